Background: an optimization exercise with open tools, aiming at small area and a short achievable clock period. Do not read the settings as production practice. Where RTL was checked, it was by simulation tests only, not by an equivalence proof against the original. Runs are listed by start time; runs that overlapped did not see each other's results, and the first one shown may already differ from the original design. The series may have gaps, and a smaller design here may also do less where the tests do not look. For run 2, only the layout was checked, not whether the RTL still works. No activity file was given, so power comes from the tool's default toggle rates.

==> flow/design.v <==
module pe #(
  parameter DATA_W = 8,
  parameter ACC_W  = 16
)(
  input  logic                 clk,
  input  logic                 rst_n,
  input  logic [DATA_W-1:0]    a_in,
  input  logic [DATA_W-1:0]    w_in,
  output logic [DATA_W-1:0]    a_out,
  output logic [DATA_W-1:0]    w_out,
  output logic [ACC_W-1:0]     psum_out
);
  logic [ACC_W-1:0] mult;
  assign mult     = a_in * w_in;
  assign a_out    = a_in;
  assign w_out    = w_in;
  always_ff @(posedge clk or negedge rst_n) begin
    if (!rst_n)
      psum_out <= '0;
    else
      psum_out <= psum_out + mult;
  end
endmodule
module systolic_array_4x4 #(
  parameter DATA_W = 8,
  parameter ACC_W  = 16,
  parameter N      = 4
)(
  input  logic                   clk,
  input  logic                   rst_n,
  input  logic [N*DATA_W-1:0]    a_in,     
  input  logic [N*DATA_W-1:0]    w_in,     
  output logic [N*N*ACC_W-1:0]   result    
);
  logic [N-1:0][DATA_W-1:0]          a_q, w_q;
  logic [N-1:0][N:0][DATA_W-1:0]     a_reg;    
  logic [N:0][N-1:0][DATA_W-1:0]     w_reg;    
  logic [N-1:0][N-1:0][ACC_W-1:0]    psum;
  integer i;
  always_ff @(posedge clk or negedge rst_n) begin
    if (!rst_n) begin
      for (i = 0; i < N; i++) begin
        a_q[i] <= 0;
        w_q[i] <= 0;
      end
    end else begin
      for (i = 0; i < N; i++) begin
        a_q[i] <= a_in[i*DATA_W +: DATA_W];
        w_q[i] <= w_in[i*DATA_W +: DATA_W];
      end
    end
  end
  genvar gi, gj;
  generate
    for (gi = 0; gi < N; gi++) begin : EDGE
      assign a_reg[gi][0] = a_q[gi];
      assign w_reg[0][gi] = w_q[gi];
    end
    for (gi = 0; gi < N; gi++) begin : ROW
      for (gj = 0; gj < N; gj++) begin : COL
        pe #(.DATA_W(DATA_W), .ACC_W(ACC_W)) u_pe (
          .clk(clk), .rst_n(rst_n),
          .a_in   (a_reg[gi][gj]),
          .w_in   (w_reg[gi][gj]),
          .a_out  (a_reg[gi][gj+1]),
          .w_out  (w_reg[gi+1][gj]),
          .psum_out(psum[gi][gj])
        );
        assign result[(gi*N+gj)*ACC_W +: ACC_W] = psum[gi][gj];
      end
    end
  endgenerate
endmodule
==> flow/config.mk <==
export PLATFORM = sky130hd
export DESIGN_NAME = systolic_array_4x4
export DESIGN_NICKNAME = systolic_array_4x4
export VERILOG_FILES = /design/flow/design.v
export SDC_FILE = /design/flow/constraint.sdc
export NUM_CORES = 4
export LEC_CHECK = 0
export CAP_MARGIN = 20
export CORE_MARGIN = 2
export CORE_UTILIZATION = 40
export SLEW_MARGIN = 20
==> flow/run.sh <==
#!/bin/bash
# synth_recipe.tcl (not shown) runs the flow's synth.tcl, then flattens the netlist and writes it again
# the make line also repeats each setting of config.mk as NAME=value (left out here)
make -C /OpenROAD-flow-scripts/flow DESIGN_CONFIG=/design/flow/config.mk WORK_HOME=/design/flow/orfs CLKGATE_MAP_FILE= SYNTH_SCRIPT=/design/flow/synth_recipe.tcl finish
==> flow/constraint.sdc <==
create_clock -name core_clock -period 5.2 [get_ports {clk}]
set_input_delay 1.0400 -clock core_clock [delete_from_list [all_inputs] [get_ports {clk}]]
set_output_delay 1.0400 -clock core_clock [all_outputs]
set_load 0.01 [all_outputs]
==> run notes, run 1 <==
Critical Path RT=5.75 ns; post-layout minimum cycle time=4.89 ns; total number of clock tree sinks=320; vias in the first global route=37,200; Skew-Pair Late Insertion Delay=0.66 ns; measured slew at the worst slew-check pin=0.878 ns; Worst R2R Setup Slack=0.31 ns; endpoint of the most critical setup path=ROW[2].COL[2].u_pe.psum_out[15]; final instance count without filler cells=7,323; number of hold-repair buffers added at the cts stage=0; kind of start point of the critical path=flop; run status=no timing/DRC/antenna violations; number of antenna-violating nets in the routed design=0; maximum fanout encountered on the critical timing path=18; routed vias/inst=4.73; number of hold violations in the final report=0; Synth-to-Final Area Change=15.6%; RD Place Congestion=0.848; maximum number of pins on one net before global-route repair=80; H-tree depth=2; Critical Path Source=a_q[21]; clock-pin transition on the worst setup and hold timing paths=0.06 ns; fraction of layout cells with a size suffix above 1=0.0384; number of flip-flops and latches in the synthesized netlist=320; critical setup path kind=reg2reg; number of buffers added on ports=321; CTS root buf=sky130_fd_sc_hd__clkbuf_16; first drt pass iteration count=4; setup repair after global routing missed its margin=false; maxcap violations=0; number of violations reported at the end of detailed-routing iteration 0=1,488; endpoints failing setup=0; Die Area=0.124 mm²; final number of max-transition violations=0; Setup Fix Bufs, Post-CTS=0; setup TNS after final layout=0 ns; achievable frequency=0.205 GHz; Post-CTS Resized=0; Slew HR=0.415; count of flip-flops with a built-in enable after synthesis=0; average size of a mapped cell=9.05 µm²; Hold Crit Class=in2async; Fin Clk Skew=0.0409 ns; buffer depth of the longest clock path=3; Post-Route Hold Slack=0.407 ns; total core area=0.120 mm²; post-synthesis net count=6,791; number of instances in the placed design=7,227; Synth Instances=5,365; Detail Placement HPWL=99,100 µm; drt drc=0; data arrival time of the critical path=5.44 ns; number of antenna violations at the first check in global routing=2; Async S/R FF share, synth=1.00; Remaining Overflow, GRT=0; height of the die=352 µm; num ports=322; die outline width=352 µm; wire length of the first global-routing pass=204,000 µm; Rows=127; average wire per cell in the routed design=17.0 µm; warning count from the yosys run=2; clock tree from TritonCTS=yes; post-layout net count=7,093; Final Cycle Share=0.940; FF-to-FF path depth=15; synthesized cell area=0.0486 mm²; number of library cell types mapped by synthesis=63; sequential share of the synthesized area=0.165; gr usage total=0.207; endpoint of the most critical register-to-register path=ROW[2].COL[2].u_pe.psum_out[15]; critical path capture point type=flop; startpoint of the worst-slack reg-to-reg timing path=a_q[21]; overall via count from detail_route=34,600; Routed Wire Length=124,000 µm; effective utilization at floorplan=0.404; total clock buffers created by CTS=50; most used flip-flop cell after synthesis=sky130_fd_sc_hd__dfrtp_1
-- cells in the final DEF (no fill, tap or decap), types with 16 or more instances in the layout --
cell type	count
sky130_fd_sc_hd__a211oi_1	16
sky130_fd_sc_hd__a21o_1	32
sky130_fd_sc_hd__a21oi_1	116
sky130_fd_sc_hd__and2_1	509
sky130_fd_sc_hd__buf_12	31
sky130_fd_sc_hd__buf_4	94
sky130_fd_sc_hd__clkbuf_16	51
sky130_fd_sc_hd__clkdlybuf4s50_1	320
sky130_fd_sc_hd__dfrtp_1	316
sky130_fd_sc_hd__fa_1	800
sky130_fd_sc_hd__ha_1	560
sky130_fd_sc_hd__inv_1	1587
sky130_fd_sc_hd__nand2_1	561
sky130_fd_sc_hd__nor2_1	93
sky130_fd_sc_hd__nor2b_1	34
sky130_fd_sc_hd__nor3_1	28
sky130_fd_sc_hd__o21a_1	26
sky130_fd_sc_hd__o21ai_0	78
sky130_fd_sc_hd__o21bai_1	19
sky130_fd_sc_hd__xnor2_1	156
sky130_fd_sc_hd__xor2_1	35
-- synthesized netlist by cell type (5+ instances only) --
cell                       count  area (µm²)
sky130_fd_sc_hd__a31oi_1       9        56.3
sky130_fd_sc_hd__and3_1        6        37.5
sky130_fd_sc_hd__nand2b_1     15        93.8
sky130_fd_sc_hd__nand3b_1      9        67.6
sky130_fd_sc_hd__nor2_1       93         349
sky130_fd_sc_hd__xor2_1       35         307
sky130_fd_sc_hd__clkbuf_1    196         736
sky130_fd_sc_hd__dfrtp_1     320        8010
sky130_fd_sc_hd__o21a_1       26         195
sky130_fd_sc_hd__mux2i_1       6        60.1
sky130_fd_sc_hd__and2_1      509        3180
sky130_fd_sc_hd__o31ai_1       7        52.6
sky130_fd_sc_hd__or3_1         7        43.8
sky130_fd_sc_hd__o311ai_0      5        43.8
sky130_fd_sc_hd__nand4_1      10        62.6
sky130_fd_sc_hd__nor4_1        6        37.5
sky130_fd_sc_hd__o21bai_1     19         143
sky130_fd_sc_hd__and4_1        5        43.8
sky130_fd_sc_hd__nand2_1     561        2110
sky130_fd_sc_hd__a221o_1       5        50.1
sky130_fd_sc_hd__a21oi_1     116         581
sky130_fd_sc_hd__ha_1        560        7010
sky130_fd_sc_hd__o22ai_1       8        50.1
sky130_fd_sc_hd__o311a_1       5        50.1
sky130_fd_sc_hd__a211o_1       5        43.8
sky130_fd_sc_hd__o21ai_0      78         390
sky130_fd_sc_hd__nand3_1      14        70.1
sky130_fd_sc_hd__o221ai_1      5        43.8
sky130_fd_sc_hd__or2_2         6        37.5
sky130_fd_sc_hd__nor2b_1      34         213
sky130_fd_sc_hd__fa_1        800       16000
sky130_fd_sc_hd__xnor2_1     156        1370
sky130_fd_sc_hd__a21o_1       32         240
sky130_fd_sc_hd__o31a_1        6        52.6
sky130_fd_sc_hd__inv_1      1587        5960
sky130_fd_sc_hd__nor3_1       28         140
sky130_fd_sc_hd__a211oi_1     16         120
-- registers in the layout, summed over array words and instances, names as in the netlist --
signal	flops
a_q	32
w_q	32
ROW.COL.u_pe.psum_out	256
-- kinds of logic (layout without fill, tap and decap cells) --
kind of cell,after synthesis,in the layout,share of synthesized area
xor gates and xnor gates,191,191,0.0344
other,0,5,0
and+or+nand+nor,1318,1318,0.136
muxes,7,7,0.00147
AOI/OAI and AO/OA,386,386,0.0512
adders and majority gates,1360,1360,0.474
buffers and inverters,1783,2124,0.138
DFF,320,320,0.165
-- worst min-delay path by stage --
stage	start	to	slack [ns]
floorplan	ROW[0].COL[0].u_pe.psum_out[0]	ROW[0].COL[0].u_pe.psum_out[0]	0.55
global placement	ROW[1].COL[1].u_pe.psum_out[0]	ROW[1].COL[1].u_pe.psum_out[0]	0.49
detailed placement	ROW[1].COL[1].u_pe.psum_out[0]	ROW[1].COL[1].u_pe.psum_out[0]	0.50
CTS	rst_n	ROW[1].COL[0].u_pe.psum_out[0]	0.39
global route	rst_n	ROW[1].COL[0].u_pe.psum_out[0]	0.44
finish	rst_n	ROW[1].COL[0].u_pe.psum_out[0]	0.41
-- worst max-delay path, stage by stage (launching register included) --
cell,delay (ns)
sky130_fd_sc_hd__dfrtp_1,0.91
sky130_fd_sc_hd__buf_4,0.33
sky130_fd_sc_hd__nand2_1,0.10
sky130_fd_sc_hd__fa_1,0.51
sky130_fd_sc_hd__fa_1,0.54
sky130_fd_sc_hd__inv_1,0.05
sky130_fd_sc_hd__fa_1,0.49
sky130_fd_sc_hd__inv_1,0.05
sky130_fd_sc_hd__fa_1,0.47
sky130_fd_sc_hd__inv_1,0.04
sky130_fd_sc_hd__ha_1,0.30
sky130_fd_sc_hd__o21ai_0,0.26
sky130_fd_sc_hd__a21o_1,0.16
sky130_fd_sc_hd__a21boi_0,0.09
sky130_fd_sc_hd__a311oi_1,0.32
sky130_fd_sc_hd__xnor2_1,0.15
-- final cells by class --
cell class              count  area (µm²)
repair buffers            446        4540
well taps                1612        2020
fillers                 11600       64000
multi-input cells        3262       33900
diodes                      5        12.5
flip-flops and latches    320        8010
inverters                1587        5960
clock buffers              73        1460
clock inverters            18         272
-- per-stage QoR --
step                      utilization  worst slack [ns]  cell area [µm²]
after CTS                       0.467             0.296            56100
after global placement          0.453             0.361            54400
after floorplan                     -             0.799            48600
final                           0.467             0.312            56100
after global routing            0.467           0.00952            56100
after detailed placement        0.453             0.318            54400
-- per-layer routing --
| layer | vias to the layer above | track usage | routed length [µm] |
|---|---|---|---|
| met5 | - | 0 | 0 |
| met4 | 0 | 0.0585 | 3500 |
| met3 | 149 | 0.0376 | 6700 |
| met2 | 678 | 0.339 | 58200 |
| met1 | 17500 | 0.282 | 55800 |
| li1 | 16300 | - | - |
Power of run 1 is not shown: the default activity estimate is doubtful for this run.
==> inputs of run 2 (changes only) <==
==> flow/design.v (replaced) <==
module pe (
  input  logic        clk,
  input  logic        rst_n,
  input  logic [7:0]  a_n,
  input  logic [7:0]  w_n,
  output logic [15:0] psum_out
);
  logic [7:0][7:0] pp;
  logic [15:0] acc, nxt;
  assign acc = psum_out;
  genvar i, j;
  for (i = 0; i < 8; i++) begin : PPI
    for (j = 0; j < 8; j++) begin : PPJ
      assign pp[i][j] = ~(a_n[i] | w_n[j]);
    end
  end
  logic s1;
  logic c2;
  logic s3;
  logic c4;
  logic s5;
  logic c6;
  logic s7;
  logic c8;
  logic s9;
  logic c10;
  logic s11;
  logic c12;
  logic s13;
  logic c14;
  logic s15;
  logic c16;
  logic s17;
  logic c18;
  logic s19;
  logic c20;
  logic s21;
  logic c22;
  logic s23;
  logic c24;
  logic s25;
  logic c26;
  logic s27;
  logic c28;
  logic s29;
  logic c30;
  logic s31;
  logic c32;
  logic s33;
  logic c34;
  logic s35;
  logic c36;
  logic s37;
  logic c38;
  logic s39;
  logic c40;
  logic s41;
  logic c42;
  logic s43;
  logic c44;
  logic s45;
  logic c46;
  logic s47;
  logic c48;
  logic s49;
  logic c50;
  logic s51;
  logic c52;
  logic s53;
  logic c54;
  logic s55;
  logic c56;
  logic s57;
  logic c58;
  logic s59;
  logic c60;
  logic s61;
  logic c62;
  logic s63;
  logic c64;
  logic s65;
  logic c66;
  logic s67;
  logic c68;
  logic s69;
  logic c70;
  logic s71;
  logic c72;
  logic s73;
  logic c74;
  logic s75;
  logic c76;
  logic s77;
  logic c78;
  logic s79;
  logic c80;
  logic s81;
  logic c82;
  logic s83;
  logic c84;
  logic s85;
  logic c86;
  logic s87;
  logic c88;
  logic s89;
  logic c90;
  logic s91;
  logic c92;
  logic s93;
  logic c94;
  logic s95;
  logic c96;
  logic s97;
  logic c98;
  logic s99;
  logic c100;
  logic s101;
  logic c102;
  logic s103;
  logic c104;
  logic s105;
  logic c106;
  logic s107;
  logic c108;
  logic s109;
  logic c110;
  logic s111;
  logic c112;
  ha u_s1 (.a(acc[1]), .b(pp[0][1]), .s(s1), .c(c2));
  fa u_s3 (.a(acc[2]), .b(pp[0][2]), .ci(pp[1][1]), .s(s3), .co(c4));
  ha u_s5 (.a(pp[2][0]), .b(c2), .s(s5), .c(c6));
  fa u_s7 (.a(acc[3]), .b(pp[0][3]), .ci(pp[1][2]), .s(s7), .co(c8));
  fa u_s9 (.a(pp[2][1]), .b(pp[3][0]), .ci(c4), .s(s9), .co(c10));
  ha u_s11 (.a(c6), .b(s7), .s(s11), .c(c12));
  fa u_s13 (.a(acc[4]), .b(pp[0][4]), .ci(pp[1][3]), .s(s13), .co(c14));
  fa u_s15 (.a(pp[2][2]), .b(pp[3][1]), .ci(pp[4][0]), .s(s15), .co(c16));
  fa u_s17 (.a(c8), .b(s13), .ci(s15), .s(s17), .co(c18));
  ha u_s19 (.a(c12), .b(c10), .s(s19), .c(c20));
  fa u_s21 (.a(acc[5]), .b(pp[0][5]), .ci(pp[1][4]), .s(s21), .co(c22));
  fa u_s23 (.a(pp[2][3]), .b(pp[3][2]), .ci(pp[4][1]), .s(s23), .co(c24));
  fa u_s25 (.a(pp[5][0]), .b(c14), .ci(c16), .s(s25), .co(c26));
  fa u_s27 (.a(s21), .b(s23), .ci(c18), .s(s27), .co(c28));
  ha u_s29 (.a(s25), .b(c20), .s(s29), .c(c30));
  fa u_s31 (.a(acc[6]), .b(pp[0][6]), .ci(pp[1][5]), .s(s31), .co(c32));
  fa u_s33 (.a(pp[2][4]), .b(pp[3][3]), .ci(pp[4][2]), .s(s33), .co(c34));
  fa u_s35 (.a(pp[5][1]), .b(pp[6][0]), .ci(c22), .s(s35), .co(c36));
  fa u_s37 (.a(c24), .b(s31), .ci(s33), .s(s37), .co(c38));
  fa u_s39 (.a(c26), .b(s35), .ci(s37), .s(s39), .co(c40));
  ha u_s41 (.a(c30), .b(c28), .s(s41), .c(c42));
  fa u_s43 (.a(acc[7]), .b(pp[0][7]), .ci(pp[1][6]), .s(s43), .co(c44));
  fa u_s45 (.a(pp[2][5]), .b(pp[3][4]), .ci(pp[4][3]), .s(s45), .co(c46));
  fa u_s47 (.a(pp[5][2]), .b(pp[6][1]), .ci(pp[7][0]), .s(s47), .co(c48));
  fa u_s49 (.a(c32), .b(c34), .ci(s43), .s(s49), .co(c50));
  fa u_s51 (.a(s45), .b(s47), .ci(c36), .s(s51), .co(c52));
  fa u_s53 (.a(c38), .b(s49), .ci(s51), .s(s53), .co(c54));
  ha u_s55 (.a(c40), .b(c42), .s(s55), .c(c56));
  fa u_s57 (.a(acc[8]), .b(pp[1][7]), .ci(pp[2][6]), .s(s57), .co(c58));
  fa u_s59 (.a(pp[3][5]), .b(pp[4][4]), .ci(pp[5][3]), .s(s59), .co(c60));
  fa u_s61 (.a(pp[6][2]), .b(pp[7][1]), .ci(c44), .s(s61), .co(c62));
  fa u_s63 (.a(c46), .b(c48), .ci(s57), .s(s63), .co(c64));
  fa u_s65 (.a(s59), .b(s61), .ci(c50), .s(s65), .co(c66));
  fa u_s67 (.a(s63), .b(c52), .ci(s65), .s(s67), .co(c68));
  ha u_s69 (.a(c54), .b(c56), .s(s69), .c(c70));
  fa u_s71 (.a(acc[9]), .b(pp[2][7]), .ci(pp[3][6]), .s(s71), .co(c72));
  fa u_s73 (.a(pp[4][5]), .b(pp[5][4]), .ci(pp[6][3]), .s(s73), .co(c74));
  fa u_s75 (.a(pp[7][2]), .b(c58), .ci(c60), .s(s75), .co(c76));
  fa u_s77 (.a(s71), .b(s73), .ci(c62), .s(s77), .co(c78));
  fa u_s79 (.a(c64), .b(s75), .ci(s77), .s(s79), .co(c80));
  fa u_s81 (.a(c66), .b(s79), .ci(c68), .s(s81), .co(c82));
  fa u_s83 (.a(acc[10]), .b(pp[3][7]), .ci(pp[4][6]), .s(s83), .co(c84));
  fa u_s85 (.a(pp[5][5]), .b(pp[6][4]), .ci(pp[7][3]), .s(s85), .co(c86));
  fa u_s87 (.a(c72), .b(c74), .ci(s83), .s(s87), .co(c88));
  fa u_s89 (.a(s85), .b(c76), .ci(s87), .s(s89), .co(c90));
  fa u_s91 (.a(c78), .b(s89), .ci(c80), .s(s91), .co(c92));
  fa u_s93 (.a(acc[11]), .b(pp[4][7]), .ci(pp[5][6]), .s(s93), .co(c94));
  fa u_s95 (.a(pp[6][5]), .b(pp[7][4]), .ci(c84), .s(s95), .co(c96));
  fa u_s97 (.a(c86), .b(s93), .ci(s95), .s(s97), .co(c98));
  fa u_s99 (.a(c88), .b(s97), .ci(c90), .s(s99), .co(c100));
  fa u_s101 (.a(acc[12]), .b(pp[5][7]), .ci(pp[6][6]), .s(s101), .co(c102));
  fa u_s103 (.a(pp[7][5]), .b(c94), .ci(s101), .s(s103), .co(c104));
  fa u_s105 (.a(c96), .b(s103), .ci(c98), .s(s105), .co(c106));
  fa u_s107 (.a(acc[13]), .b(pp[6][7]), .ci(pp[7][6]), .s(s107), .co(c108));
  fa u_s109 (.a(c102), .b(s107), .ci(c104), .s(s109), .co(c110));
  fa u_s111 (.a(acc[14]), .b(pp[7][7]), .ci(c108), .s(s111), .co(c112));
  wire [15:0] ra = {acc[15],s111,s109,s105,s99,s91,c70,s67,s53,s39,s29,s17,s11,s3,pp[1][0],acc[0]};
  wire [15:0] rb = {c112,c110,c106,c100,c92,c82,s81,s69,s55,s41,s27,s19,s9,s5,s1,pp[0][0]};
  logic nd21;
  nd2 u_nd21 (.a(ra[0]), .b(rb[0]), .y(nd21));
  logic nr22;
  nr2 u_nr22 (.a(ra[0]), .b(rb[0]), .y(nr22));
  logic nd23;
  nd2 u_nd23 (.a(ra[1]), .b(rb[1]), .y(nd23));
  logic nr24;
  nr2 u_nr24 (.a(ra[1]), .b(rb[1]), .y(nr24));
  logic nd25;
  nd2 u_nd25 (.a(ra[2]), .b(rb[2]), .y(nd25));
  logic nr26;
  nr2 u_nr26 (.a(ra[2]), .b(rb[2]), .y(nr26));
  logic nd27;
  nd2 u_nd27 (.a(ra[3]), .b(rb[3]), .y(nd27));
  logic nr28;
  nr2 u_nr28 (.a(ra[3]), .b(rb[3]), .y(nr28));
  logic nd29;
  nd2 u_nd29 (.a(ra[4]), .b(rb[4]), .y(nd29));
  logic nr210;
  nr2 u_nr210 (.a(ra[4]), .b(rb[4]), .y(nr210));
  logic nd211;
  nd2 u_nd211 (.a(ra[5]), .b(rb[5]), .y(nd211));
  logic nr212;
  nr2 u_nr212 (.a(ra[5]), .b(rb[5]), .y(nr212));
  logic nd213;
  nd2 u_nd213 (.a(ra[6]), .b(rb[6]), .y(nd213));
  logic nr214;
  nr2 u_nr214 (.a(ra[6]), .b(rb[6]), .y(nr214));
  logic nd215;
  nd2 u_nd215 (.a(ra[7]), .b(rb[7]), .y(nd215));
  logic nr216;
  nr2 u_nr216 (.a(ra[7]), .b(rb[7]), .y(nr216));
  logic nd217;
  nd2 u_nd217 (.a(ra[8]), .b(rb[8]), .y(nd217));
  logic nr218;
  nr2 u_nr218 (.a(ra[8]), .b(rb[8]), .y(nr218));
  logic nd219;
  nd2 u_nd219 (.a(ra[9]), .b(rb[9]), .y(nd219));
  logic nr220;
  nr2 u_nr220 (.a(ra[9]), .b(rb[9]), .y(nr220));
  logic nd221;
  nd2 u_nd221 (.a(ra[10]), .b(rb[10]), .y(nd221));
  logic nr222;
  nr2 u_nr222 (.a(ra[10]), .b(rb[10]), .y(nr222));
  logic nd223;
  nd2 u_nd223 (.a(ra[11]), .b(rb[11]), .y(nd223));
  logic nr224;
  nr2 u_nr224 (.a(ra[11]), .b(rb[11]), .y(nr224));
  logic nd225;
  nd2 u_nd225 (.a(ra[12]), .b(rb[12]), .y(nd225));
  logic nr226;
  nr2 u_nr226 (.a(ra[12]), .b(rb[12]), .y(nr226));
  logic nd227;
  nd2 u_nd227 (.a(ra[13]), .b(rb[13]), .y(nd227));
  logic nr228;
  nr2 u_nr228 (.a(ra[13]), .b(rb[13]), .y(nr228));
  logic nd229;
  nd2 u_nd229 (.a(ra[14]), .b(rb[14]), .y(nd229));
  logic nr230;
  nr2 u_nr230 (.a(ra[14]), .b(rb[14]), .y(nr230));
  logic nd231;
  nd2 u_nd231 (.a(ra[15]), .b(rb[15]), .y(nd231));
  logic nr232;
  nr2 u_nr232 (.a(ra[15]), .b(rb[15]), .y(nr232));
  logic x233;
  x2 u_x233 (.a(ra[0]), .b(rb[0]), .y(x233));
  logic x234;
  x2 u_x234 (.a(ra[1]), .b(rb[1]), .y(x234));
  logic x235;
  x2 u_x235 (.a(ra[2]), .b(rb[2]), .y(x235));
  logic x236;
  x2 u_x236 (.a(ra[3]), .b(rb[3]), .y(x236));
  logic x237;
  x2 u_x237 (.a(ra[4]), .b(rb[4]), .y(x237));
  logic x238;
  x2 u_x238 (.a(ra[5]), .b(rb[5]), .y(x238));
  logic x239;
  x2 u_x239 (.a(ra[6]), .b(rb[6]), .y(x239));
  logic x240;
  x2 u_x240 (.a(ra[7]), .b(rb[7]), .y(x240));
  logic x241;
  x2 u_x241 (.a(ra[8]), .b(rb[8]), .y(x241));
  logic x242;
  x2 u_x242 (.a(ra[9]), .b(rb[9]), .y(x242));
  logic x243;
  x2 u_x243 (.a(ra[10]), .b(rb[10]), .y(x243));
  logic x244;
  x2 u_x244 (.a(ra[11]), .b(rb[11]), .y(x244));
  logic x245;
  x2 u_x245 (.a(ra[12]), .b(rb[12]), .y(x245));
  logic x246;
  x2 u_x246 (.a(ra[13]), .b(rb[13]), .y(x246));
  logic x247;
  x2 u_x247 (.a(ra[14]), .b(rb[14]), .y(x247));
  logic x248;
  x2 u_x248 (.a(ra[15]), .b(rb[15]), .y(x248));
  logic oai2149;
  oai21 u_oai2149 (.a(nr24), .b(nd21), .c(nd23), .y(oai2149));
  logic nr250;
  nr2 u_nr250 (.a(nr24), .b(nr22), .y(nr250));
  logic oai2151;
  oai21 u_oai2151 (.a(nr26), .b(nd23), .c(nd25), .y(oai2151));
  logic nr252;
  nr2 u_nr252 (.a(nr26), .b(nr24), .y(nr252));
  logic oai2153;
  oai21 u_oai2153 (.a(nr28), .b(nd25), .c(nd27), .y(oai2153));
  logic nr254;
  nr2 u_nr254 (.a(nr28), .b(nr26), .y(nr254));
  logic oai2155;
  oai21 u_oai2155 (.a(nr210), .b(nd27), .c(nd29), .y(oai2155));
  logic nr256;
  nr2 u_nr256 (.a(nr210), .b(nr28), .y(nr256));
  logic oai2157;
  oai21 u_oai2157 (.a(nr212), .b(nd29), .c(nd211), .y(oai2157));
  logic nr258;
  nr2 u_nr258 (.a(nr212), .b(nr210), .y(nr258));
  logic oai2159;
  oai21 u_oai2159 (.a(nr214), .b(nd211), .c(nd213), .y(oai2159));
  logic nr260;
  nr2 u_nr260 (.a(nr214), .b(nr212), .y(nr260));
  logic oai2161;
  oai21 u_oai2161 (.a(nr216), .b(nd213), .c(nd215), .y(oai2161));
  logic nr262;
  nr2 u_nr262 (.a(nr216), .b(nr214), .y(nr262));
  logic oai2163;
  oai21 u_oai2163 (.a(nr218), .b(nd215), .c(nd217), .y(oai2163));
  logic nr264;
  nr2 u_nr264 (.a(nr218), .b(nr216), .y(nr264));
  logic oai2165;
  oai21 u_oai2165 (.a(nr220), .b(nd217), .c(nd219), .y(oai2165));
  logic nr266;
  nr2 u_nr266 (.a(nr220), .b(nr218), .y(nr266));
  logic oai2167;
  oai21 u_oai2167 (.a(nr222), .b(nd219), .c(nd221), .y(oai2167));
  logic nr268;
  nr2 u_nr268 (.a(nr222), .b(nr220), .y(nr268));
  logic oai2169;
  oai21 u_oai2169 (.a(nr224), .b(nd221), .c(nd223), .y(oai2169));
  logic nr270;
  nr2 u_nr270 (.a(nr224), .b(nr222), .y(nr270));
  logic oai2171;
  oai21 u_oai2171 (.a(nr226), .b(nd223), .c(nd225), .y(oai2171));
  logic nr272;
  nr2 u_nr272 (.a(nr226), .b(nr224), .y(nr272));
  logic oai2173;
  oai21 u_oai2173 (.a(nr228), .b(nd225), .c(nd227), .y(oai2173));
  logic nr274;
  nr2 u_nr274 (.a(nr228), .b(nr226), .y(nr274));
  logic oai2175;
  oai21 u_oai2175 (.a(nr230), .b(nd227), .c(nd229), .y(oai2175));
  logic nr276;
  nr2 u_nr276 (.a(nr230), .b(nr228), .y(nr276));
  logic oai2177;
  oai21 u_oai2177 (.a(nr232), .b(nd229), .c(nd231), .y(oai2177));
  logic nr278;
  nr2 u_nr278 (.a(nr232), .b(nr230), .y(nr278));
  logic inv179;
  inv1 u_inv179 (.a(nd21), .y(inv179));
  logic inv180;
  inv1 u_inv180 (.a(nr22), .y(inv180));
  logic aoi2181;
  aoi21 u_aoi2181 (.a(nr252), .b(inv179), .c(oai2151), .y(aoi2181));
  logic nd282;
  nd2 u_nd282 (.a(nr252), .b(inv180), .y(nd282));
  logic aoi2183;
  aoi21 u_aoi2183 (.a(nr254), .b(oai2149), .c(oai2153), .y(aoi2183));
  logic nd284;
  nd2 u_nd284 (.a(nr254), .b(nr250), .y(nd284));
  logic aoi2185;
  aoi21 u_aoi2185 (.a(nr256), .b(oai2151), .c(oai2155), .y(aoi2185));
  logic nd286;
  nd2 u_nd286 (.a(nr256), .b(nr252), .y(nd286));
  logic aoi2187;
  aoi21 u_aoi2187 (.a(nr258), .b(oai2153), .c(oai2157), .y(aoi2187));
  logic nd288;
  nd2 u_nd288 (.a(nr258), .b(nr254), .y(nd288));
  logic aoi2189;
  aoi21 u_aoi2189 (.a(nr260), .b(oai2155), .c(oai2159), .y(aoi2189));
  logic nd290;
  nd2 u_nd290 (.a(nr260), .b(nr256), .y(nd290));
  logic aoi2191;
  aoi21 u_aoi2191 (.a(nr262), .b(oai2157), .c(oai2161), .y(aoi2191));
  logic nd292;
  nd2 u_nd292 (.a(nr262), .b(nr258), .y(nd292));
  logic aoi2193;
  aoi21 u_aoi2193 (.a(nr264), .b(oai2159), .c(oai2163), .y(aoi2193));
  logic nd294;
  nd2 u_nd294 (.a(nr264), .b(nr260), .y(nd294));
  logic aoi2195;
  aoi21 u_aoi2195 (.a(nr266), .b(oai2161), .c(oai2165), .y(aoi2195));
  logic nd296;
  nd2 u_nd296 (.a(nr266), .b(nr262), .y(nd296));
  logic aoi2197;
  aoi21 u_aoi2197 (.a(nr268), .b(oai2163), .c(oai2167), .y(aoi2197));
  logic nd298;
  nd2 u_nd298 (.a(nr268), .b(nr264), .y(nd298));
  logic aoi2199;
  aoi21 u_aoi2199 (.a(nr270), .b(oai2165), .c(oai2169), .y(aoi2199));
  logic nd2100;
  nd2 u_nd2100 (.a(nr270), .b(nr266), .y(nd2100));
  logic aoi21101;
  aoi21 u_aoi21101 (.a(nr272), .b(oai2167), .c(oai2171), .y(aoi21101));
  logic nd2102;
  nd2 u_nd2102 (.a(nr272), .b(nr268), .y(nd2102));
  logic aoi21103;
  aoi21 u_aoi21103 (.a(nr274), .b(oai2169), .c(oai2173), .y(aoi21103));
  logic nd2104;
  nd2 u_nd2104 (.a(nr274), .b(nr270), .y(nd2104));
  logic aoi21105;
  aoi21 u_aoi21105 (.a(nr276), .b(oai2171), .c(oai2175), .y(aoi21105));
  logic nd2106;
  nd2 u_nd2106 (.a(nr276), .b(nr272), .y(nd2106));
  logic aoi21107;
  aoi21 u_aoi21107 (.a(nr278), .b(oai2173), .c(oai2177), .y(aoi21107));
  logic nd2108;
  nd2 u_nd2108 (.a(nr278), .b(nr274), .y(nd2108));
  logic oai21109;
  oai21 u_oai21109 (.a(nd286), .b(nd21), .c(aoi2185), .y(oai21109));
  logic nr2110;
  nr2 u_nr2110 (.a(nd286), .b(nr22), .y(nr2110));
  logic inv1111;
  inv1 u_inv1111 (.a(oai2149), .y(inv1111));
  logic inv1112;
  inv1 u_inv1112 (.a(nr250), .y(inv1112));
  logic oai21113;
  oai21 u_oai21113 (.a(nd288), .b(inv1111), .c(aoi2187), .y(oai21113));
  logic nr2114;
  nr2 u_nr2114 (.a(nd288), .b(inv1112), .y(nr2114));
  logic oai21115;
  oai21 u_oai21115 (.a(nd290), .b(aoi2181), .c(aoi2189), .y(oai21115));
  logic nr2116;
  nr2 u_nr2116 (.a(nd290), .b(nd282), .y(nr2116));
  logic oai21117;
  oai21 u_oai21117 (.a(nd292), .b(aoi2183), .c(aoi2191), .y(oai21117));
  logic nr2118;
  nr2 u_nr2118 (.a(nd292), .b(nd284), .y(nr2118));
  logic oai21119;
  oai21 u_oai21119 (.a(nd294), .b(aoi2185), .c(aoi2193), .y(oai21119));
  logic nr2120;
  nr2 u_nr2120 (.a(nd294), .b(nd286), .y(nr2120));
  logic oai21121;
  oai21 u_oai21121 (.a(nd296), .b(aoi2187), .c(aoi2195), .y(oai21121));
  logic nr2122;
  nr2 u_nr2122 (.a(nd296), .b(nd288), .y(nr2122));
  logic oai21123;
  oai21 u_oai21123 (.a(nd298), .b(aoi2189), .c(aoi2197), .y(oai21123));
  logic nr2124;
  nr2 u_nr2124 (.a(nd298), .b(nd290), .y(nr2124));
  logic oai21125;
  oai21 u_oai21125 (.a(nd2100), .b(aoi2191), .c(aoi2199), .y(oai21125));
  logic nr2126;
  nr2 u_nr2126 (.a(nd2100), .b(nd292), .y(nr2126));
  logic oai21127;
  oai21 u_oai21127 (.a(nd2102), .b(aoi2193), .c(aoi21101), .y(oai21127));
  logic nr2128;
  nr2 u_nr2128 (.a(nd2102), .b(nd294), .y(nr2128));
  logic oai21129;
  oai21 u_oai21129 (.a(nd2104), .b(aoi2195), .c(aoi21103), .y(oai21129));
  logic nr2130;
  nr2 u_nr2130 (.a(nd2104), .b(nd296), .y(nr2130));
  logic oai21131;
  oai21 u_oai21131 (.a(nd2106), .b(aoi2197), .c(aoi21105), .y(oai21131));
  logic nr2132;
  nr2 u_nr2132 (.a(nd2106), .b(nd298), .y(nr2132));
  logic oai21133;
  oai21 u_oai21133 (.a(nd2108), .b(aoi2199), .c(aoi21107), .y(oai21133));
  logic nr2134;
  nr2 u_nr2134 (.a(nd2108), .b(nd2100), .y(nr2134));
  logic inv1135;
  inv1 u_inv1135 (.a(nd21), .y(inv1135));
  logic inv1136;
  inv1 u_inv1136 (.a(nr22), .y(inv1136));
  logic aoi21137;
  aoi21 u_aoi21137 (.a(nr2120), .b(inv1135), .c(oai21119), .y(aoi21137));
  logic nd2138;
  nd2 u_nd2138 (.a(nr2120), .b(inv1136), .y(nd2138));
  logic aoi21139;
  aoi21 u_aoi21139 (.a(nr2122), .b(oai2149), .c(oai21121), .y(aoi21139));
  logic nd2140;
  nd2 u_nd2140 (.a(nr2122), .b(nr250), .y(nd2140));
  logic inv1141;
  inv1 u_inv1141 (.a(aoi2181), .y(inv1141));
  logic inv1142;
  inv1 u_inv1142 (.a(nd282), .y(inv1142));
  logic aoi21143;
  aoi21 u_aoi21143 (.a(nr2124), .b(inv1141), .c(oai21123), .y(aoi21143));
  logic nd2144;
  nd2 u_nd2144 (.a(nr2124), .b(inv1142), .y(nd2144));
  logic inv1145;
  inv1 u_inv1145 (.a(aoi2183), .y(inv1145));
  logic inv1146;
  inv1 u_inv1146 (.a(nd284), .y(inv1146));
  logic aoi21147;
  aoi21 u_aoi21147 (.a(nr2126), .b(inv1145), .c(oai21125), .y(aoi21147));
  logic nd2148;
  nd2 u_nd2148 (.a(nr2126), .b(inv1146), .y(nd2148));
  logic aoi21149;
  aoi21 u_aoi21149 (.a(nr2128), .b(oai21109), .c(oai21127), .y(aoi21149));
  logic nd2150;
  nd2 u_nd2150 (.a(nr2128), .b(nr2110), .y(nd2150));
  logic aoi21151;
  aoi21 u_aoi21151 (.a(nr2130), .b(oai21113), .c(oai21129), .y(aoi21151));
  logic nd2152;
  nd2 u_nd2152 (.a(nr2130), .b(nr2114), .y(nd2152));
  logic aoi21153;
  aoi21 u_aoi21153 (.a(nr2132), .b(oai21115), .c(oai21131), .y(aoi21153));
  logic nd2154;
  nd2 u_nd2154 (.a(nr2132), .b(nr2116), .y(nd2154));
  logic aoi21155;
  aoi21 u_aoi21155 (.a(nr2134), .b(oai21117), .c(oai21133), .y(aoi21155));
  logic nd2156;
  nd2 u_nd2156 (.a(nr2134), .b(nr2118), .y(nd2156));
  logic xn2157;
  xn2 u_xn2157 (.a(x234), .b(nd21), .y(xn2157));
  logic x2158;
  x2 u_x2158 (.a(x235), .b(oai2149), .y(x2158));
  logic xn2159;
  xn2 u_xn2159 (.a(x236), .b(aoi2181), .y(xn2159));
  logic xn2160;
  xn2 u_xn2160 (.a(x237), .b(aoi2183), .y(xn2160));
  logic x2161;
  x2 u_x2161 (.a(x238), .b(oai21109), .y(x2161));
  logic x2162;
  x2 u_x2162 (.a(x239), .b(oai21113), .y(x2162));
  logic x2163;
  x2 u_x2163 (.a(x240), .b(oai21115), .y(x2163));
  logic x2164;
  x2 u_x2164 (.a(x241), .b(oai21117), .y(x2164));
  logic xn2165;
  xn2 u_xn2165 (.a(x242), .b(aoi21137), .y(xn2165));
  logic xn2166;
  xn2 u_xn2166 (.a(x243), .b(aoi21139), .y(xn2166));
  logic xn2167;
  xn2 u_xn2167 (.a(x244), .b(aoi21143), .y(xn2167));
  logic xn2168;
  xn2 u_xn2168 (.a(x245), .b(aoi21147), .y(xn2168));
  logic xn2169;
  xn2 u_xn2169 (.a(x246), .b(aoi21149), .y(xn2169));
  logic xn2170;
  xn2 u_xn2170 (.a(x247), .b(aoi21151), .y(xn2170));
  logic xn2171;
  xn2 u_xn2171 (.a(x248), .b(aoi21153), .y(xn2171));
  assign nxt = {xn2171,xn2170,xn2169,xn2168,xn2167,xn2166,xn2165,x2164,x2163,x2162,x2161,xn2160,xn2159,x2158,xn2157,x233};
  always_ff @(posedge clk or negedge rst_n) begin
    if (!rst_n) psum_out <= 16'd0;
    else        psum_out <= nxt;
  end
endmodule
module fa (input logic a, b, ci, output logic s, co);
  assign s  = a ^ b ^ ci;
  assign co = (a & b) | (a & ci) | (b & ci);
endmodule
module x2 (input logic a, b, output logic y);
  assign y = a ^ b;
endmodule
module xn2 (input logic a, b, output logic y);
  assign y = ~(a ^ b);
endmodule
module nd2 (input logic a, b, output logic y);
  assign y = ~(a & b);
endmodule
module nr2 (input logic a, b, output logic y);
  assign y = ~(a | b);
endmodule
module inv1 (input logic a, output logic y);
  assign y = ~a;
endmodule
module aoi21 (input logic a, b, c, output logic y);
  assign y = ~((a & b) | c);
endmodule
module oai21 (input logic a, b, c, output logic y);
  assign y = ~((a | b) & c);
endmodule
module ha (input logic a, b, output logic s, c);
  assign s = a ^ b;
  assign c = a & b;
endmodule
module systolic_array_4x4 #(
  parameter DATA_W = 8,
  parameter ACC_W  = 16,
  parameter N      = 4
)(
  input  logic                   clk,
  input  logic                   rst_n,
  input  logic [N*DATA_W-1:0]    a_in,     
  input  logic [N*DATA_W-1:0]    w_in,     
  output logic [N*N*ACC_W-1:0]   result    
);
  logic [N-1:0][DATA_W-1:0] a_q, w_q, a_qn, w_qn;
  always_ff @(posedge clk or negedge rst_n) begin
    if (!rst_n) begin
      a_q <= '0;
      w_q <= '0;
    end else begin
      a_q <= a_in;
      w_q <= w_in;
    end
  end
  assign a_qn = ~a_q;
  assign w_qn = ~w_q;
  genvar gi, gj;
  for (gi = 0; gi < N; gi++) begin : ROW
    for (gj = 0; gj < N; gj++) begin : COL
      pe u_pe (
        .clk(clk), .rst_n(rst_n),
        .a_n(a_qn[gi]), .w_n(w_qn[gj]),
        .psum_out(result[(gi*N+gj)*ACC_W +: ACC_W])
      );
    end
  end
endmodule
--- a/flow/config.mk
+++ b/flow/config.mk
@@ -9,3 +9,4 @@
 export CORE_MARGIN = 2
 export CORE_UTILIZATION = 40
 export SLEW_MARGIN = 20
+export SYNTH_HIERARCHICAL = 1
==> run 2 against run 1 <==
Against the previous run: hold slack gained 0.0069 ns; wire length grew 8.8%; final area shrank 11%; via count shrank 1.7%; die area shrank 8.0%; flip-flop and latch count is the same; fmax grew 3.6%; clock-buffer cell count shrank 9; synthesized area shrank 8.1%; first-iteration DRC count grew 47%; worst setup slack gained 0.17 ns; highest routed layer is now met5; cell count shrank 10%.
==> run notes, run 2 <==
number of violations reported at the end of detailed-routing iteration 0=2,182 (was 1,488); num ports=322 (unchanged); drt drc=0 (unchanged); setup repair after global routing missed its margin=false (unchanged); final number of max-transition violations=0 (unchanged); total number of clock tree sinks=320 (unchanged); number of hold violations in the final report=0 (unchanged); Critical Path RT=5.75 ns (about the same); data arrival time of the critical path=5.27 ns (was 5.44 ns); average size of a mapped cell=9.27 µm² (was 9.05 µm²); buffer depth of the longest clock path=3 (unchanged); most used flip-flop cell after synthesis=sky130_fd_sc_hd__dfrtp_1 (unchanged); achievable frequency=0.212 GHz (was 0.205 GHz); number of hold-repair buffers added at the cts stage=0 (unchanged); leading area contributor after synthesis=sky130_fd_sc_hd__fa_1 (unchanged); clock-pin transition on the worst setup and hold timing paths=0.06 ns (about the same); CTS root buf=sky130_fd_sc_hd__clkbuf_16 (unchanged); maxcap violations=0 (unchanged); post-layout net count=6,010 (was 7,093); Post-CTS Resized=0 (unchanged); register with the highest flop count=ROW.COL.u_pe.psum_out (unchanged); dominant cells by area after synthesis=sky130_fd_sc_hd__fa_1 (34%), sky130_fd_sc_hd__dfrtp_1 (18%), sky130_fd_sc_hd__nor2_1 (13%) (was sky130_fd_sc_hd__fa_1 (33%), sky130_fd_sc_hd__dfrtp_1 (16%), sky130_fd_sc_hd__ha_1 (14%)); Die Area=0.114 mm² (was 0.124 mm²); post-synthesis net count=5,778 (was 6,791); Skew-Pair Late Insertion Delay=0.63 ns (was 0.66 ns); number of antenna cells inserted=0 (was 5); Critical Path Stages=13 (was 15); sequential share of the synthesized area=0.179 (was 0.165); routed vias/inst=5.18 (was 4.73); number of flip-flops and latches in the synthesized netlist=320 (unchanged); die outline width=338 µm (was 352 µm); synthesized cell area=0.0446 mm² (was 0.0486 mm²); run status=no timing/DRC/antenna violations (unchanged); total core area=0.111 mm² (was 0.120 mm²); first drt pass iteration count=5 (was 4); most frequent cells in the layout=sky130_fd_sc_hd__nor2_1 (1,568), sky130_fd_sc_hd__fa_1 (768), sky130_fd_sc_hd__nand2_1 (416) (was sky130_fd_sc_hd__inv_1 (1,587), sky130_fd_sc_hd__fa_1 (800), sky130_fd_sc_hd__nand2_1 (561)); FF-to-FF path depth=13 (was 15); average wire per cell in the routed design=20.6 µm (was 17.0 µm); total clock buffers created by CTS=46 (was 50); Setup Fix Bufs, Post-CTS=0 (unchanged); commonest non-fill, non-tap cell in the layout=sky130_fd_sc_hd__nor2_1 (was sky130_fd_sc_hd__inv_1); endpoints failing setup=0 (unchanged); Final Cycle Share=0.908 (was 0.940); Detail Placement HPWL=104,000 µm (was 99,100 µm); Async S/R FF share, synth=1.00 (unchanged); startpoint of the worst-slack reg-to-reg timing path=a_q[2] (was a_q[21]); Remaining Overflow, GRT=0 (unchanged); maximum number of pins on one net before global-route repair=93 (was 80); height of the die=338 µm (was 352 µm); Synth-to-Final Area Change=11.8% (was 15.6%); number of buffers added on ports=321 (unchanged); area share of the leading cell type in the synthesized netlist=0.344 (was 0.330); number of library cell types mapped by synthesis=12 (was 63); master of the slowest instance on the critical path=sky130_fd_sc_hd__clkinv_1 (was sky130_fd_sc_hd__dfrtp_1); Rows=122 (was 127); Fin Clk Skew=0.0209 ns (was 0.0409 ns); fraction of layout cells with a size suffix above 1=0.104 (was 0.0384); RD Place Congestion=0.953 (was 0.848); vias in the first global route=36,200 (was 37,200); post-layout minimum cycle time=4.72 ns (was 4.89 ns); most numerous cell in the Yosys netlist=sky130_fd_sc_hd__nor2_1 (was sky130_fd_sc_hd__inv_1); kind of start point of the critical path=flop (unchanged); number of antenna violations at the first check in global routing=1 (was 2); overall via count from detail_route=34,100 (was 34,600); Worst R2R Setup Slack=0.48 ns (was 0.31 ns); Routed Wire Length=135,000 µm (was 124,000 µm); largest delay contributor family on the critical path=adder cells (unchanged); gr usage total=0.243 (was 0.207); effective utilization at floorplan=0.403 (was 0.404); max FFs per register=256 (unchanged); critical path capture point type=flop (unchanged); measured slew at the worst slew-check pin=0.998 ns (was 0.878 ns); Slew HR=0.334 (was 0.415); wire length of the first global-routing pass=211,000 µm (was 204,000 µm); maximum fanout encountered on the critical timing path=17 (was 18); series of cell instances along the critical path=clkinv_1, buf_4, nor2_1, fa_1, fa_1, fa_1, fa_1, nor2_1, nor2_1, nand2_1, nor2_1, a21oi_2, xnor2_1 (was buf_4, nand2_1, fa_1, fa_1, inv_1, fa_1, inv_1, fa_1, inv_1, ha_1, o21ai_0, a21o_1, a21boi_0, a311oi_1, xnor2_1); Worst path max stage delay=0.66 ns (was 0.91 ns); registers with the highest flip-flop counts=ROW.COL.u_pe.psum_out: 256 flops, a_q: 32 flops, w_q: 32 flops (unchanged); clock tree from TritonCTS=yes (unchanged); warning count from the yosys run=8 (was 2); Hold Crit Class=in2async (unchanged); number of antenna-violating nets in the routed design=0 (unchanged); count of flip-flops with a built-in enable after synthesis=0 (unchanged); Synth Instances=4,816 (was 5,365); endpoint of the most critical register-to-register path=ROW[0].COL[2].u_pe.psum_out[15] (was ROW[2].COL[2].u_pe.psum_out[15]); H-tree depth=2 (unchanged); Bufs and invs on worst path=2 (was 4); Filler Cells Inserted=10,700 (was 11,600); critical setup path kind=reg2reg (unchanged); setup TNS after final layout=0 ns (unchanged); most frequent cells after synthesis=sky130_fd_sc_hd__nor2_1 (1,568), sky130_fd_sc_hd__fa_1 (768), sky130_fd_sc_hd__nand2_1 (416), sky130_fd_sc_hd__o21ai_1 (400), sky130_fd_sc_hd__xor2_1 (336) (was sky130_fd_sc_hd__inv_1 (1,587), sky130_fd_sc_hd__fa_1 (800), sky130_fd_sc_hd__nand2_1 (561), sky130_fd_sc_hd__ha_1 (560), sky130_fd_sc_hd__and2_1 (509))
[run 2: area by class of cell]
class / count / area (µm²) / area share
Multi-Input combinational cell: 4096 / 33600 / 0.672
Clock inverter: 22 / 277 / 0.00554
Clock buffer: 64 / 1380 / 0.0277
Tap cell: 1488 / 1860 / 0.0373
Sequential cell: 320 / 8010 / 0.160
Inverter: 144 / 541 / 0.0108
Timing Repair Buffer: 440 / 4290 / 0.0859
[run 2: worst max path at each step]
stage / start / endpoint / slack (ns)
after detailed placement: a_q[2] / ROW[0].COL[2].u_pe.psum_out[15] / 0.53
after global placement: a_q[2] / ROW[0].COL[2].u_pe.psum_out[11] / 0.57
after CTS: a_q[2] / ROW[0].COL[2].u_pe.psum_out[15] / 0.51
final: a_q[2] / ROW[0].COL[2].u_pe.psum_out[15] / 0.48
after global routing: a_q[2] / ROW[0].COL[2].u_pe.psum_out[9] / 0.23
after floorplan: a_q[0] / ROW[0].COL[0].u_pe.psum_out[15] / 1.45
[run 2: metal layers]
layer | global-route usage | wire, µm | part of all wire
met1 | 0.340 | 60700 | 0.45
met2 | 0.388 | 61900 | 0.46
met3 | 0.0444 | 9030 | 0.067
met4 | 0.0650 | 3500 | 0.026
met5 | 0 | 7 | 0.000052
[run 2: logic make-up after synthesis]
logic type / synth area share
AOI/OAI and AO/OA: 0.108
xor gates and xnor gates: 0.0973
adders and majority gates: 0.380
buffers and inverters: 0.0686
DFF: 0.179
and+or+nand+nor: 0.167
[run 2: per-module statistics from Yosys (local to each module, per instance), a selection]
| module | cells inside | copies in the design |
|---|---|---|
| systolic_array_4x4 | 128 | 1 |
| fa | 1 | 768 |
| aoi21 | 1 | 320 |
| nr2 | 1 | 544 |
| x2 | 1 | 336 |
| xn2 | 1 | 160 |
[run 2: per-stage QoR]
stage / hold slack (ns) / utilization / setup slack, ns / instances / area [µm²]
floorplan: 0.519 / - / 1.45 / 4816 / 44600
global placement: 0.476 / 0.436 / 0.566 / 6488 / 48300
detailed placement: 0.481 / 0.436 / 0.534 / 6488 / 48300
CTS: 0.425 / 0.451 / 0.508 / 6574 / 49900
global route: 0.465 / 0.451 / 0.231 / 6574 / 49900
finish: 0.414 / 0.451 / 0.480 / 6574 / 49900
Power of run 2 is left out: the tool's default activity adds up to more than one toggle a clock period on the data nets, which glitch-free logic cannot reach.
==> inputs of run 3 (changes only) <==
--- a/flow/design.v
+++ b/flow/design.v
@@ -285,248 +285,156 @@
   logic nr250;
   nr2 u_nr250 (.a(nr24), .b(nr22), .y(nr250));
   logic oai2151;
-  oai21 u_oai2151 (.a(nr26), .b(nd23), .c(nd25), .y(oai2151));
+  oai21 u_oai2151 (.a(nr28), .b(nd25), .c(nd27), .y(oai2151));
   logic nr252;
-  nr2 u_nr252 (.a(nr26), .b(nr24), .y(nr252));
+  nr2 u_nr252 (.a(nr28), .b(nr26), .y(nr252));
   logic oai2153;
-  oai21 u_oai2153 (.a(nr28), .b(nd25), .c(nd27), .y(oai2153));
+  oai21 u_oai2153 (.a(nr212), .b(nd29), .c(nd211), .y(oai2153));
   logic nr254;
-  nr2 u_nr254 (.a(nr28), .b(nr26), .y(nr254));
+  nr2 u_nr254 (.a(nr212), .b(nr210), .y(nr254));
   logic oai2155;
-  oai21 u_oai2155 (.a(nr210), .b(nd27), .c(nd29), .y(oai2155));
+  oai21 u_oai2155 (.a(nr216), .b(nd213), .c(nd215), .y(oai2155));
   logic nr256;
-  nr2 u_nr256 (.a(nr210), .b(nr28), .y(nr256));
+  nr2 u_nr256 (.a(nr216), .b(nr214), .y(nr256));
   logic oai2157;
-  oai21 u_oai2157 (.a(nr212), .b(nd29), .c(nd211), .y(oai2157));
+  oai21 u_oai2157 (.a(nr220), .b(nd217), .c(nd219), .y(oai2157));
   logic nr258;
-  nr2 u_nr258 (.a(nr212), .b(nr210), .y(nr258));
+  nr2 u_nr258 (.a(nr220), .b(nr218), .y(nr258));
   logic oai2159;
-  oai21 u_oai2159 (.a(nr214), .b(nd211), .c(nd213), .y(oai2159));
+  oai21 u_oai2159 (.a(nr224), .b(nd221), .c(nd223), .y(oai2159));
   logic nr260;
-  nr2 u_nr260 (.a(nr214), .b(nr212), .y(nr260));
+  nr2 u_nr260 (.a(nr224), .b(nr222), .y(nr260));
   logic oai2161;
-  oai21 u_oai2161 (.a(nr216), .b(nd213), .c(nd215), .y(oai2161));
+  oai21 u_oai2161 (.a(nr228), .b(nd225), .c(nd227), .y(oai2161));
   logic nr262;
-  nr2 u_nr262 (.a(nr216), .b(nr214), .y(nr262));
+  nr2 u_nr262 (.a(nr228), .b(nr226), .y(nr262));
   logic oai2163;
-  oai21 u_oai2163 (.a(nr218), .b(nd215), .c(nd217), .y(oai2163));
+  oai21 u_oai2163 (.a(nr232), .b(nd229), .c(nd231), .y(oai2163));
   logic nr264;
-  nr2 u_nr264 (.a(nr218), .b(nr216), .y(nr264));
-  logic oai2165;
-  oai21 u_oai2165 (.a(nr220), .b(nd217), .c(nd219), .y(oai2165));
-  logic nr266;
-  nr2 u_nr266 (.a(nr220), .b(nr218), .y(nr266));
-  logic oai2167;
-  oai21 u_oai2167 (.a(nr222), .b(nd219), .c(nd221), .y(oai2167));
-  logic nr268;
-  nr2 u_nr268 (.a(nr222), .b(nr220), .y(nr268));
-  logic oai2169;
-  oai21 u_oai2169 (.a(nr224), .b(nd221), .c(nd223), .y(oai2169));
-  logic nr270;
-  nr2 u_nr270 (.a(nr224), .b(nr222), .y(nr270));
-  logic oai2171;
-  oai21 u_oai2171 (.a(nr226), .b(nd223), .c(nd225), .y(oai2171));
-  logic nr272;
-  nr2 u_nr272 (.a(nr226), .b(nr224), .y(nr272));
+  nr2 u_nr264 (.a(nr232), .b(nr230), .y(nr264));
+  logic aoi2165;
+  aoi21 u_aoi2165 (.a(nr252), .b(oai2149), .c(oai2151), .y(aoi2165));
+  logic nd266;
+  nd2 u_nd266 (.a(nr252), .b(nr250), .y(nd266));
+  logic aoi2167;
+  aoi21 u_aoi2167 (.a(nr256), .b(oai2153), .c(oai2155), .y(aoi2167));
+  logic nd268;
+  nd2 u_nd268 (.a(nr256), .b(nr254), .y(nd268));
+  logic aoi2169;
+  aoi21 u_aoi2169 (.a(nr260), .b(oai2157), .c(oai2159), .y(aoi2169));
+  logic nd270;
+  nd2 u_nd270 (.a(nr260), .b(nr258), .y(nd270));
+  logic aoi2171;
+  aoi21 u_aoi2171 (.a(nr264), .b(oai2161), .c(oai2163), .y(aoi2171));
+  logic nd272;
+  nd2 u_nd272 (.a(nr264), .b(nr262), .y(nd272));
   logic oai2173;
-  oai21 u_oai2173 (.a(nr228), .b(nd225), .c(nd227), .y(oai2173));
+  oai21 u_oai2173 (.a(nd268), .b(aoi2165), .c(aoi2167), .y(oai2173));
   logic nr274;
-  nr2 u_nr274 (.a(nr228), .b(nr226), .y(nr274));
+  nr2 u_nr274 (.a(nd268), .b(nd266), .y(nr274));
   logic oai2175;
-  oai21 u_oai2175 (.a(nr230), .b(nd227), .c(nd229), .y(oai2175));
+  oai21 u_oai2175 (.a(nd272), .b(aoi2169), .c(aoi2171), .y(oai2175));
   logic nr276;
-  nr2 u_nr276 (.a(nr230), .b(nr228), .y(nr276));
-  logic oai2177;
-  oai21 u_oai2177 (.a(nr232), .b(nd229), .c(nd231), .y(oai2177));
-  logic nr278;
-  nr2 u_nr278 (.a(nr232), .b(nr230), .y(nr278));
+  nr2 u_nr276 (.a(nd272), .b(nd270), .y(nr276));
+  logic aoi2177;
+  aoi21 u_aoi2177 (.a(nr276), .b(oai2173), .c(oai2175), .y(aoi2177));
+  logic nd278;
+  nd2 u_nd278 (.a(nr276), .b(nr274), .y(nd278));
   logic inv179;
-  inv1 u_inv179 (.a(nd21), .y(inv179));
+  inv1 u_inv179 (.a(oai2173), .y(inv179));
   logic inv180;
-  inv1 u_inv180 (.a(nr22), .y(inv180));
-  logic aoi2181;
-  aoi21 u_aoi2181 (.a(nr252), .b(inv179), .c(oai2151), .y(aoi2181));
-  logic nd282;
-  nd2 u_nd282 (.a(nr252), .b(inv180), .y(nd282));
-  logic aoi2183;
-  aoi21 u_aoi2183 (.a(nr254), .b(oai2149), .c(oai2153), .y(aoi2183));
-  logic nd284;
-  nd2 u_nd284 (.a(nr254), .b(nr250), .y(nd284));
+  inv1 u_inv180 (.a(nr274), .y(inv180));
+  logic oai2181;
+  oai21 u_oai2181 (.a(nd270), .b(inv179), .c(aoi2169), .y(oai2181));
+  logic nr282;
+  nr2 u_nr282 (.a(nd270), .b(inv180), .y(nr282));
+  logic inv183;
+  inv1 u_inv183 (.a(aoi2165), .y(inv183));
+  logic inv184;
+  inv1 u_inv184 (.a(nd266), .y(inv184));
   logic aoi2185;
-  aoi21 u_aoi2185 (.a(nr256), .b(oai2151), .c(oai2155), .y(aoi2185));
+  aoi21 u_aoi2185 (.a(nr254), .b(inv183), .c(oai2153), .y(aoi2185));
   logic nd286;
-  nd2 u_nd286 (.a(nr256), .b(nr252), .y(nd286));
+  nd2 u_nd286 (.a(nr254), .b(inv184), .y(nd286));
   logic aoi2187;
-  aoi21 u_aoi2187 (.a(nr258), .b(oai2153), .c(oai2157), .y(aoi2187));
+  aoi21 u_aoi2187 (.a(nr258), .b(oai2173), .c(oai2157), .y(aoi2187));
   logic nd288;
-  nd2 u_nd288 (.a(nr258), .b(nr254), .y(nd288));
+  nd2 u_nd288 (.a(nr258), .b(nr274), .y(nd288));
   logic aoi2189;
-  aoi21 u_aoi2189 (.a(nr260), .b(oai2155), .c(oai2159), .y(aoi2189));
+  aoi21 u_aoi2189 (.a(nr262), .b(oai2181), .c(oai2161), .y(aoi2189));
   logic nd290;
-  nd2 u_nd290 (.a(nr260), .b(nr256), .y(nd290));
-  logic aoi2191;
-  aoi21 u_aoi2191 (.a(nr262), .b(oai2157), .c(oai2161), .y(aoi2191));
-  logic nd292;
-  nd2 u_nd292 (.a(nr262), .b(nr258), .y(nd292));
-  logic aoi2193;
-  aoi21 u_aoi2193 (.a(nr264), .b(oai2159), .c(oai2163), .y(aoi2193));
-  logic nd294;
-  nd2 u_nd294 (.a(nr264), .b(nr260), .y(nd294));
-  logic aoi2195;
-  aoi21 u_aoi2195 (.a(nr266), .b(oai2161), .c(oai2165), .y(aoi2195));
-  logic nd296;
-  nd2 u_nd296 (.a(nr266), .b(nr262), .y(nd296));
-  logic aoi2197;
-  aoi21 u_aoi2197 (.a(nr268), .b(oai2163), .c(oai2167), .y(aoi2197));
-  logic nd298;
-  nd2 u_nd298 (.a(nr268), .b(nr264), .y(nd298));
-  logic aoi2199;
-  aoi21 u_aoi2199 (.a(nr270), .b(oai2165), .c(oai2169), .y(aoi2199));
-  logic nd2100;
-  nd2 u_nd2100 (.a(nr270), .b(nr266), .y(nd2100));
-  logic aoi21101;
-  aoi21 u_aoi21101 (.a(nr272), .b(oai2167), .c(oai2171), .y(aoi21101));
-  logic nd2102;
-  nd2 u_nd2102 (.a(nr272), .b(nr268), .y(nd2102));
-  logic aoi21103;
-  aoi21 u_aoi21103 (.a(nr274), .b(oai2169), .c(oai2173), .y(aoi21103));
-  logic nd2104;
-  nd2 u_nd2104 (.a(nr274), .b(nr270), .y(nd2104));
-  logic aoi21105;
-  aoi21 u_aoi21105 (.a(nr276), .b(oai2171), .c(oai2175), .y(aoi21105));
-  logic nd2106;
-  nd2 u_nd2106 (.a(nr276), .b(nr272), .y(nd2106));
-  logic aoi21107;
-  aoi21 u_aoi21107 (.a(nr278), .b(oai2173), .c(oai2177), .y(aoi21107));
-  logic nd2108;
-  nd2 u_nd2108 (.a(nr278), .b(nr274), .y(nd2108));
+  nd2 u_nd290 (.a(nr262), .b(nr282), .y(nd290));
+  logic inv191;
+  inv1 u_inv191 (.a(oai2149), .y(inv191));
+  logic inv192;
+  inv1 u_inv192 (.a(nr250), .y(inv192));
+  logic oai2193;
+  oai21 u_oai2193 (.a(nr26), .b(inv191), .c(nd25), .y(oai2193));
+  logic nr294;
+  nr2 u_nr294 (.a(nr26), .b(inv192), .y(nr294));
+  logic oai2195;
+  oai21 u_oai2195 (.a(nr210), .b(aoi2165), .c(nd29), .y(oai2195));
+  logic nr296;
+  nr2 u_nr296 (.a(nr210), .b(nd266), .y(nr296));
+  logic oai2197;
+  oai21 u_oai2197 (.a(nr214), .b(aoi2185), .c(nd213), .y(oai2197));
+  logic nr298;
+  nr2 u_nr298 (.a(nr214), .b(nd286), .y(nr298));
+  logic inv199;
+  inv1 u_inv199 (.a(oai2173), .y(inv199));
+  logic inv1100;
+  inv1 u_inv1100 (.a(nr274), .y(inv1100));
+  logic oai21101;
+  oai21 u_oai21101 (.a(nr218), .b(inv199), .c(nd217), .y(oai21101));
+  logic nr2102;
+  nr2 u_nr2102 (.a(nr218), .b(inv1100), .y(nr2102));
+  logic oai21103;
+  oai21 u_oai21103 (.a(nr222), .b(aoi2187), .c(nd221), .y(oai21103));
+  logic nr2104;
+  nr2 u_nr2104 (.a(nr222), .b(nd288), .y(nr2104));
+  logic inv1105;
+  inv1 u_inv1105 (.a(oai2181), .y(inv1105));
+  logic inv1106;
+  inv1 u_inv1106 (.a(nr282), .y(inv1106));
+  logic oai21107;
+  oai21 u_oai21107 (.a(nr226), .b(inv1105), .c(nd225), .y(oai21107));
+  logic nr2108;
+  nr2 u_nr2108 (.a(nr226), .b(inv1106), .y(nr2108));
   logic oai21109;
-  oai21 u_oai21109 (.a(nd286), .b(nd21), .c(aoi2185), .y(oai21109));
+  oai21 u_oai21109 (.a(nr230), .b(aoi2189), .c(nd229), .y(oai21109));
   logic nr2110;
-  nr2 u_nr2110 (.a(nd286), .b(nr22), .y(nr2110));
-  logic inv1111;
-  inv1 u_inv1111 (.a(oai2149), .y(inv1111));
-  logic inv1112;
-  inv1 u_inv1112 (.a(nr250), .y(inv1112));
-  logic oai21113;
-  oai21 u_oai21113 (.a(nd288), .b(inv1111), .c(aoi2187), .y(oai21113));
-  logic nr2114;
-  nr2 u_nr2114 (.a(nd288), .b(inv1112), .y(nr2114));
-  logic oai21115;
-  oai21 u_oai21115 (.a(nd290), .b(aoi2181), .c(aoi2189), .y(oai21115));
-  logic nr2116;
-  nr2 u_nr2116 (.a(nd290), .b(nd282), .y(nr2116));
-  logic oai21117;
-  oai21 u_oai21117 (.a(nd292), .b(aoi2183), .c(aoi2191), .y(oai21117));
-  logic nr2118;
-  nr2 u_nr2118 (.a(nd292), .b(nd284), .y(nr2118));
-  logic oai21119;
-  oai21 u_oai21119 (.a(nd294), .b(aoi2185), .c(aoi2193), .y(oai21119));
-  logic nr2120;
-  nr2 u_nr2120 (.a(nd294), .b(nd286), .y(nr2120));
-  logic oai21121;
-  oai21 u_oai21121 (.a(nd296), .b(aoi2187), .c(aoi2195), .y(oai21121));
-  logic nr2122;
-  nr2 u_nr2122 (.a(nd296), .b(nd288), .y(nr2122));
-  logic oai21123;
-  oai21 u_oai21123 (.a(nd298), .b(aoi2189), .c(aoi2197), .y(oai21123));
-  logic nr2124;
-  nr2 u_nr2124 (.a(nd298), .b(nd290), .y(nr2124));
-  logic oai21125;
-  oai21 u_oai21125 (.a(nd2100), .b(aoi2191), .c(aoi2199), .y(oai21125));
-  logic nr2126;
-  nr2 u_nr2126 (.a(nd2100), .b(nd292), .y(nr2126));
-  logic oai21127;
-  oai21 u_oai21127 (.a(nd2102), .b(aoi2193), .c(aoi21101), .y(oai21127));
-  logic nr2128;
-  nr2 u_nr2128 (.a(nd2102), .b(nd294), .y(nr2128));
-  logic oai21129;
-  oai21 u_oai21129 (.a(nd2104), .b(aoi2195), .c(aoi21103), .y(oai21129));
-  logic nr2130;
-  nr2 u_nr2130 (.a(nd2104), .b(nd296), .y(nr2130));
-  logic oai21131;
-  oai21 u_oai21131 (.a(nd2106), .b(aoi2197), .c(aoi21105), .y(oai21131));
-  logic nr2132;
-  nr2 u_nr2132 (.a(nd2106), .b(nd298), .y(nr2132));
-  logic oai21133;
-  oai21 u_oai21133 (.a(nd2108), .b(aoi2199), .c(aoi21107), .y(oai21133));
-  logic nr2134;
-  nr2 u_nr2134 (.a(nd2108), .b(nd2100), .y(nr2134));
-  logic inv1135;
-  inv1 u_inv1135 (.a(nd21), .y(inv1135));
-  logic inv1136;
-  inv1 u_inv1136 (.a(nr22), .y(inv1136));
-  logic aoi21137;
-  aoi21 u_aoi21137 (.a(nr2120), .b(inv1135), .c(oai21119), .y(aoi21137));
-  logic nd2138;
-  nd2 u_nd2138 (.a(nr2120), .b(inv1136), .y(nd2138));
-  logic aoi21139;
-  aoi21 u_aoi21139 (.a(nr2122), .b(oai2149), .c(oai21121), .y(aoi21139));
-  logic nd2140;
-  nd2 u_nd2140 (.a(nr2122), .b(nr250), .y(nd2140));
-  logic inv1141;
-  inv1 u_inv1141 (.a(aoi2181), .y(inv1141));
-  logic inv1142;
-  inv1 u_inv1142 (.a(nd282), .y(inv1142));
-  logic aoi21143;
-  aoi21 u_aoi21143 (.a(nr2124), .b(inv1141), .c(oai21123), .y(aoi21143));
-  logic nd2144;
-  nd2 u_nd2144 (.a(nr2124), .b(inv1142), .y(nd2144));
-  logic inv1145;
-  inv1 u_inv1145 (.a(aoi2183), .y(inv1145));
-  logic inv1146;
-  inv1 u_inv1146 (.a(nd284), .y(inv1146));
-  logic aoi21147;
-  aoi21 u_aoi21147 (.a(nr2126), .b(inv1145), .c(oai21125), .y(aoi21147));
-  logic nd2148;
-  nd2 u_nd2148 (.a(nr2126), .b(inv1146), .y(nd2148));
-  logic aoi21149;
-  aoi21 u_aoi21149 (.a(nr2128), .b(oai21109), .c(oai21127), .y(aoi21149));
-  logic nd2150;
-  nd2 u_nd2150 (.a(nr2128), .b(nr2110), .y(nd2150));
-  logic aoi21151;
-  aoi21 u_aoi21151 (.a(nr2130), .b(oai21113), .c(oai21129), .y(aoi21151));
-  logic nd2152;
-  nd2 u_nd2152 (.a(nr2130), .b(nr2114), .y(nd2152));
-  logic aoi21153;
-  aoi21 u_aoi21153 (.a(nr2132), .b(oai21115), .c(oai21131), .y(aoi21153));
-  logic nd2154;
-  nd2 u_nd2154 (.a(nr2132), .b(nr2116), .y(nd2154));
-  logic aoi21155;
-  aoi21 u_aoi21155 (.a(nr2134), .b(oai21117), .c(oai21133), .y(aoi21155));
-  logic nd2156;
-  nd2 u_nd2156 (.a(nr2134), .b(nr2118), .y(nd2156));
-  logic xn2157;
-  xn2 u_xn2157 (.a(x234), .b(nd21), .y(xn2157));
-  logic x2158;
-  x2 u_x2158 (.a(x235), .b(oai2149), .y(x2158));
-  logic xn2159;
-  xn2 u_xn2159 (.a(x236), .b(aoi2181), .y(xn2159));
-  logic xn2160;
-  xn2 u_xn2160 (.a(x237), .b(aoi2183), .y(xn2160));
-  logic x2161;
-  x2 u_x2161 (.a(x238), .b(oai21109), .y(x2161));
-  logic x2162;
-  x2 u_x2162 (.a(x239), .b(oai21113), .y(x2162));
-  logic x2163;
-  x2 u_x2163 (.a(x240), .b(oai21115), .y(x2163));
-  logic x2164;
-  x2 u_x2164 (.a(x241), .b(oai21117), .y(x2164));
-  logic xn2165;
-  xn2 u_xn2165 (.a(x242), .b(aoi21137), .y(xn2165));
-  logic xn2166;
-  xn2 u_xn2166 (.a(x243), .b(aoi21139), .y(xn2166));
-  logic xn2167;
-  xn2 u_xn2167 (.a(x244), .b(aoi21143), .y(xn2167));
-  logic xn2168;
-  xn2 u_xn2168 (.a(x245), .b(aoi21147), .y(xn2168));
-  logic xn2169;
-  xn2 u_xn2169 (.a(x246), .b(aoi21149), .y(xn2169));
-  logic xn2170;
-  xn2 u_xn2170 (.a(x247), .b(aoi21151), .y(xn2170));
-  logic xn2171;
-  xn2 u_xn2171 (.a(x248), .b(aoi21153), .y(xn2171));
-  assign nxt = {xn2171,xn2170,xn2169,xn2168,xn2167,xn2166,xn2165,x2164,x2163,x2162,x2161,xn2160,xn2159,x2158,xn2157,x233};
+  nr2 u_nr2110 (.a(nr230), .b(nd290), .y(nr2110));
+  logic xn2111;
+  xn2 u_xn2111 (.a(x234), .b(nd21), .y(xn2111));
+  logic x2112;
+  x2 u_x2112 (.a(x235), .b(oai2149), .y(x2112));
+  logic x2113;
+  x2 u_x2113 (.a(x236), .b(oai2193), .y(x2113));
+  logic xn2114;
+  xn2 u_xn2114 (.a(x237), .b(aoi2165), .y(xn2114));
+  logic x2115;
+  x2 u_x2115 (.a(x238), .b(oai2195), .y(x2115));
+  logic xn2116;
+  xn2 u_xn2116 (.a(x239), .b(aoi2185), .y(xn2116));
+  logic x2117;
+  x2 u_x2117 (.a(x240), .b(oai2197), .y(x2117));
+  logic x2118;
+  x2 u_x2118 (.a(x241), .b(oai2173), .y(x2118));
+  logic x2119;
+  x2 u_x2119 (.a(x242), .b(oai21101), .y(x2119));
+  logic xn2120;
+  xn2 u_xn2120 (.a(x243), .b(aoi2187), .y(xn2120));
+  logic x2121;
+  x2 u_x2121 (.a(x244), .b(oai21103), .y(x2121));
+  logic x2122;
+  x2 u_x2122 (.a(x245), .b(oai2181), .y(x2122));
+  logic x2123;
+  x2 u_x2123 (.a(x246), .b(oai21107), .y(x2123));
+  logic xn2124;
+  xn2 u_xn2124 (.a(x247), .b(aoi2189), .y(xn2124));
+  logic x2125;
+  x2 u_x2125 (.a(x248), .b(oai21109), .y(x2125));
+  assign nxt = {x2125,xn2124,x2123,x2122,x2121,xn2120,x2119,x2118,x2117,xn2116,x2115,xn2114,x2113,x2112,xn2111,x233};
   always_ff @(posedge clk or negedge rst_n) begin
     if (!rst_n) psum_out <= 16'd0;
     else        psum_out <= nxt;
==> run 3 against run 2 <==
Against the previous run: still clean; register-to-register slack better by 0.17 ns; first-iteration DRC count down 25%; hold slack better by 0.036 ns; flip-flop and latch count unchanged; final area down 8.6%; die area down 9.0%; global-route usage down 2.2 points; core utilization up 0.39 points; clock skew up 0.0040 ns; non-clock buffer count down 10; critical endpoint is now ROW[3].COL[3].u_pe.psum_out[15]; largest cell class unchanged.
==> run notes, run 3 <==
Die Area=0.104 mm² (was 0.114 mm²); run status=no timing/DRC/antenna violations (unchanged); startpoint of the worst-slack reg-to-reg timing path=w_q[24] (was a_q[2]); CTS root buf=sky130_fd_sc_hd__clkbuf_16 (unchanged); Fin Clk Skew=0.0249 ns (was 0.0209 ns); RD Place Congestion=0.841 (was 0.953); Placed Instance Area=0.0442 mm² (was 0.0483 mm²); number of hold-repair buffers added at the cts stage=0 (unchanged); most numerous cell in the Yosys netlist=sky130_fd_sc_hd__nor2_1 (unchanged); final number of max-transition violations=0 (unchanged); vias in the first global route=30,800 (was 36,200); leading area contributor after synthesis=sky130_fd_sc_hd__fa_1 (unchanged); Async S/R FF share, synth=1.00 (unchanged); drt drc=0 (unchanged); number of hold violations in the final report=0 (unchanged); H-tree depth=2 (unchanged); post-layout minimum cycle time=4.55 ns (was 4.72 ns); data arrival time of the critical path=5.09 ns (was 5.27 ns); Final Cycle Share=0.876 (was 0.908); number of library cell types mapped by synthesis=12 (unchanged); most frequent cells in the layout=sky130_fd_sc_hd__nor2_1 (1,344), sky130_fd_sc_hd__fa_1 (768), sky130_fd_sc_hd__xor2_1 (416) (was sky130_fd_sc_hd__nor2_1 (1,568), sky130_fd_sc_hd__fa_1 (768), sky130_fd_sc_hd__nand2_1 (416)); Post-CTS Resized=0 (unchanged); synthesized cell area=0.0406 mm² (was 0.0446 mm²); measured slew at the worst slew-check pin=0.841 ns (was 0.998 ns); Synth-to-Final Area Change=12.5% (was 11.8%); Skew-Pair Late Insertion Delay=0.63 ns (about the same); total clock buffers created by CTS=45 (was 46); Synth Instances=4,080 (was 4,816); Worst path max stage delay=0.46 ns (was 0.66 ns); number of antenna-violating nets in the routed design=0 (unchanged); gr usage total=0.221 (was 0.243); warning count from the yosys run=8 (unchanged); Slew HR=0.439 (was 0.334); FF-to-FF path depth=17 (was 13); critical setup path kind=reg2reg (unchanged); master of the slowest instance on the critical path=sky130_fd_sc_hd__fa_1 (was sky130_fd_sc_hd__clkinv_1); sequential share of the synthesized area=0.197 (was 0.179); most frequent cells after synthesis=sky130_fd_sc_hd__nor2_1 (1,344), sky130_fd_sc_hd__fa_1 (768), sky130_fd_sc_hd__xor2_1 (416), sky130_fd_sc_hd__dfrtp_1 (320), sky130_fd_sc_hd__nand2_1 (272) (was sky130_fd_sc_hd__nor2_1 (1,568), sky130_fd_sc_hd__fa_1 (768), sky130_fd_sc_hd__nand2_1 (416), sky130_fd_sc_hd__o21ai_1 (400), sky130_fd_sc_hd__xor2_1 (336)); registers with the highest flip-flop counts=ROW.COL.u_pe.psum_out: 256 flops, a_q: 32 flops, w_q: 32 flops (unchanged); wire length of the first global-routing pass=176,000 µm (was 211,000 µm); number of buffers added on ports=321 (unchanged); achievable frequency=0.220 GHz (was 0.212 GHz); largest delay contributor family on the critical path=adder cells (unchanged); first drt pass iteration count=7 (was 5); number of violations reported at the end of detailed-routing iteration 0=1,638 (was 2,182); num ports=322 (unchanged); Setup Fix Bufs, Post-CTS=0 (unchanged); series of cell instances along the critical path=inv_1, buf_4, nor2_1, fa_1, fa_1, fa_1, ha_1, ha_1, nor2_1, nor2_1, nand2_1, o21ai_1, inv_1, o21ai_1, a21oi_2, o21ai_1, xor2_1 (was clkinv_1, buf_4, nor2_1, fa_1, fa_1, fa_1, fa_1, nor2_1, nor2_1, nand2_1, nor2_1, a21oi_2, xnor2_1); setup repair after global routing missed its margin=false (unchanged); die outline width=323 µm (was 338 µm); fraction of layout cells with a size suffix above 1=0.0626 (was 0.104); most used flip-flop cell after synthesis=sky130_fd_sc_hd__dfrtp_1 (unchanged); average size of a mapped cell=9.95 µm² (was 9.27 µm²); count of flip-flops with a built-in enable after synthesis=0 (unchanged); Routed Wire Length=110,000 µm (was 135,000 µm); maxcap violations=0 (unchanged); maximum number of pins on one net before global-route repair=83 (was 93); commonest non-fill, non-tap cell in the layout=sky130_fd_sc_hd__nor2_1 (unchanged); dominant cells by area after synthesis=sky130_fd_sc_hd__fa_1 (38%), sky130_fd_sc_hd__dfrtp_1 (20%), sky130_fd_sc_hd__nor2_1 (12%) (was sky130_fd_sc_hd__fa_1 (34%), sky130_fd_sc_hd__dfrtp_1 (18%), sky130_fd_sc_hd__nor2_1 (13%)); Rows=116 (was 122); endpoints failing setup=0 (unchanged); clock tree from TritonCTS=yes (unchanged); number of antenna violations at the first check in global routing=1 (unchanged); critical path capture point type=flop (unchanged); maximum fanout encountered on the critical timing path=10 (was 17); total core area=0.100 mm² (was 0.111 mm²); kind of start point of the critical path=flop (unchanged); area share of the leading cell type in the synthesized netlist=0.379 (was 0.344); setup TNS after final layout=0 ns (unchanged); routed vias/inst=5.03 (was 5.18); max FFs per register=256 (unchanged); Detail Placement HPWL=83,500 µm (was 104,000 µm); average wire per cell in the routed design=19.4 µm (was 20.6 µm); endpoint of the most critical register-to-register path=ROW[3].COL[3].u_pe.psum_out[15] (was ROW[0].COL[2].u_pe.psum_out[15]); number of flip-flops and latches in the synthesized netlist=320 (unchanged); Worst R2R Setup Slack=0.65 ns (was 0.48 ns); clock-pin transition on the worst setup and hold timing paths=0.06 ns (about the same); total number of clock tree sinks=320 (unchanged); post-synthesis net count=5,042 (was 5,778); post-layout net count=5,263 (was 6,010); Bufs and invs on worst path=3 (was 2); Hold Crit Class=in2async (unchanged); register with the highest flop count=ROW.COL.u_pe.psum_out (unchanged); overall via count from detail_route=28,600 (was 34,100); height of the die=323 µm (was 338 µm); Filler Cells Inserted=9,426 (was 10,700); number of antenna cells inserted=0 (unchanged); effective utilization at floorplan=0.405 (was 0.403); Remaining Overflow, GRT=0 (unchanged); buffer depth of the longest clock path=3 (unchanged); Critical Path RT=5.74 ns (was 5.75 ns); post-route standard cell area excluding fillers=0.0456 mm² (was 0.0499 mm²)
-- run 3: cell types whose count changed after synthesis, sizes merged --
cell,change
xor2,+80
nand2,-144
o21ai,-144
nor2,-224
xnor2,-80
a21oi,-224
-- run 3: cells by family (layout without fill, tap and decap cells) --
| group | count (synthesis) | in the layout | synth area share |
|---|---|---|---|
| DFF | 320 | 320 | 0.197 |
| xor gates and xnor gates | 496 | 496 | 0.107 |
| adders and majority gates | 896 | 896 | 0.418 |
| buffers and inverters | 400 | 648 | 0.0755 |
| and+or+nand+nor | 1616 | 1616 | 0.149 |
| AOI/OAI and AO/OA | 352 | 352 | 0.0523 |
-- run 3: area by class of cell --
type | count | area, µm² | area share
Multi-Input combinational cell | 3360 | 29500 | 0.647
Sequential cell | 320 | 8010 | 0.175
Timing Repair Buffer | 430 | 4460 | 0.0978
Tap cell | 1357 | 1700 | 0.0372
Clock buffer | 66 | 1350 | 0.0295
Inverter | 144 | 541 | 0.0118
Clock inverter | 8 | 68.8 | 0.00151
-- run 3: how the worst max path moves through the flow --
stage / startpoint / to / slack (ns) / depth (start not counted)
after floorplan: a_q[0] / ROW[0].COL[0].u_pe.psum_out[15] / 1.30 / 15
after global placement: w_q[22] / ROW[3].COL[2].u_pe.psum_out[15] / 0.68 / 15
after detailed placement: w_q[22] / ROW[3].COL[2].u_pe.psum_out[15] / 0.62 / 15
after CTS: w_q[22] / ROW[3].COL[2].u_pe.psum_out[15] / 0.61 / 15
after global routing: w_q[16] / ROW[3].COL[2].u_pe.psum_out[15] / 0.35 / 17
final: w_q[24] / ROW[3].COL[3].u_pe.psum_out[15] / 0.65 / 17
-- run 3: layer usage --
layer  global-route usage  part of all wire  vias to the layer above
met5                    0                 0                        -
met4               0.0717             0.031                        0
met3               0.0485             0.075                      178
met2                0.361              0.47                      843
met1                0.291              0.42                    14600
li1                     -                 -                    12900
-- run 3: per-module statistics from Yosys (local to each module, per instance) --
module	cells	copies in the design
nr2	1	320
inv1	1	80
systolic_array_4x4	128	1
ha	1	128
fa	1	768
oai21	1	256
pe	96	16
xn2	1	80
nd2	1	272
x2	1	416
aoi21	1	96
-- run 3: through the flow --
step	utilization	hold WS [ns]	instances	worst slack [ns]
floorplan	-	0.519	4080	1.30
global placement	0.441	0.482	5611	0.684
detailed placement	0.441	0.483	5611	0.620
CTS	0.455	0.450	5685	0.614
global route	0.455	0.495	5685	0.349
finish	0.455	0.450	5685	0.646
Power of run 3 is not shown: the default activity estimate is doubtful for this run.
==> inputs of run 4 (changes only) <==
==> flow/flow/run.sh (new file) <==
#!/bin/bash
# Layout flow: the standard ORFS flow (standard.sh, unchanged synthesis),
# with the port buffers that global placement inserts made from the small
# sky130_fd_sc_hd__buf_1 instead of ORFS's default choice. Every input and
# output port still gets its own buffer; timing repair may resize them later.
set -euo pipefail
export BUFFER_PORTS_ARGS="-buffer_cell sky130_fd_sc_hd__buf_1"
bash standard.sh finish > standard_flow.log 2>&1
==> flow/standard.sh (new file) <==
#!/bin/bash
# synth_recipe.tcl (not shown) runs the flow's synth.tcl, then flattens the netlist and writes it again
# the make line also repeats each setting of config.mk as NAME=value (left out here)
make -C /OpenROAD-flow-scripts/flow DESIGN_CONFIG=/design/flow/config.mk WORK_HOME=/design/flow/orfs CLKGATE_MAP_FILE= SYNTH_SCRIPT=/design/flow/synth_recipe.tcl "${@:-finish}"
removed: flow/run.sh
==> run 4 against run 3 <==
Against the previous run: non-clock buffer count down 4; critical path depth fell by 2; via count increased by 0.36%; cell count is 0.16% higher; clock-buffer cell count fell by 7; fmax grew 0.87%; hold slack better by 0.035 ns; largest cell class unchanged; wire length down 0.94%; core utilization is 1.6 points lower; register-to-register slack improved by 0.04 ns.
==> run notes, run 4 <==
run status=no timing/DRC/antenna violations (unchanged); effective utilization at floorplan=0.405 (unchanged); Routed Wire Length=109,000 µm (was 110,000 µm); total clock buffers created by CTS=47 (was 45); total number of clock tree sinks=320 (unchanged); post-synthesis net count=5,042 (unchanged); average size of a mapped cell=9.95 µm² (unchanged); setup TNS after final layout=0 ns (unchanged); master of the slowest instance on the critical path=sky130_fd_sc_hd__fa_1 (unchanged); Post-CTS Resized=0 (unchanged); Die Area=0.104 mm² (unchanged); synthesized cell area=0.0406 mm² (unchanged); maximum fanout encountered on the critical timing path=10 (unchanged); number of violations reported at the end of detailed-routing iteration 0=1,664 (was 1,638); Worst R2R Setup Slack=0.69 ns (was 0.65 ns); Async S/R FF share, synth=1.00 (unchanged); area share of the leading cell type in the synthesized netlist=0.379 (unchanged); most used flip-flop cell after synthesis=sky130_fd_sc_hd__dfrtp_1 (unchanged); Hold Crit Class=reg2reg (was in2async); sequential share of the synthesized area=0.197 (unchanged); number of hold-repair buffers added at the cts stage=0 (unchanged); CTS root buf=sky130_fd_sc_hd__clkbuf_16 (unchanged); number of antenna violations at the first check in global routing=2 (was 1); hold path cells=1; height of the die=323 µm (unchanged); number of flip-flops and latches in the synthesized netlist=320 (unchanged); Synth-to-Final Area Change=8.40% (was 12.5%); FF-to-FF path depth=15 (was 17); Skew-Pair Late Insertion Delay=0.64 ns (was 0.63 ns); Fin Clk Skew=0.0243 ns (was 0.0249 ns); gr usage total=0.218 (was 0.221); clock-pin transition on the worst setup and hold timing paths=0.06 ns (about the same); number of library cell types mapped by synthesis=12 (unchanged); max FFs per register=256 (unchanged); dominant cells by area after synthesis=sky130_fd_sc_hd__fa_1 (38%), sky130_fd_sc_hd__dfrtp_1 (20%), sky130_fd_sc_hd__nor2_1 (12%) (unchanged); number of hold violations in the final report=0 (unchanged); leading area contributor after synthesis=sky130_fd_sc_hd__fa_1 (unchanged); die outline width=323 µm (unchanged); Worst path max stage delay=0.58 ns (was 0.46 ns); H-tree depth=2 (unchanged); clock tree from TritonCTS=yes (unchanged); number of antenna cells inserted=0 (unchanged); number of buffers added on ports=321 (unchanged); maxcap violations=0 (unchanged); Filler Cells Inserted=9,576 (was 9,426); count of flip-flops with a built-in enable after synthesis=0 (unchanged); Detail Placement HPWL=81,500 µm (was 83,500 µm); Final Cycle Share=0.868 (was 0.876); series of cell instances along the critical path=inv_1, buf_4, nor2_1, fa_1, fa_1, fa_1, fa_1, fa_1, nor2_1, nor2_1, nand2_1, o21ai_1, a21oi_2, o21ai_1, xor2_1 (was inv_1, buf_4, nor2_1, fa_1, fa_1, fa_1, ha_1, ha_1, nor2_1, nor2_1, nand2_1, o21ai_1, inv_1, o21ai_1, a21oi_2, o21ai_1, xor2_1); overall via count from detail_route=28,700 (was 28,600); Worst Hold Launch=ROW[1].COL[1].u_pe.psum_out[0]; registers with the highest flip-flop counts=ROW.COL.u_pe.psum_out: 256 flops, a_q: 32 flops, w_q: 32 flops (unchanged); storage element area=0.00801 mm² (unchanged); average wire per cell in the routed design=19.2 µm (was 19.4 µm); total core area=0.100 mm² (unchanged); post-layout minimum cycle time=4.51 ns (was 4.55 ns); Rows=116 (unchanged); cell repeated most along the worst path=sky130_fd_sc_hd__fa_1; Critical Path RT=5.77 ns (was 5.74 ns); critical path capture point type=flop (unchanged); num ports=322 (unchanged); data arrival time of the critical path=5.08 ns (was 5.09 ns); endpoints failing setup=0 (unchanged); Setup Fix Bufs, Post-CTS=0 (unchanged); Synth Instances=4,080 (unchanged); critical setup path kind=reg2reg (unchanged); Slew HR=0.467 (was 0.439); most frequent cells after synthesis=sky130_fd_sc_hd__nor2_1 (1,344), sky130_fd_sc_hd__fa_1 (768), sky130_fd_sc_hd__xor2_1 (416), sky130_fd_sc_hd__dfrtp_1 (320), sky130_fd_sc_hd__nand2_1 (272) (unchanged); final number of max-transition violations=0 (unchanged); startpoint of the worst-slack reg-to-reg timing path=a_q[16] (was w_q[24]); measured slew at the worst slew-check pin=0.799 ns (was 0.841 ns); maximum number of pins on one net before global-route repair=86 (was 83); register with the highest flop count=ROW.COL.u_pe.psum_out (unchanged); warning count from the yosys run=8 (unchanged); buffer depth of the longest clock path=3 (unchanged); endpoint of the most critical register-to-register path=ROW[2].COL[3].u_pe.psum_out[15] (was ROW[3].COL[3].u_pe.psum_out[15]); area of the multi-input gates=0.0295 mm² (unchanged); Min-Delay Endpoint=ROW[1].COL[1].u_pe.psum_out[0]; most numerous cell in the Yosys netlist=sky130_fd_sc_hd__nor2_1 (unchanged); drt drc=0 (unchanged); most frequent cells in the layout=sky130_fd_sc_hd__nor2_1 (1,344), sky130_fd_sc_hd__fa_1 (768), sky130_fd_sc_hd__xor2_1 (416) (unchanged); vias in the first global route=30,700 (was 30,800); first drt pass iteration count=7 (unchanged); achievable frequency=0.222 GHz (was 0.220 GHz); kind of start point of the critical path=flop (unchanged); wire length of the first global-routing pass=175,000 µm (was 176,000 µm); post-layout net count=5,261 (was 5,263); routed vias/inst=5.04 (was 5.03); RD Place Congestion=0.837 (was 0.841); commonest non-fill, non-tap cell in the layout=sky130_fd_sc_hd__nor2_1 (unchanged); fraction of layout cells with a size suffix above 1=0.0655 (was 0.0626); number of antenna-violating nets in the routed design=0 (unchanged); Remaining Overflow, GRT=0 (unchanged); setup repair after global routing missed its margin=false (unchanged)
## run 4: critical path, delay by kind of cell (launching register included)
family                     cells  cell delay (ns)
adders and majority gates      5             2.35
DFF                            1             0.36
and+or+nand+nor                4             0.42
buffers and inverters          2             0.52
AOI/OAI and AO/OA              3             0.64
xor gates and xnor gates       1             0.15
## run 4: layout make-up
cell class,count,share of cell area
Clock buffer,59,0.0294
Clock inverter,28,0.0101
Inverter,144,0.0123
Multi-Input combinational cell,3360,0.671
Sequential cell,320,0.182
Tap cell,1357,0.0386
Timing Repair Buffer,426,0.0568
## run 4: how the worst max path moves through the flow
stage	from	end	slack [ns]	cells past startpoint
after floorplan	a_q[0]	ROW[0].COL[0].u_pe.psum_out[15]	1.30	15
after detailed placement	a_q[16]	ROW[2].COL[3].u_pe.psum_out[15]	0.69	15
after global routing	w_q[16]	ROW[1].COL[2].u_pe.psum_out[15]	0.39	16
final	a_q[16]	ROW[2].COL[3].u_pe.psum_out[15]	0.69	15
after global placement	a_q[16]	ROW[2].COL[3].u_pe.psum_out[15]	0.73	15
after CTS	a_q[16]	ROW[2].COL[3].u_pe.psum_out[15]	0.65	15
## run 4: modules after synthesis (local to each module, per instance), excerpt
| module | area, µm² | copies in the design |
|---|---|---|
| ha | 12.5 | 128 |
| xn2 | 8.76 | 80 |
| fa | 20.0 | 768 |
| systolic_array_4x4 | 1840 | 1 |
| pe | 798 | 16 |
| nr2 | 3.75 | 320 |
| oai21 | 5.00 | 256 |
| inv1 | 3.75 | 80 |
## run 4: kinds of logic (layout without fill, tap and decap cells)
logic type                 after synthesis  after routing  share of synthesized area
buffers and inverters                  400            657                     0.0755
DFF                                    320            320                      0.197
xor gates and xnor gates               496            496                      0.107
AOI/OAI and AO/OA                      352            352                     0.0523
adders and majority gates              896            896                      0.418
and+or+nand+nor                       1616           1616                      0.149
## run 4: through the flow
stage          std cells  hold slack [ns]  worst slack, ns  area (µm²)  utilization
6_report            5694            0.485            0.685       44000        0.439
5_1_grt             5694            0.466            0.390       44000        0.439
4_1_cts             5694            0.441            0.647       44000        0.439
3_5_place_dp        5607            0.478            0.685       42300        0.421
3_3_place_gp        5607            0.476            0.732       42300        0.421
2_1_floorplan       4080            0.519             1.30       40600            -
## run 4: layer usage
metal | vias up | GRT usage | share of wire
met1 | 14900 | 0.291 | 0.43
li1 | 12900 | - | -
met4 | 0 | 0.0678 | 0.029
met3 | 158 | 0.0466 | 0.068
met2 | 749 | 0.357 | 0.48
met5 | - | 0 | 0
Power of run 4 is not shown: the default activity estimate is doubtful for this run.
==> inputs of run 5 (changes only) <==
==> flow/design.v (replaced) <==
module pe (
  input  logic            clk,
  input  logic            rst_n,
  input  logic [7:0]      a,       
  input  logic [9:0]      t,       
  input  logic [3:0][2:0] s,       
  output logic [15:0]     psum_out
);
  logic [15:0] acc, nxt;
  logic kc6, knxt6, kc10, knxt10, kc13, knxt13;
  logic [15:0] kv;
  assign kv = {1'b0, 1'b0, kc13, 1'b0, 1'b0, kc10, 1'b0, 1'b0, 1'b0, kc6, 1'b0, 1'b0, 1'b0, 1'b0, 1'b0, 1'b0};
  assign psum_out = acc + kv;
  logic ppn_1;
  aoi22 u_ppn_1 (.a(s[0][0]), .b(a[0]), .c(s[0][2]), .d(t[0]), .y(ppn_1));
  logic ppn_2;
  aoi222 u_ppn_2 (.a(s[0][0]), .b(a[1]), .c(s[0][1]), .d(a[0]), .e(s[0][2]), .f(t[1]), .y(ppn_2));
  logic ppn_3;
  aoi222 u_ppn_3 (.a(s[0][0]), .b(a[2]), .c(s[0][1]), .d(a[1]), .e(s[0][2]), .f(t[2]), .y(ppn_3));
  logic ppn_4;
  aoi222 u_ppn_4 (.a(s[0][0]), .b(a[3]), .c(s[0][1]), .d(a[2]), .e(s[0][2]), .f(t[3]), .y(ppn_4));
  logic ppn_5;
  aoi222 u_ppn_5 (.a(s[0][0]), .b(a[4]), .c(s[0][1]), .d(a[3]), .e(s[0][2]), .f(t[4]), .y(ppn_5));
  logic ppn_6;
  aoi222 u_ppn_6 (.a(s[0][0]), .b(a[5]), .c(s[0][1]), .d(a[4]), .e(s[0][2]), .f(t[5]), .y(ppn_6));
  logic ppn_7;
  aoi222 u_ppn_7 (.a(s[0][0]), .b(a[6]), .c(s[0][1]), .d(a[5]), .e(s[0][2]), .f(t[6]), .y(ppn_7));
  logic ppn_8;
  aoi222 u_ppn_8 (.a(s[0][0]), .b(a[7]), .c(s[0][1]), .d(a[6]), .e(s[0][2]), .f(t[7]), .y(ppn_8));
  logic ppn_9;
  aoi22 u_ppn_9 (.a(s[0][1]), .b(a[7]), .c(s[0][2]), .d(t[8]), .y(ppn_9));
  logic ppn_10;
  nd2 u_ppn_10 (.a(s[0][2]), .b(t[9]), .y(ppn_10));
  logic ppn_11;
  aoi22 u_ppn_11 (.a(s[1][0]), .b(a[0]), .c(s[1][2]), .d(t[0]), .y(ppn_11));
  logic ppn_12;
  aoi222 u_ppn_12 (.a(s[1][0]), .b(a[1]), .c(s[1][1]), .d(a[0]), .e(s[1][2]), .f(t[1]), .y(ppn_12));
  logic ppn_13;
  aoi222 u_ppn_13 (.a(s[1][0]), .b(a[2]), .c(s[1][1]), .d(a[1]), .e(s[1][2]), .f(t[2]), .y(ppn_13));
  logic ppn_14;
  aoi222 u_ppn_14 (.a(s[1][0]), .b(a[3]), .c(s[1][1]), .d(a[2]), .e(s[1][2]), .f(t[3]), .y(ppn_14));
  logic ppn_15;
  aoi222 u_ppn_15 (.a(s[1][0]), .b(a[4]), .c(s[1][1]), .d(a[3]), .e(s[1][2]), .f(t[4]), .y(ppn_15));
  logic ppn_16;
  aoi222 u_ppn_16 (.a(s[1][0]), .b(a[5]), .c(s[1][1]), .d(a[4]), .e(s[1][2]), .f(t[5]), .y(ppn_16));
  logic ppn_17;
  aoi222 u_ppn_17 (.a(s[1][0]), .b(a[6]), .c(s[1][1]), .d(a[5]), .e(s[1][2]), .f(t[6]), .y(ppn_17));
  logic ppn_18;
  aoi222 u_ppn_18 (.a(s[1][0]), .b(a[7]), .c(s[1][1]), .d(a[6]), .e(s[1][2]), .f(t[7]), .y(ppn_18));
  logic ppn_19;
  aoi22 u_ppn_19 (.a(s[1][1]), .b(a[7]), .c(s[1][2]), .d(t[8]), .y(ppn_19));
  logic ppn_20;
  nd2 u_ppn_20 (.a(s[1][2]), .b(t[9]), .y(ppn_20));
  logic ppn_21;
  aoi22 u_ppn_21 (.a(s[2][0]), .b(a[0]), .c(s[2][2]), .d(t[0]), .y(ppn_21));
  logic ppn_22;
  aoi222 u_ppn_22 (.a(s[2][0]), .b(a[1]), .c(s[2][1]), .d(a[0]), .e(s[2][2]), .f(t[1]), .y(ppn_22));
  logic ppn_23;
  aoi222 u_ppn_23 (.a(s[2][0]), .b(a[2]), .c(s[2][1]), .d(a[1]), .e(s[2][2]), .f(t[2]), .y(ppn_23));
  logic ppn_24;
  aoi222 u_ppn_24 (.a(s[2][0]), .b(a[3]), .c(s[2][1]), .d(a[2]), .e(s[2][2]), .f(t[3]), .y(ppn_24));
  logic ppn_25;
  aoi222 u_ppn_25 (.a(s[2][0]), .b(a[4]), .c(s[2][1]), .d(a[3]), .e(s[2][2]), .f(t[4]), .y(ppn_25));
  logic ppn_26;
  aoi222 u_ppn_26 (.a(s[2][0]), .b(a[5]), .c(s[2][1]), .d(a[4]), .e(s[2][2]), .f(t[5]), .y(ppn_26));
  logic ppn_27;
  aoi222 u_ppn_27 (.a(s[2][0]), .b(a[6]), .c(s[2][1]), .d(a[5]), .e(s[2][2]), .f(t[6]), .y(ppn_27));
  logic ppn_28;
  aoi222 u_ppn_28 (.a(s[2][0]), .b(a[7]), .c(s[2][1]), .d(a[6]), .e(s[2][2]), .f(t[7]), .y(ppn_28));
  logic ppn_29;
  aoi22 u_ppn_29 (.a(s[2][1]), .b(a[7]), .c(s[2][2]), .d(t[8]), .y(ppn_29));
  logic ppn_30;
  nd2 u_ppn_30 (.a(s[2][2]), .b(t[9]), .y(ppn_30));
  logic ppn_31;
  aoi22 u_ppn_31 (.a(s[3][0]), .b(a[0]), .c(s[3][2]), .d(t[0]), .y(ppn_31));
  logic ppn_32;
  aoi222 u_ppn_32 (.a(s[3][0]), .b(a[1]), .c(s[3][1]), .d(a[0]), .e(s[3][2]), .f(t[1]), .y(ppn_32));
  logic ppn_33;
  aoi222 u_ppn_33 (.a(s[3][0]), .b(a[2]), .c(s[3][1]), .d(a[1]), .e(s[3][2]), .f(t[2]), .y(ppn_33));
  logic ppn_34;
  aoi222 u_ppn_34 (.a(s[3][0]), .b(a[3]), .c(s[3][1]), .d(a[2]), .e(s[3][2]), .f(t[3]), .y(ppn_34));
  logic ppn_35;
  aoi222 u_ppn_35 (.a(s[3][0]), .b(a[4]), .c(s[3][1]), .d(a[3]), .e(s[3][2]), .f(t[4]), .y(ppn_35));
  logic ppn_36;
  aoi222 u_ppn_36 (.a(s[3][0]), .b(a[5]), .c(s[3][1]), .d(a[4]), .e(s[3][2]), .f(t[5]), .y(ppn_36));
  logic ppn_37;
  aoi222 u_ppn_37 (.a(s[3][0]), .b(a[6]), .c(s[3][1]), .d(a[5]), .e(s[3][2]), .f(t[6]), .y(ppn_37));
  logic ppn_38;
  aoi222 u_ppn_38 (.a(s[3][0]), .b(a[7]), .c(s[3][1]), .d(a[6]), .e(s[3][2]), .f(t[7]), .y(ppn_38));
  logic ppn_39;
  aoi22 u_ppn_39 (.a(s[3][1]), .b(a[7]), .c(s[3][2]), .d(t[8]), .y(ppn_39));
  logic ppn_40;
  nd2 u_ppn_40 (.a(s[3][2]), .b(t[9]), .y(ppn_40));
  logic accn_41;
  inv1 u_accn_41 (.a(acc[0]), .y(accn_41));
  logic accn_42;
  inv1 u_accn_42 (.a(acc[1]), .y(accn_42));
  logic accn_43;
  inv1 u_accn_43 (.a(acc[2]), .y(accn_43));
  logic accn_44;
  inv1 u_accn_44 (.a(acc[3]), .y(accn_44));
  logic accn_45;
  inv1 u_accn_45 (.a(acc[4]), .y(accn_45));
  logic accn_46;
  inv1 u_accn_46 (.a(acc[5]), .y(accn_46));
  logic accn_47;
  inv1 u_accn_47 (.a(acc[6]), .y(accn_47));
  logic accn_48;
  inv1 u_accn_48 (.a(acc[7]), .y(accn_48));
  logic accn_49;
  inv1 u_accn_49 (.a(acc[8]), .y(accn_49));
  logic accn_50;
  inv1 u_accn_50 (.a(acc[9]), .y(accn_50));
  logic accn_51;
  inv1 u_accn_51 (.a(acc[10]), .y(accn_51));
  logic accn_52;
  inv1 u_accn_52 (.a(acc[11]), .y(accn_52));
  logic accn_53;
  inv1 u_accn_53 (.a(acc[12]), .y(accn_53));
  logic accn_54;
  inv1 u_accn_54 (.a(acc[13]), .y(accn_54));
  logic accn_55;
  inv1 u_accn_55 (.a(acc[14]), .y(accn_55));
  logic accn_56;
  inv1 u_accn_56 (.a(acc[15]), .y(accn_56));
  logic kcn_57;
  inv1 u_kcn_57 (.a(kc6), .y(kcn_57));
  logic kcn_58;
  inv1 u_kcn_58 (.a(kc10), .y(kcn_58));
  logic kcn_59;
  inv1 u_kcn_59 (.a(kc13), .y(kcn_59));
  logic hs_60, hc_60;
  xn2 u_hs60 (.a(accn_43), .b(ppn_11), .y(hs_60));
  or2 u_hc60 (.a(accn_43), .b(ppn_11), .y(hc_60));
  logic fs_61, fc_61;
  fa u_f61 (.a(accn_44), .b(ppn_12), .ci(ppn_4), .s(fs_61), .co(fc_61));
  logic fs_62, fc_62;
  fa u_f62 (.a(accn_45), .b(ppn_13), .ci(ppn_21), .s(fs_62), .co(fc_62));
  logic hs_63, hc_63;
  xn2 u_hs63 (.a(ppn_5), .b(fc_61), .y(hs_63));
  or2 u_hc63 (.a(ppn_5), .b(fc_61), .y(hc_63));
  logic fs_64, fc_64;
  fa u_f64 (.a(accn_46), .b(ppn_14), .ci(ppn_22), .s(fs_64), .co(fc_64));
  logic fs_65, fc_65;
  fa u_f65 (.a(ppn_6), .b(fc_62), .ci(fs_64), .s(fs_65), .co(fc_65));
  logic fs_66, fc_66;
  fa u_f66 (.a(accn_47), .b(kcn_57), .ci(ppn_15), .s(fs_66), .co(fc_66));
  logic fs_67, fc_67;
  fa u_f67 (.a(ppn_23), .b(ppn_31), .ci(ppn_7), .s(fs_67), .co(fc_67));
  logic fs_68, fc_68;
  fa u_f68 (.a(fc_64), .b(fs_66), .ci(fs_67), .s(fs_68), .co(fc_68));
  logic fs_69, fc_69;
  fa u_f69 (.a(accn_48), .b(ppn_16), .ci(ppn_24), .s(fs_69), .co(fc_69));
  logic fs_70, fc_70;
  fa u_f70 (.a(ppn_32), .b(ppn_8), .ci(fc_66), .s(fs_70), .co(fc_70));
  logic fs_71, fc_71;
  fa u_f71 (.a(fc_67), .b(fs_69), .ci(fs_70), .s(fs_71), .co(fc_71));
  logic fs_72, fc_72;
  fa u_f72 (.a(accn_49), .b(ppn_17), .ci(ppn_25), .s(fs_72), .co(fc_72));
  logic fs_73, fc_73;
  fa u_f73 (.a(ppn_33), .b(ppn_9), .ci(fc_69), .s(fs_73), .co(fc_73));
  logic fs_74, fc_74;
  fa u_f74 (.a(fs_72), .b(fc_70), .ci(fs_73), .s(fs_74), .co(fc_74));
  logic fs_75, fc_75;
  fa u_f75 (.a(accn_50), .b(ppn_10), .ci(ppn_18), .s(fs_75), .co(fc_75));
  logic fs_76, fc_76;
  fa u_f76 (.a(ppn_26), .b(ppn_34), .ci(fc_72), .s(fs_76), .co(fc_76));
  logic fs_77, fc_77;
  fa u_f77 (.a(fs_75), .b(fc_73), .ci(fs_76), .s(fs_77), .co(fc_77));
  logic fs_78, fc_78;
  fa u_f78 (.a(accn_51), .b(kcn_58), .ci(ppn_19), .s(fs_78), .co(fc_78));
  logic fs_79, fc_79;
  fa u_f79 (.a(ppn_27), .b(ppn_35), .ci(fc_75), .s(fs_79), .co(fc_79));
  logic fs_80, fc_80;
  fa u_f80 (.a(fs_78), .b(fc_76), .ci(fs_79), .s(fs_80), .co(fc_80));
  logic fs_81, fc_81;
  fa u_f81 (.a(accn_52), .b(ppn_20), .ci(ppn_28), .s(fs_81), .co(fc_81));
  logic fs_82, fc_82;
  fa u_f82 (.a(ppn_36), .b(fc_78), .ci(fs_81), .s(fs_82), .co(fc_82));
  logic hs_83, hc_83;
  xn2 u_hs83 (.a(fc_79), .b(fs_82), .y(hs_83));
  or2 u_hc83 (.a(fc_79), .b(fs_82), .y(hc_83));
  logic fs_84, fc_84;
  fa u_f84 (.a(accn_53), .b(ppn_29), .ci(ppn_37), .s(fs_84), .co(fc_84));
  logic fs_85, fc_85;
  fa u_f85 (.a(fc_81), .b(fs_84), .ci(fc_82), .s(fs_85), .co(fc_85));
  logic fs_86, fc_86;
  fa u_f86 (.a(accn_54), .b(kcn_59), .ci(ppn_30), .s(fs_86), .co(fc_86));
  logic fs_87, fc_87;
  fa u_f87 (.a(ppn_38), .b(fc_84), .ci(fs_86), .s(fs_87), .co(fc_87));
  logic fs_88, fc_88;
  fa u_f88 (.a(accn_55), .b(ppn_39), .ci(fc_86), .s(fs_88), .co(fc_88));
  logic fs_89, fc_89;
  fa u_f89 (.a(accn_56), .b(ppn_40), .ci(fc_88), .s(fs_89), .co(fc_89));   
  logic g_90;
  nr2 u_g_90 (.a(accn_41), .b(ppn_1), .y(g_90));
  logic g_91;
  nr2 u_g_91 (.a(accn_42), .b(ppn_2), .y(g_91));
  logic g_92;
  nr2 u_g_92 (.a(ppn_3), .b(hs_60), .y(g_92));
  logic g_93;
  nr2 u_g_93 (.a(hc_60), .b(fs_61), .y(g_93));
  logic g_94;
  nr2 u_g_94 (.a(fs_62), .b(hs_63), .y(g_94));
  logic g_95;
  nr2 u_g_95 (.a(hc_63), .b(fs_65), .y(g_95));
  logic g_96;
  nr2 u_g_96 (.a(fc_65), .b(fs_68), .y(g_96));
  logic g_97;
  nr2 u_g_97 (.a(fc_68), .b(fs_71), .y(g_97));
  logic g_98;
  nr2 u_g_98 (.a(fc_71), .b(fs_74), .y(g_98));
  logic g_99;
  nr2 u_g_99 (.a(fc_74), .b(fs_77), .y(g_99));
  logic g_100;
  nr2 u_g_100 (.a(fc_77), .b(fs_80), .y(g_100));
  logic g_101;
  nr2 u_g_101 (.a(hs_83), .b(fc_80), .y(g_101));
  logic g_102;
  nr2 u_g_102 (.a(hc_83), .b(fs_85), .y(g_102));
  logic g_103;
  nr2 u_g_103 (.a(fs_87), .b(fc_85), .y(g_103));
  logic g_104;
  nr2 u_g_104 (.a(fc_87), .b(fs_88), .y(g_104));
  logic t_105;
  nd2 u_t_105 (.a(accn_41), .b(ppn_1), .y(t_105));
  logic t_106;
  nd2 u_t_106 (.a(accn_42), .b(ppn_2), .y(t_106));
  logic t_107;
  nd2 u_t_107 (.a(ppn_3), .b(hs_60), .y(t_107));
  logic t_108;
  nd2 u_t_108 (.a(hc_60), .b(fs_61), .y(t_108));
  logic t_109;
  nd2 u_t_109 (.a(fs_62), .b(hs_63), .y(t_109));
  logic t_110;
  nd2 u_t_110 (.a(hc_63), .b(fs_65), .y(t_110));
  logic t_111;
  nd2 u_t_111 (.a(fc_65), .b(fs_68), .y(t_111));
  logic t_112;
  nd2 u_t_112 (.a(fc_68), .b(fs_71), .y(t_112));
  logic t_113;
  nd2 u_t_113 (.a(fc_71), .b(fs_74), .y(t_113));
  logic t_114;
  nd2 u_t_114 (.a(fc_74), .b(fs_77), .y(t_114));
  logic t_115;
  nd2 u_t_115 (.a(fc_77), .b(fs_80), .y(t_115));
  logic t_116;
  nd2 u_t_116 (.a(hs_83), .b(fc_80), .y(t_116));
  logic t_117;
  nd2 u_t_117 (.a(hc_83), .b(fs_85), .y(t_117));
  logic t_118;
  nd2 u_t_118 (.a(fs_87), .b(fc_85), .y(t_118));
  logic t_119;
  nd2 u_t_119 (.a(fc_87), .b(fs_88), .y(t_119));
  logic p_120;
  x2 u_p_120 (.a(accn_41), .b(ppn_1), .y(p_120));
  logic p_121;
  x2 u_p_121 (.a(accn_42), .b(ppn_2), .y(p_121));
  logic p_122;
  x2 u_p_122 (.a(ppn_3), .b(hs_60), .y(p_122));
  logic p_123;
  x2 u_p_123 (.a(hc_60), .b(fs_61), .y(p_123));
  logic p_124;
  x2 u_p_124 (.a(fs_62), .b(hs_63), .y(p_124));
  logic p_125;
  x2 u_p_125 (.a(hc_63), .b(fs_65), .y(p_125));
  logic p_126;
  x2 u_p_126 (.a(fc_65), .b(fs_68), .y(p_126));
  logic p_127;
  x2 u_p_127 (.a(fc_68), .b(fs_71), .y(p_127));
  logic p_128;
  x2 u_p_128 (.a(fc_71), .b(fs_74), .y(p_128));
  logic p_129;
  x2 u_p_129 (.a(fc_74), .b(fs_77), .y(p_129));
  logic p_130;
  x2 u_p_130 (.a(fc_77), .b(fs_80), .y(p_130));
  logic p_131;
  x2 u_p_131 (.a(hs_83), .b(fc_80), .y(p_131));
  logic p_132;
  x2 u_p_132 (.a(hc_83), .b(fs_85), .y(p_132));
  logic p_133;
  x2 u_p_133 (.a(fs_87), .b(fc_85), .y(p_133));
  logic p_134;
  x2 u_p_134 (.a(fc_87), .b(fs_88), .y(p_134));
  logic G_135;
  aoi21 u_G_135 (.a(t_106), .b(g_90), .c(g_91), .y(G_135));
  logic T_136;
  nd2 u_T_136 (.a(t_106), .b(t_105), .y(T_136));
  logic G_137;
  aoi21 u_G_137 (.a(t_108), .b(g_92), .c(g_93), .y(G_137));
  logic T_138;
  nd2 u_T_138 (.a(t_108), .b(t_107), .y(T_138));
  logic G_139;
  aoi21 u_G_139 (.a(t_110), .b(g_94), .c(g_95), .y(G_139));
  logic T_140;
  nd2 u_T_140 (.a(t_110), .b(t_109), .y(T_140));
  logic G_141;
  oai21 u_G_141 (.a(T_138), .b(G_135), .c(G_137), .y(G_141));
  logic T_142;
  nr2 u_T_142 (.a(T_138), .b(T_136), .y(T_142));
  logic Gi_143;
  inv1 u_Gi_143 (.a(G_141), .y(Gi_143));
  logic Ti_144;
  inv1 u_Ti_144 (.a(T_142), .y(Ti_144));
  logic G_145;
  oai21 u_G_145 (.a(T_140), .b(Gi_143), .c(G_139), .y(G_145));
  logic T_146;
  nr2 u_T_146 (.a(T_140), .b(Ti_144), .y(T_146));
  logic Gi_147;
  inv1 u_Gi_147 (.a(G_135), .y(Gi_147));
  logic Ti_148;
  inv1 u_Ti_148 (.a(T_136), .y(Ti_148));
  logic G_149;
  aoi21 u_G_149 (.a(t_107), .b(Gi_147), .c(g_92), .y(G_149));
  logic T_150;
  nd2 u_T_150 (.a(t_107), .b(Ti_148), .y(T_150));
  logic G_151;
  aoi21 u_G_151 (.a(t_109), .b(G_141), .c(g_94), .y(G_151));
  logic T_152;
  nd2 u_T_152 (.a(t_109), .b(T_142), .y(T_152));
  logic sum_153;
  x2 u_sum_153 (.a(p_121), .b(g_90), .y(sum_153));
  logic sum_154;
  xn2 u_sum_154 (.a(p_122), .b(G_135), .y(sum_154));
  logic sum_155;
  xn2 u_sum_155 (.a(p_123), .b(G_149), .y(sum_155));
  logic sum_156;
  x2 u_sum_156 (.a(p_124), .b(G_141), .y(sum_156));
  logic sum_157;
  xn2 u_sum_157 (.a(p_125), .b(G_151), .y(sum_157));
  logic G_158;
  aoi21 u_G_158 (.a(t_112), .b(g_96), .c(g_97), .y(G_158));
  logic T_159;
  nd2 u_T_159 (.a(t_112), .b(t_111), .y(T_159));
  logic G_160;
  aoi21 u_G_160 (.a(t_114), .b(g_98), .c(g_99), .y(G_160));
  logic T_161;
  nd2 u_T_161 (.a(t_114), .b(t_113), .y(T_161));
  logic G_162;
  oai21 u_G_162 (.a(T_161), .b(G_158), .c(G_160), .y(G_162));
  logic T_163;
  nr2 u_T_163 (.a(T_161), .b(T_159), .y(T_163));
  logic Gi_164;
  inv1 u_Gi_164 (.a(G_158), .y(Gi_164));
  logic Ti_165;
  inv1 u_Ti_165 (.a(T_159), .y(Ti_165));
  logic G_166;
  aoi21 u_G_166 (.a(t_113), .b(Gi_164), .c(g_98), .y(G_166));
  logic T_167;
  nd2 u_T_167 (.a(t_113), .b(Ti_165), .y(T_167));
  logic sum_168;
  x2 u_sum_168 (.a(p_127), .b(g_96), .y(sum_168));
  logic sum_169;
  xn2 u_sum_169 (.a(p_128), .b(G_158), .y(sum_169));
  logic sum_170;
  xn2 u_sum_170 (.a(p_129), .b(G_166), .y(sum_170));
  logic G_171;
  aoi21 u_G_171 (.a(t_116), .b(g_100), .c(g_101), .y(G_171));
  logic T_172;
  nd2 u_T_172 (.a(t_116), .b(t_115), .y(T_172));
  logic Gi_173;
  inv1 u_Gi_173 (.a(G_171), .y(Gi_173));
  logic Ti_174;
  inv1 u_Ti_174 (.a(T_172), .y(Ti_174));
  logic G_175;
  aoi21 u_G_175 (.a(t_117), .b(Gi_173), .c(g_102), .y(G_175));
  logic T_176;
  nd2 u_T_176 (.a(t_117), .b(Ti_174), .y(T_176));
  logic sum_177;
  x2 u_sum_177 (.a(p_131), .b(g_100), .y(sum_177));
  logic sum_178;
  xn2 u_sum_178 (.a(p_132), .b(G_171), .y(sum_178));
  logic ko_179;
  inv1 u_ko_179 (.a(G_175), .y(ko_179));
  logic G_180;
  aoi21 u_G_180 (.a(t_119), .b(g_103), .c(g_104), .y(G_180));
  logic T_181;
  nd2 u_T_181 (.a(t_119), .b(t_118), .y(T_181));
  logic sum_182;
  x2 u_sum_182 (.a(p_134), .b(g_103), .y(sum_182));
  logic sum_183;
  x2 u_sum_183 (.a(fs_89), .b(G_180), .y(sum_183));
  assign nxt = {sum_183,sum_182,p_133,sum_178,sum_177,p_130,sum_170,sum_169,sum_168,p_126,sum_157,sum_156,sum_155,sum_154,sum_153,p_120};
  assign knxt6 = G_145;
  assign knxt10 = G_162;
  assign knxt13 = ko_179;
  always_ff @(posedge clk or negedge rst_n) begin
    if (!rst_n) acc <= 16'd0;
    else        acc <= nxt;
  end
  always_ff @(posedge clk or negedge rst_n) begin
    if (!rst_n) kc6 <= 1'b0;
    else        kc6 <= knxt6;
  end
  always_ff @(posedge clk or negedge rst_n) begin
    if (!rst_n) kc10 <= 1'b0;
    else        kc10 <= knxt10;
  end
  always_ff @(posedge clk or negedge rst_n) begin
    if (!rst_n) kc13 <= 1'b0;
    else        kc13 <= knxt13;
  end
endmodule
module fa (input logic a, b, ci, output logic s, co);
  assign s  = a ^ b ^ ci;
  assign co = (a & b) | (a & ci) | (b & ci);
endmodule
module or2 (input logic a, b, output logic y);
  assign y = a | b;
endmodule
module x2 (input logic a, b, output logic y);
  assign y = a ^ b;
endmodule
module xn2 (input logic a, b, output logic y);
  assign y = ~(a ^ b);
endmodule
module nd2 (input logic a, b, output logic y);
  assign y = ~(a & b);
endmodule
module nr2 (input logic a, b, output logic y);
  assign y = ~(a | b);
endmodule
module inv1 (input logic a, output logic y);
  assign y = ~a;
endmodule
module aoi21 (input logic a, b, c, output logic y);
  assign y = ~((a & b) | c);
endmodule
module oai21 (input logic a, b, c, output logic y);
  assign y = ~((a | b) & c);
endmodule
module aoi22 (input logic a, b, c, d, output logic y);
  assign y = ~((a & b) | (c & d));
endmodule
module aoi222 (input logic a, b, c, d, e, f, output logic y);
  assign y = ~((a & b) | (c & d) | (e & f));
endmodule
module systolic_array_4x4 #(
  parameter DATA_W = 8,
  parameter ACC_W  = 16,
  parameter N      = 4
)(
  input  logic                   clk,
  input  logic                   rst_n,
  input  logic [N*DATA_W-1:0]    a_in,     
  input  logic [N*DATA_W-1:0]    w_in,     
  output logic [N*N*ACC_W-1:0]   result    
);
  logic [N-1:0][7:0]      a_q;
  logic [N-1:0][9:0]      t_q;
  logic [N-1:0][3:0][2:0] s_q;
  logic [N-1:0][7:0]      a_v, w_v;
  logic [N-1:0][9:0]      t_d;
  logic [N-1:0][3:0][2:0] s_d;
  genvar gi, gj, gr;
  for (gi = 0; gi < N; gi++) begin : OPD
    assign a_v[gi] = a_in[gi*DATA_W +: DATA_W];
    assign w_v[gi] = w_in[gi*DATA_W +: DATA_W];
    assign t_d[gi] = {2'b00, a_v[gi]} + {1'b0, a_v[gi], 1'b0};
    for (gr = 0; gr < 4; gr++) begin : DIG
      assign s_d[gi][gr][0] =  w_v[gi][2*gr] & ~w_v[gi][2*gr+1];
      assign s_d[gi][gr][1] = ~w_v[gi][2*gr] &  w_v[gi][2*gr+1];
      assign s_d[gi][gr][2] =  w_v[gi][2*gr] &  w_v[gi][2*gr+1];
    end
  end
  always_ff @(posedge clk or negedge rst_n) begin
    if (!rst_n) begin
      a_q <= '0;
      t_q <= '0;
      s_q <= '0;
    end else begin
      a_q <= a_v;
      t_q <= t_d;
      s_q <= s_d;
    end
  end
  for (gi = 0; gi < N; gi++) begin : ROW
    for (gj = 0; gj < N; gj++) begin : COL
      pe u_pe (
        .clk(clk), .rst_n(rst_n),
        .a(a_q[gi]), .t(t_q[gi]), .s(s_q[gj]),
        .psum_out(result[(gi*N+gj)*ACC_W +: ACC_W])
      );
    end
  end
endmodule
==> run 5 against run 4 <==
Against the previous run: cell count about the same; synthesized area grew 1.1%; sequential share of layout area up 4.7 points; critical path type unchanged; synthesized cell count decreased by 4.6%; hold slack worse by 0.017 ns; core utilization increased by 1.3 points; clock skew is 0.015 ns higher; critical endpoint is now ROW[2].COL[0].u_pe.acc[9]; first-iteration DRC count increased to 3.4 times the previous value.
==> run notes, run 5 <==
run status=no timing/DRC/antenna violations (unchanged); kind of start point of the critical path=flop (unchanged); final number of max-transition violations=0 (unchanged); Routed Wire Length=138,000 µm (was 109,000 µm); die outline width=324 µm (was 323 µm); area share of the leading cell type in the synthesized netlist=0.256 (was 0.379); Slew HR=0.187 (was 0.467); routed vias/inst=5.98 (was 5.04); most numerous cell in the Yosys netlist=sky130_fd_sc_hd__a222oi_1 (was sky130_fd_sc_hd__nor2_1); registers with the highest flip-flop counts=ROW.COL.u_pe.acc: 256 flops, s_q: 48 flops, t_q: 40 flops (was ROW.COL.u_pe.psum_out: 256 flops, a_q: 32 flops, w_q: 32 flops); number of violations reported at the end of detailed-routing iteration 0=5,652 (was 1,664); Placed Instance Area=0.0441 mm² (was 0.0423 mm²); Comb power frac=0.672; most used flip-flop cell after synthesis=sky130_fd_sc_hd__dfrtp_1 (unchanged); clock-pin transition on the worst setup and hold timing paths=0.06 ns (about the same); number of flip-flops and latches in the synthesized netlist=420 (was 320); most frequent cells in the layout=sky130_fd_sc_hd__a222oi_1 (448), sky130_fd_sc_hd__fa_1 (436), sky130_fd_sc_hd__inv_1 (414) (was sky130_fd_sc_hd__nor2_1 (1,344), sky130_fd_sc_hd__fa_1 (768), sky130_fd_sc_hd__xor2_1 (416)); number of buffers added on ports=321 (unchanged); count of flip-flops with a built-in enable after synthesis=0 (unchanged); Leakage=0.0184 µW; buffer depth of the longest clock path=3 (unchanged); clock tree from TritonCTS=yes (unchanged); overall via count from detail_route=34,000 (was 28,700); average size of a mapped cell=10.5 µm² (was 9.95 µm²); register share of total power=0.208; Sw Ratio=0.490; fraction of layout cells with a size suffix above 1=0.132 (was 0.0655); num ports=322 (unchanged); register with the highest flop count=ROW.COL.u_pe.acc (was ROW.COL.u_pe.psum_out); peak-usage layer in the global routing report=met2 (unchanged); Setup Fix Bufs, Post-CTS=0 (unchanged); share of power burned in the clock network=0.120; Die Area=0.105 mm² (was 0.104 mm²); Synth Instances=3,894 (was 4,080); setup repair after global routing missed its margin=false (unchanged); post-route standard cell area excluding fillers=0.0460 mm² (was 0.0440 mm²); Rows=117 (was 116); most frequent cells after synthesis=sky130_fd_sc_hd__a222oi_1 (448), sky130_fd_sc_hd__fa_1 (436), sky130_fd_sc_hd__dfrtp_1 (420), sky130_fd_sc_hd__inv_1 (414), sky130_fd_sc_hd__xor2_1 (378) (was sky130_fd_sc_hd__nor2_1 (1,344), sky130_fd_sc_hd__fa_1 (768), sky130_fd_sc_hd__xor2_1 (416), sky130_fd_sc_hd__dfrtp_1 (320), sky130_fd_sc_hd__nand2_1 (272)); total core area=0.102 mm² (was 0.100 mm²); Psw=16,700 µW; Post-Route Hold Slack=0.468 ns (was 0.485 ns); warning count from the yosys run=8 (unchanged); endpoints failing setup=0 (unchanged); number of hold-repair buffers added at the cts stage=0 (unchanged); setup TNS after final layout=0 ns (unchanged); post-layout minimum cycle time=3.69 ns (was 4.51 ns); average wire per cell in the routed design=24.3 µm (was 19.2 µm); post-synthesis net count=4,496 (was 5,042); number of antenna violations at the first check in global routing=0 (was 2); VDD IR-drop max=302 µV; sequential share of the synthesized area=0.256 (was 0.197); first drt pass iteration count=15 (was 7); GRT met3 Usage=0.0799 (was 0.0466); total clock buffers created by CTS=53 (was 47); dominant cells by area after synthesis=sky130_fd_sc_hd__dfrtp_1 (26%), sky130_fd_sc_hd__fa_1 (21%), sky130_fd_sc_hd__a222oi_1 (11%) (was sky130_fd_sc_hd__fa_1 (38%), sky130_fd_sc_hd__dfrtp_1 (20%), sky130_fd_sc_hd__nor2_1 (12%)); drt drc=0 (unchanged); number of hold violations in the final report=0 (unchanged); Synth-to-Final Area Change=12.1% (was 8.40%); height of the die=324 µm (was 323 µm); RD Place Congestion=0.870 (was 0.837); critical setup path kind=reg2reg (unchanged); data arrival time of the critical path=4.23 ns (was 5.08 ns); maximum number of pins on one net before global-route repair=118 (was 86); Critical Path RT=5.74 ns (was 5.77 ns); Post-CTS Resized=0 (unchanged); leading area contributor after synthesis=sky130_fd_sc_hd__dfrtp_1 (was sky130_fd_sc_hd__fa_1); wire length of the first global-routing pass=210,000 µm (was 175,000 µm); Detail Placement HPWL=94,800 µm (was 81,500 µm); Remaining Overflow, GRT=0 (unchanged); Filler Cells Inserted=9,708 (was 9,576); critical path capture point type=flop (unchanged); achievable frequency=0.271 GHz (was 0.222 GHz); commonest non-fill, non-tap cell in the layout=sky130_fd_sc_hd__a222oi_1 (was sky130_fd_sc_hd__nor2_1); maxcap violations=0 (unchanged); PwrDens=740 mW/mm²; vias in the first global route=35,200 (was 30,700); max FFs per register=256 (unchanged); Hold Crit Class=in2async (was reg2reg); total number of clock tree sinks=420 (was 320); global routing usage on met1=0.340 (was 0.291); synthesized cell area=0.0410 mm² (was 0.0406 mm²); effective utilization at floorplan=0.403 (was 0.405); gr usage total=0.261 (was 0.218); Fin Clk Skew=0.0396 ns (was 0.0243 ns); measured slew at the worst slew-check pin=1.22 ns (was 0.799 ns); number of antenna-violating nets in the routed design=0 (unchanged); post-layout net count=4,881 (was 5,261); Async S/R FF share, synth=1.00 (unchanged); Internal Power=17,400 µW; H-tree depth=2 (unchanged); CTS root buf=sky130_fd_sc_hd__clkbuf_16 (unchanged); number of library cell types mapped by synthesis=39 (was 12); Final Cycle Share=0.709 (was 0.868); routing usage on met2=0.412 (was 0.357); Skew-Pair Late Insertion Delay=0.65 ns (was 0.64 ns); maximum fanout encountered on the critical timing path=17 (was 10); Worst R2R Setup Slack=1.51 ns (was 0.69 ns)
## run 5: cells by family (layout without fill, tap and decap cells)
kind of cell | after synthesis | after routing | synth area share
AO/OA/AOI/OAI | 968 | 968 | 0.222
AND/OR/NAND/NOR | 849 | 849 | 0.0931
XOR/XNOR | 609 | 609 | 0.130
adder cells (fa/ha/maj) | 536 | 536 | 0.243
buffers and inverters | 512 | 941 | 0.0556
flip-flops | 420 | 420 | 0.256
other | 0 | 1 | 0
## run 5: worst max-delay path, stage by stage, from the launching register on
cell	delay (ns)
sky130_fd_sc_hd__dfrtp_1	0.92
sky130_fd_sc_hd__buf_4	0.42
sky130_fd_sc_hd__a222oi_1	0.13
sky130_fd_sc_hd__fa_1	0.43
sky130_fd_sc_hd__fa_1	0.47
sky130_fd_sc_hd__fa_1	0.57
sky130_fd_sc_hd__nand2_1	0.09
sky130_fd_sc_hd__a21oi_2	0.20
sky130_fd_sc_hd__inv_1	0.08
sky130_fd_sc_hd__a21oi_2	0.14
sky130_fd_sc_hd__xnor2_1	0.13
## run 5: per-module statistics from Yosys (local to each module, per instance), excerpt
module / flops+latches / copies in the design / cells inside / cell area [µm²]
xn2: 0 / 144 / 1 / 8.76
oai21: 0 / 48 / 1 / 5.00
inv1: 0 / 384 / 1 / 3.75
x2: 0 / 336 / 1 / 8.76
pe: 19 / 16 / 56 / 751
aoi222: 0 / 448 / 1 / 10.0
systolic_array_4x4: 116 / 1 / 326 / 4570
## run 5: layout make-up
type                    count  area (µm²)  share of cell area
inverters                 416        1560              0.0339
diodes                      1        2.50           0.0000544
clock buffers              72        1510              0.0328
flip-flops and latches    420       10500               0.229
clock inverters            27         378             0.00822
multi-input cells        2962       28200               0.614
well taps                1368        1710              0.0372
repair buffers            426        2060              0.0448
## run 5: per-layer routing
layer	part of all wire	vias to the layer above	routed length [µm]
met4	0.036	0	4910
met3	0.12	277	16900
met2	0.45	2000	62800
met5	0	-	0
met1	0.39	16900	53500
li1	-	14900	-
## run 5: power by group through the flow
stage,Clock (µW),Sequential (µW),Combinational (µW)
floorplan,0,6160,18700
global placement,0,7050,22300
detailed placement,0,7050,22900
CTS,4180,7020,23100
global route,4300,7220,25800
finish,4090,7090,22900
## run 5: final timing paths
| path | startpoint | endpoint | depth (start not counted) |
|---|---|---|---|
| setup reg to reg | s_q[4] | ROW[2].COL[0].u_pe.acc[9] | 10 |
| min in group core_clock | a_in[13] | a_q[13] | 1 |
| hold reg to reg | ROW[1].COL[0].u_pe.acc[0] | ROW[1].COL[0].u_pe.acc[0] | 2 |
| setup / recovery | s_q[4] | ROW[2].COL[0].u_pe.acc[9] | 10 |
| max in group asynchronous | rst_n | s_q[35] | 2 |
| hold / removal | rst_n | ROW[1].COL[0].u_pe.acc[11] | 1 |
## run 5: stage by stage
| stage | total power [µW] | std cells | worst slack (ns) | utilization |
|---|---|---|---|---|
| 3_3_place_gp | 29400 | 5592 | 1.63 | 0.433 |
| 5_1_grt | 37300 | 5691 | 1.45 | 0.452 |
| 6_report | 34000 | 5692 | 1.51 | 0.452 |
| 3_5_place_dp | 29900 | 5592 | 1.63 | 0.433 |
| 2_1_floorplan | 24900 | 3894 | 1.85 | - |
| 4_1_cts | 34200 | 5691 | 1.58 | 0.452 |
==> inputs of run 6 (changes only) <==
==> flow/flow/run.sh (replaced) <==
#!/bin/bash
# Layout flow: the standard ORFS flow (standard.sh) with two settings
# passed to make:
#  - the port buffers that global placement inserts are the small
#    sky130_fd_sc_hd__buf_1 (every input and output port still gets its own
#    buffer; timing repair may resize it);
#  - ABC maps with a 1 fF load per output (ABC_LOAD_IN_FF) instead of 5 fF, so
#    the design's single-gate modules map to minimum-size cells; placement
#    and timing repair size up what needs it.
# The make output goes to standard_flow.log; ORFS keeps each step's log under
# orfs/logs.
set -euo pipefail
bash standard.sh "BUFFER_PORTS_ARGS=-buffer_cell sky130_fd_sc_hd__buf_1" \
  ABC_LOAD_IN_FF=1 finish > standard_flow.log 2>&1
--- a/flow/config.mk
+++ b/flow/config.mk
@@ -6,7 +6,10 @@
 export NUM_CORES = 4
 export LEC_CHECK = 0
 export CAP_MARGIN = 20
+export CELL_PAD_IN_SITES_DETAIL_PLACEMENT = 1
+export CELL_PAD_IN_SITES_GLOBAL_PLACEMENT = 1
 export CORE_MARGIN = 2
 export CORE_UTILIZATION = 40
+export CTS_BUF_LIST = sky130_fd_sc_hd__clkbuf_8
 export SLEW_MARGIN = 20
 export SYNTH_HIERARCHICAL = 1
==> run 6 against run 5 <==
Against the previous run: worst setup slack worse by 0.10 ns; via count is 1.1% higher; wire length is 6.1% higher; sequential power is 2% lower; still clean; synthesized cell count stayed put; sequential share of layout area is 0.66 points higher; clock-buffer cell count is 39 higher; register-to-register slack worse by 0.10 ns; combinational power is 3% lower; flip-flop and latch count stayed put.
==> run notes, run 6 <==
run status=no timing/DRC/antenna violations (unchanged); Post-CTS Resized=0 (unchanged); number of flip-flops and latches in the synthesized netlist=420 (unchanged); maximum number of pins on one net before global-route repair=113 (was 118); register with the highest flop count=ROW.COL.u_pe.acc (unchanged); die outline width=319 µm (was 324 µm); clock-pin transition on the worst setup and hold timing paths=0.07 ns (was 0.06 ns); setup repair after global routing missed its margin=false (unchanged); dominant cells by area after synthesis=sky130_fd_sc_hd__dfrtp_1 (26%), sky130_fd_sc_hd__fa_1 (22%), sky130_fd_sc_hd__a222oi_1 (11%) (was sky130_fd_sc_hd__dfrtp_1 (26%), sky130_fd_sc_hd__fa_1 (21%), sky130_fd_sc_hd__a222oi_1 (11%)); Synth-to-Final Area Change=12.6% (was 12.1%); sequential share of the synthesized area=0.265 (was 0.256); Worst path max stage delay=0.98 ns (was 0.92 ns); master of the slowest instance on the critical path=sky130_fd_sc_hd__dfrtp_1 (unchanged); Rows=115 (was 117); cell repeated most along the worst path=sky130_fd_sc_hd__fa_1 (unchanged); Detail Placement HPWL=103,000 µm (was 94,800 µm); most numerous cell in the Yosys netlist=sky130_fd_sc_hd__a222oi_1 (unchanged); critical path capture point type=flop (unchanged); Final Cycle Share=0.728 (was 0.709); vias in the first global route=37,100 (was 35,200); Synth Instances=3,894 (unchanged); commonest non-fill, non-tap cell in the layout=sky130_fd_sc_hd__a222oi_1 (unchanged); critical setup path kind=reg2reg (unchanged); height of the die=319 µm (was 324 µm); Bufs and invs on worst path=2 (unchanged); warning count from the yosys run=8 (unchanged); num ports=322 (unchanged); final number of max-transition violations=0 (unchanged); post-layout minimum cycle time=3.79 ns (was 3.69 ns); synthesized cell area=0.0397 mm² (was 0.0410 mm²); clock tree from TritonCTS=yes (unchanged); number of buffers added on ports=321 (unchanged); post-layout net count=4,935 (was 4,881); Worst R2R Setup Slack=1.41 ns (was 1.51 ns); measured slew at the worst slew-check pin=1.14 ns (was 1.22 ns); Fin Clk Skew=0.0442 ns (was 0.0396 ns); kind of start point of the critical path=flop (unchanged); Hold Crit Class=in2async (unchanged); routed vias/inst=6.05 (was 5.98); data arrival time of the critical path=4.45 ns (was 4.23 ns); Critical Path RT=5.86 ns (was 5.74 ns); gr usage total=0.288 (was 0.261); RD Place Congestion=0.834 (was 0.870); total clock buffers created by CTS=87 (was 53); most frequent cells in the layout=sky130_fd_sc_hd__a222oi_1 (448), sky130_fd_sc_hd__inv_1 (437), sky130_fd_sc_hd__fa_1 (436) (was sky130_fd_sc_hd__a222oi_1 (448), sky130_fd_sc_hd__fa_1 (436), sky130_fd_sc_hd__inv_1 (414)); post-synthesis net count=4,496 (unchanged); total number of clock tree sinks=420 (unchanged); number of library cell types mapped by synthesis=37 (was 39); buffer depth of the longest clock path=3 (unchanged); max FFs per register=256 (unchanged); maximum fanout encountered on the critical timing path=18 (was 17); largest delay contributor family on the critical path=adder cells (unchanged); Leakage=0.0184 µW (about the same); VDD IR-drop max=388 µV (was 302 µV); wire length of the first global-routing pass=225,000 µm (was 210,000 µm); Skew-Pair Late Insertion Delay=0.74 ns (was 0.65 ns); number of antenna violations at the first check in global routing=2 (was 0); Slew HR=0.239 (was 0.187); series of cell instances along the critical path=buf_4, a222oi_1, fa_1, fa_1, fa_1, nand2_1, a21oi_1, inv_1, a21oi_1, xnor2_1 (was buf_4, a222oi_1, fa_1, fa_1, fa_1, nand2_1, a21oi_2, inv_1, a21oi_2, xnor2_1); endpoints failing setup=0 (unchanged); number of hold-repair buffers added at the cts stage=0 (unchanged); overall via count from detail_route=34,400 (was 34,000); registers with the highest flip-flop counts=ROW.COL.u_pe.acc: 256 flops, s_q: 48 flops, t_q: 40 flops (unchanged); number of violations reported at the end of detailed-routing iteration 0=5,044 (was 5,652); area share of the leading cell type in the synthesized netlist=0.265 (was 0.256); Async S/R FF share, synth=1.00 (unchanged); setup TNS after final layout=0 ns (unchanged); maxcap violations=0 (unchanged); H-tree depth=3 (was 2); number of antenna-violating nets in the routed design=0 (unchanged); Die Area=0.102 mm² (was 0.105 mm²); most frequent cells after synthesis=sky130_fd_sc_hd__a222oi_1 (448), sky130_fd_sc_hd__fa_1 (436), sky130_fd_sc_hd__dfrtp_1 (420), sky130_fd_sc_hd__inv_1 (416), sky130_fd_sc_hd__xor2_1 (378) (was sky130_fd_sc_hd__a222oi_1 (448), sky130_fd_sc_hd__fa_1 (436), sky130_fd_sc_hd__dfrtp_1 (420), sky130_fd_sc_hd__inv_1 (414), sky130_fd_sc_hd__xor2_1 (378)); average size of a mapped cell=10.2 µm² (was 10.5 µm²); Routed Wire Length=146,000 µm (was 138,000 µm); drt drc=0 (unchanged); average wire per cell in the routed design=25.7 µm (was 24.3 µm); PwrDens=740 mW/mm² (about the same); most used flip-flop cell after synthesis=sky130_fd_sc_hd__dfrtp_1 (unchanged); CTS root buf=sky130_fd_sc_hd__clkbuf_8 (was sky130_fd_sc_hd__clkbuf_16); Critical Path Source=s_q[15] (was s_q[4]); total core area=0.0983 mm² (was 0.102 mm²); Post-Route Hold Slack=0.308 ns (was 0.468 ns); effective utilization at floorplan=0.404 (was 0.403); achievable frequency=0.264 GHz (was 0.271 GHz); number of hold violations in the final report=0 (unchanged); startpoint of the worst-slack reg-to-reg timing path=s_q[15] (was s_q[4]); leading area contributor after synthesis=sky130_fd_sc_hd__dfrtp_1 (unchanged); utilization after layout=0.455 (was 0.452); count of flip-flops with a built-in enable after synthesis=0 (unchanged); Remaining Overflow, GRT=0 (unchanged); first drt pass iteration count=11 (was 15); fraction of layout cells with a size suffix above 1=0.0729 (was 0.132); Setup Fix Bufs, Post-CTS=0 (unchanged)
[run 6: final timing paths]
path / depth (start not counted) / endpoint
setup / recovery: 10 / ROW[0].COL[1].u_pe.acc[9]
hold reg to reg: 2 / ROW[1].COL[3].u_pe.acc[0]
min in group core_clock: 1 / t_q[0]
hold / removal: 1 / ROW[0].COL[2].u_pe.acc[2]
max in group asynchronous: 3 / a_q[28]
setup reg to reg: 10 / ROW[0].COL[1].u_pe.acc[9]
[run 6: layer usage]
| metal | track usage | wire length, µm | vias to the layer above |
|---|---|---|---|
| met4 | 0.0854 | 3630 | 0 |
| met1 | 0.393 | 61800 | 17600 |
| li1 | - | - | 15000 |
| met3 | 0.0602 | 13800 | 202 |
| met2 | 0.461 | 67200 | 1687 |
| met5 | 0 | 0 | - |
[run 6: worst register-to-register path, cell delays in order (launching register included)]
cell,delay [ns]
sky130_fd_sc_hd__dfrtp_1,0.98
sky130_fd_sc_hd__buf_4,0.39
sky130_fd_sc_hd__a222oi_1,0.16
sky130_fd_sc_hd__fa_1,0.46
sky130_fd_sc_hd__fa_1,0.47
sky130_fd_sc_hd__fa_1,0.56
sky130_fd_sc_hd__nand2_1,0.08
sky130_fd_sc_hd__a21oi_1,0.28
sky130_fd_sc_hd__inv_1,0.07
sky130_fd_sc_hd__a21oi_1,0.16
sky130_fd_sc_hd__xnor2_1,0.13
[run 6: per-stage QoR]
step	power (µW)	cell area, µm²	worst slack (ns)	std cells
CTS	33400	44700	1.46	5693
global route	36500	44700	1.20	5694
global placement	28700	42800	1.56	5531
floorplan	23900	39700	2.01	3894
finish	33100	44700	1.41	5695
detailed placement	29200	42800	1.45	5531
[run 6: logic make-up after synthesis]
logic type               count (synthesis)  synth area share
AND/OR/NAND/NOR                        849            0.0959
buffers and inverters                  512            0.0575
AO/OA/AOI/OAI                          968             0.196
flip-flops                             420             0.265
adder cells (fa/ha/maj)                536             0.252
XOR/XNOR                               609             0.134
[run 6: layout make-up]
type / instances / area [µm²]
antenna: 2 / 5.00
clock buffer: 111 / 1530
clock inverter: 51 / 342
fill: 11300 / 53600
inverter: 416 / 1560
multi-input combinational: 2962 / 26900
sequential: 420 / 10500
tap: 1287 / 1610
timing repair buffer: 446 / 2220
[run 6: power breakdown]
part           leakage, µW  total [µW]  switching [µW]  internal (µW)
logic               0.0124       22200           12700           9590
clock network      0.00105        3850            1730           2120
registers          0.00499        6980            2000           4980
total               0.0184       33100           16400          16700
[run 6: modules after synthesis, one instance, submodules excluded]
module              copies in the design  flip-flops and latches
systolic_array_4x4                     1                     116
pe                                    16                      19
fa                                   432                       0
aoi222                               448                       0
x2                                   336                       0
xn2                                  144                       0
aoi22                                128                       0
or2                                   48                       0
aoi21                                176                       0
oai21                                 48                       0
inv1                                 384                       0
nd2                                  288                       0
nr2                                  240                       0
==> inputs of run 7 (changes only) <==
==> flow/config.mk (replaced) <==
export PLATFORM = sky130hd
export DESIGN_NAME = systolic_array_4x4
export DESIGN_NICKNAME = systolic_array_4x4
export VERILOG_FILES = /design/flow/design.v
export SDC_FILE = /design/flow/constraint.sdc
export NUM_CORES = 4
export LEC_CHECK = 0
export CAP_MARGIN = 20
export CORE_MARGIN = 2
export CORE_UTILIZATION = 40
export SLEW_MARGIN = 20
export SYNTH_HIERARCHICAL = 1
==> run 7 against run 6 <==
Against the previous run: flip-flop and latch count is the same; clock skew shrank 0.024 ns; fmax grew 1.6%; wire length shrank 9.7%; global-route usage shrank 3.2 points; synthesized area is the same; clock power grew 3%; clock-buffer cell count shrank 34; total power shrank 0.75%; combinational power shrank 2%; core utilization shrank 0.17 points; register-to-register slack gained 0.06 ns; critical endpoint is now ROW[2].COL[0].u_pe.acc[9].
==> run notes, run 7 <==
endpoint of the most critical register-to-register path=ROW[2].COL[0].u_pe.acc[9] (was ROW[0].COL[1].u_pe.acc[9]); worst slack at placement=1.59 ns (was 1.45 ns); post-synthesis net count=4,496 (unchanged); kind of start point of the critical path=flop (unchanged); number of buffers added on ports=321 (unchanged); first drt pass iteration count=15 (was 11); overall via count from detail_route=33,700 (was 34,400); Post-CTS Resized=0 (unchanged); post-layout minimum cycle time=3.73 ns (was 3.79 ns); Critical Path RT=5.75 ns (was 5.86 ns); routed wl met2=56,100 µm (was 67,200 µm); number of hold-repair buffers added at the cts stage=0 (unchanged); sequential share of the synthesized area=0.265 (unchanged); Comb power frac=0.665 (was 0.672); FF-to-FF path depth=10 (unchanged); buffer depth of the longest clock path=3 (unchanged); worst path setup slack after routing=1.47 ns (was 1.41 ns); Leakage=0.0182 µW (was 0.0184 µW); master of the slowest instance on the critical path=sky130_fd_sc_hd__dfrtp_1 (unchanged); total clock buffers created by CTS=52 (was 87); registers with the highest flip-flop counts=ROW.COL.u_pe.acc: 256 flops, s_q: 48 flops, t_q: 40 flops (unchanged); clock-pin transition on the worst setup and hold timing paths=0.06 ns (was 0.07 ns); final instance count without filler cells=5,612 (was 5,695); synthesized cell area=0.0397 mm² (unchanged); number of flip-flops and latches in the synthesized netlist=420 (unchanged); most used flip-flop cell after synthesis=sky130_fd_sc_hd__dfrtp_1 (unchanged); commonest non-fill, non-tap cell in the layout=sky130_fd_sc_hd__a222oi_1 (unchanged); most numerous cell in the Yosys netlist=sky130_fd_sc_hd__a222oi_1 (unchanged); Synth-to-Final Area Change=12.2% (was 12.6%); effective utilization at floorplan=0.404 (unchanged); Routed Wire Length=132,000 µm (was 146,000 µm); PwrDens=737 mW/mm² (was 740 mW/mm²); H-tree depth=2 (was 3); number of antenna violations at the first check in global routing=8 (was 2); VDD IR-drop max=304 µV (was 388 µV); leading area contributor after synthesis=sky130_fd_sc_hd__dfrtp_1 (unchanged); post-layout net count=4,885 (was 4,935); largest delay contributor family on the critical path=adder cells (unchanged); number of instances in the placed design=5,516 (was 5,531); endpoints failing setup=0 (unchanged); number of antenna-violating nets in the routed design=0 (unchanged); met1 WL=54,700 µm (was 61,800 µm); Skew-Pair Late Insertion Delay=0.63 ns (was 0.74 ns); Slew HR=0.186 (was 0.239); maximum number of pins on one net before global-route repair=96 (was 113); number of violations reported at the end of detailed-routing iteration 0=6,467 (was 5,044); storage element area=0.0105 mm² (about the same); most frequent cells in the layout=sky130_fd_sc_hd__a222oi_1 (448), sky130_fd_sc_hd__fa_1 (436), sky130_fd_sc_hd__inv_1 (416) (was sky130_fd_sc_hd__a222oi_1 (448), sky130_fd_sc_hd__inv_1 (437), sky130_fd_sc_hd__fa_1 (436)); utilization after layout=0.453 (was 0.455); total core area=0.0983 mm² (unchanged); Placed Instance Area=0.0427 mm² (was 0.0428 mm²); Fin Clk Skew=0.0199 ns (was 0.0442 ns); share of power burned in the clock network=0.121 (was 0.117); count of flip-flops with a built-in enable after synthesis=0 (unchanged); measured slew at the worst slew-check pin=1.22 ns (was 1.14 ns); Worst path max stage delay=0.91 ns (was 0.98 ns); drt drc=0 (unchanged); series of cell instances along the critical path=buf_4, a222oi_1, fa_1, fa_1, fa_1, nand2_1, a21oi_1, inv_1, a21oi_1, xnor2_1 (unchanged); Die Area=0.102 mm² (unchanged); RD Place Congestion=0.869 (was 0.834); Critical Path Source=s_q[4] (was s_q[15]); Synth Instances=3,894 (unchanged); Filler Cells Inserted=9,378 (was 11,300); die outline width=319 µm (unchanged); number of antenna cells inserted=0 (was 2); vias in the first global route=34,200 (was 37,100); routed vias/inst=6.01 (was 6.05); register share of total power=0.214 (was 0.211); Hold Crit Class=in2reg (was in2async); gr usage total=0.256 (was 0.288); post-route standard cell area excluding fillers=0.0445 mm² (was 0.0447 mm²); critical setup path kind=reg2reg (unchanged); Worst R2R Setup Slack=1.47 ns (was 1.41 ns); warning count from the yosys run=8 (unchanged); Final Cycle Share=0.717 (was 0.728); Bufs and invs on worst path=2 (unchanged); maxcap violations=0 (unchanged); CTS root buf=sky130_fd_sc_hd__clkbuf_16 (was sky130_fd_sc_hd__clkbuf_8); num ports=322 (unchanged); Worst Hold Launch=a_in[16]; clock tree from TritonCTS=yes (unchanged); Rows=115 (unchanged); average wire per cell in the routed design=23.6 µm (was 25.7 µm); average size of a mapped cell=10.2 µm² (unchanged); highest signal layer in the routed design=met5 (was met4); number of hold violations in the final report=0 (unchanged); wire length of the first global-routing pass=203,000 µm (was 225,000 µm); setup repair after global routing missed its margin=false (unchanged); Internal Power=16,900 µW (was 16,700 µW); run status=no timing/DRC/antenna violations (unchanged); Sw Ratio=0.485 (was 0.496); most frequent cells after synthesis=sky130_fd_sc_hd__a222oi_1 (448), sky130_fd_sc_hd__fa_1 (436), sky130_fd_sc_hd__dfrtp_1 (420), sky130_fd_sc_hd__inv_1 (416), sky130_fd_sc_hd__xor2_1 (378) (unchanged); setup TNS after final layout=0 ns (unchanged); startpoint of the worst-slack reg-to-reg timing path=s_q[4] (was s_q[15]); area share of the leading cell type in the synthesized netlist=0.265 (unchanged); final number of max-transition violations=0 (unchanged); Detail Placement HPWL=93,000 µm (was 103,000 µm); maximum fanout encountered on the critical timing path=17 (was 18); register with the highest flop count=ROW.COL.u_pe.acc (unchanged); met3 layer wire length in the routed design=17,100 µm (was 13,800 µm); Setup Fix Bufs, Post-CTS=0 (unchanged); height of the die=319 µm (unchanged); area of the multi-input gates=0.0269 mm² (unchanged); critical path capture point type=flop (unchanged); total number of clock tree sinks=420 (unchanged); dominant cells by area after synthesis=sky130_fd_sc_hd__dfrtp_1 (26%), sky130_fd_sc_hd__fa_1 (22%), sky130_fd_sc_hd__a222oi_1 (11%) (unchanged); cell repeated most along the worst path=sky130_fd_sc_hd__fa_1 (unchanged); achievable frequency=0.268 GHz (was 0.264 GHz); data arrival time of the critical path=4.28 ns (was 4.45 ns); Remaining Overflow, GRT=0 (unchanged); Async S/R FF share, synth=1.00 (unchanged); endpoint of the most critical setup path=ROW[2].COL[0].u_pe.acc[9] (was ROW[0].COL[1].u_pe.acc[9]); Psw=15,900 µW (was 16,400 µW); number of library cell types mapped by synthesis=37 (unchanged); fraction of layout cells with a size suffix above 1=0.0564 (was 0.0729); Critical Path Stages=10 (unchanged); max FFs per register=256 (unchanged)
## run 7: Yosys stat by module (local to each module, per instance), a selection
module / cell area (µm²) / times used / cells / flip-flops and latches
nd2: 3.75 / 288 / 1 / 0
xn2: 8.76 / 144 / 1 / 0
aoi21: 5.00 / 176 / 1 / 0
oai21: 5.00 / 48 / 1 / 0
aoi222: 10.0 / 448 / 1 / 0
aoi22: 7.51 / 128 / 1 / 0
fa: 20.0 / 432 / 1 / 0
inv1: 3.75 / 384 / 1 / 0
x2: 8.76 / 336 / 1 / 0
nr2: 3.75 / 240 / 1 / 0
systolic_array_4x4: 4520 / 1 / 326 / 116
## run 7: worst min path at each step
stage                                endpoint  cells after the start  slack, ns
floorplan           ROW[0].COL[0].u_pe.acc[0]                      2       0.53
finish                                t_q[20]                      1       0.55
detailed placement  ROW[0].COL[0].u_pe.acc[0]                      2       0.55
CTS                                   t_q[20]                      1       0.51
global route                          t_q[20]                      1       0.53
global placement    ROW[0].COL[2].u_pe.acc[0]                      2       0.54
## run 7: worst reg2reg max path: cells and delay by family (launching register included)
kind | cells | cell delay, ns
flip-flops | 1 | 0.91
AO/OA/AOI/OAI | 3 | 0.59
buffers and inverters | 2 | 0.49
adder cells (fa/ha/maj) | 3 | 1.48
XOR/XNOR | 1 | 0.13
AND/OR/NAND/NOR | 1 | 0.06
## run 7: layout make-up
type | count | area share
Multi-Input combinational cell | 2962 | 0.604
Sequential cell | 420 | 0.237
Timing Repair Buffer | 431 | 0.0474
Tap cell | 1287 | 0.0362
Inverter | 416 | 0.0351
Clock buffer | 77 | 0.0341
Clock inverter | 19 | 0.00697
## run 7: through the flow
step	total power [µW]	hold WS (ns)
2_1_floorplan	23900	0.525
3_3_place_gp	28400	0.537
3_5_place_dp	28800	0.547
4_1_cts	33000	0.508
5_1_grt	36100	0.528
6_report	32800	0.546
## run 7: power groups by stage
| stage | clock [µW] | sequential [µW] | combinational (µW) |
|---|---|---|---|
| 6_report | 3970 | 7020 | 21800 |
| 5_1_grt | 4170 | 7180 | 24700 |
| 4_1_cts | 4040 | 6970 | 22000 |
| 3_5_place_dp | 0 | 6990 | 21800 |
| 3_3_place_gp | 0 | 7000 | 21400 |
| 2_1_floorplan | 0 | 6120 | 17800 |
## run 7: cell families after synthesis
group,after synthesis,synth area share
adders and majority gates,536,0.252
buffers and inverters,512,0.0575
and+or+nand+nor,849,0.0959
AOI/OAI and AO/OA,968,0.196
xor gates and xnor gates,609,0.134
DFF,420,0.265
## run 7: routing by layer
metal  up-vias  track usage
li1      14900            -
met1     16400        0.359
met2      2133        0.376
met3       248       0.0811
met4        16       0.0818
met5         -            0
==> inputs of run 8 (changes only) <==
--- a/flow/config.mk
+++ b/flow/config.mk
@@ -8,5 +8,6 @@
 export CAP_MARGIN = 20
 export CORE_MARGIN = 2
 export CORE_UTILIZATION = 40
+export SETUP_SLACK_MARGIN = 1.9
 export SLEW_MARGIN = 20
 export SYNTH_HIERARCHICAL = 1
==> run 8 against run 7 <==
Against the previous run: highest routed layer unchanged; cell count up 0.84%; final area up 3.2%; still clean; via count up 1.6%; critical path type is now reg2out.
==> run notes, run 8 <==
run status=no timing/DRC/antenna violations (unchanged); registers with the highest flip-flop counts=ROW.COL.u_pe.acc: 256 flops, s_q: 48 flops, t_q: 40 flops (unchanged); H-tree depth=2 (unchanged); critical path capture point type=primary output (was flop); Synth-to-Final Area Change=15.8% (was 12.2%); num ports=322 (unchanged); number of buffers added on ports=321 (unchanged); most frequent cells in the layout=sky130_fd_sc_hd__a222oi_1 (448), sky130_fd_sc_hd__fa_1 (430), sky130_fd_sc_hd__inv_1 (416) (was sky130_fd_sc_hd__a222oi_1 (448), sky130_fd_sc_hd__fa_1 (436), sky130_fd_sc_hd__inv_1 (416)); Leakage=0.0186 µW (was 0.0182 µW); die outline width=319 µm (unchanged); post-synthesis net count=4,496 (unchanged); number of flip-flops and latches in the synthesized netlist=420 (unchanged); most used flip-flop cell after synthesis=sky130_fd_sc_hd__dfrtp_1 (unchanged); critical setup path kind=reg2out (was reg2reg); post-layout minimum cycle time=3.34 ns (was 3.73 ns); vias in the first global route=34,400 (was 34,200); VDD IR-drop max=305 µV (was 304 µV); number of antenna violations at the first check in global routing=8 (unchanged); RD Place Congestion=0.869 (unchanged); post-layout net count=4,932 (was 4,885); drt drc=0 (unchanged); Fin Clk Skew=0.0224 ns (was 0.0199 ns); total number of clock tree sinks=420 (unchanged); maximum fanout encountered on the critical timing path=3 (was 17); data arrival time of the critical path=2.30 ns (was 4.28 ns); maxcap violations=0 (unchanged); Skew-Pair Late Insertion Delay=0.64 ns (was 0.63 ns); Synth Instances=3,894 (unchanged); effective utilization at floorplan=0.404 (unchanged); Final Cycle Share=0.643 (was 0.717); total clock buffers created by CTS=52 (unchanged); endpoints failing setup=0 (unchanged); gr usage total=0.258 (was 0.256); routed vias/inst=6.05 (was 6.01); clock-pin transition on the worst setup and hold timing paths=0.06 ns (about the same); buffer depth of the longest clock path=3 (unchanged); height of the die=319 µm (unchanged); most frequent cells after synthesis=sky130_fd_sc_hd__a222oi_1 (448), sky130_fd_sc_hd__fa_1 (436), sky130_fd_sc_hd__dfrtp_1 (420), sky130_fd_sc_hd__inv_1 (416), sky130_fd_sc_hd__xor2_1 (378) (unchanged); sequential share of the synthesized area=0.265 (unchanged); final number of max-transition violations=0 (unchanged); Synth Area in Compound Gates=0.196 (unchanged); Slew HR=0.407 (was 0.186); share of synthesized cell area in and, or, nand and nor gates=0.0959 (unchanged); number of antenna cells inserted=0 (unchanged); most numerous cell in the Yosys netlist=sky130_fd_sc_hd__a222oi_1 (unchanged); clock tree from TritonCTS=yes (unchanged); warning count from the yosys run=8 (unchanged); count of flip-flops with a built-in enable after synthesis=0 (unchanged); Async S/R FF share, synth=1.00 (unchanged); leading area contributor after synthesis=sky130_fd_sc_hd__dfrtp_1 (unchanged); achievable frequency=0.299 GHz (was 0.268 GHz); parity-gate share of the synthesized area counting xor and xnor cells=0.134 (unchanged); arithmetic-cell share of the synthesized area counting full adders, half adders and majority gates=0.252 (unchanged); number of instances in the placed design=5,516 (unchanged); mux cell area share after synthesis=0 (unchanged); wire length of the first global-routing pass=204,000 µm (was 203,000 µm); overall via count from detail_route=34,300 (was 33,700); measured slew at the worst slew-check pin=0.889 ns (was 1.22 ns); number of antenna-violating nets in the routed design=0 (unchanged); total core area=0.0983 mm² (unchanged); dominant cells by area after synthesis=sky130_fd_sc_hd__dfrtp_1 (26%), sky130_fd_sc_hd__fa_1 (22%), sky130_fd_sc_hd__a222oi_1 (11%) (unchanged); register with the highest flop count=ROW.COL.u_pe.acc (unchanged); Remaining Overflow, GRT=0 (unchanged); largest family of logic cells by synthesized area=adder cells (unchanged); Critical Path RT=4.16 ns (was 5.75 ns); number of violations reported at the end of detailed-routing iteration 0=6,608 (was 6,467); average size of a mapped cell=10.2 µm² (unchanged); series of cell instances along the critical path=ha_4, and3_4, nand3_2, o211ai_1, buf_2 (was buf_4, a222oi_1, fa_1, fa_1, fa_1, nand2_1, a21oi_1, inv_1, a21oi_1, xnor2_1); Hold Crit Class=in2reg (unchanged); fraction of layout cells with a size suffix above 1=0.112 (was 0.0564); number of library cell types mapped by synthesis=37 (unchanged); PwrDens=737 mW/mm² (about the same); maximum number of pins on one net before global-route repair=96 (unchanged); Rows=115 (unchanged); Detail Placement HPWL=93,000 µm (unchanged); average wire per cell in the routed design=24.3 µm (was 23.6 µm); synthesized cell area=0.0397 mm² (unchanged); CTS root buf=sky130_fd_sc_hd__clkbuf_16 (unchanged); final instance count without filler cells=5,659 (was 5,612); master of the slowest instance on the critical path=sky130_fd_sc_hd__dfrtp_2 (was sky130_fd_sc_hd__dfrtp_1); area share of the leading cell type in the synthesized netlist=0.265 (unchanged); setup repair after global routing missed its margin=true (was false); max FFs per register=256 (unchanged); first drt pass iteration count=15 (unchanged); Die Area=0.102 mm² (unchanged); number of hold violations in the final report=0 (unchanged); setup TNS after final layout=0 ns (unchanged); Routed Wire Length=138,000 µm (was 132,000 µm); commonest non-fill, non-tap cell in the layout=sky130_fd_sc_hd__a222oi_1 (unchanged); kind of start point of the critical path=flop (unchanged); Worst path max stage delay=0.45 ns (was 0.91 ns)
==> run 8: Yosys stat by module, one instance, submodules excluded <==
module,cells,flops+latches
nd2,1,0
nr2,1,0
fa,1,0
systolic_array_4x4,326,116
inv1,1,0
oai21,1,0
aoi21,1,0
aoi222,1,0
xn2,1,0
aoi22,1,0
pe,56,19
x2,1,0
or2,1,0
==> run 8: cell type report <==
class                   count  area, µm²
clock buffers              77       1520
clock inverters            19        310
fillers                  9232      52300
inverters                 416       1560
multi-input cells        2962      27500
flip-flops and latches    420      10700
well taps                1287       1610
repair buffers            478       2730
==> run 8: critical path: cells and delay by family (launching register included) <==
kind / cells / cell delay [ns]
adders and majority gates: 1 / 0.29
DFF: 1 / 0.45
AOI/OAI and AO/OA: 1 / 0.40
and+or+nand+nor: 2 / 0.30
buffers and inverters: 1 / 0.22
==> run 8: power by group <==
part / internal, µW / switching, µW
logic: 10100 / 12600
registers: 5000 / 2120
clock network: 2410 / 1580
==> run 8: metal layers <==
layer	share of wire	track usage
met1	0.40	0.360
met3	0.14	0.0834
met2	0.42	0.377
met5	0.00075	0
met4	0.037	0.0885
==> run 8: cell families (layout without fill, tap and decap cells) <==
logic type,count (synthesis),count (layout)
AOI/OAI and AO/OA,968,968
and+or+nand+nor,849,849
xor gates and xnor gates,609,609
adders and majority gates,536,536
buffers and inverters,512,990
DFF,420,420
==> run 8: worst paths after layout <==
kind                       cells after the start                         to  slack [ns]                 startpoint
max                                            5                result[223]        1.86    ROW[3].COL[1].u_pe.kc10
min                                            1                    t_q[20]        0.54                   a_in[16]
max reg2reg                                   10  ROW[2].COL[1].u_pe.acc[9]        1.99                    s_q[17]
min reg2reg                                    2  ROW[0].COL[0].u_pe.acc[0]        0.55  ROW[0].COL[0].u_pe.acc[0]
max in group asynchronous                      2                    a_q[27]        3.53                      rst_n
min in group asynchronous                      1  ROW[2].COL[2].u_pe.acc[2]        0.55                      rst_n
==> run 8: stage by stage <==
step	worst slack, ns	hold slack, ns	utilization	cell area, µm²	total power (µW)
2_1_floorplan	2.01	0.525	-	39700	23900
3_3_place_gp	1.65	0.537	0.434	42700	28400
3_5_place_dp	1.59	0.547	0.434	42700	28800
4_1_cts	1.87	0.508	0.457	44900	33200
5_1_grt	1.82	0.528	0.468	45900	37100
6_report	1.86	0.541	0.468	45900	33900
==> run 8: repair_timing <==
item                                    4_1_cts  5_1_grt
buffers inserted                              7       40
hold buffers                                  0        0
gates resized for setup                      98      157
pin swaps                                    12       49
endpoints found under the setup margin       82      100
==> inputs of run 9 (changes only) <==
--- a/flow/config.mk
+++ b/flow/config.mk
@@ -8,6 +8,6 @@
 export CAP_MARGIN = 20
 export CORE_MARGIN = 2
 export CORE_UTILIZATION = 40
-export SETUP_SLACK_MARGIN = 1.9
+export SETUP_SLACK_MARGIN = 1.7
 export SLEW_MARGIN = 20
 export SYNTH_HIERARCHICAL = 1
==> run 9 against run 8 <==
Against the previous run: cell count down 0.81%; sequential power down 1%; synthesized area is the same; non-clock buffer count is 46 lower; sequential share of layout area increased by 0.51 points; core utilization shrank 1.3 points; register-to-register slack got worse by 0.16 ns; total power down 2.9%; highest routed layer unchanged.
==> run notes, run 9 <==
Leakage=0.0182 µW (was 0.0186 µW); vias in the first global route=34,200 (was 34,400); average wire per cell in the routed design=23.7 µm (was 24.3 µm); registers with the highest flip-flop counts=ROW.COL.u_pe.acc: 256 flops, s_q: 48 flops, t_q: 40 flops (unchanged); Internal Power=16,900 µW (was 17,500 µW); endpoints failing setup=0 (unchanged); data arrival time of the critical path=2.38 ns (was 2.30 ns); routed vias/inst=6.01 (was 6.05); Fin Clk Skew=0.0176 ns (was 0.0224 ns); effective utilization at floorplan=0.404 (unchanged); Bufs and invs on worst path=1 (unchanged); CTS root buf=sky130_fd_sc_hd__clkbuf_16 (unchanged); commonest non-fill, non-tap cell in the layout=sky130_fd_sc_hd__a222oi_1 (unchanged); Rows=115 (unchanged); buffer depth of the longest clock path=3 (unchanged); number of violations reported at the end of detailed-routing iteration 0=6,346 (was 6,608); series of cell instances along the critical path=ha_1, ha_1, a21o_1, nand2_1, xnor2_1, buf_1 (was ha_4, and3_4, nand3_2, o211ai_1, buf_2); Worst path max stage delay=0.40 ns (was 0.45 ns); sequential share of the synthesized area=0.265 (unchanged); final number of max-transition violations=0 (unchanged); Async S/R FF share, synth=1.00 (unchanged); Critical Path RT=4.16 ns (about the same); Slew HR=0.244 (was 0.407); Remaining Overflow, GRT=0 (unchanged); run status=no timing/DRC/antenna violations (unchanged); utilization after layout=0.454 (was 0.468); Die Area=0.102 mm² (unchanged); most numerous cell in the Yosys netlist=sky130_fd_sc_hd__a222oi_1 (unchanged); Hold Crit Class=in2reg (unchanged); maxcap violations=0 (unchanged); post-layout net count=4,886 (was 4,932); number of antenna-violating nets in the routed design=0 (unchanged); most frequent cells in the layout=sky130_fd_sc_hd__a222oi_1 (448), sky130_fd_sc_hd__fa_1 (436), sky130_fd_sc_hd__inv_1 (416) (was sky130_fd_sc_hd__a222oi_1 (448), sky130_fd_sc_hd__fa_1 (430), sky130_fd_sc_hd__inv_1 (416)); post-layout minimum cycle time=3.42 ns (was 3.34 ns); measured slew at the worst slew-check pin=1.13 ns (was 0.889 ns); register with the highest flop count=ROW.COL.u_pe.acc (unchanged); post-synthesis net count=4,496 (unchanged); area share of the leading cell type in the synthesized netlist=0.265 (unchanged); cell repeated most along the worst path=sky130_fd_sc_hd__ha_1; kind of start point of the critical path=flop (unchanged); fraction of layout cells with a size suffix above 1=0.0654 (was 0.112); setup TNS after final layout=0 ns (unchanged); number of buffers added on ports=321 (unchanged); Sw Ratio=0.485 (was 0.482); achievable frequency=0.293 GHz (was 0.299 GHz); height of the die=319 µm (unchanged); total clock buffers created by CTS=52 (unchanged); Synth-to-Final Area Change=12.5% (was 15.8%); PwrDens=737 mW/mm² (about the same); critical setup path kind=reg2out (unchanged); VDD IR-drop max=299 µV (was 305 µV); count of flip-flops with a built-in enable after synthesis=0 (unchanged); first drt pass iteration count=17 (was 15); overall via count from detail_route=33,700 (was 34,300); largest delay contributor family on the critical path=adder cells (was flip-flops); drt drc=0 (unchanged); H-tree depth=2 (unchanged); number of library cell types mapped by synthesis=37 (unchanged); register share of total power=0.214 (was 0.210); num ports=322 (unchanged); average size of a mapped cell=10.2 µm² (unchanged); warning count from the yosys run=8 (unchanged); critical path capture point type=primary output (unchanged); share of power burned in the clock network=0.121 (was 0.118); die outline width=319 µm (unchanged); number of antenna cells inserted=0 (unchanged); clock-pin transition on the worst setup and hold timing paths=0.06 ns (about the same); max FFs per register=256 (unchanged); Worst R2R Setup Slack=1.83 ns (was 1.99 ns); Detail Placement HPWL=93,000 µm (unchanged); RD Place Congestion=0.869 (unchanged); most frequent cells after synthesis=sky130_fd_sc_hd__a222oi_1 (448), sky130_fd_sc_hd__fa_1 (436), sky130_fd_sc_hd__dfrtp_1 (420), sky130_fd_sc_hd__inv_1 (416), sky130_fd_sc_hd__xor2_1 (378) (unchanged); master of the slowest instance on the critical path=sky130_fd_sc_hd__dfrtp_1 (was sky130_fd_sc_hd__dfrtp_2); clock tree from TritonCTS=yes (unchanged); overall power of the completed layout=32,900 µW (was 33,900 µW); leading area contributor after synthesis=sky130_fd_sc_hd__dfrtp_1 (unchanged); synthesized cell area=0.0397 mm² (unchanged); Skew-Pair Late Insertion Delay=0.63 ns (was 0.64 ns); Synth Instances=3,894 (unchanged); setup repair after global routing missed its margin=true (unchanged); most used flip-flop cell after synthesis=sky130_fd_sc_hd__dfrtp_1 (unchanged); maximum fanout encountered on the critical timing path=4 (was 3); total number of clock tree sinks=420 (unchanged); Comb power frac=0.665 (was 0.672); number of flip-flops and latches in the synthesized netlist=420 (unchanged); total core area=0.0983 mm² (unchanged); Psw=15,900 µW (was 16,300 µW); gr usage total=0.256 (was 0.258); wire length of the first global-routing pass=203,000 µm (was 204,000 µm); dominant cells by area after synthesis=sky130_fd_sc_hd__dfrtp_1 (26%), sky130_fd_sc_hd__fa_1 (22%), sky130_fd_sc_hd__a222oi_1 (11%) (unchanged); maximum number of pins on one net before global-route repair=96 (unchanged); number of antenna violations at the first check in global routing=8 (unchanged); Routed Wire Length=133,000 µm (was 138,000 µm); Final Cycle Share=0.657 (was 0.643); number of hold violations in the final report=0 (unchanged)
==> run 9: cell counts after synthesis <==
Identical to the previous run, type by type.
==> run 9: logic make-up (layout without fill, tap and decap cells) <==
| logic type | Yosys count | count (layout) | share of synthesized area |
|---|---|---|---|
| AO/OA/AOI/OAI | 968 | 968 | 0.196 |
| AND/OR/NAND/NOR | 849 | 849 | 0.0959 |
| XOR/XNOR | 609 | 609 | 0.134 |
| adder cells (fa/ha/maj) | 536 | 536 | 0.252 |
| buffers and inverters | 512 | 944 | 0.0575 |
| flip-flops | 420 | 420 | 0.265 |
==> run 9: what timing repair did <==
action / 4_1_cts / 5_1_grt
hold buffers: 0 / 0
buffers inserted: 0 / 1
pin swaps: 0 / 3
gates resized for setup: 3 / 48
cloned: 0 / 0
endpoints found under the setup margin: 4 / 44
==> run 9: through the flow <==
step | instances | setup WS [ns] | instance area (µm²) | hold WS [ns]
detailed placement | 5516 | 1.59 | 42700 | 0.547
floorplan | 3894 | 2.01 | 39700 | 0.525
global placement | 5516 | 1.65 | 42700 | 0.537
global route | 5613 | 1.63 | 44600 | 0.528
finish | 5613 | 1.78 | 44600 | 0.546
CTS | 5612 | 1.71 | 44500 | 0.508
==> run 9: final timing paths <==
| path | from | to | cells after the start |
|---|---|---|---|
| worst max register to register | s_q[27] | ROW[1].COL[2].u_pe.acc[9] | 10 |
| min in group asynchronous | rst_n | ROW[2].COL[2].u_pe.acc[2] | 1 |
| worst max-delay path | ROW[3].COL[1].u_pe.acc[6] | result[220] | 6 |
| worst min-delay path | a_in[16] | t_q[20] | 1 |
| max in group asynchronous | rst_n | t_q[30] | 2 |
| worst min register to register | ROW[0].COL[0].u_pe.acc[0] | ROW[0].COL[0].u_pe.acc[0] | 2 |
==> run 9: per-module statistics from Yosys (local to each module, per instance), excerpt <==
module | copies in the design | flip-flops and latches | cells inside | cell area, µm²
fa | 432 | 0 | 1 | 20.0
aoi222 | 448 | 0 | 1 | 10.0
or2 | 48 | 0 | 1 | 6.26
oai21 | 48 | 0 | 1 | 5.00
aoi21 | 176 | 0 | 1 | 5.00
inv1 | 384 | 0 | 1 | 3.75
nd2 | 288 | 0 | 1 | 3.75
nr2 | 240 | 0 | 1 | 3.75
==> run 9: power groups by stage <==
stage                     Combinational (µW)  Sequential [µW]  Clock [µW]
final                                  21900             7030        3980
after global routing                   24700             7190        4170
after CTS                              22000             6970        4040
after detailed placement               21800             6990           0
after global placement                 21400             7000           0
after floorplan                        17800             6120           0
==> run 9: worst reg2reg max path, cell delays in order (launching register included) <==
cell	delay (ns)
sky130_fd_sc_hd__dfrtp_1	0.34
sky130_fd_sc_hd__buf_4	0.46
sky130_fd_sc_hd__a222oi_1	0.29
sky130_fd_sc_hd__fa_1	0.43
sky130_fd_sc_hd__fa_1	0.45
sky130_fd_sc_hd__fa_1	0.55
sky130_fd_sc_hd__nand2_1	0.06
sky130_fd_sc_hd__a21oi_1	0.27
sky130_fd_sc_hd__inv_1	0.08
sky130_fd_sc_hd__a21oi_1	0.19
sky130_fd_sc_hd__xnor2_1	0.15
==> run 9: layout make-up <==
| cell class | instances | area [µm²] |
|---|---|---|
| multi-input cells | 2962 | 26900 |
| inverters | 416 | 1560 |
| flip-flops and latches | 420 | 10600 |
| well taps | 1287 | 1610 |
| clock inverters | 19 | 310 |
| fillers | 9360 | 53600 |
| clock buffers | 77 | 1520 |
| repair buffers | 432 | 2130 |
==> run 9: per-layer routing <==
metal,track usage,part of all wire
met2,0.376,0.43
met3,0.0811,0.13
met4,0.0818,0.032
met1,0.359,0.41
met5,0,0.00079
==> inputs of run 10 (changes only) <==
--- a/flow/config.mk
+++ b/flow/config.mk
@@ -8,6 +8,6 @@
 export CAP_MARGIN = 20
 export CORE_MARGIN = 2
 export CORE_UTILIZATION = 40
-export SETUP_SLACK_MARGIN = 1.7
+export SETUP_SLACK_MARGIN = 1.5
 export SLEW_MARGIN = 20
 export SYNTH_HIERARCHICAL = 1
==> run 10 against run 9 <==
Against the previous run: synthesized cell count unchanged; clock-buffer cell count unchanged; flip-flop and latch count unchanged; core utilization decreased by 0.11 points; die area unchanged; total power decreased by 0.13%; via count about the same; critical path depth increased by 3; worst setup slack got worse by 0.16 ns; cell count about the same; non-clock buffer count decreased by 1; critical path type is now reg2reg; largest cell class unchanged.
==> run notes, run 10 <==
overall via count from detail_route=33,800 (was 33,700); register share of total power=0.214 (about the same); register with the highest flop count=ROW.COL.u_pe.acc (unchanged); Post-Route Hold Slack=0.546 ns (about the same); RD Place Congestion=0.869 (unchanged); number of buffers added on ports=321 (unchanged); Async S/R FF share, synth=1.00 (unchanged); H-tree depth=2 (unchanged); utilization after layout=0.453 (was 0.454); maximum fanout encountered on the critical timing path=23 (was 4); Internal Power=16,900 µW (about the same); measured slew at the worst slew-check pin=1.17 ns (was 1.13 ns); post-layout net count=4,885 (was 4,886); VDD IR-drop max=304 µV (was 299 µV); effective utilization at floorplan=0.404 (unchanged); Routed Wire Length=133,000 µm (about the same); average wire per cell in the routed design=23.6 µm (was 23.7 µm); critical setup path kind=reg2reg (was reg2out); number of antenna cells inserted=0 (unchanged); most numerous cell in the Yosys netlist=sky130_fd_sc_hd__a222oi_1 (unchanged); height of the die=319 µm (unchanged); setup TNS after final layout=0 ns (unchanged); number of flip-flops and latches in the synthesized netlist=420 (unchanged); Fin Clk Skew=0.0194 ns (was 0.0176 ns); Synth Instances=3,894 (unchanged); endpoints failing setup=0 (unchanged); average size of a mapped cell=10.2 µm² (unchanged); clock tree from TritonCTS=yes (unchanged); hold path cells=1 (unchanged); sequential share of the synthesized area=0.265 (unchanged); gr usage total=0.256 (about the same); Final Cycle Share=0.688 (was 0.657); clock-pin transition on the worst setup and hold timing paths=0.06 ns (about the same); Die Area=0.102 mm² (unchanged); maximum number of pins on one net before global-route repair=96 (unchanged); total clock buffers created by CTS=52 (unchanged); Synth-to-Final Area Change=12.2% (was 12.5%); max FFs per register=256 (unchanged); drt drc=0 (unchanged); post-layout minimum cycle time=3.58 ns (was 3.42 ns); area share of the leading cell type in the synthesized netlist=0.265 (unchanged); synthesized cell area=0.0397 mm² (unchanged); number of library cell types mapped by synthesis=37 (unchanged); kind of start point of the critical path=flop (unchanged); Comb power frac=0.665 (about the same); routed vias/inst=6.02 (was 6.01); first drt pass iteration count=14 (was 17); count of flip-flops with a built-in enable after synthesis=0 (unchanged); data arrival time of the critical path=4.14 ns (was 2.38 ns); share of power burned in the clock network=0.121 (about the same); run status=no timing/DRC/antenna violations (unchanged); most frequent cells after synthesis=sky130_fd_sc_hd__a222oi_1 (448), sky130_fd_sc_hd__fa_1 (436), sky130_fd_sc_hd__dfrtp_1 (420), sky130_fd_sc_hd__inv_1 (416), sky130_fd_sc_hd__xor2_1 (378) (unchanged); Sw Ratio=0.485 (about the same); Worst R2R Setup Slack=1.62 ns (was 1.83 ns); leading area contributor after synthesis=sky130_fd_sc_hd__dfrtp_1 (unchanged); Detail Placement HPWL=93,000 µm (unchanged); dominant cells by area after synthesis=sky130_fd_sc_hd__dfrtp_1 (26%), sky130_fd_sc_hd__fa_1 (22%), sky130_fd_sc_hd__a222oi_1 (11%) (unchanged); commonest non-fill, non-tap cell in the layout=sky130_fd_sc_hd__a222oi_1 (unchanged); most used flip-flop cell after synthesis=sky130_fd_sc_hd__dfrtp_1 (unchanged); Critical Path RT=5.76 ns (was 4.16 ns); Remaining Overflow, GRT=0 (unchanged); vias in the first global route=34,200 (unchanged); setup repair after global routing missed its margin=false (was true); Leakage=0.0182 µW (about the same); buffer depth of the longest clock path=3 (unchanged); most frequent cells in the layout=sky130_fd_sc_hd__a222oi_1 (448), sky130_fd_sc_hd__fa_1 (436), sky130_fd_sc_hd__inv_1 (416) (unchanged); Slew HR=0.218 (was 0.244); total core area=0.0983 mm² (unchanged); number of antenna violations at the first check in global routing=8 (unchanged); number of violations reported at the end of detailed-routing iteration 0=6,068 (was 6,346); post-synthesis net count=4,496 (unchanged); number of antenna-violating nets in the routed design=0 (unchanged); PwrDens=737 mW/mm² (about the same); total number of clock tree sinks=420 (unchanged); warning count from the yosys run=8 (unchanged); Psw=15,900 µW (about the same); final number of max-transition violations=0 (unchanged); wire length of the first global-routing pass=203,000 µm (about the same); num ports=322 (unchanged); achievable frequency=0.279 GHz (was 0.293 GHz); number of hold violations in the final report=0 (unchanged); number of hold-repair buffers added at the cts stage=0 (unchanged); maxcap violations=0 (unchanged); Rows=115 (unchanged); CTS root buf=sky130_fd_sc_hd__clkbuf_16 (unchanged); die outline width=319 µm (unchanged); Skew-Pair Late Insertion Delay=0.63 ns (about the same); critical path capture point type=flop (was primary output); registers with the highest flip-flop counts=ROW.COL.u_pe.acc: 256 flops, s_q: 48 flops, t_q: 40 flops (unchanged); Hold Crit Class=in2reg (unchanged); FF-to-FF path depth=9 (was 10); fraction of layout cells with a size suffix above 1=0.0576 (was 0.0654)
run 10: cell families (layout without fill, tap and decap cells):
group	after synthesis	count (layout)	share of synthesized area
XOR/XNOR	609	609	0.134
flip-flops	420	420	0.265
AND/OR/NAND/NOR	849	849	0.0959
buffers and inverters	512	943	0.0575
adder cells (fa/ha/maj)	536	536	0.252
AO/OA/AOI/OAI	968	968	0.196
run 10: per-layer routing:
metal / part of all wire / global-route usage / vias to the layer above
li1: - / - / 14900
met1: 0.41 / 0.359 / 16400
met2: 0.42 / 0.376 / 2161
met3: 0.13 / 0.0811 / 278
met4: 0.034 / 0.0818 / 16
met5: 0.00079 / 0 / -
run 10: final timing paths:
path / start / to
worst min-delay path: a_in[16] / t_q[20]
worst max-delay path: a_q[28] / ROW[3].COL[2].u_pe.acc[9]
min in group asynchronous: rst_n / ROW[2].COL[2].u_pe.acc[2]
worst max register to register: a_q[28] / ROW[3].COL[2].u_pe.acc[9]
max in group asynchronous: rst_n / a_q[25]
worst min register to register: ROW[0].COL[0].u_pe.acc[0] / ROW[0].COL[0].u_pe.acc[0]
run 10: power groups by stage:
stage	registers, µW	clock network (µW)	logic, µW
after CTS	6970	4040	22000
after detailed placement	6990	0	21800
after global placement	7000	0	21400
after floorplan	6120	0	17800
after global routing	7180	4170	24700
final	7030	3970	21800
run 10: timing repair:
item,4_1_cts,5_1_grt
buffers inserted,0,0
endpoints found under the setup margin,0,7
gates resized for setup,0,8
run 10: modules after synthesis (local to each module, per instance), a selection:
module	copies in the design	cell area, µm²	flip-flops and latches
systolic_array_4x4	1	4520	116
pe	16	751	19
aoi222	448	10.0	0
xn2	144	8.76	0
x2	336	8.76	0
aoi22	128	7.51	0
or2	48	6.26	0
aoi21	176	5.00	0
inv1	384	3.75	0
nr2	240	3.75	0
run 10: critical path, cell delays in order (launching register included):
cell	delay (ns)
sky130_fd_sc_hd__dfrtp_1	1.03
sky130_fd_sc_hd__a222oi_1	0.30
sky130_fd_sc_hd__fa_1	0.46
sky130_fd_sc_hd__fa_1	0.45
sky130_fd_sc_hd__fa_1	0.54
sky130_fd_sc_hd__nand2_1	0.06
sky130_fd_sc_hd__a21oi_1	0.27
sky130_fd_sc_hd__inv_1	0.08
sky130_fd_sc_hd__a21oi_1	0.16
sky130_fd_sc_hd__xnor2_1	0.14
run 10: stage by stage:
stage / power [µW] / cell area [µm²] / setup slack (ns) / instances
final: 32800 / 44500 / 1.62 / 5612
after global routing: 36100 / 44500 / 1.51 / 5612
after CTS: 33000 / 44500 / 1.58 / 5612
after detailed placement: 28800 / 42700 / 1.59 / 5516
after global placement: 28400 / 42700 / 1.65 / 5516
after floorplan: 23900 / 39700 / 2.01 / 3894
run 10: area by class of cell:
| type | count | area (µm²) |
|---|---|---|
| flip-flops and latches | 420 | 10500 |
| clock inverters | 19 | 310 |
| fillers | 9370 | 53700 |
| inverters | 416 | 1560 |
| clock buffers | 77 | 1520 |
| multi-input cells | 2962 | 26900 |
| well taps | 1287 | 1610 |
| repair buffers | 431 | 2110 |

## static timing again, ports no longer ideal
The flow's constraints put no driver on any port. The routed layouts listed below were extracted and timed again, unchanged, in two steps.
Step 1: set_driving_cell puts a clkbuf_16 on clk and a buf_2 on each other input, an assumption about the parent block.
Step 2 adds t to the input delays and takes it off the output delays; t is the mean of the earliest and latest rising clock arrival at the registers after step 1. Input paths then give back, and output paths get back, about the clock's delay inside the block.
Slacks: ideal ports / drivers / drivers and shift; pairs: ideal ports / drivers.
| run | t (ns) | setup WS [ns] | hold WS [ns] | worst setup path after step 2 | worst data-port slew with drivers (ns) |
|---|---|---|---|---|---|
| run 1 | 0.710 | 0.312 / 0.312 / 0.312 | 0.407 / 0.390 / 0.505 | register to register | 0.07 |
| run 2 | 0.687 | 0.480 / 0.480 / 0.480 | 0.414 / 0.395 / 0.490 | register to register | 0.06 |
| run 3 | 0.682 | 0.646 / 0.646 / 0.646 | 0.450 / 0.436 / 0.486 | register to register | 0.12 |
| run 4 | 0.702 | 0.685 / 0.685 / 0.685 | 0.485 / 0.447 / 0.485 | register to register | 0.04 |
| run 5 | 0.696 | 1.512 / 1.512 / 1.512 | 0.468 / 0.425 / 0.558 | register to register | 0.09 |
| run 6 | 0.789 | 1.412 / 1.412 / 1.412 | 0.308 / 0.272 / 0.556 | register to register | 0.06 |
| run 7 | 0.693 | 1.470 / 1.470 / 1.470 | 0.546 / 0.498 / 0.555 | register to register | 0.10 |
| run 8 | 0.697 | 1.856 / 1.787 / 1.985 | 0.541 / 0.494 / 0.553 | register to register | 0.10 |
| run 9 | 0.693 | 1.784 / 1.716 / 1.829 | 0.546 / 0.498 / 0.553 | register to register | 0.10 |
| run 10 | 0.694 | 1.620 / 1.620 / 1.620 | 0.546 / 0.498 / 0.553 | register to register | 0.10 |
After both steps setup and hold are still met in every run listed.
